From an optimization exercise on the open Yosys and OpenROAD flow, aimed at small area; shortcuts taken in it are not production practice.
The RTL was checked by simulation tests, not by an equivalence proof against the original design.
The runs stand in the order in which they began. Some may have run side by side, so a run need not build on the results above it, and the first need not be the original design.
Not every run is shown, and edits may drop behaviour that the tests do not exercise.
Power figures rest on the tool's default switching activity, not on a simulated workload.

<file path="config.mk">
export PLATFORM = sky130hd
export DESIGN_NAME = qcv_rv32i_core
export DESIGN_NICKNAME = qcv_rv32i_core
export VERILOG_FILES = /design/flow/design.v
export SDC_FILE = /design/flow/constraint.sdc
export NUM_CORES = 8
export LEC_CHECK = 0
export CAP_MARGIN = 20
export CORE_MARGIN = 2
export CORE_UTILIZATION = 40
export SLEW_MARGIN = 20
</file>
<file path="constraint.sdc">
create_clock -name core_clock -period 15.0 [get_ports {clk_i}]
set_input_delay 3.0000 -clock core_clock [delete_from_list [all_inputs] [get_ports {clk_i}]]
set_output_delay 3.0000 -clock core_clock [all_outputs]
set_load 0.01 [all_outputs]
</file>
<file path="design.v">
module qcv_alu (
    input  wire [3:0]  operator_i,     
    input  wire [31:0] operand_a_i,    
    input  wire [31:0] operand_b_i,    
    output wire [31:0] adder_result_o,       
    output wire [31:0] result_o,             
    output wire        comparison_result_o,  
    output wire        is_equal_result_o     
);
    localparam ALU_ADD  = 4'b0000;  
    localparam ALU_SUB  = 4'b1000;  
    localparam ALU_SLL  = 4'b0001;  
    localparam ALU_SLT  = 4'b0010;  
    localparam ALU_SLTU = 4'b0011;  
    localparam ALU_XOR  = 4'b0100;  
    localparam ALU_SRL  = 4'b0101;  
    localparam ALU_SRA  = 4'b1101;  
    localparam ALU_OR   = 4'b0110;  
    localparam ALU_AND  = 4'b0111;  
    localparam ALU_LUI  = 4'b1111;  
    wire [31:0] operand_b_neg;     
    wire [32:0] adder_result_ext;  
    wire [31:0] shift_result;      
    wire [31:0] logic_result;      
    wire        op_a_lt_op_b_signed;  
    wire        op_a_lt_op_b_unsigned;  
    assign operand_b_neg = ~operand_b_i;
    assign adder_result_ext = (operator_i == ALU_SUB || operator_i == ALU_SLT || operator_i == ALU_SLTU) ?
                              ({1'b0, operand_a_i} + {1'b0, operand_b_neg} + 33'd1) :  
                              ({1'b0, operand_a_i} + {1'b0, operand_b_i} + 33'd0);    
    assign adder_result_o = adder_result_ext[31:0];
    wire [4:0] shamt = operand_b_i[4:0];
    wire [31:0] sll_result = operand_a_i << shamt;
    wire [31:0] srl_result = operand_a_i >> shamt;
    wire [31:0] sra_result = $signed(operand_a_i) >>> shamt;  
    assign shift_result = (operator_i == ALU_SLL) ? sll_result :
                          (operator_i == ALU_SRL) ? srl_result :
                          (operator_i == ALU_SRA) ? sra_result :
                          32'b0;  
    assign logic_result = (operator_i == ALU_AND) ? (operand_a_i & operand_b_i) :
                          (operator_i == ALU_OR)  ? (operand_a_i | operand_b_i) :
                          (operator_i == ALU_XOR) ? (operand_a_i ^ operand_b_i) :
                          32'b0;  
    assign op_a_lt_op_b_signed = $signed(operand_a_i) < $signed(operand_b_i);
    assign op_a_lt_op_b_unsigned = operand_a_i < operand_b_i;
    assign is_equal_result_o = (adder_result_o == 32'b0) & (operator_i == ALU_SUB);
    assign comparison_result_o = (operator_i == ALU_SLT)  ? op_a_lt_op_b_signed :
                                 (operator_i == ALU_SLTU) ? op_a_lt_op_b_unsigned :
                                 1'b0;  
    assign result_o = (operator_i == ALU_ADD || operator_i == ALU_SUB) ? adder_result_o :  
                      (operator_i == ALU_SLL || operator_i == ALU_SRL || operator_i == ALU_SRA) ? shift_result :  
                      (operator_i == ALU_AND || operator_i == ALU_OR || operator_i == ALU_XOR) ? logic_result :  
                      (operator_i == ALU_SLT || operator_i == ALU_SLTU) ? {31'b0, comparison_result_o} :  
                      (operator_i == ALU_LUI) ? operand_b_i :  
                      32'b0;
endmodule
module qcv_controller (
    input  wire        clk_i,
    input  wire        rst_ni,
    input  wire        illegal_insn_i,
    input  wire        ecall_insn_i,          
    input  wire        mret_insn_i,           
    input  wire        dret_insn_i,           
    input  wire        wfi_insn_i,            
    input  wire        ebrk_insn_i,           
    input  wire        csr_pipe_flush_i,      
    input  wire [1:0]  priv_mode_i,           
    input  wire        instr_valid_i,
    input  wire        instr_fetch_err_i,
    input  wire [31:0] pc_id_i,
    input  wire        load_err_i,
    input  wire        store_err_i,
    input  wire        branch_set_i,          
    input  wire        jump_set_i,            
    input  wire        stall_id_i,            
    output wire        instr_valid_clear_o,   
    output wire        id_in_ready_o,         
    output wire        instr_req_o,           
    output wire        pc_set_o,              
    output wire [1:0]  pc_mux_o,              
    output wire        exc_pc_mux_o,          
    output wire        controller_run_o,      
    output wire        flush_id_o,            
    output wire [6:0]  exc_cause_o,           
    output wire        csr_save_if_o,         
    output wire        csr_save_id_o,         
    output wire        csr_restore_mret_id_o, 
    output wire        csr_restore_dret_id_o, 
    output wire        csr_save_cause_o,      
    output wire [31:0] csr_mtval_o            
);
    localparam EXC_CAUSE_ILLEGAL_INSTRUCTION = 7'd2;
    localparam EXC_CAUSE_LOAD_ACCESS_FAULT   = 7'd5;  
    localparam EXC_CAUSE_STORE_ACCESS_FAULT  = 7'd7;  
    localparam EXC_CAUSE_INSTRUCTION_ACCESS_FAULT = 7'd1;  
    localparam PC_JUMP  = 2'b01;
    localparam PC_EXC   = 2'b10;
    localparam EXC_PC_EXC = 1'b0;
    wire exception_detected;  
    wire exception_in_id;     
    wire exception_in_lsu;    
    wire exception_in_if;     
    wire take_branch;         
    wire take_jump;           
    wire do_flush;            
    wire do_stall;            
    wire [6:0]  exc_cause_comb;
    wire [31:0] csr_mtval_comb;
    assign exception_in_id  = illegal_insn_i;  
    assign exception_in_lsu = load_err_i | store_err_i;  
    assign exception_in_if  = instr_fetch_err_i;  
    assign exception_detected = instr_valid_i & (exception_in_if | exception_in_id | exception_in_lsu);
    assign take_branch = branch_set_i;
    assign take_jump   = jump_set_i;
    assign do_stall = stall_id_i | exception_detected;
    assign do_flush = (take_branch | take_jump | exception_detected) & instr_valid_i;
    assign id_in_ready_o = ~do_stall;
    assign controller_run_o = ~do_stall;
    assign instr_valid_clear_o = do_flush;
    assign flush_id_o = do_flush;
    assign pc_set_o = do_flush;  
    assign pc_mux_o = exception_detected ? PC_EXC : PC_JUMP;  
    assign exc_pc_mux_o = EXC_PC_EXC;  
    assign exc_cause_comb = exception_in_if  ? EXC_CAUSE_INSTRUCTION_ACCESS_FAULT :
                            exception_in_id  ? EXC_CAUSE_ILLEGAL_INSTRUCTION :
                            load_err_i       ? EXC_CAUSE_LOAD_ACCESS_FAULT :
                            store_err_i      ? EXC_CAUSE_STORE_ACCESS_FAULT :
                            7'b0;  
    assign csr_mtval_comb = (exception_in_if | exception_in_id | exception_in_lsu) ? pc_id_i : 32'b0;
    assign exc_cause_o = exception_detected ? exc_cause_comb : 7'b0;
    assign csr_mtval_o = exception_detected ? csr_mtval_comb : 32'b0;
    assign csr_save_cause_o = exception_detected;
    assign csr_save_id_o = exception_detected;
    assign csr_save_if_o = 1'b0;  
    assign instr_req_o = 1'b1;
    assign csr_restore_mret_id_o = 1'b0;
    assign csr_restore_dret_id_o = 1'b0;
endmodule
module qcv_cs_registers (
    input  wire        clk_i,
    input  wire        rst_ni,
    input  wire [31:0] hart_id_i,           
    input  wire        csr_mtvec_init_i,    
    input  wire [31:0] boot_addr_i,         
    input  wire        csr_access_i,        
    input  wire [11:0] csr_addr_i,          
    input  wire [31:0] csr_wdata_i,         
    input  wire [1:0]  csr_op_i,            
    input  wire        csr_op_en_i,         
    input  wire [31:0] pc_if_i,             
    input  wire [31:0] pc_id_i,             
    input  wire        csr_save_if_i,       
    input  wire        csr_save_id_i,       
    input  wire        csr_save_cause_i,    
    input  wire [6:0]  csr_mcause_i,        
    input  wire [31:0] csr_mtval_i,         
    output wire [1:0]  priv_mode_id_o,      
    output wire [1:0]  priv_mode_lsu_o,     
    output wire [31:0] csr_mtvec_o,         
    output wire [31:0] csr_rdata_o,         
    output wire [31:0] csr_mepc_o,          
    output wire        illegal_csr_insn_o   
);
    localparam CSR_MSTATUS  = 12'h300;
    localparam CSR_MISA     = 12'h301;
    localparam CSR_MIE      = 12'h304;  
    localparam CSR_MTVEC    = 12'h305;
    localparam CSR_MSCRATCH = 12'h340;
    localparam CSR_MEPC     = 12'h341;
    localparam CSR_MCAUSE   = 12'h342;
    localparam CSR_MTVAL    = 12'h343;
    localparam CSR_MIP      = 12'h344;  
    localparam CSR_MHARTID  = 12'hF14;  
    localparam CSR_OP_READ  = 2'b00;  
    localparam CSR_OP_WRITE = 2'b01;
    localparam CSR_OP_SET   = 2'b10;
    localparam CSR_OP_CLEAR = 2'b11;
    localparam PRIV_LVL_M = 2'b11;
    localparam MISA_VALUE = 32'h40000100;  
    reg [31:0] mstatus_q;
    reg [31:0] mie_q;      
    reg [31:0] mip_q;      
    reg [31:0] mtvec_q;
    reg [31:0] mscratch_q;
    reg [31:0] mepc_q;
    reg [31:0] mcause_q;
    reg [31:0] mtval_q;
    reg [1:0]  priv_lvl_q;  
    wire [31:0] csr_read_data;     
    wire [31:0] csr_write_data;    
    wire        csr_write_enable;  
    wire        illegal_csr_addr;  
    wire        illegal_csr_write; 
    wire        illegal_csr_priv;  
    assign csr_read_data =
        (csr_addr_i == CSR_MSTATUS)  ? mstatus_q  :
        (csr_addr_i == CSR_MISA)     ? MISA_VALUE :
        (csr_addr_i == CSR_MIE)      ? mie_q      :  
        (csr_addr_i == CSR_MTVEC)    ? mtvec_q    :
        (csr_addr_i == CSR_MSCRATCH) ? mscratch_q :
        (csr_addr_i == CSR_MEPC)     ? mepc_q     :
        (csr_addr_i == CSR_MCAUSE)   ? mcause_q   :
        (csr_addr_i == CSR_MTVAL)    ? mtval_q    :
        (csr_addr_i == CSR_MIP)      ? mip_q      :  
        (csr_addr_i == CSR_MHARTID)  ? hart_id_i  :
        32'b0;  
    assign csr_write_data =
        (csr_op_i == CSR_OP_WRITE) ? csr_wdata_i :
        (csr_op_i == CSR_OP_SET)   ? (csr_read_data | csr_wdata_i) :
        (csr_op_i == CSR_OP_CLEAR) ? (csr_read_data & ~csr_wdata_i) :
        csr_read_data;  
    assign illegal_csr_addr = ~((csr_addr_i == CSR_MSTATUS)  ||
                                (csr_addr_i == CSR_MISA)     ||  
                                (csr_addr_i == CSR_MIE)      ||  
                                (csr_addr_i == CSR_MTVEC)    ||
                                (csr_addr_i == CSR_MSCRATCH) ||
                                (csr_addr_i == CSR_MEPC)     ||
                                (csr_addr_i == CSR_MCAUSE)   ||
                                (csr_addr_i == CSR_MTVAL)    ||
                                (csr_addr_i == CSR_MIP)      ||  
                                (csr_addr_i == CSR_MHARTID));     
    assign illegal_csr_write = (csr_op_i != CSR_OP_READ) &
                               ((csr_addr_i == CSR_MISA) || (csr_addr_i == CSR_MHARTID));
    assign illegal_csr_priv = 1'b0;  
    assign illegal_csr_insn_o = csr_access_i & (illegal_csr_addr | illegal_csr_write | illegal_csr_priv);
    assign csr_write_enable = csr_access_i & csr_op_en_i & (csr_op_i != CSR_OP_READ) & ~illegal_csr_insn_o;
    wire mstatus_en = csr_write_enable & (csr_addr_i == CSR_MSTATUS);
    wire mie_en     = csr_write_enable & (csr_addr_i == CSR_MIE);
    wire mip_en     = csr_write_enable & (csr_addr_i == CSR_MIP);
    wire mtvec_en   = csr_write_enable & (csr_addr_i == CSR_MTVEC);
    wire mscratch_en= csr_write_enable & (csr_addr_i == CSR_MSCRATCH);
    wire mepc_en    = csr_write_enable & (csr_addr_i == CSR_MEPC);
    wire mcause_en  = csr_write_enable & (csr_addr_i == CSR_MCAUSE);
    wire mtval_en   = csr_write_enable & (csr_addr_i == CSR_MTVAL);
    wire save_on_exception = csr_save_cause_i;  
    wire [31:0] pc_to_save = csr_save_id_i ? pc_id_i : pc_if_i;  
    localparam MSTATUS_MIE_BIT = 3;
    localparam MSTATUS_MPIE_BIT = 7;
    localparam MSTATUS_MPP_BIT_HI = 12;
    localparam MSTATUS_MPP_BIT_LO = 11;
    wire mstatus_mie = mstatus_q[MSTATUS_MIE_BIT];
    wire [1:0] mstatus_mpp = mstatus_q[MSTATUS_MPP_BIT_HI:MSTATUS_MPP_BIT_LO];
    wire [31:0] mstatus_next_write = csr_write_data;  
    wire [31:0] mstatus_next_exception;
    assign mstatus_next_exception = {mstatus_q[31:MSTATUS_MPP_BIT_HI+1],
                                     priv_lvl_q,  
                                     mstatus_q[MSTATUS_MPP_BIT_LO-1:MSTATUS_MPIE_BIT+1],
                                     mstatus_mie,  
                                     mstatus_q[MSTATUS_MPIE_BIT-1:MSTATUS_MIE_BIT+1],
                                     1'b0,  
                                     mstatus_q[MSTATUS_MIE_BIT-1:0]};
    always @(posedge clk_i or negedge rst_ni) begin
        if (!rst_ni) begin
            mstatus_q <= 32'b0;  
            priv_lvl_q <= PRIV_LVL_M;  
        end else begin
            if (save_on_exception) begin
                mstatus_q <= mstatus_next_exception;
                priv_lvl_q <= PRIV_LVL_M;  
            end else if (mstatus_en) begin
                mstatus_q <= mstatus_next_write;
            end
        end
    end
    always @(posedge clk_i or negedge rst_ni) begin
        if (!rst_ni) begin
            mie_q <= 32'b0;
        end else if (mie_en) begin
            mie_q <= csr_write_data;  
        end
    end
    always @(posedge clk_i or negedge rst_ni) begin
        if (!rst_ni) begin
            mip_q <= 32'b0;
        end else if (mip_en) begin
            mip_q <= csr_write_data;
        end
    end
    always @(posedge clk_i or negedge rst_ni) begin
        if (!rst_ni) begin
            mtvec_q <= 32'b0;  
        end else if (csr_mtvec_init_i) begin
             mtvec_q <= {boot_addr_i[31:2], 2'b00};  
        end else if (mtvec_en) begin
            mtvec_q <= {csr_write_data[31:2], csr_write_data[1:0] & 2'b01};
        end
    end
    always @(posedge clk_i or negedge rst_ni) begin
        if (!rst_ni) begin
            mscratch_q <= 32'b0;
        end else if (mscratch_en) begin
            mscratch_q <= csr_write_data;
        end
    end
    always @(posedge clk_i or negedge rst_ni) begin
        if (!rst_ni) begin
            mepc_q <= 32'b0;
        end else if (save_on_exception) begin
            mepc_q <= {pc_to_save[31:1], 1'b0};  
        end else if (mepc_en) begin
            mepc_q <= {csr_write_data[31:1], 1'b0};  
        end
    end
    always @(posedge clk_i or negedge rst_ni) begin
        if (!rst_ni) begin
            mcause_q <= 32'b0;
        end else if (save_on_exception) begin
            mcause_q <= {1'b0, 24'b0, csr_mcause_i};
        end else if (mcause_en) begin
            mcause_q <= csr_write_data;
        end
    end
    always @(posedge clk_i or negedge rst_ni) begin
        if (!rst_ni) begin
            mtval_q <= 32'b0;
        end else if (save_on_exception) begin
            mtval_q <= csr_mtval_i;  
        end else if (mtval_en) begin
            mtval_q <= csr_write_data;
        end
    end
    assign priv_mode_id_o  = priv_lvl_q;
    assign priv_mode_lsu_o = priv_lvl_q;
    assign csr_mtvec_o     = mtvec_q;
    assign csr_mepc_o      = mepc_q;
    assign csr_rdata_o     = csr_read_data;
endmodule
module qcv_decoder (
    input  wire [31:0] instr_rdata_i,
    output wire        illegal_insn_o,
    output wire        ebrk_insn_o,           
    output wire        mret_insn_o,           
    output wire        dret_insn_o,           
    output wire        ecall_insn_o,          
    output wire        wfi_insn_o,            
    output wire        jump_set_o,            
    output wire        imm_a_mux_sel_o,       
    output wire [2:0]  imm_b_mux_sel_o,       
    output wire [31:0] imm_i_type_o,
    output wire [31:0] imm_s_type_o,
    output wire [31:0] imm_b_type_o,
    output wire [31:0] imm_u_type_o,
    output wire [31:0] imm_j_type_o,
    output wire [31:0] zimm_rs1_type_o,       
    output wire        rf_wdata_sel_o,        
    output wire        rf_we_o,               
    output wire [4:0]  rf_raddr_a_o,          
    output wire [4:0]  rf_raddr_b_o,          
    output wire [4:0]  rf_waddr_o,            
    output wire        rf_ren_a_o,            
    output wire        rf_ren_b_o,            
    output wire [3:0]  alu_operator_o,        
    output wire [1:0]  alu_op_a_mux_sel_o,    
    output wire        alu_op_b_mux_sel_o,    
    output wire        csr_access_o,          
    output wire [1:0]  csr_op_o,              
    output wire        data_req_o,            
    output wire        data_we_o,             
    output wire [1:0]  data_type_o,           
    output wire        data_sign_extension_o, 
    output wire        jump_in_dec_o,         
    output wire        branch_in_dec_o        
);
    wire [6:0] opcode = instr_rdata_i[6:0];
    wire [4:0] rd     = instr_rdata_i[11:7];
    wire [2:0] funct3 = instr_rdata_i[14:12];
    wire [4:0] rs1    = instr_rdata_i[19:15];
    wire [4:0] rs2    = instr_rdata_i[24:20];
    wire [6:0] funct7 = instr_rdata_i[31:25];
    wire [11:0] imm_i_raw = instr_rdata_i[31:20];
    wire [11:0] imm_s_raw = {instr_rdata_i[31:25], instr_rdata_i[11:7]};
    wire [12:0] imm_b_raw = {instr_rdata_i[31], instr_rdata_i[7], instr_rdata_i[30:25], instr_rdata_i[11:8], 1'b0};
    wire [31:12] imm_u_raw = instr_rdata_i[31:12];
    wire [20:0] imm_j_raw = {instr_rdata_i[31], instr_rdata_i[19:12], instr_rdata_i[20], instr_rdata_i[30:21], 1'b0};
    assign imm_i_type_o = {{20{imm_i_raw[11]}}, imm_i_raw};
    assign imm_s_type_o = {{20{imm_s_raw[11]}}, imm_s_raw};
    assign imm_b_type_o = {{19{imm_b_raw[12]}}, imm_b_raw};
    assign imm_u_type_o = {imm_u_raw, 12'b0};
    assign imm_j_type_o = {{11{imm_j_raw[20]}}, imm_j_raw};
    assign zimm_rs1_type_o = {27'b0, rs1};
    localparam ALU_ADD  = 4'b0000;
    localparam ALU_SUB  = 4'b1000;
    localparam ALU_SLL  = 4'b0001;
    localparam ALU_SLT  = 4'b0010;
    localparam ALU_SLTU = 4'b0011;
    localparam ALU_XOR  = 4'b0100;
    localparam ALU_SRL  = 4'b0101;
    localparam ALU_SRA  = 4'b1101;
    localparam ALU_OR   = 4'b0110;
    localparam ALU_AND  = 4'b0111;
    localparam ALU_LUI  = 4'b1111;  
    localparam CSR_OP_READ  = 2'b00;  
    localparam CSR_OP_WRITE = 2'b01;
    localparam CSR_OP_SET   = 2'b10;
    localparam CSR_OP_CLEAR = 2'b11;
    reg        illegal_insn_int;
    reg        ebrk_insn_int;
    reg        mret_insn_int;
    reg        dret_insn_int;
    reg        ecall_insn_int;
    reg        wfi_insn_int;
    reg        jump_set_int;
    reg        imm_a_mux_sel_int;
    reg [2:0]  imm_b_mux_sel_int;
    reg        rf_wdata_sel_int;
    reg        rf_we_int;
    reg [4:0]  rf_raddr_a_int;
    reg [4:0]  rf_raddr_b_int;
    reg [4:0]  rf_waddr_int;
    reg        rf_ren_a_int;
    reg        rf_ren_b_int;
    reg [3:0]  alu_operator_int;
    reg [1:0]  alu_op_a_mux_sel_int;
    reg        alu_op_b_mux_sel_int;
    reg        csr_access_int;
    reg [1:0]  csr_op_int;
    reg        data_req_int;
    reg        data_we_int;
    reg [1:0]  data_type_int;
    reg        data_sign_extension_int;
    reg        jump_in_dec_int;
    reg        branch_in_dec_int;
    always @(*) begin
        illegal_insn_int        = 1'b0;
        ebrk_insn_int           = 1'b0;
        mret_insn_int           = 1'b0;
        dret_insn_int           = 1'b0;
        ecall_insn_int          = 1'b0;
        wfi_insn_int            = 1'b0;
        jump_set_int            = 1'b0;
        imm_a_mux_sel_int       = 1'b0;  
        imm_b_mux_sel_int       = 3'b000;  
        rf_wdata_sel_int        = 1'b0;  
        rf_we_int               = 1'b0;
        rf_raddr_a_int          = 5'b0;
        rf_raddr_b_int          = 5'b0;
        rf_waddr_int            = 5'b0;
        rf_ren_a_int            = 1'b0;
        rf_ren_b_int            = 1'b0;
        alu_operator_int        = ALU_ADD;  
        alu_op_a_mux_sel_int    = 2'b00;  
        alu_op_b_mux_sel_int    = 1'b0;  
        csr_access_int          = 1'b0;
        csr_op_int              = CSR_OP_READ;  
        data_req_int            = 1'b0;
        data_we_int             = 1'b0;
        data_type_int           = 2'b00;  
        data_sign_extension_int = 1'b0;
        jump_in_dec_int         = 1'b0;
        branch_in_dec_int       = 1'b0;
        case (opcode)
            7'b0110111: begin  
                rf_we_int            = 1'b1;
                rf_waddr_int         = rd;
                alu_operator_int     = ALU_LUI;  
                alu_op_b_mux_sel_int = 1'b1;  
                imm_b_mux_sel_int    = 3'b011;  
            end
            7'b0010111: begin  
                rf_we_int            = 1'b1;
                rf_waddr_int         = rd;
                alu_operator_int     = ALU_ADD;
                alu_op_a_mux_sel_int = 2'b01;  
                alu_op_b_mux_sel_int = 1'b1;  
                imm_b_mux_sel_int    = 3'b011;  
            end
            7'b1101111: begin  
                rf_we_int            = 1'b1;
                rf_waddr_int         = rd;
                alu_operator_int     = ALU_ADD;  
                alu_op_a_mux_sel_int = 2'b01;  
                alu_op_b_mux_sel_int = 1'b1;  
                imm_b_mux_sel_int    = 3'b100;  
                jump_in_dec_int      = 1'b1;
                jump_set_int         = 1'b1;  
            end
            7'b1100111: begin  
                rf_we_int            = 1'b1;
                rf_waddr_int         = rd;
                rf_ren_a_int         = 1'b1;  
                rf_raddr_a_int       = rs1;
                alu_operator_int     = ALU_ADD;  
                alu_op_a_mux_sel_int = 2'b01;  
                alu_op_b_mux_sel_int = 1'b1;  
                imm_b_mux_sel_int    = 3'b000;  
                jump_in_dec_int      = 1'b1;
                jump_set_int         = 1'b1;  
            end
            7'b1100011: begin  
                rf_ren_a_int         = 1'b1;  
                rf_raddr_a_int       = rs1;
                rf_ren_b_int         = 1'b1;  
                rf_raddr_b_int       = rs2;
                alu_operator_int     = ALU_SUB;  
                alu_op_a_mux_sel_int = 2'b00;  
                alu_op_b_mux_sel_int = 1'b0;  
                imm_b_mux_sel_int    = 3'b010;  
                branch_in_dec_int    = 1'b1;
            end
            7'b0000011: begin  
                rf_we_int            = 1'b1;
                rf_waddr_int         = rd;
                rf_ren_a_int         = 1'b1;  
                rf_raddr_a_int       = rs1;
                alu_operator_int     = ALU_ADD;  
                alu_op_a_mux_sel_int = 2'b00;  
                alu_op_b_mux_sel_int = 1'b1;  
                imm_b_mux_sel_int    = 3'b000;  
                data_req_int         = 1'b1;
                data_we_int          = 1'b0;  
                rf_wdata_sel_int     = 1'b1;  
                case (funct3)
                    3'b000: begin  
                        data_type_int           = 2'b01;  
                        data_sign_extension_int = 1'b1;
                    end
                    3'b001: begin  
                        data_type_int           = 2'b10;  
                        data_sign_extension_int = 1'b1;
                    end
                    3'b010: begin  
                        data_type_int           = 2'b11;  
                        data_sign_extension_int = 1'b0;  
                    end
                    3'b100: begin  
                        data_type_int           = 2'b01;  
                        data_sign_extension_int = 1'b0;
                    end
                    3'b101: begin  
                        data_type_int           = 2'b10;  
                        data_sign_extension_int = 1'b0;
                    end
                    default: illegal_insn_int = 1'b1;
                endcase
            end
            7'b0100011: begin  
                rf_ren_a_int         = 1'b1;  
                rf_raddr_a_int       = rs1;
                rf_ren_b_int         = 1'b1;  
                rf_raddr_b_int       = rs2;
                alu_operator_int     = ALU_ADD;  
                alu_op_a_mux_sel_int = 2'b00;  
                alu_op_b_mux_sel_int = 1'b1;  
                imm_b_mux_sel_int    = 3'b001;  
                data_req_int         = 1'b1;
                data_we_int          = 1'b1;  
                case (funct3)
                    3'b000: data_type_int = 2'b01;  
                    3'b001: data_type_int = 2'b10;  
                    3'b010: data_type_int = 2'b11;  
                    default: illegal_insn_int = 1'b1;
                endcase
            end
            7'b0010011: begin  
                rf_we_int            = 1'b1;
                rf_waddr_int         = rd;
                rf_ren_a_int         = 1'b1;  
                rf_raddr_a_int       = rs1;
                alu_op_a_mux_sel_int = 2'b00;  
                alu_op_b_mux_sel_int = 1'b1;  
                imm_b_mux_sel_int    = 3'b000;  
                case (funct3)
                    3'b000: alu_operator_int = ALU_ADD;   
                    3'b010: alu_operator_int = ALU_SLT;   
                    3'b011: alu_operator_int = ALU_SLTU;  
                    3'b100: alu_operator_int = ALU_XOR;   
                    3'b110: alu_operator_int = ALU_OR;    
                    3'b111: alu_operator_int = ALU_AND;   
                    3'b001: begin  
                        alu_operator_int = ALU_SLL;
                        if (funct7 != 7'b0000000) illegal_insn_int = 1'b1;
                    end
                    3'b101: begin  
                        if (funct7 == 7'b0000000) alu_operator_int = ALU_SRL;  
                        else if (funct7 == 7'b0100000) alu_operator_int = ALU_SRA;  
                        else illegal_insn_int = 1'b1;
                    end
                    default: illegal_insn_int = 1'b1;
                endcase
            end
            7'b0110011: begin  
                rf_we_int            = 1'b1;
                rf_waddr_int         = rd;
                rf_ren_a_int         = 1'b1;  
                rf_raddr_a_int       = rs1;
                rf_ren_b_int         = 1'b1;  
                rf_raddr_b_int       = rs2;
                alu_op_a_mux_sel_int = 2'b00;  
                alu_op_b_mux_sel_int = 1'b0;  
                case (funct3)
                    3'b000: begin  
                        if (funct7 == 7'b0000000) alu_operator_int = ALU_ADD;  
                        else if (funct7 == 7'b0100000) alu_operator_int = ALU_SUB;  
                        else illegal_insn_int = 1'b1;
                    end
                    3'b001: begin  
                        alu_operator_int = ALU_SLL;
                        if (funct7 != 7'b0000000) illegal_insn_int = 1'b1;
                    end
                    3'b010: begin  
                        alu_operator_int = ALU_SLT;
                        if (funct7 != 7'b0000000) illegal_insn_int = 1'b1;
                    end
                    3'b011: begin  
                        alu_operator_int = ALU_SLTU;
                        if (funct7 != 7'b0000000) illegal_insn_int = 1'b1;
                    end
                    3'b100: begin  
                        alu_operator_int = ALU_XOR;
                        if (funct7 != 7'b0000000) illegal_insn_int = 1'b1;
                    end
                    3'b101: begin  
                        if (funct7 == 7'b0000000) alu_operator_int = ALU_SRL;  
                        else if (funct7 == 7'b0100000) alu_operator_int = ALU_SRA;  
                        else illegal_insn_int = 1'b1;
                    end
                    3'b110: begin  
                        alu_operator_int = ALU_OR;
                        if (funct7 != 7'b0000000) illegal_insn_int = 1'b1;
                    end
                    3'b111: begin  
                        alu_operator_int = ALU_AND;
                        if (funct7 != 7'b0000000) illegal_insn_int = 1'b1;
                    end
                    default: illegal_insn_int = 1'b1;
                endcase
            end
            7'b0001111: begin  
                jump_in_dec_int = (funct3 == 3'b001);  
                jump_set_int    = (funct3 == 3'b001);  
            end
            7'b1110011: begin  
                csr_access_int = 1'b1;
                case (funct3)
                    3'b000: begin  
                        casex (instr_rdata_i[31:20])
                            12'b000000000000: ecall_insn_int = 1'b1;  
                            12'b000000000001: ebrk_insn_int  = 1'b1;  
                            12'b001100000010: mret_insn_int  = 1'b1;  
                            12'b011110110010: dret_insn_int  = 1'b1;  
                            12'b000100000101: wfi_insn_int   = 1'b1;  
                            default: illegal_insn_int = 1'b1;
                        endcase
                    end
                    3'b001: begin  
                        rf_we_int            = (rd != 5'b0);  
                        rf_waddr_int         = rd;
                        rf_ren_a_int         = 1'b1;  
                        rf_raddr_a_int       = rs1;
                        alu_op_a_mux_sel_int = 2'b00;  
                        csr_op_int           = CSR_OP_WRITE;
                        rf_wdata_sel_int     = 1'b1;  
                    end
                    3'b010: begin  
                        rf_we_int            = (rd != 5'b0);
                        rf_waddr_int         = rd;
                        rf_ren_a_int         = (rs1 != 5'b0);  
                        rf_raddr_a_int       = rs1;
                        alu_op_a_mux_sel_int = 2'b00;  
                        csr_op_int           = (rs1 == 5'b0) ? CSR_OP_READ : CSR_OP_SET;  
                        rf_wdata_sel_int     = 1'b1;  
                    end
                    3'b011: begin  
                        rf_we_int            = (rd != 5'b0);
                        rf_waddr_int         = rd;
                        rf_ren_a_int         = (rs1 != 5'b0);  
                        rf_raddr_a_int       = rs1;
                        alu_op_a_mux_sel_int = 2'b00;  
                        csr_op_int           = (rs1 == 5'b0) ? CSR_OP_READ : CSR_OP_CLEAR;  
                        rf_wdata_sel_int     = 1'b1;  
                    end
                    3'b101: begin  
                        rf_we_int            = (rd != 5'b0);
                        rf_waddr_int         = rd;
                        alu_op_a_mux_sel_int = 2'b10;  
                        imm_a_mux_sel_int    = 1'b1;  
                        csr_op_int           = CSR_OP_WRITE;
                        rf_wdata_sel_int     = 1'b1;  
                    end
                    3'b110: begin  
                        rf_we_int            = (rd != 5'b0);
                        rf_waddr_int         = rd;
                        alu_op_a_mux_sel_int = 2'b10;  
                        imm_a_mux_sel_int    = 1'b1;  
                        csr_op_int           = (rs1 == 5'b0) ? CSR_OP_READ : CSR_OP_SET;  
                        rf_wdata_sel_int     = 1'b1;  
                    end
                    3'b111: begin  
                        rf_we_int            = (rd != 5'b0);
                        rf_waddr_int         = rd;
                        alu_op_a_mux_sel_int = 2'b10;  
                        imm_a_mux_sel_int    = 1'b1;  
                        csr_op_int           = (rs1 == 5'b0) ? CSR_OP_READ : CSR_OP_CLEAR;  
                        rf_wdata_sel_int     = 1'b1;  
                    end
                    default: illegal_insn_int = 1'b1;
                endcase
            end
            default: illegal_insn_int = 1'b1;  
        endcase
        if (rf_waddr_int == 5'b0) begin
            rf_we_int = 1'b0;
        end
    end  
    assign illegal_insn_o        = illegal_insn_int;
    assign ebrk_insn_o           = ebrk_insn_int;
    assign mret_insn_o           = mret_insn_int;
    assign dret_insn_o           = dret_insn_int;
    assign ecall_insn_o          = ecall_insn_int;
    assign wfi_insn_o            = wfi_insn_int;
    assign jump_set_o            = jump_set_int;
    assign imm_a_mux_sel_o       = imm_a_mux_sel_int;
    assign imm_b_mux_sel_o       = imm_b_mux_sel_int;
    assign rf_wdata_sel_o        = rf_wdata_sel_int;
    assign rf_we_o               = rf_we_int;
    assign rf_raddr_a_o          = rf_raddr_a_int;
    assign rf_raddr_b_o          = rf_raddr_b_int;
    assign rf_waddr_o            = rf_waddr_int;
    assign rf_ren_a_o            = rf_ren_a_int;
    assign rf_ren_b_o            = rf_ren_b_int;
    assign alu_operator_o        = alu_operator_int;
    assign alu_op_a_mux_sel_o    = alu_op_a_mux_sel_int;
    assign alu_op_b_mux_sel_o    = alu_op_b_mux_sel_int;
    assign csr_access_o          = csr_access_int;
    assign csr_op_o              = csr_op_int;
    assign data_req_o            = data_req_int;
    assign data_we_o             = data_we_int;
    assign data_type_o           = data_type_int;
    assign data_sign_extension_o = data_sign_extension_int;
    assign jump_in_dec_o         = jump_in_dec_int;
    assign branch_in_dec_o       = branch_in_dec_int;
endmodule
module qcv_ex_block (
    input  wire        clk_i,
    input  wire        rst_ni,
    input  wire [3:0]  alu_operator_i,
    input  wire [31:0] alu_operand_a_i,
    input  wire [31:0] alu_operand_b_i,
    input  wire        alu_instr_first_cycle_i,  
    output wire [31:0] result_ex_o,            
    output wire [31:0] branch_target_o,        
    output wire        branch_decision_o,      
    output wire        ex_valid_o,             
    output wire [31:0] alu_adder_result_ex_o   
);
    wire [31:0] alu_result;
    wire [31:0] alu_adder_result;
    wire        alu_comparison_result;
    wire        alu_is_equal_result;  
    qcv_alu u_alu (
        .operator_i   (alu_operator_i),
        .operand_a_i  (alu_operand_a_i),
        .operand_b_i  (alu_operand_b_i),
        .adder_result_o      (alu_adder_result),
        .result_o            (alu_result),
        .comparison_result_o (alu_comparison_result),
        .is_equal_result_o   (alu_is_equal_result)
    );
    assign result_ex_o = alu_result;
    assign alu_adder_result_ex_o = alu_adder_result;
    assign branch_target_o = alu_adder_result;
    assign branch_decision_o = alu_comparison_result;
    assign ex_valid_o = 1'b1;
endmodule
module qcv_id_stage (
    input  wire        clk_i,
    input  wire        rst_ni,
    input  wire        instr_valid_i,
    input  wire [31:0] instr_rdata_i,
    input  wire        instr_fetch_err_i,
    input  wire [31:0] pc_id_i,
    output wire        instr_req_o,           
    output wire        instr_valid_clear_o,   
    output wire        id_in_ready_o,         
    output wire        pc_set_o,              
    output wire [1:0]  pc_mux_o,              
    output wire        exc_pc_mux_o,          
    input  wire        branch_decision_i,
    input  wire        ex_valid_i,
    input  wire [31:0] result_ex_i,
    output wire [3:0]  alu_operator_ex_o,
    output wire [31:0] alu_operand_a_ex_o,
    output wire [31:0] alu_operand_b_ex_o,
    output wire        instr_first_cycle_id_o,  
    input  wire        lsu_resp_valid_i,
    input  wire        lsu_load_err_i,
    input  wire        lsu_store_err_i,
    output wire        lsu_req_o,
    output wire        lsu_we_o,
    output wire [1:0]  lsu_type_o,
    output wire        lsu_sign_ext_o,
    output wire [31:0] lsu_wdata_o,
    input  wire [31:0] rf_rdata_a_i,
    input  wire [31:0] rf_rdata_b_i,
    output wire [4:0]  rf_raddr_a_o,
    output wire [4:0]  rf_raddr_b_o,
    output wire        rf_ren_a_o,
    output wire        rf_ren_b_o,
    input  wire [1:0]  priv_mode_i,
    input  wire        illegal_csr_insn_i,
    input  wire [31:0] csr_rdata_i,
    output wire        csr_access_o,
    output wire [1:0]  csr_op_o,
    output wire        csr_op_en_o,           
    output wire        csr_save_if_o,         
    output wire        csr_save_id_o,         
    output wire        csr_save_cause_o,      
    output wire [31:0] csr_mtval_o,           
    output wire [6:0]  exc_cause_o,           
    output wire [4:0]  rf_waddr_id_o,
    output wire [31:0] rf_wdata_id_o,
    output wire        rf_we_id_o,
    output wire        en_wb_o,               
    output wire        instr_id_done_o        
);
    wire        illegal_insn_dec;
    wire        ebrk_insn_dec;
    wire        mret_insn_dec;
    wire        dret_insn_dec;
    wire        ecall_insn_dec;
    wire        wfi_insn_dec;
    wire        jump_set_dec;
    wire        imm_a_mux_sel_dec;
    wire [2:0]  imm_b_mux_sel_dec;
    wire [31:0] imm_i_type_dec;
    wire [31:0] imm_s_type_dec;
    wire [31:0] imm_b_type_dec;
    wire [31:0] imm_u_type_dec;
    wire [31:0] imm_j_type_dec;
    wire [31:0] zimm_rs1_type_dec;
    wire        rf_wdata_sel_dec;
    wire        rf_we_dec;
    wire [4:0]  rf_raddr_a_dec;
    wire [4:0]  rf_raddr_b_dec;
    wire [4:0]  rf_waddr_dec;
    wire        rf_ren_a_dec;
    wire        rf_ren_b_dec;
    wire [3:0]  alu_operator_dec;
    wire [1:0]  alu_op_a_mux_sel_dec;
    wire        alu_op_b_mux_sel_dec;
    wire        csr_access_dec;
    wire [1:0]  csr_op_dec;
    wire        data_req_dec;
    wire        data_we_dec;
    wire [1:0]  data_type_dec;
    wire        data_sign_extension_dec;
    wire        jump_in_dec;
    wire        branch_in_dec;
    wire        controller_run;
    wire        flush_id;
    wire [31:0] alu_operand_a;
    wire [31:0] alu_operand_b;
    wire [31:0] immediate;  
    reg         id_fsm_q;  
    wire        id_fsm_next;
    wire        stall_id;  
    wire        branch_set;  
    wire        jump_set;    
    wire        instr_executing;  
    wire        instr_done;       
    wire [31:0] wb_rf_wdata;
    wire        wb_rf_we;
    qcv_decoder u_decoder (
        .instr_rdata_i          (instr_rdata_i),
        .illegal_insn_o         (illegal_insn_dec),
        .ebrk_insn_o            (ebrk_insn_dec),
        .mret_insn_o            (mret_insn_dec),
        .dret_insn_o            (dret_insn_dec),
        .ecall_insn_o           (ecall_insn_dec),
        .wfi_insn_o             (wfi_insn_dec),
        .jump_set_o             (jump_set_dec),
        .imm_a_mux_sel_o        (imm_a_mux_sel_dec),  
        .imm_b_mux_sel_o        (imm_b_mux_sel_dec),
        .imm_i_type_o           (imm_i_type_dec),
        .imm_s_type_o           (imm_s_type_dec),
        .imm_b_type_o           (imm_b_type_dec),
        .imm_u_type_o           (imm_u_type_dec),
        .imm_j_type_o           (imm_j_type_dec),
        .zimm_rs1_type_o        (zimm_rs1_type_dec),
        .rf_wdata_sel_o         (rf_wdata_sel_dec),
        .rf_we_o                (rf_we_dec),
        .rf_raddr_a_o           (rf_raddr_a_dec),
        .rf_raddr_b_o           (rf_raddr_b_dec),
        .rf_waddr_o             (rf_waddr_dec),
        .rf_ren_a_o             (rf_ren_a_dec),
        .rf_ren_b_o             (rf_ren_b_dec),
        .alu_operator_o         (alu_operator_dec),
        .alu_op_a_mux_sel_o     (alu_op_a_mux_sel_dec),
        .alu_op_b_mux_sel_o     (alu_op_b_mux_sel_dec),
        .csr_access_o           (csr_access_dec),
        .csr_op_o               (csr_op_dec),
        .data_req_o             (data_req_dec),
        .data_we_o              (data_we_dec),
        .data_type_o            (data_type_dec),
        .data_sign_extension_o  (data_sign_extension_dec),
        .jump_in_dec_o          (jump_in_dec),
        .branch_in_dec_o        (branch_in_dec)
    );
    qcv_controller u_controller (
        .clk_i                  (clk_i),
        .rst_ni                 (rst_ni),
        .illegal_insn_i         (illegal_insn_dec),
        .ecall_insn_i           (ecall_insn_dec),
        .mret_insn_i            (mret_insn_dec),
        .dret_insn_i            (dret_insn_dec),
        .wfi_insn_i             (wfi_insn_dec),
        .ebrk_insn_i            (ebrk_insn_dec),
        .csr_pipe_flush_i       (1'b0),  
        .priv_mode_i            (priv_mode_i),
        .instr_valid_i          (instr_valid_i),
        .instr_fetch_err_i      (instr_fetch_err_i),
        .pc_id_i                (pc_id_i),
        .load_err_i             (lsu_load_err_i),
        .store_err_i            (lsu_store_err_i),
        .branch_set_i           (branch_set),
        .jump_set_i             (jump_set),
        .stall_id_i             (stall_id),
        .instr_valid_clear_o    (instr_valid_clear_o),
        .id_in_ready_o          (id_in_ready_o),
        .controller_run_o       (controller_run),
        .instr_req_o            (instr_req_o),
        .pc_set_o               (pc_set_o),
        .pc_mux_o               (pc_mux_o),
        .exc_pc_mux_o           (exc_pc_mux_o),
        .exc_cause_o            (exc_cause_o),
        .csr_save_if_o          (csr_save_if_o),
        .csr_save_id_o          (csr_save_id_o),
        .csr_restore_mret_id_o  (),  
        .csr_restore_dret_id_o  (),  
        .csr_save_cause_o       (csr_save_cause_o),
        .csr_mtval_o            (csr_mtval_o),
        .flush_id_o             (flush_id)
    );
    assign immediate = (imm_b_mux_sel_dec == 3'b000) ? imm_i_type_dec :
                       (imm_b_mux_sel_dec == 3'b001) ? imm_s_type_dec :
                       (imm_b_mux_sel_dec == 3'b010) ? imm_b_type_dec :
                       (imm_b_mux_sel_dec == 3'b011) ? imm_u_type_dec :
                       (imm_b_mux_sel_dec == 3'b100) ? imm_j_type_dec :
                       32'b0;  
    assign alu_operand_a = (alu_op_a_mux_sel_dec == 2'b00) ? rf_rdata_a_i :
                           (alu_op_a_mux_sel_dec == 2'b01) ? pc_id_i :
                           (alu_op_a_mux_sel_dec == 2'b10) ? zimm_rs1_type_dec :
                           32'b0;  
    assign alu_operand_b = alu_op_b_mux_sel_dec ? immediate : rf_rdata_b_i;
    assign stall_id = id_fsm_q & ~lsu_resp_valid_i;
    assign id_fsm_next = ~id_fsm_q ? (instr_valid_i & controller_run & data_req_dec) :  
                         id_fsm_q  ? (lsu_resp_valid_i | flush_id) :  
                         1'b0;  
    always @(posedge clk_i or negedge rst_ni) begin
        if (!rst_ni) begin
            id_fsm_q <= 1'b0;
        end else begin
            if (flush_id) begin  
                id_fsm_q <= 1'b0;
            end else begin
                id_fsm_q <= id_fsm_next;
            end
        end
    end
    assign instr_executing = instr_valid_i & controller_run;
    assign instr_done = instr_executing & (~data_req_dec | lsu_resp_valid_i);
    wire [2:0] funct3 = instr_rdata_i[14:12];
    wire branch_cond_met;
    assign branch_cond_met = (branch_in_dec &
                             ((funct3 == 3'b000 & (result_ex_i == 32'b0)) |  
                              (funct3 == 3'b001 & (result_ex_i != 32'b0)) |  
                              (funct3 == 3'b100 & branch_decision_i) |  
                              (funct3 == 3'b101 & ~branch_decision_i)|  
                              (funct3 == 3'b110 & branch_decision_i) |  
                              (funct3 == 3'b111 & ~branch_decision_i)   
                             ));
    assign branch_set = instr_executing & branch_cond_met;
    assign jump_set   = instr_executing & jump_in_dec;  
    assign alu_operator_ex_o    = alu_operator_dec;
    assign alu_operand_a_ex_o   = alu_operand_a;
    assign alu_operand_b_ex_o   = alu_operand_b;
    assign instr_first_cycle_id_o = ~id_fsm_q;  
    assign lsu_req_o      = instr_executing & data_req_dec & ~id_fsm_q;  
    assign lsu_we_o       = data_we_dec;
    assign lsu_type_o     = data_type_dec;
    assign lsu_sign_ext_o = data_sign_extension_dec;
    assign lsu_wdata_o    = rf_rdata_b_i;  
    assign rf_raddr_a_o = rf_raddr_a_dec;
    assign rf_raddr_b_o = rf_raddr_b_dec;
    assign rf_ren_a_o   = instr_valid_i & controller_run & rf_ren_a_dec;  
    assign rf_ren_b_o   = instr_valid_i & controller_run & rf_ren_b_dec;
    assign csr_access_o = instr_executing & csr_access_dec;
    assign csr_op_o     = csr_op_dec;
    assign csr_op_en_o  = instr_executing;  
    assign wb_rf_wdata = rf_wdata_sel_dec ? csr_rdata_i : result_ex_i;
    assign rf_wdata_id_o = wb_rf_wdata;  
    assign rf_waddr_id_o = rf_waddr_dec;
    assign rf_we_id_o    = instr_done & rf_we_dec & ~data_req_dec;
    assign en_wb_o       = instr_done;  
    assign instr_id_done_o = instr_done;
endmodule
module qcv_if_stage (
    input  wire        clk_i,
    input  wire        rst_ni,
    input  wire [31:0] boot_addr_i,
    input  wire        req_i,            
    output wire        instr_req_o,
    output wire [31:0] instr_addr_o,
    input  wire        instr_gnt_i,
    input  wire        instr_rvalid_i,
    input  wire [31:0] instr_rdata_i,
    input  wire        instr_err_i,
    output wire        instr_valid_id_o,
    output wire        instr_new_id_o,      
    output wire [31:0] instr_rdata_id_o,
    output wire        instr_fetch_err_o,
    output wire [31:0] pc_id_o,
    input  wire        instr_valid_clear_i,  
    input  wire        pc_set_i,             
    input  wire [1:0]  pc_mux_i,             
    input  wire [0:0]  exc_pc_mux_i,         
    input  wire [6:0]  exc_cause,            
    input  wire [31:0] branch_target_ex_i,   
    input  wire        id_in_ready_i,        
    input  wire [31:0] csr_mepc_i,           
    input  wire [31:0] csr_depc_i,           
    input  wire [31:0] csr_mtvec_i,          
    output wire        csr_mtvec_init_o,     
    output wire        if_busy_o             
);
    localparam PC_BOOT  = 2'b00;  
    localparam PC_JUMP  = 2'b01;  
    localparam PC_EXC   = 2'b10;  
    localparam EXC_PC_EXC = 1'b0;  
    reg  [31:0] pc_q;              
    wire [31:0] pc_next;           
    wire [31:0] pc_plus4;          
    wire [31:0] exc_pc;            
    wire        pc_set;            
    wire        fetch_valid;
    wire [31:0] fetch_rdata;
    wire [31:0] fetch_addr;
    wire        fetch_err;
    wire        prefetch_busy;
    wire [31:0] fetch_addr_n;      
    reg         instr_valid_id_q;
    reg  [31:0] pc_id_q;
    reg  [31:0] instr_rdata_id_q;
    reg         instr_fetch_err_q;
    wire        if_id_pipe_valid;  
    wire        if_id_pipe_ready;  
    wire        if_id_pipe_flush;  
    assign pc_plus4 = pc_q + 32'd4;
    assign exc_pc = csr_mtvec_i;  
    assign pc_next = pc_set_i ?
                     (pc_mux_i == PC_JUMP ? branch_target_ex_i :
                      pc_mux_i == PC_EXC  ? exc_pc :
                      pc_plus4  
                     ) :
                     pc_plus4;  
    always @(posedge clk_i or negedge rst_ni) begin
        if (!rst_ni) begin
            pc_q <= 32'b0;
        end else begin
             pc_q <= pc_next;
        end
    end
    assign fetch_addr_n = pc_next;  
    qcv_prefetch_buffer u_prefetch_buffer (
        .clk_i            (clk_i),
        .rst_ni           (rst_ni),
        .req_i            (req_i),           
        .branch_i         (pc_set_i),        
        .addr_i           (pc_next),         
        .ready_i          (if_id_pipe_ready), 
        .valid_o          (fetch_valid),
        .rdata_o          (fetch_rdata),
        .addr_o           (fetch_addr),
        .err_o            (fetch_err),
        .instr_req_o      (instr_req_o),
        .instr_gnt_i      (instr_gnt_i),
        .instr_addr_o     (instr_addr_o),
        .instr_rdata_i    (instr_rdata_i),
        .instr_err_i      (instr_err_i),
        .instr_rvalid_i   (instr_rvalid_i),
        .busy_o           (prefetch_busy)
    );
    assign if_busy_o = prefetch_busy;
    assign if_id_pipe_ready = id_in_ready_i;  
    assign if_id_pipe_flush = instr_valid_clear_i | pc_set_i;  
    always @(posedge clk_i or negedge rst_ni) begin
        if (!rst_ni) begin
            instr_valid_id_q  <= 1'b0;
            pc_id_q           <= 32'b0;
            instr_rdata_id_q  <= 32'b0;
            instr_fetch_err_q <= 1'b0;
        end else begin
            if (if_id_pipe_flush) begin  
                instr_valid_id_q <= 1'b0;
                pc_id_q           <= 32'b0;
                instr_rdata_id_q  <= 32'b0;
                instr_fetch_err_q <= 1'b0;
            end else if (if_id_pipe_ready) begin  
                instr_valid_id_q  <= fetch_valid;
                if (fetch_valid) begin
                    pc_id_q           <= fetch_addr;
                    instr_rdata_id_q  <= fetch_rdata;
                    instr_fetch_err_q <= fetch_err;
                end else begin
                    instr_valid_id_q <= 1'b0;
                end
            end
        end
    end
    assign instr_valid_id_o  = instr_valid_id_q;
    assign pc_id_o           = pc_id_q;
    assign instr_rdata_id_o  = instr_rdata_id_q;
    assign instr_fetch_err_o = instr_fetch_err_q;
    assign instr_new_id_o    = instr_valid_id_q;  
    reg rst_req_q;
    always @(posedge clk_i or negedge rst_ni) begin
        if (!rst_ni) begin
            rst_req_q <= 1'b1;
        end else begin
            rst_req_q <= 1'b0;
        end
    end
    assign csr_mtvec_init_o = rst_req_q;
endmodule
module qcv_load_store_unit (
    input  wire        clk_i,
    input  wire        rst_ni,
    output wire        data_req_o,
    input  wire        data_gnt_i,
    input  wire        data_rvalid_i,
    input  wire        data_err_i,
    output wire [31:0] data_addr_o,
    output wire        data_we_o,
    output wire [3:0]  data_be_o,
    output wire [31:0] data_wdata_o,
    input  wire [31:0] data_rdata_i,
    input  wire        lsu_we_i,              
    input  wire [1:0]  lsu_type_i,            
    input  wire [31:0] lsu_wdata_i,           
    input  wire        lsu_sign_ext_i,        
    input  wire        lsu_req_i,             
    input  wire [31:0] adder_result_ex_i,     
    output wire [31:0] lsu_rdata_o,           
    output wire        lsu_rdata_valid_o,     
    output wire        addr_incr_req_o,       
    output wire [31:0] addr_last_o,           
    output wire        lsu_resp_valid_o,      
    output wire        load_err_o,            
    output wire        store_err_o,           
    output wire        busy_o                 
);
    localparam [1:0] FSM_IDLE      = 2'b00;
    localparam [1:0] FSM_WAIT_GNT  = 2'b01;
    localparam [1:0] FSM_WAIT_RVALID = 2'b10;
    reg [1:0]  ls_fsm_cs;  
    reg [1:0]  ls_fsm_ns;  
    reg [31:0] data_addr_q;       
    reg [3:0]  data_be_q;         
    reg [31:0] data_wdata_q;      
    reg        data_we_q;         
    reg        data_req_q;        
    reg [1:0]  data_type_q;       
    reg        data_sign_ext_q;   
    reg [1:0]  rdata_offset_q;    
    reg [31:0] lsu_rdata_q;       
    reg        lsu_rdata_valid_int;  
    reg        lsu_err_q;         
    reg [31:0] addr_last_q;       
    wire [1:0] addr_offset;       
    wire [31:0] data_addr_w_aligned;  
    wire [3:0]  data_be_calc;      
    wire [31:0] data_wdata_aligned;  
    wire        is_load;
    wire        is_store;
    wire        req_valid_and_ready;  
    assign addr_offset = adder_result_ex_i[1:0];
    assign data_addr_w_aligned = {adder_result_ex_i[31:2], 2'b00};
    assign data_be_calc = (lsu_type_i == 2'b01) ? (4'b1 << addr_offset) :  
                          (lsu_type_i == 2'b10) ? (4'b11 << addr_offset) :  
                          (lsu_type_i == 2'b11) ? 4'b1111 :  
                          4'b0000;  
    assign data_wdata_aligned = lsu_wdata_i << (addr_offset * 8);
    assign req_valid_and_ready = lsu_req_i & (ls_fsm_cs == FSM_IDLE);
    assign is_load = req_valid_and_ready & ~lsu_we_i;
    assign is_store = req_valid_and_ready & lsu_we_i;
    always @(*) begin
        ls_fsm_ns = ls_fsm_cs;  
        lsu_rdata_valid_int = 1'b0;  
        lsu_err_q = 1'b0;          
        case (ls_fsm_cs)
            FSM_IDLE: begin
                if (lsu_req_i) begin
                    ls_fsm_ns = FSM_WAIT_GNT;
                end
            end
            FSM_WAIT_GNT: begin
                if (data_gnt_i) begin
                    if (data_we_q) begin  
                        ls_fsm_ns = FSM_IDLE;  
                        lsu_err_q = data_err_i;  
                    end else begin  
                        ls_fsm_ns = FSM_WAIT_RVALID;
                    end
                end
            end
            FSM_WAIT_RVALID: begin  
                if (data_rvalid_i) begin
                    ls_fsm_ns = FSM_IDLE;
                    lsu_rdata_valid_int = 1'b1;  
                    lsu_err_q = data_err_i;    
                end
            end
            default: ls_fsm_ns = FSM_IDLE;
        endcase
    end
    always @(posedge clk_i or negedge rst_ni) begin
        if (!rst_ni) begin
            ls_fsm_cs <= FSM_IDLE;
        end else begin
            ls_fsm_cs <= ls_fsm_ns;
        end
    end
    always @(posedge clk_i or negedge rst_ni) begin
        if (!rst_ni) begin
            data_req_q <= 1'b0;
            data_addr_q <= 32'b0;
            data_be_q <= 4'b0;
            data_wdata_q <= 32'b0;
            data_we_q <= 1'b0;
            addr_last_q <= 32'b0;
        end else begin
            if (req_valid_and_ready) begin
                data_req_q <= 1'b1;  
                data_addr_q <= data_addr_w_aligned;
                data_be_q <= data_be_calc;
                data_wdata_q <= data_wdata_aligned;
                data_we_q <= lsu_we_i;
                addr_last_q <= adder_result_ex_i;  
            end else if (ls_fsm_cs == FSM_WAIT_GNT && data_gnt_i) begin
                data_req_q <= 1'b0;
            end else if (ls_fsm_cs == FSM_IDLE) begin
                 data_req_q <= 1'b0;  
            end
        end
    end
    assign data_req_o   = data_req_q;
    assign data_addr_o  = data_addr_q;
    assign data_be_o    = data_be_q;
    assign data_wdata_o = data_wdata_q;
    assign data_we_o    = data_we_q;
    always @(posedge clk_i or negedge rst_ni) begin
        if (!rst_ni) begin
            data_type_q <= 2'b0;
            data_sign_ext_q <= 1'b0;
            rdata_offset_q <= 2'b0;
        end else begin
            if (req_valid_and_ready) begin
                data_type_q <= lsu_type_i;
                data_sign_ext_q <= lsu_sign_ext_i;
                rdata_offset_q <= addr_offset;
            end
        end
    end
    wire [31:0] rdata_shifted = data_rdata_i >> (rdata_offset_q * 8);
    wire [15:0] rdata_half = rdata_shifted[15:0];
    wire [7:0]  rdata_byte = rdata_shifted[7:0];
    reg [31:0]  lsu_rdata_comb;  
    always @(*) begin
        case (data_type_q)
            2'b01: begin  
                lsu_rdata_comb = data_sign_ext_q ? {{24{rdata_byte[7]}}, rdata_byte} : {24'b0, rdata_byte};
            end
            2'b10: begin  
                lsu_rdata_comb = data_sign_ext_q ? {{16{rdata_half[15]}}, rdata_half} : {16'b0, rdata_half};
            end
            2'b11: begin  
                lsu_rdata_comb = data_rdata_i;
            end
            default: lsu_rdata_comb = 32'b0;  
        endcase
    end
    always @(posedge clk_i or negedge rst_ni) begin
        if (!rst_ni) begin
            lsu_rdata_q <= 32'b0;
        end else begin
            if (lsu_rdata_valid_int) begin
                lsu_rdata_q <= lsu_rdata_comb;
            end
        end
    end
    assign lsu_rdata_o = lsu_rdata_q;
    assign lsu_rdata_valid_o = lsu_rdata_valid_int;  
    assign lsu_resp_valid_o = lsu_rdata_valid_int | (ls_fsm_cs == FSM_WAIT_GNT && data_gnt_i && data_we_q);
    assign load_err_o  = lsu_err_q & lsu_rdata_valid_int;  
    assign store_err_o = lsu_err_q & (ls_fsm_cs == FSM_WAIT_GNT && data_gnt_i && data_we_q);   
    assign busy_o = (ls_fsm_cs != FSM_IDLE);
    assign addr_last_o = addr_last_q;
    assign addr_incr_req_o = 1'b0;  
endmodule
module qcv_prefetch_buffer (
    input  wire        clk_i,
    input  wire        rst_ni,
    input  wire        req_i,        
    input  wire        branch_i,     
    input  wire [31:0] addr_i,       
    input  wire        ready_i,      
    output wire        valid_o,      
    output wire [31:0] rdata_o,      
    output wire [31:0] addr_o,       
    output wire        err_o,        
    output wire        instr_req_o,    
    input  wire        instr_gnt_i,    
    output wire [31:0] instr_addr_o,   
    input  wire [31:0] instr_rdata_i,  
    input  wire        instr_err_i,    
    input  wire        instr_rvalid_i, 
    output wire        busy_o        
);
    localparam NUM_REQS = 2;  
    reg [31:0] fifo_rdata_q [NUM_REQS-1:0];
    reg [31:0] fifo_addr_q  [NUM_REQS-1:0];
    reg [NUM_REQS-1:0]       fifo_err_q   ;
    reg [NUM_REQS-1:0]       fifo_valid_q ;
    reg [0:0] fifo_wptr_q;  
    reg [0:0] fifo_rptr_q;  
    reg [1:0]  fifo_cnt_q;  
    reg [31:0] fetch_addr_q;         
    reg [31:0] stored_addr_q [NUM_REQS-1:0];  
    reg [NUM_REQS-1:0]       rdata_outstanding_q;  
    reg [NUM_REQS-1:0]       branch_discard_q;     
    wire fifo_full;
    wire fifo_empty;
    wire fifo_push;
    wire fifo_pop;
    wire [0:0] fifo_wptr_next;  
    wire [0:0] fifo_rptr_next;  
    reg  [1:0] fifo_cnt_next;
    wire [31:0] fetch_addr_next;
    wire        do_fetch;
    wire        mem_req_ok;
    wire        accept_branch;
    wire        clear_outstanding;
    wire [31:0] fifo_rdata_out;
    wire [31:0] fifo_addr_out;
    wire        fifo_err_out;
    assign fifo_empty = (fifo_cnt_q == 2'b00);
    assign fifo_full  = (fifo_cnt_q == NUM_REQS);  
    assign fifo_pop = ~fifo_empty & ready_i;
    assign fifo_push = instr_rvalid_i & ~branch_discard_q[0];  
    assign fifo_wptr_next = fifo_push ? ~fifo_wptr_q : fifo_wptr_q;
    assign fifo_rptr_next = fifo_pop  ? ~fifo_rptr_q : fifo_rptr_q;
    always @(*) begin
        case ({fifo_push, fifo_pop})
            2'b00: fifo_cnt_next = fifo_cnt_q;
            2'b01: fifo_cnt_next = fifo_cnt_q - 1;  
            2'b10: fifo_cnt_next = fifo_cnt_q + 1;  
            2'b11: fifo_cnt_next = fifo_cnt_q;      
            default: fifo_cnt_next = fifo_cnt_q;
        endcase
    end
    always @(posedge clk_i or negedge rst_ni) begin
        if (!rst_ni) begin
            fifo_valid_q[0] <= 1'b0;
            fifo_valid_q[1] <= 1'b0;
            fifo_wptr_q <= 1'b0;
            fifo_rptr_q <= 1'b0;
            fifo_cnt_q  <= 2'b00;
        end else begin
            fifo_wptr_q <= fifo_wptr_next;
            fifo_rptr_q <= fifo_rptr_next;
            fifo_cnt_q  <= fifo_cnt_next;
            if (fifo_push) begin
                fifo_rdata_q[fifo_wptr_q] <= instr_rdata_i;
                fifo_addr_q[fifo_wptr_q]  <= stored_addr_q[0];  
                fifo_err_q[fifo_wptr_q]   <= instr_err_i;
                fifo_valid_q[fifo_wptr_q] <= 1'b1;
            end
            if (fifo_pop) begin
                fifo_valid_q[fifo_rptr_q] <= 1'b0;
            end
            if (branch_i) begin
                fifo_valid_q[0] <= 1'b0;
                fifo_valid_q[1] <= 1'b0;
                fifo_wptr_q <= 1'b0;
                fifo_rptr_q <= 1'b0;
                fifo_cnt_q  <= 2'b00;
            end
        end
    end
    assign fifo_rdata_out = fifo_rdata_q[fifo_rptr_q];
    assign fifo_addr_out  = fifo_addr_q[fifo_rptr_q];
    assign fifo_err_out   = fifo_err_q[fifo_rptr_q];
    assign valid_o        = fifo_valid_q[fifo_rptr_q] & ~fifo_empty;  
    assign rdata_o        = fifo_rdata_out;
    assign addr_o         = fifo_addr_out;
    assign err_o          = fifo_err_out;
    assign fetch_addr_next = branch_i ? addr_i : fetch_addr_q + 32'd4;
    always @(posedge clk_i or negedge rst_ni) begin
        if (!rst_ni) begin
            fetch_addr_q <= 32'b0;  
        end else begin
            if (do_fetch || branch_i) begin
                 fetch_addr_q <= fetch_addr_next;
            end
        end
    end
    assign mem_req_ok = req_i & ~fifo_full & (rdata_outstanding_q[NUM_REQS-1] == 1'b0);  
    assign do_fetch = mem_req_ok & instr_gnt_i;  
    assign instr_req_o = mem_req_ok;
    assign instr_addr_o = fetch_addr_q;  
    assign accept_branch = branch_i;
    assign clear_outstanding = ~rst_ni | accept_branch;
    always @(posedge clk_i or negedge rst_ni) begin
        if (!rst_ni) begin
            rdata_outstanding_q[0] <= 1'b0;
            rdata_outstanding_q[1] <= 1'b0;
            branch_discard_q[0]    <= 1'b0;
            branch_discard_q[1]    <= 1'b0;
            stored_addr_q[0]       <= 32'b0;
            stored_addr_q[1]       <= 32'b0;
        end else begin
            if (instr_rvalid_i) begin  
                rdata_outstanding_q[0] <= rdata_outstanding_q[1];
                branch_discard_q[0]    <= branch_discard_q[1];
                stored_addr_q[0]       <= stored_addr_q[1];
            end else begin  
                if (do_fetch) begin  
                     rdata_outstanding_q[0] <= rdata_outstanding_q[1];
                     branch_discard_q[0]    <= branch_discard_q[1];
                     stored_addr_q[0]       <= stored_addr_q[1];
                end
            end
            if (do_fetch) begin
                rdata_outstanding_q[1] <= 1'b1;  
                branch_discard_q[1]    <= accept_branch;  
                stored_addr_q[1]       <= fetch_addr_q;  
            end else begin
                 if (~instr_rvalid_i) begin  
                     rdata_outstanding_q[1] <= rdata_outstanding_q[0] ? rdata_outstanding_q[1] : 1'b0;  
                 end else begin  
                     rdata_outstanding_q[1] <= 1'b0;
                 end
            end
            if (accept_branch) begin
                rdata_outstanding_q[0] <= 1'b0;  
                rdata_outstanding_q[1] <= 1'b0;
                branch_discard_q[0]    <= 1'b1;  
                branch_discard_q[1]    <= 1'b1;
            end
        end
    end
    assign busy_o = |rdata_outstanding_q | instr_req_o;  
endmodule
module qcv_register_file_ff (
    input  wire        clk_i,
    input  wire        rst_ni,
    input  wire [4:0]  raddr_a_i,
    output wire [31:0] rdata_a_o,
    input  wire [4:0]  raddr_b_i,
    output wire [31:0] rdata_b_o,
    input  wire [4:0]  waddr_a_i,
    input  wire [31:0] wdata_a_i,
    input  wire        we_a_i
);
    reg [31:0] rf_reg_q [31:1];
    integer i;
    always @(posedge clk_i or negedge rst_ni) begin
        if (!rst_ni) begin
            for (i = 1; i <= 31; i = i + 1) begin
                rf_reg_q[i] <= 32'b0;
            end
        end else begin
            if (we_a_i && (waddr_a_i != 5'b0)) begin
                rf_reg_q[waddr_a_i] <= wdata_a_i;
            end
        end
    end
    assign rdata_a_o = (raddr_a_i == 5'b0) ? 32'b0 : rf_reg_q[raddr_a_i];
    assign rdata_b_o = (raddr_b_i == 5'b0) ? 32'b0 : rf_reg_q[raddr_b_i];
endmodule
module qcv_wb (
    input  wire        clk_i,               
    input  wire        rst_ni,              
    input  wire        en_wb_i,             
    input  wire [4:0]  rf_waddr_id_i,       
    input  wire [31:0] rf_wdata_id_i,       
    input  wire        rf_we_id_i,          
    input  wire [31:0] rf_wdata_lsu_i,      
    input  wire        rf_we_lsu_i,         
    input  wire        lsu_resp_valid_i,    
    input  wire        lsu_resp_err_i,      
    output wire [4:0]  rf_waddr_wb_o,       
    output wire [31:0] rf_wdata_wb_o,       
    output wire        rf_we_wb_o           
);
    assign rf_waddr_wb_o = rf_waddr_id_i;
    assign rf_wdata_wb_o = rf_we_lsu_i ? rf_wdata_lsu_i : rf_wdata_id_i;
    assign rf_we_wb_o = rf_we_id_i | rf_we_lsu_i;
endmodule
module qcv_rv32i_core (
    input  wire        clk_i,
    input  wire        rst_ni,
    input  wire [31:0] hart_id_i,
    input  wire [31:0] boot_addr_i,
    output wire        instr_req_o,
    input  wire        instr_gnt_i,
    input  wire        instr_rvalid_i,
    output wire [31:0] instr_addr_o,
    input  wire [31:0] instr_rdata_i,
    input  wire        instr_err_i,
    output wire        data_req_o,
    input  wire        data_gnt_i,
    input  wire        data_rvalid_i,
    output wire        data_we_o,
    output wire [3:0]  data_be_o,
    output wire [31:0] data_addr_o,
    output wire [31:0] data_wdata_o,
    input  wire [31:0] data_rdata_i,
    input  wire        data_err_i,
    output wire        irq_pending_o,
    output wire        core_busy_o
);
    wire        if_instr_valid_id;
    wire        if_instr_new_id;
    wire [31:0] if_instr_rdata_id;
    wire        if_instr_fetch_err;
    wire [31:0] if_pc_id;
    wire        id_instr_req;           
    wire        id_instr_valid_clear;   
    wire        id_ready_if;            
    wire        id_pc_set;              
    wire [1:0]  id_pc_mux;              
    wire        id_exc_pc_mux;          
    wire [3:0]  id_alu_operator_ex;
    wire [31:0] id_alu_operand_a_ex;
    wire [31:0] id_alu_operand_b_ex;
    wire        id_instr_first_cycle;
    wire        ex_branch_decision;
    wire        ex_valid;
    wire [31:0] ex_result;
    wire [31:0] ex_branch_target;       
    wire        id_lsu_req;
    wire        id_lsu_we;
    wire [1:0]  id_lsu_type;
    wire        id_lsu_sign_ext;
    wire [31:0] id_lsu_wdata;
    wire        lsu_resp_valid;
    wire        lsu_load_err;
    wire        lsu_store_err;
    wire [31:0] lsu_rdata;              
    wire        lsu_rdata_valid;        
    wire        lsu_addr_incr_req;      
    wire [31:0] lsu_addr_last;          
    wire        lsu_busy;
    wire [31:0] ex_alu_adder_result;    
    wire [4:0]  id_rf_raddr_a;
    wire [4:0]  id_rf_raddr_b;
    wire        id_rf_ren_a;
    wire        id_rf_ren_b;
    wire [31:0] rf_rdata_a;
    wire [31:0] rf_rdata_b;
    wire [4:0]  id_rf_waddr;
    wire [31:0] id_rf_wdata;            
    wire        id_rf_we;               
    wire        id_en_wb;
    wire        id_instr_done;
    wire [4:0]  wb_rf_waddr;
    wire [31:0] wb_rf_wdata;
    wire        wb_rf_we;
    wire        id_csr_access;
    wire [1:0]  id_csr_op;
    wire        id_csr_op_en;
    wire        id_csr_save_if;
    wire        id_csr_save_id;
    wire        id_csr_save_cause;
    wire [31:0] id_csr_mtval;
    wire [6:0]  id_exc_cause;
    wire [1:0]  csr_priv_mode_id;
    wire        csr_illegal_insn;
    wire [31:0] csr_rdata;
    wire [31:0] csr_mepc;
    wire [31:0] csr_mtvec;
    wire        if_csr_mtvec_init;
    wire [1:0]  csr_priv_mode_lsu;  
    wire        if_busy;
    qcv_if_stage u_if_stage (
        .clk_i                (clk_i),
        .rst_ni               (rst_ni),
        .boot_addr_i          (boot_addr_i),
        .req_i                (1'b1),  
        .instr_req_o          (instr_req_o),
        .instr_addr_o         (instr_addr_o),
        .instr_gnt_i          (instr_gnt_i),
        .instr_rvalid_i       (instr_rvalid_i),
        .instr_rdata_i        (instr_rdata_i),
        .instr_err_i          (instr_err_i),
        .instr_valid_id_o     (if_instr_valid_id),
        .instr_new_id_o       (if_instr_new_id),  
        .instr_rdata_id_o     (if_instr_rdata_id),
        .instr_fetch_err_o    (if_instr_fetch_err),
        .pc_id_o              (if_pc_id),
        .instr_valid_clear_i  (id_instr_valid_clear),
        .pc_set_i             (id_pc_set),
        .pc_mux_i             (id_pc_mux),
        .exc_pc_mux_i         (id_exc_pc_mux),
        .exc_cause            (),  
        .branch_target_ex_i   (ex_branch_target),  
        .id_in_ready_i        (id_ready_if),
        .csr_mepc_i           (csr_mepc),
        .csr_depc_i           (32'b0),  
        .csr_mtvec_i          (csr_mtvec),
        .csr_mtvec_init_o     (if_csr_mtvec_init),
        .if_busy_o            (if_busy)
    );
    qcv_id_stage u_id_stage (
        .clk_i                (clk_i),
        .rst_ni               (rst_ni),
        .instr_valid_i        (if_instr_valid_id),
        .instr_rdata_i        (if_instr_rdata_id),
        .instr_fetch_err_i    (if_instr_fetch_err),
        .pc_id_i              (if_pc_id),
        .instr_req_o          (id_instr_req),
        .instr_valid_clear_o  (id_instr_valid_clear),
        .id_in_ready_o        (id_ready_if),
        .pc_set_o             (id_pc_set),
        .pc_mux_o             (id_pc_mux),
        .exc_pc_mux_o         (id_exc_pc_mux),
        .branch_decision_i    (ex_branch_decision),
        .ex_valid_i           (ex_valid),
        .result_ex_i          (ex_result),
        .alu_operator_ex_o    (id_alu_operator_ex),
        .alu_operand_a_ex_o   (id_alu_operand_a_ex),
        .alu_operand_b_ex_o   (id_alu_operand_b_ex),
        .instr_first_cycle_id_o(id_instr_first_cycle),
        .lsu_resp_valid_i     (lsu_resp_valid),
        .lsu_load_err_i       (lsu_load_err),
        .lsu_store_err_i      (lsu_store_err),
        .lsu_req_o            (id_lsu_req),
        .lsu_we_o             (id_lsu_we),
        .lsu_type_o           (id_lsu_type),
        .lsu_sign_ext_o       (id_lsu_sign_ext),
        .lsu_wdata_o          (id_lsu_wdata),
        .rf_rdata_a_i         (rf_rdata_a),
        .rf_rdata_b_i         (rf_rdata_b),
        .rf_raddr_a_o         (id_rf_raddr_a),
        .rf_raddr_b_o         (id_rf_raddr_b),
        .rf_ren_a_o           (id_rf_ren_a),
        .rf_ren_b_o           (id_rf_ren_b),
        .priv_mode_i          (csr_priv_mode_id),
        .illegal_csr_insn_i   (csr_illegal_insn),
        .csr_rdata_i          (csr_rdata),
        .csr_access_o         (id_csr_access),
        .csr_op_o             (id_csr_op),
        .csr_op_en_o          (id_csr_op_en),
        .csr_save_if_o        (id_csr_save_if),
        .csr_save_id_o        (id_csr_save_id),
        .csr_save_cause_o     (id_csr_save_cause),
        .csr_mtval_o          (id_csr_mtval),  
        .exc_cause_o          (id_exc_cause),  
        .rf_waddr_id_o        (id_rf_waddr),
        .rf_wdata_id_o        (id_rf_wdata),
        .rf_we_id_o           (id_rf_we),
        .en_wb_o              (id_en_wb),
        .instr_id_done_o      (id_instr_done)
    );
    qcv_ex_block u_ex_block (
        .clk_i                  (clk_i),
        .rst_ni                 (rst_ni),
        .alu_operator_i         (id_alu_operator_ex),
        .alu_operand_a_i        (id_alu_operand_a_ex),
        .alu_operand_b_i        (id_alu_operand_b_ex),
        .alu_instr_first_cycle_i(id_instr_first_cycle),
        .result_ex_o            (ex_result),
        .branch_target_o        (ex_branch_target),
        .branch_decision_o      (ex_branch_decision),
        .ex_valid_o             (ex_valid),
        .alu_adder_result_ex_o  (ex_alu_adder_result)
    );
    qcv_load_store_unit u_lsu (
        .clk_i                (clk_i),
        .rst_ni               (rst_ni),
        .data_req_o           (data_req_o),
        .data_gnt_i           (data_gnt_i),
        .data_rvalid_i        (data_rvalid_i),
        .data_err_i           (data_err_i),
        .data_addr_o          (data_addr_o),
        .data_we_o            (data_we_o),
        .data_be_o            (data_be_o),
        .data_wdata_o         (data_wdata_o),
        .data_rdata_i         (data_rdata_i),
        .lsu_we_i             (id_lsu_we),
        .lsu_type_i           (id_lsu_type),
        .lsu_wdata_i          (rf_rdata_b),  
        .lsu_sign_ext_i       (id_lsu_sign_ext),
        .lsu_req_i            (id_lsu_req),
        .adder_result_ex_i    (ex_alu_adder_result),  
        .lsu_rdata_o          (lsu_rdata),
        .lsu_rdata_valid_o    (lsu_rdata_valid),
        .addr_incr_req_o      (lsu_addr_incr_req),  
        .addr_last_o          (lsu_addr_last),      
        .lsu_resp_valid_o     (lsu_resp_valid),
        .load_err_o           (lsu_load_err),
        .store_err_o          (lsu_store_err),
        .busy_o               (lsu_busy)
    );
    qcv_wb u_wb_stage (
        .clk_i              (clk_i),  
        .rst_ni             (rst_ni),  
        .en_wb_i            (id_en_wb),
        .rf_waddr_id_i      (id_rf_waddr),
        .rf_wdata_id_i      (id_rf_wdata),  
        .rf_we_id_i         (id_rf_we),     
        .rf_wdata_lsu_i     (lsu_rdata),
        .rf_we_lsu_i        (lsu_rdata_valid & ~lsu_load_err),  
        .lsu_resp_valid_i   (lsu_resp_valid),  
        .lsu_resp_err_i     (lsu_load_err | lsu_store_err),  
        .rf_waddr_wb_o      (wb_rf_waddr),
        .rf_wdata_wb_o      (wb_rf_wdata),
        .rf_we_wb_o         (wb_rf_we)
    );
    qcv_register_file_ff u_register_file (
        .clk_i        (clk_i),
        .rst_ni       (rst_ni),
        .raddr_a_i    (id_rf_raddr_a),
        .rdata_a_o    (rf_rdata_a),
        .raddr_b_i    (id_rf_raddr_b),
        .rdata_b_o    (rf_rdata_b),
        .waddr_a_i    (wb_rf_waddr),
        .wdata_a_i    (wb_rf_wdata),
        .we_a_i       (wb_rf_we)
    );
    qcv_cs_registers u_cs_registers (
        .clk_i                (clk_i),
        .rst_ni               (rst_ni),
        .hart_id_i            (hart_id_i),
        .csr_mtvec_init_i     (if_csr_mtvec_init),
        .boot_addr_i          (boot_addr_i),
        .csr_access_i         (id_csr_access),
        .csr_addr_i           (if_instr_rdata_id[31:20]),  
        .csr_wdata_i          (id_alu_operand_a_ex),  
        .csr_op_i             (id_csr_op),
        .csr_op_en_i          (id_csr_op_en),
        .pc_if_i              (if_pc_id),  
        .pc_id_i              (if_pc_id),
        .csr_save_if_i        (id_csr_save_if),
        .csr_save_id_i        (id_csr_save_id),
        .csr_save_cause_i     (id_csr_save_cause),
        .csr_mcause_i         (id_exc_cause),  
        .csr_mtval_i          (id_csr_mtval),  
        .priv_mode_id_o       (csr_priv_mode_id),
        .priv_mode_lsu_o      (csr_priv_mode_lsu),  
        .csr_rdata_o          (csr_rdata),
        .illegal_csr_insn_o   (csr_illegal_insn),
        .csr_mtvec_o          (csr_mtvec),
        .csr_mepc_o           (csr_mepc)
    );
    assign core_busy_o = if_busy | lsu_busy;
    assign irq_pending_o = 1'b0;  
endmodule
</file>
<file path="run.sh">
#!/bin/bash
# synth_recipe.tcl (not shown) runs the flow's synth.tcl, then flattens the netlist and writes it again
# the make line also repeats each setting of config.mk as NAME=value (left out here)
make -C /OpenROAD-flow-scripts/flow DESIGN_CONFIG=/design/flow/config.mk WORK_HOME=/design/flow/orfs CLKGATE_MAP_FILE= SYNTH_SCRIPT=/design/flow/synth_recipe.tcl finish
</file>
==> impl_metrics.env, run 1 <==
export IMPL_pwr_density_cell_nw_per_um2=160
export IMPL_htree_levels=4
export IMPL_num_vias=103243
export IMPL_cts_resized=0
export IMPL_clk_pin_slew_ns=0.07
export IMPL_wl_per_cell_um=44.0
export IMPL_min_path_type="flip-flop to flip-flop"
export IMPL_dr_pass1_iters=13
export IMPL_cts_tree="built"
export IMPL_grt_remaining_overflow=0
export IMPL_path_buf_inv=5
export IMPL_die_x_um=488
export IMPL_fin_crit_ns=12.44
export IMPL_synthFlopType="dfrtp_1"
export IMPL_netlist_area_um2=93800
export IMPL_avgSynthCellArea_um2=8.74
export IMPL_synth_seq_area_share_pct=44.9
export IMPL_cts_made_buffers=186
export IMPL_crit_type="flip-flop to flip-flop"
export IMPL_fmax_mhz=80.4
export IMPL_synth_simple_area_share_pct=16.4
export IMPL_drv_slew=0
export IMPL_async_flop_share_pct=92.2
export IMPL_final_nets=10949
export IMPL_worstSetupEndpointType="flip-flop"
export IMPL_status="no timing/DRC/antenna violations"
export IMPL_p_leak_nw=44.4
export IMPL_die_area_um2=239000
export IMPL_grt_pass1_vias=92704
export IMPL_synthXorXnorAreaFrac_pct=0.355
export IMPL_rsz0062_at_grt="no"
export IMPL_io_pins=241
export IMPL_place_gp_congestion=1.10
export IMPL_ir_drop_v=0.000185
export IMPL_synth_cell_type_count=114
export IMPL_preCtsSetupSlack_ns=3.51
export IMPL_start_util_pct=40.3
export IMPL_drive_gt1_share_pct=12.1
export IMPL_root_buffer="clkbuf_16"
export IMPL_hold_violations=0
export IMPL_grt_pass1_wl_mm=821
export IMPL_wirelength_mm=620
export IMPL_synth_seq_cells=1657
export IMPL_synth_compound_area_share_pct=26.2
export IMPL_slowest_delay_ns=1.13
export IMPL_critPathMostFrequentCell="buf_4"
export IMPL_synthMuxAreaShare_pct=5.82
export IMPL_max_slew_margin_pct=6.72
export IMPL_hpwl_mm=430
export IMPL_synth_top_family_by_area="compound AO/OA/AOI/OAI gates"
export IMPL_arrival_ns=13.23
export IMPL_worst_setup_path_start_kind="flip-flop"
export IMPL_clkLatencyLatePin_ns=0.95
export IMPL_critical_path_top_delay_family="compound AO/OA/AOI/OAI gates"
export IMPL_syn_inst=10732
export IMPL_fin_skew_ns=0.113
export IMPL_drv_cap=0
export IMPL_grt_use_total_pct=50.4
export IMPL_rows=177
export IMPL_cp_required_ns=15.79
export IMPL_post_route_period_util_pct=82.9
export IMPL_grt_max_degree=165
export IMPL_drcViolationCount=0
export IMPL_setup_viol=0
export IMPL_ctsHoldBuffers=0
export IMPL_antenna_left=0
export IMPL_antenna_found_initial=87
export IMPL_fp_dieH_um=488
export IMPL_final_util_pct=46.7
export IMPL_worst_pin_slew_ns=1.40
export IMPL_port_buffers=235
export IMPL_drtIter0Drc=20111
export IMPL_clkSinkCount=1657
export IMPL_syn2layout_area_growth_pct=15.8
export IMPL_synth_edff_count=130
export IMPL_cp_max_fo=24
export IMPL_yosysWarnings=11
export IMPL_cp_slowest_cell="a211oi_1"
export IMPL_viasPerCell=7.33
export IMPL_cts_setup_buffers=0
export IMPL_synthAdderAreaFrac_pct=1.46
export IMPL_clockBufferDepth=3
export IMPL_fin_ws_ns=2.56
export IMPL_setup_tns_ns=0
export IMPL_core_area_um2=233000
==> power breakdown <==
group	switching, mW	internal [mW]	leakage [nW]	total, mW
combinational	4.96	1.60	19.2	6.56
clock	2.15	2.94	3.23	5.08
sequential	0.800	4.93	22.0	5.73
==> metrics by stage <==
stage	instances	total power [mW]	instance area [um2]	hold WS, ns
2_1_floorplan	10735	8.34	93900	0.437
3_3_place_gp	13638	11.7	101000	0.442
3_5_place_dp	13644	11.8	102000	0.448
4_1_cts	13982	16.8	108000	0.462
5_1_grt	13995	17.4	108000	0.473
6_report	14079	17.4	109000	0.462
==> per-layer routing <==
metal,GRT usage [%],vias up,share of wire (%),wire (um)
met4,36.8,79,9.4,58200
met5,4.00,-,0.30,1850
li1,-,39569,-,-
met3,26.0,2875,16,99100
met1,62.5,50600,37,227000
met2,65.6,10120,38,233000
==> final timing paths <==
path | from | endpoint | slack [ns] | cells past startpoint
setup reg to reg | u_if_stage.instr_rdata_id_q[6] | u_if_stage.u_prefetch_buffer.fetch_addr_q[24] | 2.56 | 32
hold reg to reg | flip-flop | u_if_stage.u_prefetch_buffer.fifo_addr_q[0][17] | 0.46 | 0
setup / recovery | u_if_stage.instr_rdata_id_q[6] | u_if_stage.u_prefetch_buffer.fetch_addr_q[24] | 2.56 | 32
min in group asynchronous | rst_ni | u_register_file.rf_reg_q[22][4] | 2.03 | 1
hold / removal | flip-flop | u_if_stage.u_prefetch_buffer.fifo_addr_q[0][17] | 0.46 | 0
max in group asynchronous | rst_ni | u_if_stage.instr_rdata_id_q[17] | 9.59 | 5
==> synthesized netlist by cell type (all sizes together) (48+ instances only) <==
library cell  number  area share [%]
dfrtp           1526              41
a31oi             78            0.52
nand4             96            0.64
nand3            182            0.97
ha               106             1.4
nand2           1477             5.9
and3              72            0.48
nor2            1009             4.0
buf              220             1.2
o21ai           1114             5.9
o2111ai           49            0.46
edfxtp           130             4.2
nor4              82            0.57
a22o             186             1.7
a211oi           236             1.9
o211ai            54            0.43
nor3             203             1.1
mux2             146             1.8
a22oi            308             2.5
a222oi            64            0.68
mux2i            333             3.6
nand3b            48            0.39
a221oi           190             1.8
a21oi            980             5.2
clkbuf           773             3.1
inv              143            0.57
o22ai            112            0.75
==> sequential cells by signal, indices dropped and copies added, names as in the netlist, 64 cells and up, named ones only <==
register	flops
u_if_stage.u_prefetch_buffer.stored_addr_q	64
u_if_stage.u_prefetch_buffer.fifo_addr_q	64
u_register_file.rf_reg_q	992
u_if_stage.u_prefetch_buffer.fifo_rdata_q	64
==> final cells by class <==
cell class,instances,area (um2)
multi-input combinational,7939,48400
clock inverter,75,1350
inverter,146,549
clock buffer,263,5340
tap,3132,3920
sequential,1657,42100
antenna,92,230
timing repair buffer,775,6740
fill,22764,124000
==> worst reg2reg max path: cells and delay by family (launching register included) <==
family | cells | cell delay (ns)
and+or+nand+nor | 8 | 2.45
adders and majority gates | 2 | 1.04
DFF | 1 | 0.85
buffers and inverters | 5 | 1.50
AOI/OAI and AO/OA | 16 | 6.21
xor gates and xnor gates | 1 | 0.28
==> cell families after synthesis <==
kind of cell             count (synthesis)
AO/OA/AOI/OAI                         3825
AND/OR/NAND/NOR                       3464
flip-flops                            1657
buffers and inverters                 1139
multiplexers                           500
adder cells (fa/ha/maj)                108
XOR/XNOR                                38
other                                    1
==> cell usage in the layout (no fill, tap or decap), types with 92 or more instances in the layout <==
master,n
nand3_1,178
nor2_1,975
mux2i_1,332
a221oi_1,189
a22oi_1,308
dfrtp_1,1515
clkbuf_16,189
nand4_1,96
a22o_1,186
buf_4,514
a21oi_1,935
edfxtp_1,130
o21ai_0,1089
diode_2,92
nor3_1,185
clkdlybuf4s50_1,234
inv_1,131
a211oi_1,227
nand2_1,1452
mux2_2,146
o22ai_1,112
ha_1,106
==> run 2: changes to the inputs <==
==> design.v (replaced) <==
module qcv_rv32i_core (
    input  wire        clk_i,
    input  wire        rst_ni,
    input  wire [31:0] hart_id_i,
    input  wire [31:0] boot_addr_i,
    output wire        instr_req_o,
    input  wire        instr_gnt_i,
    input  wire        instr_rvalid_i,
    output wire [31:0] instr_addr_o,
    input  wire [31:0] instr_rdata_i,
    input  wire        instr_err_i,
    output wire        data_req_o,
    input  wire        data_gnt_i,
    input  wire        data_rvalid_i,
    output wire        data_we_o,
    output wire [3:0]  data_be_o,
    output wire [31:0] data_addr_o,
    output wire [31:0] data_wdata_o,
    input  wire [31:0] data_rdata_i,
    input  wire        data_err_i,
    output wire        irq_pending_o,
    output wire        core_busy_o
);
    reg  [31:0] fifo_rdata0, fifo_rdata1;
    reg  [31:0] fifo_addr0, fifo_addr1;
    reg         fifo_err0, fifo_err1;
    reg         fifo_valid0, fifo_valid1;
    reg         fifo_wptr_q, fifo_rptr_q;
    reg  [1:0]  fifo_cnt_q;
    reg  [31:0] fetch_addr_q;
    reg  [31:0] stored_addr0, stored_addr1;
    reg         outst0, outst1;
    reg         disc0, disc1;
    reg         id_valid_q;
    reg         id_clr_q;       
    reg  [31:0] id_instr_q;
    reg  [31:0] id_pc_q;
    reg         id_ferr_q;
    reg         rst_req_q;
    reg         id_fsm_q;
    reg         ls_gnt_q;       
    reg         ls_rv_q;        
    reg  [29:0] ls_addr_q;
    reg  [3:0]  ls_be_q;
    reg  [31:0] ls_wdata_q;
    reg         ls_we_q;
    reg  [1:0]  ls_type_q;
    reg         ls_sign_q;
    reg  [1:0]  ls_off_q;
    reg  [31:0] ls_rdata_q;
    reg  [31:0] mstatus_q;
    reg  [31:0] mie_q, mip_q, mscratch_q, mcause_q, mtval_q;
    reg  [30:0] mepc_q;
    reg         mie_v, mip_v, mscratch_v, mcause_v, mtval_v, mepc_v;
    reg  [31:0] mtvec_q;
    wire [31:0] ins = id_instr_q;
    wire [6:0]  opcode = ins[6:0];
    wire [4:0]  rd     = ins[11:7];
    wire [2:0]  f3     = ins[14:12];
    wire [4:0]  rs1    = ins[19:15];
    wire [4:0]  rs2    = ins[24:20];
    wire [6:0]  f7     = ins[31:25];
    wire op_lui    = (opcode == 7'b0110111);
    wire op_auipc  = (opcode == 7'b0010111);
    wire op_jal    = (opcode == 7'b1101111);
    wire op_jalr   = (opcode == 7'b1100111);
    wire op_branch = (opcode == 7'b1100011);
    wire op_load   = (opcode == 7'b0000011);
    wire op_store  = (opcode == 7'b0100011);
    wire op_imm    = (opcode == 7'b0010011);
    wire op_reg    = (opcode == 7'b0110011);
    wire op_misc   = (opcode == 7'b0001111);
    wire op_system = (opcode == 7'b1110011);
    wire f7_zero = (f7 == 7'b0000000);
    wire f7_alt  = (f7 == 7'b0100000);
    wire sys_f3_csr = op_system & (f3[1:0] != 2'b00);    
    reg illegal_dec;
    always @(*) begin
        illegal_dec = 1'b0;
        if (op_load)  illegal_dec = (f3 == 3'b011) | (f3[2] & f3[1]);
        else if (op_store) illegal_dec = f3[2] | (f3[1] & f3[0]);
        else if (op_imm) begin
            if (f3 == 3'b001) illegal_dec = ~f7_zero;
            else if (f3 == 3'b101) illegal_dec = ~(f7_zero | f7_alt);
        end
        else if (op_reg) begin
            if (f3 == 3'b000 || f3 == 3'b101) illegal_dec = ~(f7_zero | f7_alt);
            else illegal_dec = ~f7_zero;
        end
        else if (op_system) begin
            if (f3 == 3'b100) illegal_dec = 1'b1;
            else if (f3 == 3'b000)
                illegal_dec = ~((ins[31:20] == 12'h000) | (ins[31:20] == 12'h001) |
                                (ins[31:20] == 12'h302) | (ins[31:20] == 12'h7b2) |
                                (ins[31:20] == 12'h105));
        end
        else if (!(op_lui | op_auipc | op_jal | op_jalr | op_branch | op_misc))
            illegal_dec = 1'b1;
    end
    wire data_req_dec = op_load | op_store;
    wire jump_dec     = op_jal | op_jalr | (op_misc & (f3 == 3'b001));
    wire use_rs1 = op_jalr | op_branch | op_load | op_store | op_imm | op_reg |
                   (op_system & ~f3[2] & (f3[1:0] != 2'b00));
    wire use_rs2 = op_branch | op_store | op_reg;
    wire [4:0] raddr_a = use_rs1 ? rs1 : 5'd0;
    wire [4:0] raddr_b = use_rs2 ? rs2 : 5'd0;
    wire wr_class = op_lui | op_auipc | op_jal | op_jalr | op_load | op_imm | op_reg | sys_f3_csr;
    wire [4:0] waddr = (wr_class & ~id_clr_q) ? rd : 5'd0;
    reg  [991:0] rf_q;
    reg  [31:1]  rf_v;
    wire [31:0]  rf_wdata;
    wire         rf_we;
    wire [31:0] rf_rdata_a, rf_rdata_b;
    wire [31:0] dec_a, dec_b, dec_w;
    genvar gi;
    generate
        for (gi = 0; gi < 32; gi = gi + 1) begin : g_dec
            assign dec_a[gi] = (raddr_a == gi);
            assign dec_b[gi] = (raddr_b == gi);
            assign dec_w[gi] = (waddr == gi);
        end
    endgenerate
    wire [31:1] sel_a = dec_a[31:1] & rf_v;
    wire [31:1] sel_b = dec_b[31:1] & rf_v;
    generate
        for (gi = 1; gi < 32; gi = gi + 1) begin : g_rf
            always @(posedge clk_i) begin
                if (rf_we & dec_w[gi]) rf_q[gi*32-32 +: 32] <= rf_wdata;
            end
            always @(posedge clk_i or negedge rst_ni) begin
                if (!rst_ni) rf_v[gi] <= 1'b0;
                else if (rf_we & dec_w[gi]) rf_v[gi] <= 1'b1;
            end
        end
    endgenerate
    integer ri;
    reg [31:0] ra_acc, rb_acc;
    always @(*) begin
        ra_acc = 32'b0;
        rb_acc = 32'b0;
        for (ri = 1; ri < 32; ri = ri + 1) begin
            ra_acc = ra_acc | ({32{sel_a[ri]}} & rf_q[ri*32-32 +: 32]);
            rb_acc = rb_acc | ({32{sel_b[ri]}} & rf_q[ri*32-32 +: 32]);
        end
    end
    assign rf_rdata_a = ra_acc;
    assign rf_rdata_b = rb_acc;
    wire ls_store_done = ls_gnt_q & data_gnt_i & ls_we_q;
    wire lsu_rvalid    = ls_rv_q & data_rvalid_i;
    wire lsu_resp_valid = lsu_rvalid | ls_store_done;
    wire load_err  = lsu_rvalid & data_err_i;
    wire store_err = ls_store_done & data_err_i;
    wire exc_any  = id_ferr_q | illegal_dec | load_err | store_err;
    wire exc_det  = id_valid_q & exc_any;
    wire stall_id = id_fsm_q & ~lsu_resp_valid;
    wire do_stall = stall_id | exc_det;
    wire executing = id_valid_q & ~do_stall;
    wire [31:0] imm_i = {{20{ins[31]}}, ins[31:20]};
    wire [31:0] imm_s = {{20{ins[31]}}, ins[31:25], ins[11:7]};
    wire [31:0] imm_u = {ins[31:12], 12'b0};
    wire [31:0] imm_j = {{12{ins[31]}}, ins[19:12], ins[20], ins[30:21], 1'b0};
    wire use_imm_i = op_jalr | op_load | op_imm;
    reg  [31:0] imm;
    always @(*) begin
        imm = 32'b0;
        if (use_imm_i) imm = imm_i;
        else if (op_store) imm = imm_s;
        else if (op_lui | op_auipc) imm = imm_u;
        else if (op_jal) imm = imm_j;
    end
    wire sel_pc  = op_auipc | op_jal | op_jalr;
    wire op_b_imm = op_lui | op_auipc | op_jal | op_jalr | op_load | op_store | op_imm;
    wire [31:0] opa = sel_pc ? id_pc_q : rf_rdata_a;    
    wire [31:0] opb = op_b_imm ? imm : rf_rdata_b;
    wire alu_regimm = op_imm | op_reg;
    wire is_sub  = op_branch | (op_reg & (f3 == 3'b000) & ins[30]) |
                   (alu_regimm & (f3[2:1] == 2'b01));
    wire [32:0] add_res = {1'b0, opa} + {1'b0, is_sub ? ~opb : opb} + {32'b0, is_sub};
    wire [31:0] adder = add_res[31:0];
    wire sltu = ~add_res[32];
    wire slt  = (opa[31] ^ opb[31]) ? opa[31] : adder[31];
    wire [4:0]  shamt = opb[4:0];
    wire        sh_left = (f3 == 3'b001);
    wire        sh_fill = ins[30] & opa[31];
    wire [31:0] opa_rev;
    generate
        for (gi = 0; gi < 32; gi = gi + 1) begin : g_rev
            assign opa_rev[gi] = opa[31-gi];
        end
    endgenerate
    wire [31:0] sh_in = sh_left ? opa_rev : opa;
    wire [63:0] sh_ext = {{32{sh_fill & ~sh_left}}, sh_in};
    wire [63:0] sh_full = sh_ext >> shamt;
    wire [31:0] sh_r = sh_full[31:0];
    wire [31:0] sh_l;
    generate
        for (gi = 0; gi < 32; gi = gi + 1) begin : g_rev2
            assign sh_l[gi] = sh_r[31-gi];
        end
    endgenerate
    reg [31:0] alu_res;
    always @(*) begin
        alu_res = adder;
        if (alu_regimm) begin
            case (f3)
                3'b001: alu_res = sh_l;
                3'b010: alu_res = {31'b0, slt};
                3'b011: alu_res = {31'b0, sltu};
                3'b100: alu_res = opa ^ opb;
                3'b101: alu_res = sh_r;
                3'b110: alu_res = opa | opb;
                3'b111: alu_res = opa & opb;
                default: alu_res = adder;
            endcase
        end
    end
    wire diff_zero = (adder == 32'b0);
    wire br_cond = (f3 == 3'b000) ? diff_zero :
                   (f3 == 3'b001) ? ~diff_zero :
                   (f3 == 3'b101) | (f3 == 3'b111);
    wire take = (op_branch & br_cond) | jump_dec;
    wire do_flush = id_valid_q & (exc_any | (~do_stall & take));
    wire [11:0] caddr = ins[31:20];
    wire a_mstatus  = (caddr == 12'h300);
    wire a_misa     = (caddr == 12'h301);
    wire a_mie      = (caddr == 12'h304);
    wire a_mtvec    = (caddr == 12'h305);
    wire a_mscratch = (caddr == 12'h340);
    wire a_mepc     = (caddr == 12'h341);
    wire a_mcause   = (caddr == 12'h342);
    wire a_mtval    = (caddr == 12'h343);
    wire a_mip      = (caddr == 12'h344);
    wire a_mhartid  = (caddr == 12'hF14);
    wire [31:0] csr_rdata =
        ({32{a_mstatus}}           & mstatus_q) |
        ({32{a_misa}}              & 32'h40000100) |
        ({32{a_mie & mie_v}}       & mie_q) |
        ({32{a_mtvec}}             & mtvec_q) |
        ({32{a_mscratch & mscratch_v}} & mscratch_q) |
        ({32{a_mepc & mepc_v}}     & {mepc_q, 1'b0}) |
        ({32{a_mcause & mcause_v}} & mcause_q) |
        ({32{a_mtval & mtval_v}}   & mtval_q) |
        ({32{a_mip & mip_v}}       & mip_q) |
        ({32{a_mhartid}}           & hart_id_i);
    wire [31:0] csr_wsrc = f3[2] ? {27'b0, rs1} : rf_rdata_a;
    wire csr_wr_op  = (f3[1:0] == 2'b01) | ((f3[1:0] != 2'b00) & (rs1 != 5'd0));
    wire csr_rw_ok  = a_mstatus | a_mie | a_mtvec | a_mscratch | a_mepc | a_mcause | a_mtval | a_mip;
    wire csr_we     = executing & op_system & csr_wr_op & csr_rw_ok;
    wire [31:0] csr_wdata = (f3[1:0] == 2'b01) ? csr_wsrc :
                            (f3[1:0] == 2'b10) ? (csr_rdata | csr_wsrc) :
                                                 (csr_rdata & ~csr_wsrc);
    wire [2:0] exc_cause = id_ferr_q ? 3'd1 : illegal_dec ? 3'd2 : load_err ? 3'd5 : 3'd7;
    always @(posedge clk_i or negedge rst_ni) begin
        if (!rst_ni) begin
            mstatus_q <= 32'b0;
        end else if (exc_det) begin
            mstatus_q[12:11] <= 2'b11;
            mstatus_q[7]     <= mstatus_q[3];
            mstatus_q[3]     <= 1'b0;
        end else if (csr_we & a_mstatus) begin
            mstatus_q <= csr_wdata;
        end
    end
    always @(posedge clk_i) begin
        if (rst_req_q) mtvec_q <= {boot_addr_i[31:2], 2'b00};
        else if (csr_we & a_mtvec) mtvec_q <= {csr_wdata[31:2], 1'b0, csr_wdata[0]};
        if (csr_we & a_mie) mie_q <= csr_wdata;
        if (csr_we & a_mip) mip_q <= csr_wdata;
        if (csr_we & a_mscratch) mscratch_q <= csr_wdata;
        if (exc_det) begin
            mepc_q   <= id_pc_q[31:1];
            mcause_q <= {29'b0, exc_cause};
            mtval_q  <= id_pc_q;
        end else begin
            if (csr_we & a_mepc)   mepc_q   <= csr_wdata[31:1];
            if (csr_we & a_mcause) mcause_q <= csr_wdata;
            if (csr_we & a_mtval)  mtval_q  <= csr_wdata;
        end
    end
    always @(posedge clk_i or negedge rst_ni) begin
        if (!rst_ni) begin
            mie_v <= 1'b0; mip_v <= 1'b0; mscratch_v <= 1'b0;
            mepc_v <= 1'b0; mcause_v <= 1'b0; mtval_v <= 1'b0;
        end else begin
            if (csr_we & a_mie) mie_v <= 1'b1;
            if (csr_we & a_mip) mip_v <= 1'b1;
            if (csr_we & a_mscratch) mscratch_v <= 1'b1;
            if (exc_det | (csr_we & a_mepc))   mepc_v   <= 1'b1;
            if (exc_det | (csr_we & a_mcause)) mcause_v <= 1'b1;
            if (exc_det | (csr_we & a_mtval))  mtval_v  <= 1'b1;
        end
    end
    wire rf_we_lsu = lsu_rvalid & ~data_err_i;
    wire rf_we_id  = executing & wr_class & ~op_load;
    assign rf_we    = rf_we_id | rf_we_lsu;
    assign rf_wdata = rf_we_lsu ? ls_rdata_q : (op_system ? csr_rdata : alu_res);
    always @(posedge clk_i or negedge rst_ni) begin
        if (!rst_ni) id_fsm_q <= 1'b0;
        else if (do_flush) id_fsm_q <= 1'b0;
        else id_fsm_q <= id_fsm_q ? lsu_resp_valid : (executing & data_req_dec);
    end
    wire lsu_req = executing & data_req_dec & ~id_fsm_q;
    wire ls_idle = ~ls_gnt_q & ~ls_rv_q;
    wire ls_start = lsu_req & ls_idle;
    wire [1:0] ls_type = (f3[1:0] == 2'b00) ? 2'b01 : (f3[1:0] == 2'b01) ? 2'b10 : 2'b11;
    wire [1:0] aoff = adder[1:0];
    wire [3:0] be_calc = (ls_type == 2'b01) ? (4'b0001 << aoff) :
                         (ls_type == 2'b10) ? (4'b0011 << aoff) : 4'b1111;
    always @(posedge clk_i or negedge rst_ni) begin
        if (!rst_ni) begin
            ls_gnt_q <= 1'b0;
            ls_rv_q  <= 1'b0;
        end else begin
            if (ls_idle) ls_gnt_q <= lsu_req;
            else if (ls_gnt_q & data_gnt_i) begin
                ls_gnt_q <= 1'b0;
                ls_rv_q  <= ~ls_we_q;
            end else if (ls_rv_q & data_rvalid_i) ls_rv_q <= 1'b0;
        end
    end
    always @(posedge clk_i) begin
        if (ls_start) begin
            ls_addr_q  <= adder[31:2];
            ls_be_q    <= be_calc;
            ls_wdata_q <= rf_rdata_b << {aoff, 3'b000};
            ls_we_q    <= op_store;
            ls_type_q  <= ls_type;
            ls_sign_q  <= ~f3[2];
            ls_off_q   <= aoff;
        end
    end
    wire [31:0] rsh = data_rdata_i >> {ls_off_q, 3'b000};
    wire [31:0] ld_val = (ls_type_q == 2'b01) ? {{24{ls_sign_q & rsh[7]}}, rsh[7:0]} :
                         (ls_type_q == 2'b10) ? {{16{ls_sign_q & rsh[15]}}, rsh[15:0]} :
                         data_rdata_i;
    always @(posedge clk_i or negedge rst_ni) begin
        if (!rst_ni) ls_rdata_q <= 32'b0;
        else if (lsu_rvalid) ls_rdata_q <= ld_val;
    end
    assign data_req_o   = ls_gnt_q;
    assign data_addr_o  = {ls_addr_q, 2'b00};
    assign data_be_o    = ls_be_q;
    assign data_wdata_o = ls_wdata_q;
    assign data_we_o    = ls_we_q;
    wire branch = do_flush;
    wire [31:0] br_target = exc_det ? mtvec_q : adder;
    wire id_ready = ~do_stall;
    wire fifo_empty = (fifo_cnt_q == 2'b00);
    wire fifo_full  = (fifo_cnt_q == 2'b10);
    wire fifo_pop   = ~fifo_empty & id_ready;
    wire fifo_push  = instr_rvalid_i & ~disc0;
    wire mem_req_ok = ~fifo_full & ~outst1;
    wire do_fetch   = mem_req_ok & instr_gnt_i;
    assign instr_req_o  = mem_req_ok;
    assign instr_addr_o = fetch_addr_q;
    always @(posedge clk_i or negedge rst_ni) begin
        if (!rst_ni) begin
            fifo_valid0 <= 1'b0;
            fifo_valid1 <= 1'b0;
            fifo_wptr_q <= 1'b0;
            fifo_rptr_q <= 1'b0;
            fifo_cnt_q  <= 2'b00;
        end else if (branch) begin
            fifo_valid0 <= 1'b0;
            fifo_valid1 <= 1'b0;
            fifo_wptr_q <= 1'b0;
            fifo_rptr_q <= 1'b0;
            fifo_cnt_q  <= 2'b00;
        end else begin
            fifo_wptr_q <= fifo_wptr_q ^ fifo_push;
            fifo_rptr_q <= fifo_rptr_q ^ fifo_pop;
            if (fifo_push & ~fifo_pop) fifo_cnt_q <= fifo_cnt_q + 2'd1;
            else if (~fifo_push & fifo_pop) fifo_cnt_q <= fifo_cnt_q - 2'd1;
            if (fifo_pop & ~fifo_rptr_q) fifo_valid0 <= 1'b0;
            else if (fifo_push & ~fifo_wptr_q) fifo_valid0 <= 1'b1;
            if (fifo_pop & fifo_rptr_q) fifo_valid1 <= 1'b0;
            else if (fifo_push & fifo_wptr_q) fifo_valid1 <= 1'b1;
        end
    end
    always @(posedge clk_i) begin
        if (fifo_push & ~fifo_wptr_q) begin
            fifo_rdata0 <= instr_rdata_i;
            fifo_addr0  <= stored_addr0;
            fifo_err0   <= instr_err_i;
        end
        if (fifo_push & fifo_wptr_q) begin
            fifo_rdata1 <= instr_rdata_i;
            fifo_addr1  <= stored_addr0;
            fifo_err1   <= instr_err_i;
        end
    end
    wire        f_valid = (fifo_rptr_q ? fifo_valid1 : fifo_valid0) & ~fifo_empty;
    wire [31:0] f_rdata = fifo_rptr_q ? fifo_rdata1 : fifo_rdata0;
    wire [31:0] f_addr  = fifo_rptr_q ? fifo_addr1  : fifo_addr0;
    wire        f_err   = fifo_rptr_q ? fifo_err1   : fifo_err0;
    always @(posedge clk_i or negedge rst_ni) begin
        if (!rst_ni) fetch_addr_q <= 32'b0;
        else if (branch) fetch_addr_q <= br_target;
        else if (do_fetch) fetch_addr_q <= fetch_addr_q + 32'd4;
    end
    always @(posedge clk_i or negedge rst_ni) begin
        if (!rst_ni) begin
            outst0 <= 1'b0; outst1 <= 1'b0;
            disc0  <= 1'b0; disc1  <= 1'b0;
            stored_addr0 <= 32'b0;
            stored_addr1 <= 32'b0;
        end else begin
            if (instr_rvalid_i | do_fetch) begin
                stored_addr0 <= stored_addr1;
            end
            if (do_fetch) stored_addr1 <= fetch_addr_q;
            if (branch) begin
                outst0 <= 1'b0; outst1 <= 1'b0;
                disc0  <= 1'b1; disc1  <= 1'b1;
            end else begin
                if (instr_rvalid_i | do_fetch) begin
                    outst0 <= outst1;
                    disc0  <= disc1;
                end
                if (do_fetch) begin
                    outst1 <= 1'b1;
                    disc1  <= 1'b0;
                end else if (~instr_rvalid_i) begin
                    outst1 <= outst0 & outst1;
                end else begin
                    outst1 <= 1'b0;
                end
            end
        end
    end
    wire id_load = ~branch & id_ready & f_valid;
    always @(posedge clk_i or negedge rst_ni) begin
        if (!rst_ni) begin
            id_valid_q <= 1'b0;
            id_clr_q   <= 1'b1;
            rst_req_q  <= 1'b1;
        end else begin
            rst_req_q <= 1'b0;
            if (branch) begin
                id_valid_q <= 1'b0;
                id_clr_q   <= 1'b1;
            end else if (id_ready) begin
                id_valid_q <= f_valid;
                if (f_valid) id_clr_q <= 1'b0;
            end
        end
    end
    always @(posedge clk_i) begin
        if (id_load) begin
            id_instr_q <= f_rdata;
            id_pc_q    <= f_addr;
            id_ferr_q  <= f_err;
        end
    end
    assign core_busy_o   = outst0 | outst1 | mem_req_ok | ls_gnt_q | ls_rv_q;
    assign irq_pending_o = 1'b0;
endmodule
==> impl_metrics.env, run 2 <==
export IMPL_status="no timing/DRC/antenna violations"
export IMPL_min_from="stored_addr0[30]"
export IMPL_largest_register="rf_q"
export IMPL_die_x_um=460
export IMPL_root_buffer="clkbuf_16"
export IMPL_synthFlopType="edfxtp_1"
export IMPL_io_pins=241
export IMPL_pwr_share_seq_pct=43.5
export IMPL_wl_per_cell_um=50.7
export IMPL_wirelength_mm=521
export IMPL_cp_slowest_cell="nand3_1"
export IMPL_fin_crit_ns=12.65
export IMPL_arrival_ns=13.42
export IMPL_cts_setup_buffers=0
export IMPL_synth_top_cell_area_share_pct=52.4
export IMPL_pwr_density_cell_nw_per_um2=144
export IMPL_slowest_delay_ns=1.00
export IMPL_port_buffers=235
export IMPL_grt_pass1_wl_mm=674
export IMPL_clk_pin_slew_ns=0.06
export IMPL_antenna_found_initial=93
export IMPL_path_buf_inv=6
export IMPL_synth_cell_type_count=98
export IMPL_viasPerCell=7.72
export IMPL_num_vias=79387
export IMPL_synth_most_common_cell="edfxtp_1"
export IMPL_drcViolationCount=0
export IMPL_fin_skew_ns=0.0783
export IMPL_reg2reg_from="id_instr_q[13]"
export IMPL_htree_levels=4
export IMPL_pwr_share_clk_pct=34.2
export IMPL_n_fill_cell=18601
export IMPL_max_slew_margin_pct=8.11
export IMPL_grt_pass1_vias=71033
export IMPL_setup_tns_ns=0
export IMPL_synthAdderAreaFrac_pct=1.57
export IMPL_grt_max_degree=135
export IMPL_critical_path_top_delay_family="compound AO/OA/AOI/OAI gates"
export IMPL_drv_slew=0
export IMPL_worst_setup_path_start_kind="flip-flop"
export IMPL_syn_inst=7036
export IMPL_synth_edff_count=1451
export IMPL_post_route_period_util_pct=84.3
export IMPL_core_area_um2=207000
export IMPL_dr_pass1_iters=12
export IMPL_cts_resized=0
export IMPL_netlist_area_um2=83200
export IMPL_ir_drop_v=0.000138
export IMPL_cp_max_fo=54
export IMPL_synth_seq_cells=1694
export IMPL_worst_pin_slew_ns=1.38
export IMPL_ctsHoldBuffers=0
export IMPL_cell_internal_pwr_mw=9.26
export IMPL_dpl_instance_area_um2=91200
export IMPL_yosysTopAreaCell="edfxtp_1"
export IMPL_synthMuxAreaShare_pct=3.09
export IMPL_cp_required_ns=15.78
export IMPL_synth_area_leaders="edfxtp_1 52%, dfrtp_1 6.3%, a22oi_1 3.6%, nand2_1 2.8%, nand4_1 2.5%"
export IMPL_rrSetupSlack_ns=2.35
export IMPL_async_flop_share_pct=12.6
export IMPL_fp_dieH_um=460
export IMPL_cts_made_buffers=182
export IMPL_seqCellArea_um2=49500
export IMPL_synth_seq_area_share_pct=59.5
export IMPL_drv_cap=0
export IMPL_synth_simple_area_share_pct=14.0
export IMPL_r2r_end="fetch_addr_q[10]"
export IMPL_clkLatencyLatePin_ns=0.92
export IMPL_min_path_type="flip-flop to flip-flop"
export IMPL_setup_viol=0
export IMPL_r2r_cells=28
export IMPL_critPathMostFrequentCell="buf_4"
export IMPL_synth_top_family_by_area="compound AO/OA/AOI/OAI gates"
export IMPL_worstSetupEndpointType="flip-flop"
export IMPL_switchingPower_mw=4.79
export IMPL_drtIter0Drc=18085
export IMPL_crit_type="flip-flop to flip-flop"
export IMPL_synth_compound_area_share_pct=17.5
export IMPL_rows=167
export IMPL_synthXorXnorAreaFrac_pct=1.18
export IMPL_clockBufferDepth=3
export IMPL_place_gp_congestion=1.07
export IMPL_hold_violations=0
export IMPL_avgSynthCellArea_um2=11.8
export IMPL_start_util_pct=40.2
export IMPL_syn2layout_area_growth_pct=17.5
export IMPL_yosysWarnings=1
export IMPL_grt_use_total_pct=48.0
export IMPL_swShare_pct=34.1
export IMPL_antenna_left=0
export IMPL_min_path_cells=0
export IMPL_grt_remaining_overflow=0
export IMPL_multiInputGateArea_um2=32000
export IMPL_fmax_mhz=79.1
export IMPL_netlist_top_cells_count="1451 x edfxtp_1, 615 x nand2_1, 468 x clkbuf_1"
export IMPL_drive_gt1_share_pct=14.7
export IMPL_hpwl_mm=341
export IMPL_final_common_cell="edfxtp_1"
export IMPL_rsz0062_at_grt="no"
export IMPL_largest_reg_flops=992
export IMPL_final_nets=7582
export IMPL_clkSinkCount=1694
export IMPL_layout_common_cells="1451 x edfxtp_1, 613 x nand2_1, 420 x buf_4, 400 x a22oi_1, 338 x nand4_1"
export IMPL_hold_path_endpoint="fifo_addr0[30]"
export IMPL_die_area_um2=212000
export IMPL_combPwrFrac_pct=22.2
export IMPL_cts_tree="built"
export IMPL_final_cell_area_um2=97700
export IMPL_p_leak_nw=34.4
-- run 2: changes by cell type after synthesis, moves of 637 or more --
cell	delta
a21oi_1	-759
dfrtp_1	-1315
edfxtp_1	+1321
nand2_1	-862
nor2_1	-637
o21ai_0	-867
-- run 2: stage by stage --
step	total power [mW]	worst slack [ns]	hold WS, ns	instances	utilization, %
2_1_floorplan	7.46	3.55	0.431	7039	-
3_5_place_dp	9.13	3.19	0.445	9857	44.1
4_1_cts	13.8	3.16	0.452	10197	47.1
5_1_grt	14.2	2.24	0.472	10211	47.2
6_report	14.0	2.35	0.449	10288	47.3
3_3_place_gp	9.10	3.36	0.440	9855	44.0
-- run 2: layout make-up --
class                   instances  share of cell area, %
repair buffers                666                   5.87
flip-flops and latches       1694                   50.6
clock inverters               119                   1.43
clock buffers                 221                   4.99
well taps                    2704                   3.46
multi-input cells            4642                   32.8
inverters                     156                  0.599
diodes                         86                  0.220
-- run 2: metal layers --
| layer | wire (um) | GRT usage (%) | up-vias |
|---|---|---|---|
| met2 | 204000 | 64.5 | 8700 |
| met4 | 56400 | 40.9 | 44 |
| met1 | 177000 | 56.8 | 39081 |
| met3 | 84200 | 23.4 | 2674 |
| met5 | 669 | 1.26 | - |
| li1 | - | - | 28888 |
-- run 2: how the worst max path moves through the flow --
stage	startpoint	depth (start not counted)	end	slack [ns]
floorplan	data_rvalid_i	6	ls_addr_q[0]	3.55
global placement	id_instr_q[13]	28	id_instr_q[15]	3.36
detailed placement	id_instr_q[13]	28	fetch_addr_q[10]	3.19
CTS	id_instr_q[13]	28	fetch_addr_q[10]	3.16
global route	id_instr_q[13]	28	fetch_addr_q[6]	2.24
finish	id_instr_q[13]	28	fetch_addr_q[10]	2.35
-- run 2: power groups by stage --
stage	registers, mW	clock network (mW)	logic (mW)
6_report	6.12	4.81	3.12
5_1_grt	6.13	4.97	3.14
4_1_cts	6.10	4.79	2.95
3_5_place_dp	6.19	0	2.94
3_3_place_gp	6.18	0	2.92
2_1_floorplan	6.02	0	1.44
-- run 2: cells by family (layout without fill, tap and decap cells) --
family,Yosys count,count (layout)
buffers and inverters,703,1162
xor gates and xnor gates,112,112
AOI/OAI and AO/OA,1927,1927
muxes,237,237
and+or+nand+nor,2258,2258
DFF,1694,1694
adders and majority gates,104,104
other,1,90
==> run 3: changes to the inputs <==
--- a/design.v
+++ b/design.v
@@ -1 +1,158 @@
+module qcv_fa (input a, input b, input c, output s, output co);
+    assign {co, s} = a + b + c;
+endmodule
+module qcv_addsub (
+    input  wire [31:0] a,
+    input  wire [31:0] b,
+    input  wire        sub,
+    output wire [31:0] y,
+    output wire        co
+);
+    localparam LO = 16;
+    wire [31:0] bx = b ^ {32{sub}};
+    wire [LO:0] cl;
+    wire [32:LO] c0, c1;
+    wire [31:LO] s0, s1;
+    wire cn = ~cl[LO];
+    assign cl[0] = sub;
+    genvar i;
+    generate
+        for (i = 0; i < LO; i = i + 1) begin : g_lo
+            qcv_fa u (.a(a[i]), .b(bx[i]), .c(cl[i]), .s(y[i]), .co(cl[i+1]));
+        end
+        assign c0[LO] = 1'b0;
+        assign c1[LO] = 1'b1;
+        for (i = LO; i < 32; i = i + 1) begin : g_hi
+            qcv_fa u0 (.a(a[i]), .b(bx[i]), .c(c0[i]), .s(s0[i]), .co(c0[i+1]));
+            qcv_fa u1 (.a(a[i]), .b(bx[i]), .c(c1[i]), .s(s1[i]), .co(c1[i+1]));
+            qcv_ao22 um (.a1(cn), .b1(s0[i]), .a2(cl[LO]), .b2(s1[i]), .y(y[i]));
+        end
+    endgenerate
+    qcv_ao22 umc (.a1(cn), .b1(c0[32]), .a2(cl[LO]), .b2(c1[32]), .y(co));
+endmodule
+module qcv_alu (
+    input  wire [31:0] opa,
+    input  wire [31:0] opb,
+    input  wire        is_sub,
+    input  wire [2:0]  f3,
+    input  wire        ins30,
+    input  wire        regimm,      
+    output wire [31:0] adder,
+    output reg  [31:0] res,
+    output wire        eq           
+);
+    wire co;
+    qcv_addsub u_add (.a(opa), .b(opb), .sub(is_sub), .y(adder), .co(co));
+    wire sltu = ~co;
+    wire slt  = (opa[31] ^ opb[31]) ? opa[31] : adder[31];
+    wire [31:0] x = opa ^ opb;
+    assign eq = ~|x;
+    wire [4:0]  shamt = opb[4:0];
+    wire        sh_left = (f3 == 3'b001);
+    wire        sh_fill = ins30 & opa[31] & ~sh_left;
+    wire [31:0] opa_rev, sh_l;
+    genvar gi;
+    generate
+        for (gi = 0; gi < 32; gi = gi + 1) begin : g_rev
+            assign opa_rev[gi] = opa[31-gi];
+        end
+    endgenerate
+    wire [31:0] sh_in = sh_left ? opa_rev : opa;
+    wire [63:0] sh_full = {{32{sh_fill}}, sh_in} >> shamt;
+    wire [31:0] sh_r = sh_full[31:0];
+    generate
+        for (gi = 0; gi < 32; gi = gi + 1) begin : g_rev2
+            assign sh_l[gi] = sh_r[31-gi];
+        end
+    endgenerate
+    always @(*) begin
+        res = adder;
+        if (regimm) begin
+            case (f3)
+                3'b001: res = sh_l;
+                3'b010: res = {31'b0, slt};
+                3'b011: res = {31'b0, sltu};
+                3'b100: res = x;
+                3'b101: res = sh_r;
+                3'b110: res = opa | opb;
+                3'b111: res = opa & opb;
+                default: res = adder;
+            endcase
+        end
+    end
+endmodule
+module qcv_aoi222 (input a1, input b1, input a2, input b2, input a3, input b3, output y);
+    assign y = ~((a1 & b1) | (a2 & b2) | (a3 & b3));
+endmodule
+module qcv_ao222 (input a1, input b1, input a2, input b2, input a3, input b3, output y);
+    assign y = (a1 & b1) | (a2 & b2) | (a3 & b3);
+endmodule
+module qcv_ao22 (input a1, input b1, input a2, input b2, output y);
+    assign y = (a1 & b1) | (a2 & b2);
+endmodule
+module qcv_nand2 (input a, input b, output y);
+    assign y = ~(a & b);
+endmodule
+module qcv_or_nand4x2_nand3 (input [3:0] a, input [3:0] b, input [2:0] c, output y);
+    assign y = ~(&a) | ~(&b) | ~(&c);
+endmodule
+module qcv_ld32 (input [31:0] d, input [31:0] q, input ld, input hold, output [31:0] y);
+    genvar i;
+    generate
+        for (i = 0; i < 32; i = i + 1) begin : g
+            qcv_ao22 u (.a1(ld), .b1(d[i]), .a2(hold), .b2(q[i]), .y(y[i]));
+        end
+    endgenerate
+endmodule
+module qcv_sel3x32 (input [31:0] a, input [31:0] b, input [31:0] c,
+                    input sa, input sb, input sc, output [31:0] y);
+    genvar i;
+    generate
+        for (i = 0; i < 32; i = i + 1) begin : g
+            qcv_ao222 u (.a1(sa), .b1(a[i]), .a2(sb), .b2(b[i]), .a3(sc), .b3(c[i]), .y(y[i]));
+        end
+    endgenerate
+endmodule
+module qcv_rf_rdport (
+    input  wire [991:0] rf,
+    input  wire [31:1]  sel,
+    output wire [31:0]  rdata
+);
+    genvar b, k;
+    generate
+        for (b = 0; b < 32; b = b + 1) begin : g_bit
+            wire [10:0] n;
+            for (k = 0; k < 10; k = k + 1) begin : g_grp
+                qcv_aoi222 u_aoi (
+                    .a1(sel[3*k+1]), .b1(rf[(3*k+0)*32+b]),
+                    .a2(sel[3*k+2]), .b2(rf[(3*k+1)*32+b]),
+                    .a3(sel[3*k+3]), .b3(rf[(3*k+2)*32+b]),
+                    .y(n[k]));
+            end
+            qcv_nand2 u_last (.a(sel[31]), .b(rf[30*32+b]), .y(n[10]));
+            qcv_or_nand4x2_nand3 u_or (.a(n[3:0]), .b(n[7:4]), .c(n[10:8]), .y(rdata[b]));
+        end
+    endgenerate
+endmodule
+module qcv_csr_rdmux (
+    input  wire [9*32-1:0] d,
+    input  wire [8:0]      s,
+    input  wire            s_misa,
+    output wire [31:0]     y
+);
+    genvar b;
+    generate
+        for (b = 0; b < 32; b = b + 1) begin : g_bit
+            wire [2:0] n;
+            qcv_aoi222 u0 (.a1(s[0]), .b1(d[0*32+b]), .a2(s[1]), .b2(d[1*32+b]), .a3(s[2]), .b3(d[2*32+b]), .y(n[0]));
+            qcv_aoi222 u1 (.a1(s[3]), .b1(d[3*32+b]), .a2(s[4]), .b2(d[4*32+b]), .a3(s[5]), .b3(d[5*32+b]), .y(n[1]));
+            qcv_aoi222 u2 (.a1(s[6]), .b1(d[6*32+b]), .a2(s[7]), .b2(d[7*32+b]), .a3(s[8]), .b3(d[8*32+b]), .y(n[2]));
+            if (b == 30 || b == 8) begin : g_misa
+                assign y[b] = ~(n[0] & n[1] & n[2]) | s_misa;
+            end else begin : g_plain
+                assign y[b] = ~(n[0] & n[1] & n[2]);
+            end
+        end
+    endgenerate
+endmodule
 module qcv_rv32i_core (
@@ -30,3 +187,4 @@
     reg  [31:0] fetch_addr_q;
-    reg  [31:0] stored_addr0, stored_addr1;
+    reg  [1:0]  sd0;
+    reg         sd1;
     reg         outst0, outst1;
@@ -52,5 +210,8 @@
     reg  [31:0] mie_q, mip_q, mscratch_q, mcause_q, mtval_q;
-    reg  [30:0] mepc_q;
+    reg  [31:1] mepc_q;
+    reg  [31:2] mtvec_hi_q;
+    reg         mtvec_lo_q;
     reg         mie_v, mip_v, mscratch_v, mcause_v, mtval_v, mepc_v;
-    reg  [31:0] mtvec_q;
+    reg  [991:0] rf_q;
+    reg  [31:1]  rf_v;
     wire [31:0] ins = id_instr_q;
@@ -108,26 +269,18 @@
     wire [4:0] waddr = (wr_class & ~id_clr_q) ? rd : 5'd0;
-    reg  [991:0] rf_q;
-    reg  [31:1]  rf_v;
-    wire [31:0]  rf_wdata;
-    wire         rf_we;
+    wire [31:0] rf_wdata;
+    wire        rf_we;
     wire [31:0] rf_rdata_a, rf_rdata_b;
-    wire [31:0] dec_a, dec_b, dec_w;
+    wire [31:1] sel_a, sel_b, rf_wen;
     genvar gi;
     generate
-        for (gi = 0; gi < 32; gi = gi + 1) begin : g_dec
-            assign dec_a[gi] = (raddr_a == gi);
-            assign dec_b[gi] = (raddr_b == gi);
-            assign dec_w[gi] = (waddr == gi);
-        end
-    endgenerate
-    wire [31:1] sel_a = dec_a[31:1] & rf_v;
-    wire [31:1] sel_b = dec_b[31:1] & rf_v;
-    generate
         for (gi = 1; gi < 32; gi = gi + 1) begin : g_rf
-            always @(posedge clk_i) begin
-                if (rf_we & dec_w[gi]) rf_q[gi*32-32 +: 32] <= rf_wdata;
-            end
+            assign sel_a[gi]  = (raddr_a == gi) & rf_v[gi];
+            assign sel_b[gi]  = (raddr_b == gi) & rf_v[gi];
+            assign rf_wen[gi] = rf_we & (waddr == gi);
+            wire [31:0] d;
+            qcv_ld32 u_ld (.d(rf_wdata), .q(rf_q[gi*32-32 +: 32]), .ld(rf_wen[gi]), .hold(~rf_wen[gi]), .y(d));
+            always @(posedge clk_i) rf_q[gi*32-32 +: 32] <= d;
             always @(posedge clk_i or negedge rst_ni) begin
                 if (!rst_ni) rf_v[gi] <= 1'b0;
-                else if (rf_we & dec_w[gi]) rf_v[gi] <= 1'b1;
+                else if (rf_wen[gi]) rf_v[gi] <= 1'b1;
             end
@@ -135,16 +288,6 @@
     endgenerate
-    integer ri;
-    reg [31:0] ra_acc, rb_acc;
-    always @(*) begin
-        ra_acc = 32'b0;
-        rb_acc = 32'b0;
-        for (ri = 1; ri < 32; ri = ri + 1) begin
-            ra_acc = ra_acc | ({32{sel_a[ri]}} & rf_q[ri*32-32 +: 32]);
-            rb_acc = rb_acc | ({32{sel_b[ri]}} & rf_q[ri*32-32 +: 32]);
-        end
-    end
-    assign rf_rdata_a = ra_acc;
-    assign rf_rdata_b = rb_acc;
-    wire ls_store_done = ls_gnt_q & data_gnt_i & ls_we_q;
-    wire lsu_rvalid    = ls_rv_q & data_rvalid_i;
+    qcv_rf_rdport u_rd_a (.rf(rf_q), .sel(sel_a), .rdata(rf_rdata_a));
+    qcv_rf_rdport u_rd_b (.rf(rf_q), .sel(sel_b), .rdata(rf_rdata_b));
+    wire ls_store_done  = ls_gnt_q & data_gnt_i & ls_we_q;
+    wire lsu_rvalid     = ls_rv_q & data_rvalid_i;
     wire lsu_resp_valid = lsu_rvalid | ls_store_done;
@@ -152,6 +295,6 @@
     wire store_err = ls_store_done & data_err_i;
-    wire exc_any  = id_ferr_q | illegal_dec | load_err | store_err;
-    wire exc_det  = id_valid_q & exc_any;
-    wire stall_id = id_fsm_q & ~lsu_resp_valid;
-    wire do_stall = stall_id | exc_det;
+    wire exc_any   = id_ferr_q | illegal_dec | load_err | store_err;
+    wire exc_det   = id_valid_q & exc_any;
+    wire stall_id  = id_fsm_q & ~lsu_resp_valid;
+    wire do_stall  = stall_id | exc_det;
     wire executing = id_valid_q & ~do_stall;
@@ -170,53 +313,18 @@
     end
-    wire sel_pc  = op_auipc | op_jal | op_jalr;
+    wire sel_pc   = op_auipc | op_jal | op_jalr;
     wire op_b_imm = op_lui | op_auipc | op_jal | op_jalr | op_load | op_store | op_imm;
-    wire [31:0] opa = sel_pc ? id_pc_q : rf_rdata_a;    
+    wire [31:0] opa;
+    qcv_ld32 u_opa (.d(id_pc_q), .q(rf_rdata_a), .ld(sel_pc), .hold(~sel_pc), .y(opa));
     wire [31:0] opb = op_b_imm ? imm : rf_rdata_b;
     wire alu_regimm = op_imm | op_reg;
-    wire is_sub  = op_branch | (op_reg & (f3 == 3'b000) & ins[30]) |
-                   (alu_regimm & (f3[2:1] == 2'b01));
-    wire [32:0] add_res = {1'b0, opa} + {1'b0, is_sub ? ~opb : opb} + {32'b0, is_sub};
-    wire [31:0] adder = add_res[31:0];
-    wire sltu = ~add_res[32];
-    wire slt  = (opa[31] ^ opb[31]) ? opa[31] : adder[31];
-    wire [4:0]  shamt = opb[4:0];
-    wire        sh_left = (f3 == 3'b001);
-    wire        sh_fill = ins[30] & opa[31];
-    wire [31:0] opa_rev;
-    generate
-        for (gi = 0; gi < 32; gi = gi + 1) begin : g_rev
-            assign opa_rev[gi] = opa[31-gi];
-        end
-    endgenerate
-    wire [31:0] sh_in = sh_left ? opa_rev : opa;
-    wire [63:0] sh_ext = {{32{sh_fill & ~sh_left}}, sh_in};
-    wire [63:0] sh_full = sh_ext >> shamt;
-    wire [31:0] sh_r = sh_full[31:0];
-    wire [31:0] sh_l;
-    generate
-        for (gi = 0; gi < 32; gi = gi + 1) begin : g_rev2
-            assign sh_l[gi] = sh_r[31-gi];
-        end
-    endgenerate
-    reg [31:0] alu_res;
-    always @(*) begin
-        alu_res = adder;
-        if (alu_regimm) begin
-            case (f3)
-                3'b001: alu_res = sh_l;
-                3'b010: alu_res = {31'b0, slt};
-                3'b011: alu_res = {31'b0, sltu};
-                3'b100: alu_res = opa ^ opb;
-                3'b101: alu_res = sh_r;
-                3'b110: alu_res = opa | opb;
-                3'b111: alu_res = opa & opb;
-                default: alu_res = adder;
-            endcase
-        end
-    end
-    wire diff_zero = (adder == 32'b0);
-    wire br_cond = (f3 == 3'b000) ? diff_zero :
-                   (f3 == 3'b001) ? ~diff_zero :
+    wire is_sub = op_branch | (op_reg & (f3 == 3'b000) & ins[30]) |
+                  (alu_regimm & (f3[2:1] == 2'b01));
+    wire [31:0] adder, alu_res;
+    wire        ops_eq;
+    qcv_alu u_alu (.opa(opa), .opb(opb), .is_sub(is_sub), .f3(f3), .ins30(ins[30]),
+                   .regimm(alu_regimm), .adder(adder), .res(alu_res), .eq(ops_eq));
+    wire br_cond = (f3 == 3'b000) ? ops_eq :
+                   (f3 == 3'b001) ? ~ops_eq :
                    (f3 == 3'b101) | (f3 == 3'b111);
-    wire take = (op_branch & br_cond) | jump_dec;
+    wire take     = (op_branch & br_cond) | jump_dec;
     wire do_flush = id_valid_q & (exc_any | (~do_stall & take));
@@ -233,13 +341,10 @@
     wire a_mhartid  = (caddr == 12'hF14);
-    wire [31:0] csr_rdata =
-        ({32{a_mstatus}}           & mstatus_q) |
-        ({32{a_misa}}              & 32'h40000100) |
-        ({32{a_mie & mie_v}}       & mie_q) |
-        ({32{a_mtvec}}             & mtvec_q) |
-        ({32{a_mscratch & mscratch_v}} & mscratch_q) |
-        ({32{a_mepc & mepc_v}}     & {mepc_q, 1'b0}) |
-        ({32{a_mcause & mcause_v}} & mcause_q) |
-        ({32{a_mtval & mtval_v}}   & mtval_q) |
-        ({32{a_mip & mip_v}}       & mip_q) |
-        ({32{a_mhartid}}           & hart_id_i);
+    wire [31:0] mtvec_q = {mtvec_hi_q, 1'b0, mtvec_lo_q};
+    wire [31:0] csr_rdata;
+    qcv_csr_rdmux u_csr_rd (
+        .d({hart_id_i, mip_q, mtval_q, mcause_q, {mepc_q, 1'b0}, mscratch_q, mtvec_q, mie_q, mstatus_q}),
+        .s({a_mhartid, a_mip & mip_v, a_mtval & mtval_v, a_mcause & mcause_v, a_mepc & mepc_v,
+            a_mscratch & mscratch_v, a_mtvec, a_mie & mie_v, a_mstatus}),
+        .s_misa(a_misa),
+        .y(csr_rdata));
     wire [31:0] csr_wsrc = f3[2] ? {27'b0, rs1} : rf_rdata_a;
@@ -252,28 +357,41 @@
     wire [2:0] exc_cause = id_ferr_q ? 3'd1 : illegal_dec ? 3'd2 : load_err ? 3'd5 : 3'd7;
+    wire we_mstatus  = csr_we & a_mstatus;
+    wire we_mie      = csr_we & a_mie;
+    wire we_mip      = csr_we & a_mip;
+    wire we_mscratch = csr_we & a_mscratch;
+    wire we_mtvec    = csr_we & a_mtvec;
+    wire we_mepc     = csr_we & a_mepc;
+    wire we_mcause   = csr_we & a_mcause;
+    wire we_mtval    = csr_we & a_mtval;
+    wire [31:0] mstatus_d, mstatus_t;
+    qcv_ld32 u_ms (.d(csr_wdata), .q(mstatus_q), .ld(we_mstatus), .hold(~we_mstatus), .y(mstatus_t));
+    assign mstatus_d = {mstatus_t[31:13], mstatus_t[12:11] | {2{exc_det}}, mstatus_t[10:8],
+                        exc_det ? mstatus_q[3] : mstatus_t[7], mstatus_t[6:4],
+                        mstatus_t[3] & ~exc_det, mstatus_t[2:0]};
     always @(posedge clk_i or negedge rst_ni) begin
-        if (!rst_ni) begin
-            mstatus_q <= 32'b0;
-        end else if (exc_det) begin
-            mstatus_q[12:11] <= 2'b11;
-            mstatus_q[7]     <= mstatus_q[3];
-            mstatus_q[3]     <= 1'b0;
-        end else if (csr_we & a_mstatus) begin
-            mstatus_q <= csr_wdata;
-        end
+        if (!rst_ni) mstatus_q <= 32'b0;
+        else mstatus_q <= mstatus_d;
     end
+    wire [31:0] mie_d, mip_d, mscratch_d, mtval_d, mcause_d, mepc_d, mtvec_d;
+    qcv_ld32 u_mie (.d(csr_wdata), .q(mie_q), .ld(we_mie), .hold(~we_mie), .y(mie_d));
+    qcv_ld32 u_mip (.d(csr_wdata), .q(mip_q), .ld(we_mip), .hold(~we_mip), .y(mip_d));
+    qcv_ld32 u_mscr (.d(csr_wdata), .q(mscratch_q), .ld(we_mscratch), .hold(~we_mscratch), .y(mscratch_d));
+    qcv_sel3x32 u_mtval (.a(id_pc_q), .b(csr_wdata), .c(mtval_q),
+                         .sa(exc_det), .sb(we_mtval), .sc(~(exc_det | we_mtval)), .y(mtval_d));
+    qcv_sel3x32 u_mepc (.a(id_pc_q), .b(csr_wdata), .c({mepc_q, 1'b0}),
+                        .sa(exc_det), .sb(we_mepc), .sc(~(exc_det | we_mepc)), .y(mepc_d));
+    wire [31:0] mcause_t;
+    qcv_ld32 u_mcause (.d(csr_wdata), .q(mcause_q), .ld(we_mcause), .hold(~(exc_det | we_mcause)), .y(mcause_t));
+    assign mcause_d = {mcause_t[31:3], mcause_t[2:0] | (exc_det ? exc_cause : 3'b000)};
+    qcv_sel3x32 u_mtvec (.a({boot_addr_i[31:2], 2'b00}), .b(csr_wdata), .c(mtvec_q),
+                         .sa(rst_req_q), .sb(we_mtvec), .sc(~(rst_req_q | we_mtvec)), .y(mtvec_d));
     always @(posedge clk_i) begin
-        if (rst_req_q) mtvec_q <= {boot_addr_i[31:2], 2'b00};
-        else if (csr_we & a_mtvec) mtvec_q <= {csr_wdata[31:2], 1'b0, csr_wdata[0]};
-        if (csr_we & a_mie) mie_q <= csr_wdata;
-        if (csr_we & a_mip) mip_q <= csr_wdata;
-        if (csr_we & a_mscratch) mscratch_q <= csr_wdata;
-        if (exc_det) begin
-            mepc_q   <= id_pc_q[31:1];
-            mcause_q <= {29'b0, exc_cause};
-            mtval_q  <= id_pc_q;
-        end else begin
-            if (csr_we & a_mepc)   mepc_q   <= csr_wdata[31:1];
-            if (csr_we & a_mcause) mcause_q <= csr_wdata;
-            if (csr_we & a_mtval)  mtval_q  <= csr_wdata;
-        end
+        mie_q      <= mie_d;
+        mip_q      <= mip_d;
+        mscratch_q <= mscratch_d;
+        mtval_q    <= mtval_d;
+        mepc_q     <= mepc_d[31:1];
+        mcause_q   <= mcause_d;
+        mtvec_hi_q <= mtvec_d[31:2];
+        mtvec_lo_q <= mtvec_d[0];
     end
@@ -284,8 +402,8 @@
         end else begin
-            if (csr_we & a_mie) mie_v <= 1'b1;
-            if (csr_we & a_mip) mip_v <= 1'b1;
-            if (csr_we & a_mscratch) mscratch_v <= 1'b1;
-            if (exc_det | (csr_we & a_mepc))   mepc_v   <= 1'b1;
-            if (exc_det | (csr_we & a_mcause)) mcause_v <= 1'b1;
-            if (exc_det | (csr_we & a_mtval))  mtval_v  <= 1'b1;
+            if (we_mie) mie_v <= 1'b1;
+            if (we_mip) mip_v <= 1'b1;
+            if (we_mscratch) mscratch_v <= 1'b1;
+            if (exc_det | we_mepc)   mepc_v   <= 1'b1;
+            if (exc_det | we_mcause) mcause_v <= 1'b1;
+            if (exc_det | we_mtval)  mtval_v  <= 1'b1;
         end
@@ -294,4 +412,6 @@
     wire rf_we_id  = executing & wr_class & ~op_load;
-    assign rf_we    = rf_we_id | rf_we_lsu;
-    assign rf_wdata = rf_we_lsu ? ls_rdata_q : (op_system ? csr_rdata : alu_res);
+    assign rf_we   = rf_we_id | rf_we_lsu;
+    qcv_sel3x32 u_wb (.a(ls_rdata_q), .b(csr_rdata), .c(alu_res),
+                      .sa(rf_we_lsu), .sb(~rf_we_lsu & op_system), .sc(~rf_we_lsu & ~op_system),
+                      .y(rf_wdata));
     always @(posedge clk_i or negedge rst_ni) begin
@@ -303,3 +423,2 @@
     wire ls_idle = ~ls_gnt_q & ~ls_rv_q;
-    wire ls_start = lsu_req & ls_idle;
     wire [1:0] ls_type = (f3[1:0] == 2'b00) ? 2'b01 : (f3[1:0] == 2'b01) ? 2'b10 : 2'b11;
@@ -320,12 +439,13 @@
     end
+    wire [31:0] ls_wd_new = rf_rdata_b << {aoff, 3'b000};
+    wire [31:0] ls_wdata_d, ls_addr_d, ls_misc_d;
+    qcv_ld32 u_ls_wd (.d(ls_wd_new), .q(ls_wdata_q), .ld(ls_idle), .hold(~ls_idle), .y(ls_wdata_d));
+    qcv_ld32 u_ls_ad (.d({2'b00, adder[31:2]}), .q({2'b00, ls_addr_q}), .ld(ls_idle), .hold(~ls_idle), .y(ls_addr_d));
+    qcv_ld32 u_ls_mi (.d({21'b0, be_calc, op_store, ls_type, ~f3[2], aoff}),
+                      .q({21'b0, ls_be_q, ls_we_q, ls_type_q, ls_sign_q, ls_off_q}),
+                      .ld(ls_idle), .hold(~ls_idle), .y(ls_misc_d));
     always @(posedge clk_i) begin
-        if (ls_start) begin
-            ls_addr_q  <= adder[31:2];
-            ls_be_q    <= be_calc;
-            ls_wdata_q <= rf_rdata_b << {aoff, 3'b000};
-            ls_we_q    <= op_store;
-            ls_type_q  <= ls_type;
-            ls_sign_q  <= ~f3[2];
-            ls_off_q   <= aoff;
-        end
+        ls_wdata_q <= ls_wdata_d;
+        ls_addr_q  <= ls_addr_d[29:0];
+        {ls_be_q, ls_we_q, ls_type_q, ls_sign_q, ls_off_q} <= ls_misc_d[10:0];
     end
@@ -335,5 +455,7 @@
                          data_rdata_i;
+    wire [31:0] ls_rdata_d;
+    qcv_ld32 u_ls_rd (.d(ld_val), .q(ls_rdata_q), .ld(lsu_rvalid), .hold(~lsu_rvalid), .y(ls_rdata_d));
     always @(posedge clk_i or negedge rst_ni) begin
         if (!rst_ni) ls_rdata_q <= 32'b0;
-        else if (lsu_rvalid) ls_rdata_q <= ld_val;
+        else ls_rdata_q <= ls_rdata_d;
     end
@@ -344,4 +466,3 @@
     assign data_we_o    = ls_we_q;
-    wire branch = do_flush;
-    wire [31:0] br_target = exc_det ? mtvec_q : adder;
+    wire branch   = do_flush;
     wire id_ready = ~do_stall;
@@ -351,2 +472,3 @@
     wire fifo_push  = instr_rvalid_i & ~disc0;
+    wire [31:0] push_addr = {fetch_addr_q[31:2] - {28'b0, sd0}, fetch_addr_q[1:0]};
     wire mem_req_ok = ~fifo_full & ~outst1;
@@ -379,22 +501,28 @@
     end
+    wire push0 = fifo_push & ~fifo_wptr_q;
+    wire push1 = fifo_push & fifo_wptr_q;
+    wire [31:0] f_rdata0_d, f_rdata1_d, f_addr0_d, f_addr1_d, f_err_d;
+    qcv_ld32 u_fd0 (.d(instr_rdata_i), .q(fifo_rdata0), .ld(push0), .hold(~push0), .y(f_rdata0_d));
+    qcv_ld32 u_fd1 (.d(instr_rdata_i), .q(fifo_rdata1), .ld(push1), .hold(~push1), .y(f_rdata1_d));
+    qcv_ld32 u_fa0 (.d(push_addr), .q(fifo_addr0), .ld(push0), .hold(~push0), .y(f_addr0_d));
+    qcv_ld32 u_fa1 (.d(push_addr), .q(fifo_addr1), .ld(push1), .hold(~push1), .y(f_addr1_d));
     always @(posedge clk_i) begin
-        if (fifo_push & ~fifo_wptr_q) begin
-            fifo_rdata0 <= instr_rdata_i;
-            fifo_addr0  <= stored_addr0;
-            fifo_err0   <= instr_err_i;
-        end
-        if (fifo_push & fifo_wptr_q) begin
-            fifo_rdata1 <= instr_rdata_i;
-            fifo_addr1  <= stored_addr0;
-            fifo_err1   <= instr_err_i;
-        end
-    end
-    wire        f_valid = (fifo_rptr_q ? fifo_valid1 : fifo_valid0) & ~fifo_empty;
-    wire [31:0] f_rdata = fifo_rptr_q ? fifo_rdata1 : fifo_rdata0;
-    wire [31:0] f_addr  = fifo_rptr_q ? fifo_addr1  : fifo_addr0;
-    wire        f_err   = fifo_rptr_q ? fifo_err1   : fifo_err0;
+        fifo_rdata0 <= f_rdata0_d;
+        fifo_rdata1 <= f_rdata1_d;
+        fifo_addr0  <= f_addr0_d;
+        fifo_addr1  <= f_addr1_d;
+        if (push0) fifo_err0 <= instr_err_i;
+        if (push1) fifo_err1 <= instr_err_i;
+    end
+    wire f_valid = (fifo_rptr_q ? fifo_valid1 : fifo_valid0) & ~fifo_empty;
+    wire f_err   = fifo_rptr_q ? fifo_err1 : fifo_err0;
+    wire [31:0] br_target, fetch_addr_d;
+    wire        s_br  = branch;
+    wire        s_inc = do_fetch & ~branch;
+    qcv_ld32 u_tgt (.d(mtvec_q), .q(adder), .ld(exc_det), .hold(~exc_det), .y(br_target));
+    qcv_sel3x32 u_fetch (.a(br_target), .b(fetch_addr_q + 32'd4), .c(fetch_addr_q),
+                         .sa(s_br), .sb(s_inc), .sc(~(s_br | s_inc)), .y(fetch_addr_d));
     always @(posedge clk_i or negedge rst_ni) begin
         if (!rst_ni) fetch_addr_q <= 32'b0;
-        else if (branch) fetch_addr_q <= br_target;
-        else if (do_fetch) fetch_addr_q <= fetch_addr_q + 32'd4;
+        else fetch_addr_q <= fetch_addr_d;
     end
@@ -404,9 +532,11 @@
             disc0  <= 1'b0; disc1  <= 1'b0;
-            stored_addr0 <= 32'b0;
-            stored_addr1 <= 32'b0;
+            sd0 <= 2'd0;
+            sd1 <= 1'b0;
         end else begin
-            if (instr_rvalid_i | do_fetch) begin
-                stored_addr0 <= stored_addr1;
+            if (do_fetch) begin
+                sd0 <= {sd1, ~sd1};
+                sd1 <= 1'b1;
+            end else if (instr_rvalid_i) begin
+                sd0 <= {1'b0, sd1};
             end
-            if (do_fetch) stored_addr1 <= fetch_addr_q;
             if (branch) begin
@@ -431,2 +561,4 @@
     wire id_load = ~branch & id_ready & f_valid;
+    wire id_ld0  = id_load & ~fifo_rptr_q;
+    wire id_ld1  = id_load & fifo_rptr_q;
     always @(posedge clk_i or negedge rst_ni) begin
@@ -447,8 +579,11 @@
     end
+    wire [31:0] id_instr_d, id_pc_d;
+    qcv_sel3x32 u_id_i (.a(fifo_rdata0), .b(fifo_rdata1), .c(id_instr_q),
+                        .sa(id_ld0), .sb(id_ld1), .sc(~id_load), .y(id_instr_d));
+    qcv_sel3x32 u_id_p (.a(fifo_addr0), .b(fifo_addr1), .c(id_pc_q),
+                        .sa(id_ld0), .sb(id_ld1), .sc(~id_load), .y(id_pc_d));
     always @(posedge clk_i) begin
-        if (id_load) begin
-            id_instr_q <= f_rdata;
-            id_pc_q    <= f_addr;
-            id_ferr_q  <= f_err;
-        end
+        id_instr_q <= id_instr_d;
+        id_pc_q    <= id_pc_d;
+        if (id_load) id_ferr_q <= f_err;
     end
--- a/config.mk
+++ b/config.mk
@@ -11 +11,3 @@
 export SLEW_MARGIN = 20
+export SYNTH_HIERARCHICAL = 1
+export SYNTH_MINIMUM_KEEP_SIZE = 0
==> impl_metrics.env, run 3 <==
export IMPL_p_total_mw=11.9
export IMPL_drive_gt1_share_pct=10.8
export IMPL_drv_slew=0
export IMPL_largest_reg_flops=992
export IMPL_seqCellArea_um2=33500
export IMPL_root_buffer="clkbuf_16"
export IMPL_cell_internal_pwr_mw=8.07
export IMPL_min_path_type="flip-flop to flip-flop"
export IMPL_wl_per_cell_um=37.6
export IMPL_yosysWarnings=10
export IMPL_switchingPower_mw=3.79
export IMPL_antenna_left=0
export IMPL_post_route_period_util_pct=93.1
export IMPL_die_area_um2=183000
export IMPL_largest_register="rf_q"
export IMPL_port_buffers=235
export IMPL_hold_slack_ns=0.462
export IMPL_clockBufferDepth=3
export IMPL_grt_use_total_pct=37.8
export IMPL_crit_type="flip-flop to flip-flop"
export IMPL_layout_common_cells="1479 x a22o_1, 1475 x dfxtp_1, 960 x a222oi_1, 320 x inv_1, 320 x buf_4"
export IMPL_ctsHoldBuffers=0
export IMPL_max_slew_margin_pct=10.1
export IMPL_worst_setup_path_start_kind="flip-flop"
export IMPL_pwr_share_clk_pct=37.6
export IMPL_pwr_share_seq_pct=43.5
export IMPL_start_util_pct=40.2
export IMPL_die_x_um=428
export IMPL_dr_pass1_iters=12
export IMPL_cp_max_fo=31
export IMPL_cts_tree="built"
export IMPL_grt_pass1_wl_mm=505
export IMPL_cts_resized=0
export IMPL_hold_violations=0
export IMPL_drcViolationCount=0
export IMPL_rsz0062_at_grt="no"
export IMPL_num_vias=71929
export IMPL_clk_pin_slew_ns=0.06
export IMPL_fin_crit_ns=13.96
export IMPL_fin_skew_ns=0.0350
export IMPL_cts_made_buffers=173
export IMPL_ir_drop_v=0.000105
export IMPL_p_leak_nw=34.2
export IMPL_arrival_ns=14.72
export IMPL_drtIter0Drc=15668
export IMPL_grt_pass1_vias=66269
export IMPL_worst_pin_slew_ns=1.35
export IMPL_clkLatencyLatePin_ns=0.84
export IMPL_multiInputGateArea_um2=36500
export IMPL_cp_required_ns=15.76
export IMPL_viasPerCell=7.50
export IMPL_fmax_mhz=71.6
export IMPL_htree_levels=4
export IMPL_io_pins=241
export IMPL_place_gp_congestion=0.986
export IMPL_final_nets=7347
export IMPL_combPwrFrac_pct=18.9
export IMPL_netlist_area_um2=71800
export IMPL_drv_cap=0
export IMPL_hpwl_mm=236
export IMPL_syn_inst=6500
export IMPL_cp_slowest_cell="fa_1"
export IMPL_grt_remaining_overflow=0
export IMPL_setup_tns_ns=0
export IMPL_pwr_density_cell_nw_per_um2=140
export IMPL_placedCellCount=9256
export IMPL_syn2layout_area_growth_pct=18.4
export IMPL_fp_dieH_um=428
export IMPL_setup_viol=0
export IMPL_status="no timing/DRC/antenna violations"
export IMPL_fin_cells=9594
export IMPL_n_fill_cell=16329
export IMPL_worstSetupEndpointType="flip-flop"
export IMPL_clkSinkCount=1633
export IMPL_core_area_um2=178000
export IMPL_wirelength_mm=361
export IMPL_cts_setup_buffers=0
export IMPL_swShare_pct=32.0
export IMPL_grt_max_degree=73
export IMPL_rows=155
export IMPL_avgSynthCellArea_um2=11.0
export IMPL_final_common_cell="a22o_1"
export IMPL_critPathMostFrequentCell="fa_1"
export IMPL_antenna_found_initial=21
export IMPL_slowest_delay_ns=0.68
-- run 3: path summary, 6_finish.rpt --
kind / start / endpoint / slack [ns] / cells after the start
min in group asynchronous: rst_ni / ls_rdata_q[0] / 2.11 / 1
worst max-delay path: id_instr_q[4] / rf_q[252] / 1.04 / 36
worst max register to register: id_instr_q[4] / rf_q[252] / 1.04 / 36
worst min register to register: mscratch_v / mscratch_v / 0.46 / 1
worst min-delay path: mscratch_v / mscratch_v / 0.46 / 1
max in group asynchronous: rst_ni / fetch_addr_q[13] / 10.81 / 3
-- run 3: metrics by stage --
| step | utilization [%] | cell area (um2) | setup WS (ns) |
|---|---|---|---|
| finish | 47.7 | 85000 | 1.04 |
| global route | 47.6 | 85000 | 0.951 |
| CTS | 47.6 | 84900 | 1.34 |
| detailed placement | 44.3 | 79100 | 1.36 |
| global placement | 44.3 | 79000 | 1.41 |
| floorplan | - | 71800 | 3.25 |
-- run 3: cell type report --
class                      count  area share, %
antenna                        9         0.0265
multi-input combinational   4375           43.0
clock buffer                 252           5.98
clock inverter                67          0.895
sequential                  1633           39.4
tap                         2355           3.47
timing repair buffer         568           5.81
inverter                     335           1.48
-- run 3: critical path: cells and delay by family, from the launching register on --
family | cells | cell delay [ns]
AND/OR/NAND/NOR | 7 | 2.26
AO/OA/AOI/OAI | 9 | 3.19
flip-flops | 1 | 0.67
adder cells (fa/ha/maj) | 15 | 6.45
buffers and inverters | 5 | 1.22
-- run 3: routing by layer --
metal  routed length, um  GRT usage (%)  share of wire, %
met2              152000           55.6                42
met4               32900           27.9               9.1
met1              128000           46.4                35
met5                  73              0             0.020
met3               48700           11.8                13
-- run 3: power groups by stage --
stage               registers, mW  clock network [mW]  logic, mW
detailed placement           5.23                   0       2.17
finish                       5.16                4.46       2.24
CTS                          5.14                4.48       2.19
global route                 5.19                4.66       2.37
global placement             5.22                   0       2.14
floorplan                    5.02                   0       1.36
==> run 4: changes to the inputs <==
==> flow/run.sh (new file) <==
#!/bin/bash
# Own layout flow: the standard ORFS flow (standard.sh) with three changes:
#  - synthesis maps logic with an area-oriented ABC script (flow/abc_area.script);
#    everything else in synthesis, including the registers, is the standard flow's own
#  - port buffers use the smallest buffer cell
#  - clock tree synthesis inserts no dummy loads and uses larger sink clusters
# Each tool's full output is in orfs/logs/; make's output is in own_flow.log.
set -uo pipefail
W=$(pwd)
F=$W/flow
sed "s|source \$::env(SCRIPTS_DIR)/synth.tcl|source $W/own_synth.tcl|" synth_recipe.tcl > own_synth_recipe.tcl
sed "s|^source \$::env(SCRIPTS_DIR)/synth_preamble.tcl\$|source \$::env(SCRIPTS_DIR)/synth_preamble.tcl\nset abc_args [lreplace \$abc_args 1 1 $F/abc_area.script]|" \
    "$FLOW_HOME/scripts/synth.tcl" > own_synth.tcl
if ! grep -q "own_synth.tcl" own_synth_recipe.tcl || ! grep -q "abc_area.script" own_synth.tcl; then
    echo "could not patch the synthesis script" > own_flow.log
    exit 1
fi
bash standard.sh \
    "SYNTH_SCRIPT=$W/own_synth_recipe.tcl" \
    "BUFFER_PORTS_ARGS=-buffer_cell sky130_fd_sc_hd__buf_1" \
    "CTS_ARGS=-sink_clustering_enable -repair_clock_nets -dont_use_dummy_load -sink_clustering_size 30 -sink_clustering_max_diameter 100" \
    finish > own_flow.log 2>&1
==> flow/abc_area.script (new file) <==
strash
ifraig
scorr
dc2
strash
dch -f
amap
topo
==> standard.sh (new file) <==
#!/bin/bash
# synth_recipe.tcl (not shown) runs the flow's synth.tcl, then flattens the netlist and writes it again
# the make line also repeats each setting of config.mk as NAME=value (left out here)
make -C /OpenROAD-flow-scripts/flow DESIGN_CONFIG=/design/flow/config.mk WORK_HOME=/design/flow/orfs CLKGATE_MAP_FILE= SYNTH_SCRIPT=/design/flow/synth_recipe.tcl "${@:-finish}"
removed: run.sh
==> impl_metrics.env, run 4 <==
export IMPL_dr_pass1_iters=14
export IMPL_min_path_type="flip-flop to flip-flop"
export IMPL_yosysWarnings=10
export IMPL_largest_register="rf_q"
export IMPL_ir_drop_v=0.000120
export IMPL_crit_type="flip-flop to flip-flop"
export IMPL_placedCellCount=9260
export IMPL_final_util_pct=45.4
export IMPL_io_pins=241
export IMPL_grt_use_total_pct=37.7
export IMPL_r2r_cells=48
export IMPL_cp_max_fo=31
export IMPL_preCtsSetupSlack_ns=0.478
export IMPL_avgSynthCellArea_um2=10.8
export IMPL_num_vias=69910
export IMPL_drive_gt1_share_pct=7.70
export IMPL_place_gp_congestion=1.01
export IMPL_grt_max_degree=67
export IMPL_fmax_mhz=69.6
export IMPL_setup_viol=0
export IMPL_rows=152
export IMPL_hold_violations=0
export IMPL_worstSetupEndpointType="flip-flop"
export IMPL_critPathMostFrequentCell="fa_1"
export IMPL_fp_dieH_um=419
export IMPL_drv_cap=0
export IMPL_core_area_um2=172000
export IMPL_die_area_um2=176000
export IMPL_cp_slowest_cell="o21ai_1"
export IMPL_root_buffer="clkbuf_16"
export IMPL_grt_pass1_vias=63595
export IMPL_htree_levels=3
export IMPL_n_fill_cell=16250
export IMPL_multiInputGateArea_um2=34300
export IMPL_antenna_left=0
export IMPL_start_util_pct=40.2
export IMPL_setup_tns_ns=0
export IMPL_arrival_ns=15.02
export IMPL_clockBufferDepth=3
export IMPL_layout_common_cells="1478 x dfxtp_1, 1470 x a22o_1, 959 x a222oi_1, 543 x clkinv_1, 322 x buf_4"
export IMPL_hpwl_mm=232
export IMPL_viasPerCell=7.49
export IMPL_cts_made_buffers=70
export IMPL_syn_inst=6393
export IMPL_ctsHoldBuffers=0
export IMPL_clk_pin_slew_ns=0.12
export IMPL_seqCellArea_um2=33500
export IMPL_final_nets=7286
export IMPL_port_buffers=235
export IMPL_pwr_density_cell_nw_per_um2=125
export IMPL_antenna_found_initial=19
export IMPL_netlist_area_um2=69000
export IMPL_fin_ws_ns=0.623
export IMPL_syn2layout_area_growth_pct=12.8
export IMPL_largest_reg_flops=992
export IMPL_worst_setup_path_start_kind="flip-flop"
export IMPL_wirelength_mm=347
export IMPL_slowest_delay_ns=0.47
export IMPL_cp_required_ns=15.65
export IMPL_wl_per_cell_um=37.2
export IMPL_grt_pass1_wl_mm=484
export IMPL_drtIter0Drc=15110
export IMPL_rsz0062_at_grt="no"
export IMPL_drv_slew=0
export IMPL_post_route_period_util_pct=95.8
export IMPL_clkLatencyLatePin_ns=0.77
export IMPL_fin_skew_ns=0.126
export IMPL_fin_cells=9333
export IMPL_min_path_cells=2
export IMPL_p_leak_nw=27.9
export IMPL_max_slew_margin_pct=16.1
export IMPL_cts_tree="built"
export IMPL_die_x_um=419
export IMPL_status="no timing/DRC/antenna violations"
export IMPL_drcViolationCount=0
export IMPL_fin_crit_ns=14.38
export IMPL_n_antenna_cell=0
export IMPL_clkSinkCount=1633
export IMPL_final_common_cell="dfxtp_1"
export IMPL_worst_pin_slew_ns=1.25
export IMPL_grt_remaining_overflow=0
-- run 4: cell type report --
cell class                      instances  share of cell area [%]
Clock buffer                           70                    2.25
Inverter                              549                    2.66
Multi-Input combinational cell       4213                    44.1
Sequential cell                      1633                    43.0
Tap cell                             2310                    3.71
Timing Repair Buffer                  558                    4.28
-- run 4: power breakdown --
part           leakage [nW]  internal, mW  switching, mW
sequential             13.9          4.76          0.411
combinational          13.2         0.668           1.60
clock                 0.863         0.846           1.45
-- run 4: per-stage QoR --
step | hold slack, ns | total power [mW] | area (um2)
after global placement | 0.441 | 7.38 | 76000
after global routing | 0.480 | 10.0 | 77800
after detailed placement | 0.442 | 7.42 | 76000
after CTS | 0.444 | 9.63 | 77800
after floorplan | 0.424 | 6.38 | 69300
final | 0.452 | 9.73 | 77800
-- run 4: timing repair --
item / CTS / global route
gates resized for setup: 0 / 3
setup buffers: 0 / 2
endpoints found under the setup margin: 0 / 97
-- run 4: routing by layer --
| layer | track usage [%] | vias to the layer above | wire length (um) |
|---|---|---|---|
| met5 | 0.194 | - | 166 |
| met3 | 13.4 | 1052 | 53500 |
| met2 | 52.2 | 5816 | 138000 |
| met4 | 20.1 | 20 | 22800 |
| li1 | - | 28690 | - |
| met1 | 50.7 | 34332 | 133000 |
-- run 4: worst paths after layout --
path | end | slack, ns | start
worst max register to register | rf_q[736] | 0.62 | id_instr_q[3]
worst min-delay path | id_pc_q[4] | 0.45 | fifo_addr0[4]
min in group asynchronous | fetch_addr_q[30] | 2.38 | rst_ni
worst min register to register | id_pc_q[4] | 0.45 | fifo_addr0[4]
worst max-delay path | rf_q[736] | 0.62 | id_instr_q[3]
max in group asynchronous | rf_v[3] | 10.40 | rst_ni
-- run 4: critical path, delay by kind of cell (launching register included) --
| family | cells | cell delay (ns) |
|---|---|---|
| AOI/OAI and AO/OA | 10 | 2.71 |
| buffers and inverters | 8 | 1.80 |
| DFF | 1 | 0.39 |
| adders and majority gates | 16 | 6.75 |
| and+or+nand+nor | 14 | 2.61 |
==> run 5: changes to the inputs <==
--- a/design.v
+++ b/design.v
@@ -201,3 +201,2 @@
     reg  [29:0] ls_addr_q;
-    reg  [3:0]  ls_be_q;
     reg  [31:0] ls_wdata_q;
@@ -213,3 +212,3 @@
     reg         mtvec_lo_q;
-    reg         mie_v, mip_v, mscratch_v, mcause_v, mtval_v, mepc_v;
+    reg         mstatus_v, mie_v, mip_v, mscratch_v, mcause_v, mtval_v, mepc_v;
     reg  [991:0] rf_q;
@@ -346,3 +345,3 @@
         .s({a_mhartid, a_mip & mip_v, a_mtval & mtval_v, a_mcause & mcause_v, a_mepc & mepc_v,
-            a_mscratch & mscratch_v, a_mtvec, a_mie & mie_v, a_mstatus}),
+            a_mscratch & mscratch_v, a_mtvec, a_mie & mie_v, a_mstatus & mstatus_v}),
         .s_misa(a_misa),
@@ -366,10 +365,8 @@
     wire [31:0] mstatus_d, mstatus_t;
-    qcv_ld32 u_ms (.d(csr_wdata), .q(mstatus_q), .ld(we_mstatus), .hold(~we_mstatus), .y(mstatus_t));
+    qcv_ld32 u_ms (.d(csr_wdata), .q(mstatus_q), .ld(we_mstatus),
+                   .hold(~we_mstatus & ~(exc_det & ~mstatus_v)), .y(mstatus_t));
     assign mstatus_d = {mstatus_t[31:13], mstatus_t[12:11] | {2{exc_det}}, mstatus_t[10:8],
-                        exc_det ? mstatus_q[3] : mstatus_t[7], mstatus_t[6:4],
+                        exc_det ? (mstatus_v & mstatus_q[3]) : mstatus_t[7], mstatus_t[6:4],
                         mstatus_t[3] & ~exc_det, mstatus_t[2:0]};
-    always @(posedge clk_i or negedge rst_ni) begin
-        if (!rst_ni) mstatus_q <= 32'b0;
-        else mstatus_q <= mstatus_d;
-    end
+    always @(posedge clk_i) mstatus_q <= mstatus_d;
     wire [31:0] mie_d, mip_d, mscratch_d, mtval_d, mcause_d, mepc_d, mtvec_d;
@@ -399,2 +396,3 @@
         if (!rst_ni) begin
+            mstatus_v <= 1'b0;
             mie_v <= 1'b0; mip_v <= 1'b0; mscratch_v <= 1'b0;
@@ -402,2 +400,3 @@
         end else begin
+            if (exc_det | we_mstatus) mstatus_v <= 1'b1;
             if (we_mie) mie_v <= 1'b1;
@@ -425,4 +424,2 @@
     wire [1:0] aoff = adder[1:0];
-    wire [3:0] be_calc = (ls_type == 2'b01) ? (4'b0001 << aoff) :
-                         (ls_type == 2'b10) ? (4'b0011 << aoff) : 4'b1111;
     always @(posedge clk_i or negedge rst_ni) begin
@@ -443,4 +440,4 @@
     qcv_ld32 u_ls_ad (.d({2'b00, adder[31:2]}), .q({2'b00, ls_addr_q}), .ld(ls_idle), .hold(~ls_idle), .y(ls_addr_d));
-    qcv_ld32 u_ls_mi (.d({21'b0, be_calc, op_store, ls_type, ~f3[2], aoff}),
-                      .q({21'b0, ls_be_q, ls_we_q, ls_type_q, ls_sign_q, ls_off_q}),
+    qcv_ld32 u_ls_mi (.d({25'b0, op_store, ls_type, ~f3[2], aoff}),
+                      .q({25'b0, ls_we_q, ls_type_q, ls_sign_q, ls_off_q}),
                       .ld(ls_idle), .hold(~ls_idle), .y(ls_misc_d));
@@ -449,3 +446,3 @@
         ls_addr_q  <= ls_addr_d[29:0];
-        {ls_be_q, ls_we_q, ls_type_q, ls_sign_q, ls_off_q} <= ls_misc_d[10:0];
+        {ls_we_q, ls_type_q, ls_sign_q, ls_off_q} <= ls_misc_d[6:0];
     end
@@ -463,3 +460,4 @@
     assign data_addr_o  = {ls_addr_q, 2'b00};
-    assign data_be_o    = ls_be_q;
+    assign data_be_o    = (ls_type_q == 2'b01) ? (4'b0001 << ls_off_q) :
+                          (ls_type_q == 2'b10) ? (4'b0011 << ls_off_q) : 4'b1111;
     assign data_wdata_o = ls_wdata_q;
--- a/flow/run.sh
+++ b/flow/run.sh
@@ -20,3 +20,3 @@
     "BUFFER_PORTS_ARGS=-buffer_cell sky130_fd_sc_hd__buf_1" \
-    "CTS_ARGS=-sink_clustering_enable -repair_clock_nets -dont_use_dummy_load -sink_clustering_size 30 -sink_clustering_max_diameter 100" \
+    "CTS_ARGS=-sink_clustering_enable -repair_clock_nets -dont_use_dummy_load -sink_clustering_size 25 -sink_clustering_max_diameter 90" \
     finish > own_flow.log 2>&1
==> impl_metrics.env, run 5 <==
export IMPL_drv_slew=0
export IMPL_avgSynthCellArea_um2=10.7
export IMPL_min_path_type="flip-flop to flip-flop"
export IMPL_worstSetupEndpointType="flip-flop"
export IMPL_port_buffers=235
export IMPL_viasPerCell=7.45
export IMPL_root_buffer="clkbuf_16"
export IMPL_grt_use_total_pct=37.6
export IMPL_largest_reg_flops=992
export IMPL_clkLatencyLatePin_ns=0.79
export IMPL_grt_pass1_vias=63576
export IMPL_drv_cap=0
export IMPL_setup_viol=0
export IMPL_cts_made_buffers=85
export IMPL_worst_setup_path_start_kind="flip-flop"
export IMPL_num_vias=69731
export IMPL_crit_type="flip-flop to flip-flop"
export IMPL_path_buf_inv=4
export IMPL_cp_slowest_cell="a222oi_1"
export IMPL_met2_usage_pct=54.1
export IMPL_final_common_cell="dfxtp_1"
export IMPL_die_x_um=419
export IMPL_syn2layout_area_growth_pct=13.2
export IMPL_place_gp_congestion=1.01
export IMPL_die_area_um2=176000
export IMPL_hold_violations=0
export IMPL_wl_per_cell_um=37.0
export IMPL_fin_crit_ns=14.72
export IMPL_critical_path_top_delay_family="adder cells"
export IMPL_start_util_pct=40.2
export IMPL_grt_busiest_layer="met2"
export IMPL_cp_required_ns=15.67
export IMPL_ir_drop_v=0.000145
export IMPL_critPathMostFrequentCell="fa_1"
export IMPL_drtIter0Drc=15519
export IMPL_worst_pin_slew_ns=1.24
export IMPL_use_met1_pct=49.5
export IMPL_yosysWarnings=10
export IMPL_syn_inst=6419
export IMPL_largest_register="rf_q"
export IMPL_max_slew_margin_pct=16.4
export IMPL_status="no timing/DRC/antenna violations"
export IMPL_use_met3_pct=11.1
export IMPL_fp_dieH_um=419
export IMPL_final_nets=7301
export IMPL_core_area_um2=171000
export IMPL_wirelength_mm=346
export IMPL_hold_slack_ns=0.450
export IMPL_fin_ws_ns=0.275
export IMPL_preCtsSetupSlack_ns=-0.0108
export IMPL_arrival_ns=15.39
export IMPL_fin_skew_ns=0.106
export IMPL_cp_max_fo=20
export IMPL_antenna_left=0
export IMPL_grt_max_degree=70
export IMPL_pwr_density_cell_nw_per_um2=128
export IMPL_clk_pin_slew_ns=0.10
export IMPL_ctsHoldBuffers=0
export IMPL_antenna_found_initial=21
export IMPL_slowest_delay_ns=0.81
export IMPL_clkSinkCount=1630
export IMPL_grt_pass1_wl_mm=484
export IMPL_io_pins=241
export IMPL_netlist_area_um2=68900
export IMPL_drive_gt1_share_pct=7.59
export IMPL_p_leak_nw=27.8
export IMPL_cts_tree="built"
export IMPL_htree_levels=3
export IMPL_hpwl_mm=230
export IMPL_clockBufferDepth=3
export IMPL_dr_pass1_iters=14
export IMPL_rsz0062_at_grt="no"
export IMPL_post_route_period_util_pct=98.2
export IMPL_fmax_mhz=67.9
export IMPL_layout_common_cells="1506 x dfxtp_1, 1464 x a22o_1, 958 x a222oi_1, 559 x clkinv_1, 292 x buf_4"
export IMPL_drcViolationCount=0
export IMPL_final_util_pct=45.5
export IMPL_rows=152
export IMPL_grt_remaining_overflow=0
## run 5: power breakdown
group	internal (mW)	switching (mW)	leakage [nW]
Combinational	0.702	1.70	13.1
Clock	1.01	1.47	1.05
Sequential	4.74	0.393	13.7
Total	6.45	3.57	27.8
## run 5: worst reg2reg max path, delay by kind of cell (launching register included)
kind / cells / cell delay, ns
compound gates: 7 / 2.94
fa+ha+maj: 14 / 6.09
buf+inv: 4 / 1.56
flops: 1 / 0.37
simple gates: 12 / 3.69
## run 5: per-layer routing
metal | up-vias | wire, um
met3 | 1036 | 47900
li1 | 28718 | -
met1 | 34265 | 130000
met4 | 26 | 26100
met5 | - | 172
met2 | 5686 | 142000
## run 5: path summary, 6_finish.rpt
kind,startpoint,slack [ns],cells after the start,to
min reg2reg,fifo_addr1[13],0.45,2,id_pc_q[13]
min,fifo_addr1[13],0.45,2,id_pc_q[13]
max,id_instr_q[2],0.28,37,rf_q[914]
min in group asynchronous,rst_ni,2.23,2,fetch_addr_q[21]
max in group asynchronous,rst_ni,11.16,4,ls_rdata_q[14]
max reg2reg,id_instr_q[2],0.28,37,rf_q[914]
## run 5: layout make-up
cell class	count	area (um2)
clock buffers	85	2130
well taps	2310	2890
multi-input cells	4225	34400
flip-flops and latches	1630	33300
fillers	16227	93400
repair buffers	532	3190
diodes	6	15.0
inverters	566	2130
## run 5: what timing repair did
action | 4_1_cts | 5_1_grt
gates resized for setup | 1 | 4
endpoints found under the setup margin | 12 | 131
setup buffers | 0 | 3
endpoints found under the hold margin | 0 | 0
## run 5: through the flow
step	instances	power, mW	cell area [um2]	setup TNS (ns)
floorplan	6426	6.43	69200	0
global placement	9258	7.48	75700	0
detailed placement	9258	7.53	75700	-0.0266
CTS	9343	9.93	77900	0
global route	9348	10.3	78000	0
finish	9354	10.0	78000	0
==> run 6: changes to the inputs <==
--- a/config.mk
+++ b/config.mk
@@ -7,6 +7,7 @@
 export LEC_CHECK = 0
-export CAP_MARGIN = 20
+export CAP_MARGIN = 10
 export CORE_MARGIN = 2
 export CORE_UTILIZATION = 40
-export SLEW_MARGIN = 20
+export PLACE_DENSITY = 0.72
+export SLEW_MARGIN = 10
 export SYNTH_HIERARCHICAL = 1
==> impl_metrics.env, run 6 <==
export IMPL_status="no timing/DRC/antenna violations"
export IMPL_critPathMostFrequentCell="fa_1"
export IMPL_cp_slowest_cell="clkinvlp_4"
export IMPL_port_buffers=235
export IMPL_cts_tree="built"
export IMPL_slowest_delay_ns=0.78
export IMPL_pwr_density_cell_nw_per_um2=128
export IMPL_hpwl_mm=217
export IMPL_dr_pass1_iters=14
export IMPL_grt_pass1_vias=65326
export IMPL_cp_required_ns=15.67
export IMPL_fin_skew_ns=0.118
export IMPL_clkSinkCount=1630
export IMPL_pwr_share_seq_pct=51.4
export IMPL_cp_max_fo=20
export IMPL_crit_type="flip-flop to flip-flop"
export IMPL_n_fill_cell=16025
export IMPL_start_util_pct=40.2
export IMPL_antenna_left=0
export IMPL_final_nets=7279
export IMPL_worstSetupEndpointType="flip-flop"
export IMPL_clk_pin_slew_ns=0.10
export IMPL_netlist_area_um2=68900
export IMPL_swShare_pct=35.7
export IMPL_grt_pass1_wl_mm=475
export IMPL_grt_remaining_overflow=0
export IMPL_drv_slew=0
export IMPL_multiInputGateArea_um2=34400
export IMPL_placedCellCount=9239
export IMPL_final_common_cell="dfxtp_1"
export IMPL_rsz0062_at_grt="no"
export IMPL_fin_cells=9329
export IMPL_post_route_period_util_pct=98.0
export IMPL_fp_dieH_um=419
export IMPL_min_path_cells=2
export IMPL_max_slew_margin_pct=8.27
export IMPL_cts_made_buffers=83
export IMPL_antenna_found_initial=11
export IMPL_ctsHoldBuffers=0
export IMPL_place_gp_congestion=1.03
export IMPL_avgSynthCellArea_um2=10.7
export IMPL_ir_drop_v=0.000174
export IMPL_p_leak_nw=27.7
export IMPL_syn_inst=6419
export IMPL_yosysWarnings=10
export IMPL_clockBufferDepth=3
export IMPL_pwr_share_clk_pct=24.3
export IMPL_setup_tns_ns=0
export IMPL_root_buffer="clkbuf_16"
export IMPL_drcViolationCount=0
export IMPL_rows=152
export IMPL_setup_viol=0
export IMPL_seqCellArea_um2=33300
export IMPL_fin_crit_ns=14.70
export IMPL_combPwrFrac_pct=24.3
export IMPL_cell_internal_pwr_mw=6.43
export IMPL_grt_use_total_pct=36.6
export IMPL_fmax_mhz=68.0
export IMPL_drive_gt1_share_pct=7.43
export IMPL_worst_pin_slew_ns=1.37
export IMPL_num_vias=71090
export IMPL_syn2layout_area_growth_pct=12.9
export IMPL_htree_levels=3
export IMPL_die_x_um=419
export IMPL_wirelength_mm=339
export IMPL_die_area_um2=176000
export IMPL_worst_setup_path_start_kind="flip-flop"
export IMPL_arrival_ns=15.37
export IMPL_drv_cap=0
export IMPL_core_area_um2=171000
export IMPL_layout_common_cells="1506 x dfxtp_1, 1464 x a22o_1, 958 x a222oi_1, 549 x clkinv_1, 285 x nor2_1"
export IMPL_viasPerCell=7.62
export IMPL_largest_register="rf_q"
export IMPL_largest_reg_flops=992
export IMPL_min_path_type="flip-flop to flip-flop"
export IMPL_drtIter0Drc=16656
export IMPL_wl_per_cell_um=36.3
export IMPL_rrSetupSlack_ns=0.30
export IMPL_clkLatencyLatePin_ns=0.80
export IMPL_switchingPower_mw=3.56
export IMPL_r2r_cells=40
export IMPL_grt_max_degree=109
export IMPL_hold_violations=0
export IMPL_io_pins=241
run 6: worst paths after layout:
kind                                     to     startpoint
max                                rf_q[93]  id_instr_q[2]
min                              id_pc_q[7]  fifo_addr0[7]
max reg2reg                        rf_q[93]  id_instr_q[2]
min reg2reg                      id_pc_q[7]  fifo_addr0[7]
max in group asynchronous          rf_v[31]         rst_ni
min in group asynchronous  fetch_addr_q[24]         rst_ni
run 6: timing repair:
| item | in CTS | in global routing |
|---|---|---|
| setup buffers | 0 | 3 |
| hold endpoints to repair | 0 | 0 |
| setup endpoints to repair | 0 | 527 |
| resized for setup | 0 | 3 |
run 6: worst max-delay path, delay by kind of cell, from the launching register on:
kind            cells  cell delay, ns
compound gates      7            2.79
flops               1            0.36
fa+ha+maj          15            6.19
simple gates       11            2.87
buf+inv             7            2.43
run 6: stage by stage:
step	hold slack [ns]	total power, mW	area (um2)	worst slack [ns]	util, %
detailed placement	0.446	7.51	75700	0.166	44.2
global placement	0.443	7.46	75700	0.217	44.2
finish	0.459	9.99	77800	0.300	45.4
CTS	0.452	9.84	77800	0.116	45.4
global route	0.476	10.3	77800	0.0568	45.4
floorplan	0.424	6.43	69200	0.158	-
run 6: metal layers:
| metal | part of all wire [%] | global-route usage [%] | up-vias |
|---|---|---|---|
| li1 | - | - | 28674 |
| met1 | 34 | 44.8 | 34435 |
| met2 | 40 | 52.0 | 6488 |
| met3 | 15 | 12.5 | 1479 |
| met4 | 10 | 29.6 | 14 |
| met5 | 0.072 | 1.19 | - |
run 6: cell type report:
class                           instances  share of cell area [%]
Antenna cell                            3                 0.00965
Clock buffer                           83                    2.67
Inverter                              566                    2.74
Multi-Input combinational cell       4225                    44.2
Sequential cell                      1630                    42.8
Tap cell                             2310                    3.72
Timing Repair Buffer                  512                    3.93
run 6: power groups by stage:
stage	Clock, mW	Combinational, mW	Sequential (mW)
2_1_floorplan	0	1.37	5.06
3_3_place_gp	0	2.27	5.19
3_5_place_dp	0	2.31	5.20
4_1_cts	2.41	2.32	5.11
5_1_grt	2.57	2.54	5.16
6_report	2.43	2.42	5.13
==> run 7: changes to the inputs <==
--- a/design.v
+++ b/design.v
@@ -95,2 +95,8 @@
 endmodule
+module qcv_nand3 (input a, input b, input c, output y);
+    assign y = ~(a & b & c);
+endmodule
+module qcv_inv (input a, output y);
+    assign y = ~a;
+endmodule
 module qcv_or_nand4x2_nand3 (input [3:0] a, input [3:0] b, input [2:0] c, output y);
@@ -261,9 +267,12 @@
     wire jump_dec     = op_jal | op_jalr | (op_misc & (f3 == 3'b001));
-    wire use_rs1 = op_jalr | op_branch | op_load | op_store | op_imm | op_reg |
-                   (op_system & ~f3[2] & (f3[1:0] != 2'b00));
-    wire use_rs2 = op_branch | op_store | op_reg;
-    wire [4:0] raddr_a = use_rs1 ? rs1 : 5'd0;
-    wire [4:0] raddr_b = use_rs2 ? rs2 : 5'd0;
+    function f_use_rs1(input [31:0] i);
+        f_use_rs1 = (i[6:0] == 7'b1100111) | (i[6:0] == 7'b1100011) | (i[6:0] == 7'b0000011) |
+                    (i[6:0] == 7'b0100011) | (i[6:0] == 7'b0010011) | (i[6:0] == 7'b0110011) |
+                    ((i[6:0] == 7'b1110011) & ~i[14] & (i[13:12] != 2'b00));
+    endfunction
+    function f_use_rs2(input [31:0] i);
+        f_use_rs2 = (i[6:0] == 7'b1100011) | (i[6:0] == 7'b0100011) | (i[6:0] == 7'b0110011);
+    endfunction
+    reg use_rs1, use_rs2;
     wire wr_class = op_lui | op_auipc | op_jal | op_jalr | op_load | op_imm | op_reg | sys_f3_csr;
-    wire [4:0] waddr = (wr_class & ~id_clr_q) ? rd : 5'd0;
     wire [31:0] rf_wdata;
@@ -271,11 +280,27 @@
     wire [31:0] rf_rdata_a, rf_rdata_b;
-    wire [31:1] sel_a, sel_b, rf_wen;
+    wire [31:1] sel_a, sel_b, sel_an, sel_bn, rf_wen, rf_wn, rf_hold;
+    wire [3:0] ra_h, rb_h, w_h;
+    wire [7:0] ra_l, rb_l, w_l;
     genvar gi;
     generate
+        for (gi = 0; gi < 4; gi = gi + 1) begin : g_pdh
+            assign ra_h[gi] = use_rs1 & (rs1[4:3] == gi);
+            assign rb_h[gi] = use_rs2 & (rs2[4:3] == gi);
+            assign w_h[gi]  = rf_we & wr_class & ~id_clr_q & (rd[4:3] == gi);
+        end
+        for (gi = 0; gi < 8; gi = gi + 1) begin : g_pdl
+            assign ra_l[gi] = (rs1[2:0] == gi);
+            assign rb_l[gi] = (rs2[2:0] == gi);
+            assign w_l[gi]  = (rd[2:0] == gi);
+        end
         for (gi = 1; gi < 32; gi = gi + 1) begin : g_rf
-            assign sel_a[gi]  = (raddr_a == gi) & rf_v[gi];
-            assign sel_b[gi]  = (raddr_b == gi) & rf_v[gi];
-            assign rf_wen[gi] = rf_we & (waddr == gi);
+            qcv_nand3 u_san (.a(ra_h[gi/8]), .b(ra_l[gi%8]), .c(rf_v[gi]), .y(sel_an[gi]));
+            qcv_inv   u_sa  (.a(sel_an[gi]), .y(sel_a[gi]));
+            qcv_nand3 u_sbn (.a(rb_h[gi/8]), .b(rb_l[gi%8]), .c(rf_v[gi]), .y(sel_bn[gi]));
+            qcv_inv   u_sb  (.a(sel_bn[gi]), .y(sel_b[gi]));
+            qcv_nand2 u_wn  (.a(w_h[gi/8]), .b(w_l[gi%8]), .y(rf_wn[gi]));
+            qcv_inv   u_we  (.a(rf_wn[gi]), .y(rf_wen[gi]));
+            qcv_inv   u_wh  (.a(rf_wen[gi]), .y(rf_hold[gi]));
             wire [31:0] d;
-            qcv_ld32 u_ld (.d(rf_wdata), .q(rf_q[gi*32-32 +: 32]), .ld(rf_wen[gi]), .hold(~rf_wen[gi]), .y(d));
+            qcv_ld32 u_ld (.d(rf_wdata), .q(rf_q[gi*32-32 +: 32]), .ld(rf_wen[gi]), .hold(rf_hold[gi]), .y(d));
             always @(posedge clk_i) rf_q[gi*32-32 +: 32] <= d;
@@ -584,2 +609,4 @@
         id_instr_q <= id_instr_d;
+        use_rs1    <= f_use_rs1(id_instr_d);
+        use_rs2    <= f_use_rs2(id_instr_d);
         id_pc_q    <= id_pc_d;
--- a/flow/run.sh
+++ b/flow/run.sh
@@ -1,5 +1,3 @@
 #!/bin/bash
-# Own layout flow: the standard ORFS flow (standard.sh) with three changes:
-#  - synthesis maps logic with an area-oriented ABC script (flow/abc_area.script);
-#    everything else in synthesis, including the registers, is the standard flow's own
+# Own layout flow: the standard ORFS flow (standard.sh) with these changes:
 #  - port buffers use the smallest buffer cell
@@ -11,3 +9,3 @@
 sed "s|source \$::env(SCRIPTS_DIR)/synth.tcl|source $W/own_synth.tcl|" synth_recipe.tcl > own_synth_recipe.tcl
-sed "s|^source \$::env(SCRIPTS_DIR)/synth_preamble.tcl\$|source \$::env(SCRIPTS_DIR)/synth_preamble.tcl\nset abc_args [lreplace \$abc_args 1 1 $F/abc_area.script]|" \
+sed "s|^source \$::env(SCRIPTS_DIR)/synth_preamble.tcl\$|source \$::env(SCRIPTS_DIR)/synth_preamble.tcl\nset abc_args [lreplace \$abc_args 1 1 $F/abc_area.script]\nlappend abc_args -dont_use sky130_fd_sc_hd__clkinv_1 -dont_use sky130_fd_sc_hd__clkinv_2 -dont_use sky130_fd_sc_hd__clkinvlp_2|" \
     "$FLOW_HOME/scripts/synth.tcl" > own_synth.tcl
--- a/config.mk
+++ b/config.mk
@@ -7,7 +7,6 @@
 export LEC_CHECK = 0
-export CAP_MARGIN = 10
+export CAP_MARGIN = 20
 export CORE_MARGIN = 2
 export CORE_UTILIZATION = 40
-export PLACE_DENSITY = 0.72
-export SLEW_MARGIN = 10
+export SLEW_MARGIN = 20
 export SYNTH_HIERARCHICAL = 1
==> impl_metrics.env, run 7 <==
export IMPL_cts_made_buffers=82
export IMPL_cp_slowest_cell="fa_1"
export IMPL_crit_type="flip-flop to flip-flop"
export IMPL_antenna_found_initial=14
export IMPL_min_path_type="flip-flop to flip-flop"
export IMPL_clkSinkCount=1632
export IMPL_slowest_delay_ns=0.69
export IMPL_drive_gt1_share_pct=6.05
export IMPL_r2r_cells=39
export IMPL_met1Wirelength_mm=132
export IMPL_root_buffer="clkbuf_16"
export IMPL_largest_reg_flops=992
export IMPL_yosysWarnings=10
export IMPL_cts_tree="built"
export IMPL_netlist_area_um2=69100
export IMPL_viasPerCell=7.47
export IMPL_grt_max_degree=69
export IMPL_arrival_ns=14.28
export IMPL_wl_per_cell_um=36.4
export IMPL_status="no timing/DRC/antenna violations"
export IMPL_grt_pass1_wl_mm=479
export IMPL_largest_register="rf_q"
export IMPL_fin_skew_ns=0.104
export IMPL_wirelength_mm=342
export IMPL_port_buffers=235
export IMPL_clk_pin_slew_ns=0.10
export IMPL_start_util_pct=40.3
export IMPL_cts_setup_buffers=0
export IMPL_crit_end="rf_q[319]"
export IMPL_setup_viol=0
export IMPL_drv_cap=0
export IMPL_cp_max_fo=32
export IMPL_antenna_left=0
export IMPL_worst_pin_slew_ns=1.20
export IMPL_hpwl_mm=227
export IMPL_place_gp_congestion=1.06
export IMPL_critPathMostFrequentCell="fa_1"
export IMPL_rrSetupSlack_ns=1.37
export IMPL_ctsHoldBuffers=0
export IMPL_dr_wl_met3_mm=51.5
export IMPL_htree_levels=3
export IMPL_grt_pass1_vias=63332
export IMPL_worstSetupEndpointType="flip-flop"
export IMPL_avgSynthCellArea_um2=10.7
export IMPL_setup_tns_ns=0
export IMPL_worst_setup_path_start_kind="flip-flop"
export IMPL_syn_inst=6467
export IMPL_fin_ws_ns=1.37
export IMPL_io_pins=241
export IMPL_syn2layout_area_growth_pct=11.9
export IMPL_n_antenna_cell=0
export IMPL_ir_drop_v=0.000163
export IMPL_min_from="fifo_addr1[2]"
export IMPL_rows=152
export IMPL_drv_slew=0
export IMPL_grt_use_total_pct=37.0
export IMPL_die_area_um2=176000
export IMPL_grt_remaining_overflow=0
export IMPL_dr_pass1_iters=15
export IMPL_post_route_period_util_pct=90.9
export IMPL_core_area_um2=172000
export IMPL_preCtsSetupSlack_ns=1.99
export IMPL_route_met2_wl_mm=137
export IMPL_cp_required_ns=15.65
export IMPL_pwr_density_cell_nw_per_um2=127
export IMPL_fin_crit_ns=13.63
export IMPL_rsz0062_at_grt="no"
export IMPL_r2r_end="rf_q[319]"
export IMPL_final_common_cell="dfxtp_1"
export IMPL_num_vias=70077
export IMPL_drtIter0Drc=16201
export IMPL_fp_dieH_um=420
export IMPL_final_nets=7339
export IMPL_clockBufferDepth=3
export IMPL_startpoint="id_instr_q[20]"
export IMPL_reg2reg_from="id_instr_q[20]"
export IMPL_clkLatencyLatePin_ns=0.76
export IMPL_p_leak_nw=30.4
export IMPL_max_slew_margin_pct=20.0
export IMPL_die_x_um=420
export IMPL_cts_resized=0
export IMPL_hold_violations=0
export IMPL_drcViolationCount=0
export IMPL_layout_common_cells="1508 x dfxtp_1, 1464 x a22o_1, 962 x a222oi_1, 611 x inv_1, 291 x nor2_1"
export IMPL_highest_layer="met5"
export IMPL_fmax_mhz=73.4
-- run 7: layer usage --
layer  vias up  track usage [%]
li1      28686                -
met1     34761             51.5
met2      5750             51.7
met3       878             10.7
met4         2             18.5
met5         -                0
-- run 7: worst min-delay path by stage --
stage	to	slack [ns]	cells past startpoint
floorplan	mepc_v	0.42	1
global placement	mcause_v	0.44	1
detailed placement	mepc_v	0.44	1
CTS	id_pc_q[2]	0.45	2
global route	id_pc_q[2]	0.47	2
finish	id_pc_q[2]	0.45	2
-- run 7: metrics by stage --
stage                     utilization (%)  cells  power (mW)  instance area (um2)  hold slack [ns]
final                                45.1   9386        9.86                77300            0.447
after global routing                 45.1   9386        10.2                77300            0.468
after CTS                            45.1   9385        9.76                77300            0.454
after detailed placement             43.9   9303        7.41                75200            0.442
after global placement               43.9   9303        7.36                75200            0.443
after floorplan                         -   6474        6.37                69100            0.424
-- run 7: power by group --
part / internal [mW] / switching (mW) / total [mW]
registers: 4.74 / 0.412 / 5.16
logic: 0.673 / 1.59 / 2.27
clock network: 0.979 / 1.45 / 2.43
total: 6.40 / 3.46 / 9.86
-- run 7: cell type report --
type | count | area [um2]
clock buffer | 82 | 2050
fill | 16272 | 94200
tap | 2310 | 2890
timing repair buffer | 525 | 3080
sequential | 1632 | 33300
inverter | 625 | 2350
multi-input combinational | 4212 | 33600
-- run 7: worst max-delay path: cells and delay by family, from the launching register on --
family | cells | cell delay (ns)
AOI/OAI and AO/OA | 7 | 1.79
adders and majority gates | 15 | 6.56
buffers and inverters | 10 | 2.60
DFF | 1 | 0.58
and+or+nand+nor | 7 | 1.99
==> run 8: changes to the inputs <==
--- a/design.v
+++ b/design.v
@@ -121,5 +121,22 @@
 endmodule
-module qcv_rf_rdport (
+module qcv_aoi22 (input a1, input b1, input a2, input b2, output y);
+    assign y = ~((a1 & b1) | (a2 & b2));
+endmodule
+module qcv_sel4x32 (input [31:0] a, input [31:0] b, input [31:0] c, input [31:0] d,
+                    input sa, input sb, input sc, input sd, output [31:0] y);
+    genvar i;
+    generate
+        for (i = 0; i < 32; i = i + 1) begin : g
+            wire n0, n1;
+            qcv_aoi22 u0 (.a1(sa), .b1(a[i]), .a2(sb), .b2(b[i]), .y(n0));
+            qcv_aoi22 u1 (.a1(sc), .b1(c[i]), .a2(sd), .b2(d[i]), .y(n1));
+            qcv_nand2 u2 (.a(n0), .b(n1), .y(y[i]));
+        end
+    endgenerate
+endmodule
+module qcv_rf_rdport #(parameter HAS_X = 1) (
     input  wire [991:0] rf,
     input  wire [31:1]  sel,
+    input  wire [31:0]  x,
+    input  wire         sel_x,
     output wire [31:0]  rdata
@@ -137,3 +154,7 @@
             end
-            qcv_nand2 u_last (.a(sel[31]), .b(rf[30*32+b]), .y(n[10]));
+            if (HAS_X) begin : g_x
+                qcv_aoi22 u_last (.a1(sel[31]), .b1(rf[30*32+b]), .a2(sel_x), .b2(x[b]), .y(n[10]));
+            end else begin : g_nx
+                qcv_nand2 u_last (.a(sel[31]), .b(rf[30*32+b]), .y(n[10]));
+            end
             qcv_or_nand4x2_nand3 u_or (.a(n[3:0]), .b(n[7:4]), .c(n[10:8]), .y(rdata[b]));
@@ -268,3 +289,3 @@
     function f_use_rs1(input [31:0] i);
-        f_use_rs1 = (i[6:0] == 7'b1100111) | (i[6:0] == 7'b1100011) | (i[6:0] == 7'b0000011) |
+        f_use_rs1 = (i[6:0] == 7'b1100011) | (i[6:0] == 7'b0000011) |
                     (i[6:0] == 7'b0100011) | (i[6:0] == 7'b0010011) | (i[6:0] == 7'b0110011) |
@@ -275,3 +296,6 @@
     endfunction
-    reg use_rs1, use_rs2;
+    function f_sel_pc(input [31:0] i);
+        f_sel_pc = (i[6:0] == 7'b0010111) | (i[6:0] == 7'b1101111) | (i[6:0] == 7'b1100111);
+    endfunction
+    reg use_rs1, use_rs2, sel_pc;
     wire wr_class = op_lui | op_auipc | op_jal | op_jalr | op_load | op_imm | op_reg | sys_f3_csr;
@@ -312,4 +336,4 @@
     endgenerate
-    qcv_rf_rdport u_rd_a (.rf(rf_q), .sel(sel_a), .rdata(rf_rdata_a));
-    qcv_rf_rdport u_rd_b (.rf(rf_q), .sel(sel_b), .rdata(rf_rdata_b));
+    qcv_rf_rdport #(.HAS_X(1)) u_rd_a (.rf(rf_q), .sel(sel_a), .x(id_pc_q), .sel_x(sel_pc), .rdata(rf_rdata_a));
+    qcv_rf_rdport #(.HAS_X(0)) u_rd_b (.rf(rf_q), .sel(sel_b), .x(32'b0), .sel_x(1'b0), .rdata(rf_rdata_b));
     wire ls_store_done  = ls_gnt_q & data_gnt_i & ls_we_q;
@@ -337,6 +361,4 @@
     end
-    wire sel_pc   = op_auipc | op_jal | op_jalr;
     wire op_b_imm = op_lui | op_auipc | op_jal | op_jalr | op_load | op_store | op_imm;
-    wire [31:0] opa;
-    qcv_ld32 u_opa (.d(id_pc_q), .q(rf_rdata_a), .ld(sel_pc), .hold(~sel_pc), .y(opa));
+    wire [31:0] opa = rf_rdata_a;
     wire [31:0] opb = op_b_imm ? imm : rf_rdata_b;
@@ -541,8 +563,8 @@
     wire f_err   = fifo_rptr_q ? fifo_err1 : fifo_err0;
-    wire [31:0] br_target, fetch_addr_d;
-    wire        s_br  = branch;
+    wire [31:0] fetch_addr_d;
+    wire        s_exc = exc_det;
+    wire        s_br  = branch & ~exc_det;
     wire        s_inc = do_fetch & ~branch;
-    qcv_ld32 u_tgt (.d(mtvec_q), .q(adder), .ld(exc_det), .hold(~exc_det), .y(br_target));
-    qcv_sel3x32 u_fetch (.a(br_target), .b(fetch_addr_q + 32'd4), .c(fetch_addr_q),
-                         .sa(s_br), .sb(s_inc), .sc(~(s_br | s_inc)), .y(fetch_addr_d));
+    qcv_sel4x32 u_fetch (.a(mtvec_q), .b(adder), .c(fetch_addr_q + 32'd4), .d(fetch_addr_q),
+                         .sa(s_exc), .sb(s_br), .sc(s_inc), .sd(~(branch | s_inc)), .y(fetch_addr_d));
     always @(posedge clk_i or negedge rst_ni) begin
@@ -610,2 +632,3 @@
         use_rs1    <= f_use_rs1(id_instr_d);
+        sel_pc     <= f_sel_pc(id_instr_d);
         use_rs2    <= f_use_rs2(id_instr_d);
--- a/flow/run.sh
+++ b/flow/run.sh
@@ -3,3 +3,4 @@
 #  - port buffers use the smallest buffer cell
-#  - clock tree synthesis inserts no dummy loads and uses larger sink clusters
+#  - clock tree synthesis builds the tree from clkbuf_8 cells with sink clusters
+#    sized to keep flip-flop clock-pin slew well under the limit, and inserts no dummy loads
 # Each tool's full output is in orfs/logs/; make's output is in own_flow.log.
@@ -18,3 +19,3 @@
     "BUFFER_PORTS_ARGS=-buffer_cell sky130_fd_sc_hd__buf_1" \
-    "CTS_ARGS=-sink_clustering_enable -repair_clock_nets -dont_use_dummy_load -sink_clustering_size 25 -sink_clustering_max_diameter 90" \
+    "CTS_ARGS=-sink_clustering_enable -repair_clock_nets -dont_use_dummy_load -buf_list sky130_fd_sc_hd__clkbuf_8 -sink_clustering_size 16 -sink_clustering_max_diameter 65" \
     finish > own_flow.log 2>&1
==> impl_metrics.env, run 8 <==
export IMPL_status="no timing/DRC/antenna violations"
export IMPL_ir_drop_v=0.0000892
export IMPL_rsz0062_at_grt="no"
export IMPL_cts_resized=0
export IMPL_clkSinkCount=1633
export IMPL_viasPerCell=7.36
export IMPL_switchingPower_mw=3.44
export IMPL_crit_end="rf_q[352]"
export IMPL_wirelength_mm=343
export IMPL_grt_remaining_overflow=0
export IMPL_use_met3_pct=10.1
export IMPL_reg2reg_from="id_instr_q[20]"
export IMPL_start_util_pct=40.2
export IMPL_final_nets=7352
export IMPL_port_buffers=235
export IMPL_cell_internal_pwr_mw=6.13
export IMPL_antenna_found_initial=11
export IMPL_grt_busiest_layer="met2"
export IMPL_cts_made_buffers=121
export IMPL_fp_dieH_um=419
export IMPL_core_area_um2=171000
export IMPL_cts_tree="built"
export IMPL_syn_inst=6429
export IMPL_final_common_cell="dfxtp_1"
export IMPL_startpoint="id_instr_q[20]"
export IMPL_largest_register="rf_q"
export IMPL_grt_max_degree=69
export IMPL_avgSynthCellArea_um2=10.7
export IMPL_rrSetupSlack_ns=1.20
export IMPL_use_met1_pct=46.3
export IMPL_clkLatencyLatePin_ns=0.98
export IMPL_hpwl_mm=226
export IMPL_r2r_end="rf_q[352]"
export IMPL_dr_pass1_iters=15
export IMPL_cts_setup_buffers=0
export IMPL_htree_levels=3
export IMPL_worstSetupEndpointType="flip-flop"
export IMPL_drive_gt1_share_pct=7.11
export IMPL_post_route_period_util_pct=92.0
export IMPL_drv_slew=0
export IMPL_cp_max_fo=31
export IMPL_netlist_area_um2=68800
export IMPL_drcViolationCount=0
export IMPL_clk_pin_slew_ns=0.10
export IMPL_critPathMostFrequentCell="fa_1"
export IMPL_swShare_pct=36.0
export IMPL_max_slew_margin_pct=20.3
export IMPL_worst_pin_slew_ns=1.18
export IMPL_crit_type="flip-flop to flip-flop"
export IMPL_die_x_um=419
export IMPL_largest_reg_flops=992
export IMPL_drtIter0Drc=15114
export IMPL_pwr_share_seq_pct=55.1
export IMPL_met2_usage_pct=54.5
export IMPL_grt_use_total_pct=37.3
export IMPL_grt_pass1_wl_mm=479
export IMPL_dpl_instance_area_um2=75100
export IMPL_io_pins=241
export IMPL_min_path_type="flip-flop to flip-flop"
export IMPL_clockBufferDepth=3
export IMPL_fin_crit_ns=13.80
export IMPL_cp_required_ns=15.79
export IMPL_yosysWarnings=10
export IMPL_place_gp_congestion=1.05
export IMPL_cp_slowest_cell="a222oi_1"
export IMPL_setup_tns_ns=0
export IMPL_arrival_ns=14.59
export IMPL_fmax_mhz=72.5
export IMPL_layout_common_cells="1509 x dfxtp_1, 1400 x a22o_1, 927 x a222oi_1, 558 x inv_1, 307 x nor2_1"
export IMPL_combPwrFrac_pct=22.2
export IMPL_rows=152
export IMPL_num_vias=69275
export IMPL_fin_skew_ns=0.149
export IMPL_ctsHoldBuffers=0
export IMPL_wl_per_cell_um=36.4
export IMPL_p_leak_nw=30.0
export IMPL_slowest_delay_ns=0.80
export IMPL_setup_viol=0
export IMPL_final_cell_area_um2=76800
export IMPL_pwr_share_clk_pct=22.7
export IMPL_die_area_um2=175000
export IMPL_drv_cap=0
export IMPL_root_buffer="clkbuf_8"
export IMPL_antenna_left=0
export IMPL_r2r_cells=39
export IMPL_pwr_density_cell_nw_per_um2=125
export IMPL_syn2layout_area_growth_pct=11.5
export IMPL_worst_setup_path_start_kind="flip-flop"
export IMPL_hold_violations=0
export IMPL_grt_pass1_vias=64225
[run 8: worst min path at each step]
stage                  start          to  cells after the start
6_report       fifo_addr0[6]  id_pc_q[6]                      2
5_1_grt        fifo_addr0[6]  id_pc_q[6]                      2
4_1_cts        fifo_addr0[6]  id_pc_q[6]                      2
3_5_place_dp         mtval_v     mtval_v                      1
3_3_place_gp         mtval_v     mtval_v                      1
2_1_floorplan       mcause_v    mcause_v                      1
[run 8: final cells by class]
type	count	area, um2
well taps	2310	2890
clock buffers	121	1670
fillers	16318	94600
repair buffers	537	3150
flip-flops and latches	1633	33300
multi-input cells	4204	33500
diodes	8	20.0
inverters	594	2230
[run 8: critical path, delay by kind of cell (launching register included)]
| family | cells | cell delay, ns |
|---|---|---|
| fa+ha+maj | 16 | 6.62 |
| flops | 1 | 0.64 |
| buf+inv | 4 | 1.06 |
| simple gates | 10 | 2.29 |
| compound gates | 9 | 3.01 |
[run 8: layer usage]
layer / vias up / routed length (um)
met5: - / 7
met4: 2 / 33100
met3: 1115 / 44300
met2: 5456 / 142000
met1: 34079 / 124000
li1: 28623 / -
[run 8: power by group through the flow]
stage          sequential, mW  combinational (mW)  clock [mW]
2_1_floorplan            5.09                1.25           0
3_5_place_dp             5.34                2.07           0
6_report                 5.28                2.13        2.17
4_1_cts                  5.24                2.07        2.18
5_1_grt                  5.30                2.27        2.33
3_3_place_gp             5.33                2.03           0
[run 8: per-stage QoR]
step | hold slack (ns) | std cells | power [mW] | util [%] | setup WS [ns]
finish | 0.395 | 9407 | 9.57 | 44.8 | 1.20
global route | 0.432 | 9402 | 9.90 | 44.8 | 1.30
CTS | 0.389 | 9397 | 9.50 | 44.8 | 1.80
detailed placement | 0.445 | 9276 | 7.41 | 43.8 | 1.88
global placement | 0.440 | 9275 | 7.37 | 43.8 | 1.97
floorplan | 0.424 | 6436 | 6.35 | - | 0.669
==> run 9: changes to the inputs <==
--- a/design.v
+++ b/design.v
@@ -487,4 +487,4 @@
     qcv_ld32 u_ls_ad (.d({2'b00, adder[31:2]}), .q({2'b00, ls_addr_q}), .ld(ls_idle), .hold(~ls_idle), .y(ls_addr_d));
-    qcv_ld32 u_ls_mi (.d({25'b0, op_store, ls_type, ~f3[2], aoff}),
-                      .q({25'b0, ls_we_q, ls_type_q, ls_sign_q, ls_off_q}),
+    qcv_ld32 u_ls_mi (.d({26'b0, op_store, ls_type, ~f3[2], aoff}),
+                      .q({26'b0, ls_we_q, ls_type_q, ls_sign_q, ls_off_q}),
                       .ld(ls_idle), .hold(~ls_idle), .y(ls_misc_d));
--- a/flow/run.sh
+++ b/flow/run.sh
@@ -3,2 +3,3 @@
 #  - port buffers use the smallest buffer cell
+#  - timing-driven global placement keeps its repairs only from overflow 0.3 on
 #  - clock tree synthesis builds the tree from clkbuf_8 cells with sink clusters
@@ -19,2 +20,3 @@
     "BUFFER_PORTS_ARGS=-buffer_cell sky130_fd_sc_hd__buf_1" \
+    "GPL_KEEP_OVERFLOW=0.3" \
     "CTS_ARGS=-sink_clustering_enable -repair_clock_nets -dont_use_dummy_load -buf_list sky130_fd_sc_hd__clkbuf_8 -sink_clustering_size 16 -sink_clustering_max_diameter 65" \
==> impl_metrics.env, run 9 <==
export IMPL_combPwrFrac_pct=22.1
export IMPL_grt_pass1_wl_mm=482
export IMPL_yosysWarnings=8
export IMPL_grt_remaining_overflow=0
export IMPL_cts_resized=0
export IMPL_max_slew_margin_pct=19.2
export IMPL_status="no timing/DRC/antenna violations"
export IMPL_cts_made_buffers=120
export IMPL_worstSetupEndpointType="flip-flop"
export IMPL_io_pins=241
export IMPL_avgSynthCellArea_um2=10.7
export IMPL_switchingPower_mw=3.46
export IMPL_pwr_density_cell_nw_per_um2=125
export IMPL_ctsHoldBuffers=0
export IMPL_largest_reg_flops=992
export IMPL_worst_setup_path_start_kind="flip-flop"
export IMPL_root_buffer="clkbuf_8"
export IMPL_swShare_pct=36.1
export IMPL_grt_pass1_vias=64144
export IMPL_crit_type="flip-flop to flip-flop"
export IMPL_antenna_found_initial=10
export IMPL_port_buffers=235
export IMPL_fin_ws_ns=1.28
export IMPL_cp_max_fo=31
export IMPL_syn_inst=6429
export IMPL_viasPerCell=7.47
export IMPL_place_gp_congestion=1.05
export IMPL_grt_max_degree=70
export IMPL_core_area_um2=171000
export IMPL_p_total_mw=9.59
export IMPL_p_leak_nw=29.5
export IMPL_htree_levels=3
export IMPL_layout_common_cells="1508 x dfxtp_1, 1400 x a22o_1, 927 x a222oi_1, 464 x inv_1, 307 x nor2_1"
export IMPL_pwr_share_clk_pct=22.8
export IMPL_netlist_area_um2=68800
export IMPL_cp_required_ns=15.85
export IMPL_cell_internal_pwr_mw=6.12
export IMPL_clkSinkCount=1633
export IMPL_placedCellCount=9221
export IMPL_drv_slew=0
export IMPL_preCtsSetupSlack_ns=2.20
export IMPL_die_area_um2=175000
export IMPL_hold_violations=0
export IMPL_final_nets=7294
export IMPL_cp_slowest_cell="a222oi_1"
export IMPL_arrival_ns=14.57
export IMPL_num_vias=69778
export IMPL_clkLatencyLatePin_ns=1.00
export IMPL_drcViolationCount=0
export IMPL_fin_crit_ns=13.72
export IMPL_drtIter0Drc=15198
export IMPL_syn2layout_area_growth_pct=11.2
export IMPL_rsz0062_at_grt="no"
export IMPL_setup_tns_ns=0
export IMPL_dpl_instance_area_um2=74800
export IMPL_final_cell_area_um2=76500
export IMPL_fin_skew_ns=0.165
export IMPL_die_x_um=419
export IMPL_clockBufferDepth=3
export IMPL_fp_dieH_um=419
export IMPL_hold_slack_ns=0.418
export IMPL_drive_gt1_share_pct=7.62
export IMPL_dr_pass1_iters=13
export IMPL_fin_cells=9347
export IMPL_slowest_delay_ns=0.82
export IMPL_drv_cap=0
export IMPL_grt_use_total_pct=37.7
export IMPL_ir_drop_v=0.000125
export IMPL_final_util_pct=44.7
export IMPL_min_path_type="flip-flop to flip-flop"
export IMPL_largest_register="rf_q"
export IMPL_final_common_cell="dfxtp_1"
export IMPL_clk_pin_slew_ns=0.10
export IMPL_antenna_left=0
export IMPL_rows=152
export IMPL_wirelength_mm=348
export IMPL_fmax_mhz=72.9
export IMPL_hpwl_mm=222
export IMPL_pwr_share_seq_pct=55.1
export IMPL_worst_pin_slew_ns=1.21
export IMPL_cts_setup_buffers=0
export IMPL_setup_viol=0
export IMPL_wl_per_cell_um=37.2
export IMPL_post_route_period_util_pct=91.5
export IMPL_critPathMostFrequentCell="fa_1"
export IMPL_start_util_pct=40.2
export IMPL_cts_tree="built"
## run 9: final cells by class
type	count	area, um2
Fill cell	16341	94800
Multi-Input combinational cell	4204	33600
Sequential cell	1633	33300
Tap cell	2310	2890
Timing Repair Buffer	480	2770
Inverter	594	2230
Clock buffer	120	1650
Antenna cell	6	15.0
## run 9: critical path: cells and delay by family, from the launching register on
kind                       cells  cell delay (ns)
buffers and inverters          7             2.21
and+or+nand+nor                7             2.17
AOI/OAI and AO/OA              7             2.35
DFF                            1             0.50
adders and majority gates     15             6.32
## run 9: worst paths after layout
kind                                     start                to  slack (ns)  cells past startpoint
worst max-delay path            id_instr_q[20]         rf_q[607]        1.28                     36
worst min-delay path             fifo_addr0[6]        id_pc_q[6]        0.42                      2
worst max register to register  id_instr_q[20]         rf_q[607]        1.28                     36
worst min register to register   fifo_addr0[6]        id_pc_q[6]        0.42                      2
max in group asynchronous               rst_ni  fetch_addr_q[20]       11.15                      3
min in group asynchronous               rst_ni    ls_rdata_q[24]        1.84                      1
## run 9: power groups by stage
stage               registers [mW]  logic (mW)  clock network, mW
floorplan                     5.09        1.25                  0
global placement              5.34        2.02                  0
detailed placement            5.35        2.05                  0
CTS                           5.26        2.06               2.18
global route                  5.30        2.25               2.33
finish                        5.28        2.12               2.18
## run 9: layer usage
metal,share of wire [%],up-vias,track usage (%)
met3,14,1248,12.4
met1,35,34236,46.0
met4,9.7,10,30.2
li1,-,28531,-
met2,41,5753,54.4
met5,0.058,-,0.0278
==> run 10: changes to the inputs <==
--- a/design.v
+++ b/design.v
@@ -39,5 +39,8 @@
     input  wire        regimm,      
+    input  wire        st,          
+    input  wire [31:0] st_data,
     output wire [31:0] adder,
     output reg  [31:0] res,
-    output wire        eq           
+    output wire        eq,          
+    output wire [31:0] st_aligned   
 );
@@ -49,6 +52,7 @@
     assign eq = ~|x;
-    wire [4:0]  shamt = opb[4:0];
-    wire        sh_left = (f3 == 3'b001);
+    wire [4:0]  shamt = st ? {adder[1:0], 3'b000} : opb[4:0];
+    wire        sh_left = st | (f3 == 3'b001);
     wire        sh_fill = ins30 & opa[31] & ~sh_left;
-    wire [31:0] opa_rev, sh_l;
+    wire [31:0] lsrc = st ? st_data : opa;
+    wire [31:0] lsrc_rev, sh_l;
     genvar gi;
@@ -56,6 +60,6 @@
         for (gi = 0; gi < 32; gi = gi + 1) begin : g_rev
-            assign opa_rev[gi] = opa[31-gi];
+            assign lsrc_rev[gi] = lsrc[31-gi];
         end
     endgenerate
-    wire [31:0] sh_in = sh_left ? opa_rev : opa;
+    wire [31:0] sh_in = sh_left ? lsrc_rev : opa;
     wire [63:0] sh_full = {{32{sh_fill}}, sh_in} >> shamt;
@@ -67,2 +71,3 @@
     endgenerate
+    assign st_aligned = sh_l;
     always @(*) begin
@@ -367,6 +372,7 @@
                   (alu_regimm & (f3[2:1] == 2'b01));
-    wire [31:0] adder, alu_res;
+    wire [31:0] adder, alu_res, st_aligned;
     wire        ops_eq;
     qcv_alu u_alu (.opa(opa), .opb(opb), .is_sub(is_sub), .f3(f3), .ins30(ins[30]),
-                   .regimm(alu_regimm), .adder(adder), .res(alu_res), .eq(ops_eq));
+                   .regimm(alu_regimm), .st(op_store), .st_data(rf_rdata_b),
+                   .adder(adder), .res(alu_res), .eq(ops_eq), .st_aligned(st_aligned));
     wire br_cond = (f3 == 3'b000) ? ops_eq :
@@ -483,3 +489,3 @@
     end
-    wire [31:0] ls_wd_new = rf_rdata_b << {aoff, 3'b000};
+    wire [31:0] ls_wd_new = st_aligned;    
     wire [31:0] ls_wdata_d, ls_addr_d, ls_misc_d;
==> impl_metrics.env, run 10 <==
export IMPL_io_pins=241
export IMPL_grt_max_degree=68
export IMPL_rrSetupSlack_ns=1.31
export IMPL_cts_resized=0
export IMPL_min_path_type="flip-flop to flip-flop"
export IMPL_cp_max_fo=18
export IMPL_fin_crit_ns=13.69
export IMPL_grt_pass1_wl_mm=481
export IMPL_crit_end="rf_q[477]"
export IMPL_viasPerCell=7.47
export IMPL_root_buffer="clkbuf_8"
export IMPL_final_nets=7344
export IMPL_drv_slew=0
export IMPL_grt_remaining_overflow=0
export IMPL_startpoint="id_instr_q[20]"
export IMPL_worst_pin_slew_ns=1.30
export IMPL_core_area_um2=171000
export IMPL_slowest_delay_ns=0.68
export IMPL_max_slew_margin_pct=13.6
export IMPL_port_buffers=235
export IMPL_num_vias=69800
export IMPL_final_common_cell="dfxtp_1"
export IMPL_place_gp_congestion=1.05
export IMPL_antenna_left=0
export IMPL_r2r_end="rf_q[477]"
export IMPL_drv_cap=0
export IMPL_critPathMostFrequentCell="fa_1"
export IMPL_dr_pass1_iters=13
export IMPL_fin_skew_ns=0.117
export IMPL_grt_pass1_vias=63629
export IMPL_grt_use_total_pct=37.6
export IMPL_cp_slowest_cell="fa_1"
export IMPL_antenna_found_initial=23
export IMPL_rsz0062_at_grt="no"
export IMPL_cp_required_ns=15.85
export IMPL_start_util_pct=40.2
export IMPL_wirelength_mm=346
export IMPL_largest_reg_flops=992
export IMPL_min_from="fifo_addr0[14]"
export IMPL_hold_violations=0
export IMPL_wl_per_cell_um=37.1
export IMPL_ctsHoldBuffers=0
export IMPL_setup_tns_ns=0
export IMPL_r2r_cells=36
export IMPL_crit_type="flip-flop to flip-flop"
export IMPL_clkLatencyLatePin_ns=1.01
export IMPL_hold_slack_ns=0.441
export IMPL_netlist_area_um2=68700
export IMPL_syn_inst=6450
export IMPL_worstSetupEndpointType="flip-flop"
export IMPL_clk_pin_slew_ns=0.10
export IMPL_syn2layout_area_growth_pct=11.4
export IMPL_drcViolationCount=0
export IMPL_reg2reg_from="id_instr_q[20]"
export IMPL_status="no timing/DRC/antenna violations"
export IMPL_dpl_instance_area_um2=74700
export IMPL_clkSinkCount=1633
export IMPL_largest_register="rf_q"
export IMPL_drive_gt1_share_pct=7.63
export IMPL_avgSynthCellArea_um2=10.7
export IMPL_drtIter0Drc=15468
export IMPL_post_route_period_util_pct=91.3
export IMPL_pwr_density_cell_nw_per_um2=129
export IMPL_setup_viol=0
export IMPL_cts_tree="built"
export IMPL_layout_common_cells="1508 x dfxtp_1, 1400 x a22o_1, 930 x a222oi_1, 495 x inv_1"
export IMPL_final_cell_area_um2=76600
export IMPL_fp_dieH_um=419
export IMPL_rows=152
export IMPL_arrival_ns=14.54
export IMPL_cts_made_buffers=131
export IMPL_die_x_um=419
export IMPL_hpwl_mm=227
export IMPL_clockBufferDepth=3
export IMPL_worst_setup_path_start_kind="flip-flop"
export IMPL_cts_setup_buffers=0
export IMPL_yosysWarnings=8
export IMPL_ir_drop_v=0.000106
export IMPL_fmax_mhz=73.0
export IMPL_die_area_um2=175000
export IMPL_n_fill_cell=16349
export IMPL_htree_levels=4
export IMPL_p_leak_nw=29.7
## run 10: report_power, final
part	switching [mW]	internal, mW	total, mW
combinational	1.61	0.707	2.31
clock	1.48	0.784	2.26
sequential	0.525	4.77	5.29
## run 10: worst max-delay path, delay by kind of cell (launching register included)
kind            cells  cell delay (ns)
flops               1             0.57
simple gates        7             1.84
buf+inv             6             1.86
fa+ha+maj          16             6.88
compound gates      7             2.39
## run 10: metal layers
| layer | vias up | routed length [um] | track usage [%] |
|---|---|---|---|
| met2 | 5679 | 148000 | 56.2 |
| met4 | 10 | 27700 | 25.5 |
| met3 | 1160 | 46300 | 10.7 |
| met1 | 34374 | 124000 | 46.9 |
| li1 | 28577 | - | - |
| met5 | - | 55 | 0 |
## run 10: layout make-up
cell class | instances | area [um2] | share of cell area (%)
repair buffers | 498 | 2860 | 3.73
diodes | 24 | 60.1 | 0.0784
flip-flops and latches | 1633 | 33300 | 43.5
multi-input cells | 4208 | 33400 | 43.7
inverters | 611 | 2300 | 3.00
well taps | 2233 | 2790 | 3.65
clock buffers | 131 | 1800 | 2.35
## run 10: how the worst min path moves through the flow
stage / depth (start not counted) / to / slack (ns)
after detailed placement: 2 / mtval_q[4] / 0.45
after floorplan: 1 / mcause_v / 0.42
after global routing: 2 / id_pc_q[14] / 0.45
after CTS: 2 / id_pc_q[14] / 0.43
after global placement: 2 / mepc_q[4] / 0.44
final: 2 / id_pc_q[14] / 0.44
## run 10: per-stage QoR
| step | power [mW] | cells | utilization [%] | worst slack [ns] |
|---|---|---|---|---|
| floorplan | 6.43 | 6457 | - | 0.845 |
| global placement | 7.55 | 9182 | 43.6 | 1.98 |
| detailed placement | 7.60 | 9182 | 43.7 | 2.01 |
| CTS | 9.78 | 9313 | 44.7 | 1.94 |
| global route | 10.2 | 9318 | 44.7 | 1.30 |
| finish | 9.87 | 9338 | 44.7 | 1.31 |
==> run 11: changes to the inputs <==
--- a/flow/run.sh
+++ b/flow/run.sh
@@ -3,2 +3,4 @@
 #  - port buffers use the smallest buffer cell
+#  - before global placement, cells driving three or more pins are swapped for the
+#    stronger cell of the same function and area (flow/free_upsize.tcl)
 #  - timing-driven global placement keeps its repairs only from overflow 0.3 on
@@ -21,2 +23,3 @@
     "GPL_KEEP_OVERFLOW=0.3" \
+    "PRE_GLOBAL_PLACE_TCL=$F/free_upsize.tcl" \
     "CTS_ARGS=-sink_clustering_enable -repair_clock_nets -dont_use_dummy_load -buf_list sky130_fd_sc_hd__clkbuf_8 -sink_clustering_size 16 -sink_clustering_max_diameter 65" \
==> flow/free_upsize.tcl (new file) <==
# Before global placement: a cell whose output drives several pins is swapped
# for the stronger variant of the same function that has the same area
# (inv_1 -> inv_2, o21ai_0 -> o21ai_1, ...). Area is unchanged.
set swaps {
  inv_1 inv_2  o21ai_0 o21ai_1  and2_0 and2_1  or2_0 or2_2  or2_1 or2_2
  a31o_1 a31o_2  a21boi_0 a21boi_1  o311ai_0 o311ai_1  mux2_1 mux2_2
  a21bo_1 a21bo_2  o211a_1 o211a_2  o21ba_1 o21ba_2  o221a_1 o221a_2
  or3b_1 or3b_2  or4b_1 or4b_2  and4bb_1 and4bb_2
}
set min_fanout 3
set db [ord::get_db]
set block [ord::get_db_block]
set to {}
foreach {a b} $swaps { dict set to sky130_fd_sc_hd__$a [$db findMaster sky130_fd_sc_hd__$b] }
set n 0
foreach inst [$block getInsts] {
  set m [[$inst getMaster] getName]
  if {![dict exists $to $m]} { continue }
  foreach it [$inst getITerms] {
    if {[$it isOutputSignal]} {
      set net [$it getNet]
      if {$net ne "NULL" && [llength [$net getITerms]] > $min_fanout} {
        $inst swapMaster [dict get $to $m]
        incr n
      }
    }
  }
}
puts "free_upsize: $n cells changed to a stronger cell of the same area"
==> impl_metrics.env, run 11 <==
export IMPL_critPathMostFrequentCell="fa_1"
export IMPL_htree_levels=4
export IMPL_num_vias=69046
export IMPL_grt_pass1_wl_mm=479
export IMPL_arrival_ns=14.54
export IMPL_root_buffer="clkbuf_8"
export IMPL_largest_reg_flops=992
export IMPL_clk_pin_slew_ns=0.10
export IMPL_setup_tns_ns=0
export IMPL_clockBufferDepth=3
export IMPL_rows=152
export IMPL_port_buffers=235
export IMPL_drive_gt1_share_pct=9.42
export IMPL_wirelength_mm=344
export IMPL_fin_crit_ns=13.73
export IMPL_die_x_um=419
export IMPL_cp_slowest_cell="a222oi_1"
export IMPL_setup_viol=0
export IMPL_rsz0062_at_grt="no"
export IMPL_fin_skew_ns=0.110
export IMPL_min_path_type="flip-flop to flip-flop"
export IMPL_grt_pass1_vias=62961
export IMPL_cts_tree="built"
export IMPL_worstSetupEndpointType="flip-flop"
export IMPL_netlist_area_um2=68700
export IMPL_hold_slack_ns=0.451
export IMPL_hpwl_mm=224
export IMPL_syn_inst=6450
export IMPL_final_common_cell="dfxtp_1"
export IMPL_drv_cap=0
export IMPL_antenna_left=0
export IMPL_ctsHoldBuffers=0
export IMPL_cts_setup_buffers=0
export IMPL_grt_use_total_pct=37.4
export IMPL_clkSinkCount=1633
export IMPL_largest_register="rf_q"
export IMPL_crit_type="flip-flop to flip-flop"
export IMPL_slowest_delay_ns=1.04
export IMPL_wl_per_cell_um=37.2
export IMPL_cts_resized=0
export IMPL_worst_setup_path_start_kind="flip-flop"
export IMPL_drtIter0Drc=14706
export IMPL_cts_made_buffers=133
export IMPL_final_nets=7268
export IMPL_layout_common_cells="1508 x dfxtp_1, 1400 x a22o_1, 930 x a222oi_1, 334 x inv_1"
export IMPL_post_route_period_util_pct=91.5
export IMPL_hold_violations=0
export IMPL_status="no timing/DRC/antenna violations"
export IMPL_die_area_um2=175000
export IMPL_grt_max_degree=109
export IMPL_viasPerCell=7.47
export IMPL_max_slew_margin_pct=9.99
export IMPL_antenna_found_initial=18
export IMPL_grt_remaining_overflow=0
export IMPL_drv_slew=0
export IMPL_avgSynthCellArea_um2=10.7
export IMPL_cp_max_fo=31
export IMPL_fmax_mhz=72.8
export IMPL_yosysWarnings=8
export IMPL_start_util_pct=40.2
export IMPL_clkLatencyLatePin_ns=0.97
export IMPL_pwr_density_cell_nw_per_um2=130
export IMPL_drcViolationCount=0
export IMPL_ir_drop_v=0.000113
export IMPL_path_buf_inv=5
export IMPL_syn2layout_area_growth_pct=10.6
export IMPL_core_area_um2=171000
export IMPL_critical_path_top_delay_family="adder cells"
export IMPL_worst_pin_slew_ns=1.35
export IMPL_p_leak_nw=29.3
export IMPL_io_pins=241
export IMPL_dr_pass1_iters=14
export IMPL_place_gp_congestion=1.07
export IMPL_fp_dieH_um=419
export IMPL_cp_required_ns=15.81
-- run 11: worst min-delay path: stages (launching register included) --
cell and delay [ns]:
dfxtp_1 0.33, a222oi_1 0.08, inv_1 0.06
-- run 11: power by group --
part	switching (mW)	internal [mW]	leakage, nW
Clock	1.48	0.795	0.956
Sequential	0.548	4.77	13.8
Combinational	1.58	0.701	14.5
Total	3.61	6.26	29.3
-- run 11: cell type report --
class                      count  area [um2]
fill                       16484       95100
multi-input combinational   4208       33500
inverter                     611        2290
tap                         2233        2790
antenna                       10        25.0
timing repair buffer         420        2290
clock buffer                 133        1830
sequential                  1633       33300
-- run 11: layer usage --
metal | part of all wire [%] | vias up | global-route usage (%) | wire (um)
met2 | 42 | 5464 | 55.4 | 146000
met5 | 0.033 | - | 0 | 115
li1 | - | 28450 | - | -
met3 | 13 | 1022 | 9.73 | 44500
met1 | 36 | 34094 | 47.1 | 125000
met4 | 8.4 | 16 | 27.1 | 29100
-- run 11: final timing paths --
path	slack, ns	startpoint	cells after the start	end
worst max register to register	1.27	id_instr_q[20]	35	rf_q[23]
worst min-delay path	0.45	fifo_addr0[5]	2	id_pc_q[5]
worst min register to register	0.45	fifo_addr0[5]	2	id_pc_q[5]
worst max-delay path	1.27	id_instr_q[20]	35	rf_q[23]
min in group asynchronous	2.04	rst_ni	1	ls_rdata_q[22]
max in group asynchronous	11.01	rst_ni	3	rf_v[12]
-- run 11: through the flow --
step | std cells | setup slack (ns) | area (um2) | total power [mW] | utilization (%)
4_1_cts | 9237 | 1.86 | 76000 | 9.80 | 44.4
6_report | 9248 | 1.27 | 76000 | 9.87 | 44.4
2_1_floorplan | 6457 | 0.845 | 68800 | 6.43 | -
3_3_place_gp | 9104 | 1.97 | 74100 | 7.55 | 43.3
5_1_grt | 9243 | 1.05 | 76000 | 10.2 | 44.4
3_5_place_dp | 9104 | 1.88 | 74100 | 7.59 | 43.3
==> run 12: changes to the inputs <==
--- a/design.v
+++ b/design.v
@@ -117,2 +117,8 @@
 endmodule
+module qcv_ld32b (input [31:0] d, input [31:0] q, input ldn, input holdn, output [31:0] y);
+    wire ld, hold;
+    qcv_inv u_l (.a(ldn), .y(ld));
+    qcv_inv u_h (.a(holdn), .y(hold));
+    qcv_ld32 u (.d(d), .q(q), .ld(ld), .hold(hold), .y(y));
+endmodule
 module qcv_sel3x32 (input [31:0] a, input [31:0] b, input [31:0] c,
@@ -141,2 +147,19 @@
 endmodule
+module qcv_sel3x32b (input [31:0] a, input [31:0] b, input [31:0] c,
+                     input san, input sbn, input scn, output [31:0] y);
+    wire sa, sb, sc;
+    qcv_inv u_a (.a(san), .y(sa));
+    qcv_inv u_b (.a(sbn), .y(sb));
+    qcv_inv u_c (.a(scn), .y(sc));
+    qcv_sel3x32 u (.a(a), .b(b), .c(c), .sa(sa), .sb(sb), .sc(sc), .y(y));
+endmodule
+module qcv_sel4x32b (input [31:0] a, input [31:0] b, input [31:0] c, input [31:0] d,
+                     input san, input sbn, input scn, input sdn, output [31:0] y);
+    wire sa, sb, sc, sd;
+    qcv_inv u_a (.a(san), .y(sa));
+    qcv_inv u_b (.a(sbn), .y(sb));
+    qcv_inv u_c (.a(scn), .y(sc));
+    qcv_inv u_d (.a(sdn), .y(sd));
+    qcv_sel4x32 u (.a(a), .b(b), .c(c), .d(d), .sa(sa), .sb(sb), .sc(sc), .sd(sd), .y(y));
+endmodule
 module qcv_rf_rdport #(parameter HAS_X = 1) (
@@ -418,4 +441,4 @@
     wire [31:0] mstatus_d, mstatus_t;
-    qcv_ld32 u_ms (.d(csr_wdata), .q(mstatus_q), .ld(we_mstatus),
-                   .hold(~we_mstatus & ~(exc_det & ~mstatus_v)), .y(mstatus_t));
+    qcv_ld32b u_ms (.d(csr_wdata), .q(mstatus_q), .ldn(~we_mstatus),
+                    .holdn(we_mstatus | (exc_det & ~mstatus_v)), .y(mstatus_t));
     assign mstatus_d = {mstatus_t[31:13], mstatus_t[12:11] | {2{exc_det}}, mstatus_t[10:8],
@@ -425,14 +448,14 @@
     wire [31:0] mie_d, mip_d, mscratch_d, mtval_d, mcause_d, mepc_d, mtvec_d;
-    qcv_ld32 u_mie (.d(csr_wdata), .q(mie_q), .ld(we_mie), .hold(~we_mie), .y(mie_d));
-    qcv_ld32 u_mip (.d(csr_wdata), .q(mip_q), .ld(we_mip), .hold(~we_mip), .y(mip_d));
-    qcv_ld32 u_mscr (.d(csr_wdata), .q(mscratch_q), .ld(we_mscratch), .hold(~we_mscratch), .y(mscratch_d));
-    qcv_sel3x32 u_mtval (.a(id_pc_q), .b(csr_wdata), .c(mtval_q),
-                         .sa(exc_det), .sb(we_mtval), .sc(~(exc_det | we_mtval)), .y(mtval_d));
-    qcv_sel3x32 u_mepc (.a(id_pc_q), .b(csr_wdata), .c({mepc_q, 1'b0}),
-                        .sa(exc_det), .sb(we_mepc), .sc(~(exc_det | we_mepc)), .y(mepc_d));
+    qcv_ld32b u_mie (.d(csr_wdata), .q(mie_q), .ldn(~we_mie), .holdn(we_mie), .y(mie_d));
+    qcv_ld32b u_mip (.d(csr_wdata), .q(mip_q), .ldn(~we_mip), .holdn(we_mip), .y(mip_d));
+    qcv_ld32b u_mscr (.d(csr_wdata), .q(mscratch_q), .ldn(~we_mscratch), .holdn(we_mscratch), .y(mscratch_d));
+    qcv_sel3x32b u_mtval (.a(id_pc_q), .b(csr_wdata), .c(mtval_q),
+                          .san(~exc_det), .sbn(~we_mtval), .scn(exc_det | we_mtval), .y(mtval_d));
+    qcv_sel3x32b u_mepc (.a(id_pc_q), .b(csr_wdata), .c({mepc_q, 1'b0}),
+                         .san(~exc_det), .sbn(~we_mepc), .scn(exc_det | we_mepc), .y(mepc_d));
     wire [31:0] mcause_t;
-    qcv_ld32 u_mcause (.d(csr_wdata), .q(mcause_q), .ld(we_mcause), .hold(~(exc_det | we_mcause)), .y(mcause_t));
+    qcv_ld32b u_mcause (.d(csr_wdata), .q(mcause_q), .ldn(~we_mcause), .holdn(exc_det | we_mcause), .y(mcause_t));
     assign mcause_d = {mcause_t[31:3], mcause_t[2:0] | (exc_det ? exc_cause : 3'b000)};
-    qcv_sel3x32 u_mtvec (.a({boot_addr_i[31:2], 2'b00}), .b(csr_wdata), .c(mtvec_q),
-                         .sa(rst_req_q), .sb(we_mtvec), .sc(~(rst_req_q | we_mtvec)), .y(mtvec_d));
+    qcv_sel3x32b u_mtvec (.a({boot_addr_i[31:2], 2'b00}), .b(csr_wdata), .c(mtvec_q),
+                          .san(~rst_req_q), .sbn(~we_mtvec), .scn(rst_req_q | we_mtvec), .y(mtvec_d));
     always @(posedge clk_i) begin
@@ -465,5 +488,5 @@
     assign rf_we   = rf_we_id | rf_we_lsu;
-    qcv_sel3x32 u_wb (.a(ls_rdata_q), .b(csr_rdata), .c(alu_res),
-                      .sa(rf_we_lsu), .sb(~rf_we_lsu & op_system), .sc(~rf_we_lsu & ~op_system),
-                      .y(rf_wdata));
+    qcv_sel3x32b u_wb (.a(ls_rdata_q), .b(csr_rdata), .c(alu_res),
+                       .san(~rf_we_lsu), .sbn(rf_we_lsu | ~op_system), .scn(rf_we_lsu | op_system),
+                       .y(rf_wdata));
     always @(posedge clk_i or negedge rst_ni) begin
@@ -491,7 +514,7 @@
     wire [31:0] ls_wdata_d, ls_addr_d, ls_misc_d;
-    qcv_ld32 u_ls_wd (.d(ls_wd_new), .q(ls_wdata_q), .ld(ls_idle), .hold(~ls_idle), .y(ls_wdata_d));
-    qcv_ld32 u_ls_ad (.d({2'b00, adder[31:2]}), .q({2'b00, ls_addr_q}), .ld(ls_idle), .hold(~ls_idle), .y(ls_addr_d));
-    qcv_ld32 u_ls_mi (.d({26'b0, op_store, ls_type, ~f3[2], aoff}),
-                      .q({26'b0, ls_we_q, ls_type_q, ls_sign_q, ls_off_q}),
-                      .ld(ls_idle), .hold(~ls_idle), .y(ls_misc_d));
+    qcv_ld32b u_ls_wd (.d(ls_wd_new), .q(ls_wdata_q), .ldn(~ls_idle), .holdn(ls_idle), .y(ls_wdata_d));
+    qcv_ld32b u_ls_ad (.d({2'b00, adder[31:2]}), .q({2'b00, ls_addr_q}), .ldn(~ls_idle), .holdn(ls_idle), .y(ls_addr_d));
+    qcv_ld32b u_ls_mi (.d({26'b0, op_store, ls_type, ~f3[2], aoff}),
+                       .q({26'b0, ls_we_q, ls_type_q, ls_sign_q, ls_off_q}),
+                       .ldn(~ls_idle), .holdn(ls_idle), .y(ls_misc_d));
     always @(posedge clk_i) begin
@@ -506,3 +529,3 @@
     wire [31:0] ls_rdata_d;
-    qcv_ld32 u_ls_rd (.d(ld_val), .q(ls_rdata_q), .ld(lsu_rvalid), .hold(~lsu_rvalid), .y(ls_rdata_d));
+    qcv_ld32b u_ls_rd (.d(ld_val), .q(ls_rdata_q), .ldn(~lsu_rvalid), .holdn(lsu_rvalid), .y(ls_rdata_d));
     always @(posedge clk_i or negedge rst_ni) begin
@@ -555,6 +578,6 @@
     wire [31:0] f_rdata0_d, f_rdata1_d, f_addr0_d, f_addr1_d, f_err_d;
-    qcv_ld32 u_fd0 (.d(instr_rdata_i), .q(fifo_rdata0), .ld(push0), .hold(~push0), .y(f_rdata0_d));
-    qcv_ld32 u_fd1 (.d(instr_rdata_i), .q(fifo_rdata1), .ld(push1), .hold(~push1), .y(f_rdata1_d));
-    qcv_ld32 u_fa0 (.d(push_addr), .q(fifo_addr0), .ld(push0), .hold(~push0), .y(f_addr0_d));
-    qcv_ld32 u_fa1 (.d(push_addr), .q(fifo_addr1), .ld(push1), .hold(~push1), .y(f_addr1_d));
+    qcv_ld32b u_fd0 (.d(instr_rdata_i), .q(fifo_rdata0), .ldn(~push0), .holdn(push0), .y(f_rdata0_d));
+    qcv_ld32b u_fd1 (.d(instr_rdata_i), .q(fifo_rdata1), .ldn(~push1), .holdn(push1), .y(f_rdata1_d));
+    qcv_ld32b u_fa0 (.d(push_addr), .q(fifo_addr0), .ldn(~push0), .holdn(push0), .y(f_addr0_d));
+    qcv_ld32b u_fa1 (.d(push_addr), .q(fifo_addr1), .ldn(~push1), .holdn(push1), .y(f_addr1_d));
     always @(posedge clk_i) begin
@@ -573,4 +596,4 @@
     wire        s_inc = do_fetch & ~branch;
-    qcv_sel4x32 u_fetch (.a(mtvec_q), .b(adder), .c(fetch_addr_q + 32'd4), .d(fetch_addr_q),
-                         .sa(s_exc), .sb(s_br), .sc(s_inc), .sd(~(branch | s_inc)), .y(fetch_addr_d));
+    qcv_sel4x32b u_fetch (.a(mtvec_q), .b(adder), .c(fetch_addr_q + 32'd4), .d(fetch_addr_q),
+                          .san(~s_exc), .sbn(~s_br), .scn(~s_inc), .sdn(branch | s_inc), .y(fetch_addr_d));
     always @(posedge clk_i or negedge rst_ni) begin
@@ -631,6 +654,6 @@
     wire [31:0] id_instr_d, id_pc_d;
-    qcv_sel3x32 u_id_i (.a(fifo_rdata0), .b(fifo_rdata1), .c(id_instr_q),
-                        .sa(id_ld0), .sb(id_ld1), .sc(~id_load), .y(id_instr_d));
-    qcv_sel3x32 u_id_p (.a(fifo_addr0), .b(fifo_addr1), .c(id_pc_q),
-                        .sa(id_ld0), .sb(id_ld1), .sc(~id_load), .y(id_pc_d));
+    qcv_sel3x32b u_id_i (.a(fifo_rdata0), .b(fifo_rdata1), .c(id_instr_q),
+                         .san(~id_ld0), .sbn(~id_ld1), .scn(id_load), .y(id_instr_d));
+    qcv_sel3x32b u_id_p (.a(fifo_addr0), .b(fifo_addr1), .c(id_pc_q),
+                         .san(~id_ld0), .sbn(~id_ld1), .scn(id_load), .y(id_pc_d));
     always @(posedge clk_i) begin
==> impl_metrics.env, run 12 <==
export IMPL_htree_levels=4
export IMPL_num_vias=69096
export IMPL_drcViolationCount=0
export IMPL_die_area_um2=175000
export IMPL_setup_viol=0
export IMPL_clk_pin_slew_ns=0.10
export IMPL_dpl_instance_area_um2=73900
export IMPL_rsz0062_at_grt="no"
export IMPL_max_slew_margin_pct=19.1
export IMPL_grt_busiest_layer="met2"
export IMPL_final_common_cell="dfxtp_1"
export IMPL_critPathMostFrequentCell="fa_1"
export IMPL_clkSinkCount=1633
export IMPL_use_met3_pct=10.2
export IMPL_use_met1_pct=46.2
export IMPL_grt_max_degree=67
export IMPL_io_pins=241
export IMPL_swShare_pct=35.7
export IMPL_ir_drop_v=0.000109
export IMPL_hold_violations=0
export IMPL_drv_slew=0
export IMPL_place_gp_congestion=1.05
export IMPL_clkLatencyLatePin_ns=0.97
export IMPL_p_leak_nw=29.3
export IMPL_fin_crit_ns=13.55
export IMPL_drive_gt1_share_pct=9.19
export IMPL_cts_tree="built"
export IMPL_cts_setup_buffers=0
export IMPL_cts_made_buffers=131
export IMPL_final_util_pct=44.2
export IMPL_drtIter0Drc=15711
export IMPL_r2r_cells=40
export IMPL_largest_register="rf_q"
export IMPL_grt_use_total_pct=36.1
export IMPL_worstSetupEndpointType="flip-flop"
export IMPL_setup_tns_ns=0
export IMPL_crit_type="flip-flop to flip-flop"
export IMPL_dr_pass1_iters=12
export IMPL_largest_reg_flops=992
export IMPL_post_route_period_util_pct=90.3
export IMPL_pwr_share_clk_pct=23.4
export IMPL_min_path_cells=2
export IMPL_syn2layout_area_growth_pct=10.0
export IMPL_wirelength_mm=333
export IMPL_avgSynthCellArea_um2=10.6
export IMPL_cp_slowest_cell="fa_1"
export IMPL_wl_per_cell_um=35.6
export IMPL_netlist_area_um2=68900
export IMPL_fin_skew_ns=0.108
export IMPL_status="no timing/DRC/antenna violations"
export IMPL_viasPerCell=7.40
export IMPL_syn_inst=6494
export IMPL_multiInputGateArea_um2=33200
export IMPL_worst_setup_path_start_kind="flip-flop"
export IMPL_pwr_share_seq_pct=54.3
export IMPL_root_buffer="clkbuf_8"
export IMPL_slowest_delay_ns=0.67
export IMPL_cp_max_fo=31
export IMPL_met2_usage_pct=53.8
export IMPL_fp_dieH_um=419
export IMPL_grt_pass1_wl_mm=467
export IMPL_grt_pass1_vias=63270
export IMPL_p_total_mw=9.66
export IMPL_core_area_um2=171000
export IMPL_arrival_ns=14.38
export IMPL_combPwrFrac_pct=22.3
export IMPL_antenna_found_initial=11
export IMPL_final_nets=7282
export IMPL_ctsHoldBuffers=0
export IMPL_cp_required_ns=15.83
export IMPL_start_util_pct=40.2
export IMPL_cell_internal_pwr_mw=6.21
export IMPL_port_buffers=235
export IMPL_drv_cap=0
export IMPL_grt_remaining_overflow=0
export IMPL_die_x_um=419
export IMPL_layout_common_cells="1508 x dfxtp_1, 1400 x a22o_1, 932 x a222oi_1, 339 x inv_1, 320 x inv_2"
export IMPL_min_path_type="flip-flop to flip-flop"
export IMPL_rows=152
export IMPL_final_cell_area_um2=75800
export IMPL_n_fill_cell=16458
export IMPL_seqCellArea_um2=33300
export IMPL_hpwl_mm=218
export IMPL_fmax_mhz=73.8
export IMPL_yosysWarnings=8
export IMPL_clockBufferDepth=3
export IMPL_worst_pin_slew_ns=1.21
export IMPL_switchingPower_mw=3.44
export IMPL_antenna_left=0
export IMPL_cts_resized=0
export IMPL_pwr_density_cell_nw_per_um2=127
run 12: final timing paths:
| check | from | to | slack (ns) |
|---|---|---|---|
| setup / recovery | id_instr_q[20] | rf_q[800] | 1.45 |
| hold / removal | fifo_addr0[27] | id_pc_q[27] | 0.45 |
| setup reg to reg | id_instr_q[20] | rf_q[800] | 1.45 |
| hold reg to reg | fifo_addr0[27] | id_pc_q[27] | 0.45 |
| max in group asynchronous | rst_ni | ls_rdata_q[25] | 11.12 |
| min in group asynchronous | rst_ni | fetch_addr_q[22] | 1.97 |
run 12: through the flow:
| stage | cells | setup WS [ns] | hold slack [ns] |
|---|---|---|---|
| after floorplan | 6501 | 0.878 | 0.424 |
| after global placement | 9198 | 2.04 | 0.445 |
| after detailed placement | 9198 | 2.02 | 0.449 |
| after CTS | 9329 | 2.00 | 0.450 |
| after global routing | 9331 | 1.48 | 0.465 |
| final | 9335 | 1.45 | 0.448 |
run 12: final cells by class:
class | instances | area share [%]
Sequential cell | 1633 | 44.0
Clock buffer | 131 | 2.38
Antenna cell | 6 | 0.0198
Timing Repair Buffer | 392 | 2.72
Inverter | 659 | 3.26
Tap cell | 2310 | 3.81
Multi-Input combinational cell | 4204 | 43.8
run 12: per-layer routing:
metal | wire, um | part of all wire, %
met3 | 44400 | 13
met2 | 141000 | 42
met1 | 123000 | 37
met5 | 113 | 0.034
met4 | 24700 | 7.4
run 12: power groups by stage:
stage	clock network (mW)	logic, mW	registers (mW)
CTS	2.28	2.09	5.21
finish	2.26	2.15	5.24
global placement	0	2.06	5.30
detailed placement	0	2.08	5.31
global route	2.44	2.29	5.27
floorplan	0	1.26	5.12
run 12: critical path, delay by kind of cell, from the launching register on:
family,cells,cell delay (ns)
DFF,1,0.65
and+or+nand+nor,10,2.18
buffers and inverters,4,1.23
adders and majority gates,16,6.81
AOI/OAI and AO/OA,10,2.56
==> run 13: changes to the inputs <==
--- a/design.v
+++ b/design.v
@@ -10,23 +10,43 @@
 );
-    localparam LO = 16;
+    localparam S1 = 11;
+    localparam S2 = 22;
     wire [31:0] bx = b ^ {32{sub}};
-    wire [LO:0] cl;
-    wire [32:LO] c0, c1;
-    wire [31:LO] s0, s1;
-    wire cn = ~cl[LO];
+    wire [S1:0] cl;
+    wire [S2:S1] m0, m1;           
+    wire [32:S2] h0, h1;           
+    wire [S2-1:S1] ms0, ms1;
+    wire [31:S2] hs0, hs1;
     assign cl[0] = sub;
+    assign m0[S1] = 1'b0;
+    assign m1[S1] = 1'b1;
+    assign h0[S2] = 1'b0;
+    assign h1[S2] = 1'b1;
     genvar i;
     generate
-        for (i = 0; i < LO; i = i + 1) begin : g_lo
+        for (i = 0; i < S1; i = i + 1) begin : g_lo
             qcv_fa u (.a(a[i]), .b(bx[i]), .c(cl[i]), .s(y[i]), .co(cl[i+1]));
         end
-        assign c0[LO] = 1'b0;
-        assign c1[LO] = 1'b1;
-        for (i = LO; i < 32; i = i + 1) begin : g_hi
-            qcv_fa u0 (.a(a[i]), .b(bx[i]), .c(c0[i]), .s(s0[i]), .co(c0[i+1]));
-            qcv_fa u1 (.a(a[i]), .b(bx[i]), .c(c1[i]), .s(s1[i]), .co(c1[i+1]));
-            qcv_ao22 um (.a1(cn), .b1(s0[i]), .a2(cl[LO]), .b2(s1[i]), .y(y[i]));
+        for (i = S1; i < S2; i = i + 1) begin : g_mid
+            qcv_fa u0 (.a(a[i]), .b(bx[i]), .c(m0[i]), .s(ms0[i]), .co(m0[i+1]));
+            qcv_fa u1 (.a(a[i]), .b(bx[i]), .c(m1[i]), .s(ms1[i]), .co(m1[i+1]));
+        end
+        for (i = S2; i < 32; i = i + 1) begin : g_hi
+            qcv_fa u0 (.a(a[i]), .b(bx[i]), .c(h0[i]), .s(hs0[i]), .co(h0[i+1]));
+            qcv_fa u1 (.a(a[i]), .b(bx[i]), .c(h1[i]), .s(hs1[i]), .co(h1[i+1]));
+        end
+    endgenerate
+    wire c1  = cl[S1];
+    wire c1n = ~c1;
+    wire c2, c2n;
+    qcv_ao22 uc2 (.a1(c1n), .b1(m0[S2]), .a2(c1), .b2(m1[S2]), .y(c2));
+    assign c2n = ~c2;
+    generate
+        for (i = S1; i < S2; i = i + 1) begin : g_mid_sel
+            qcv_ao22 um (.a1(c1n), .b1(ms0[i]), .a2(c1), .b2(ms1[i]), .y(y[i]));
+        end
+        for (i = S2; i < 32; i = i + 1) begin : g_hi_sel
+            qcv_ao22 um (.a1(c2n), .b1(hs0[i]), .a2(c2), .b2(hs1[i]), .y(y[i]));
         end
     endgenerate
-    qcv_ao22 umc (.a1(cn), .b1(c0[32]), .a2(cl[LO]), .b2(c1[32]), .y(co));
+    qcv_ao22 umc (.a1(c2n), .b1(h0[32]), .a2(c2), .b2(h1[32]), .y(co));
 endmodule
--- a/flow/run.sh
+++ b/flow/run.sh
@@ -5,3 +5,4 @@
 #    stronger cell of the same function and area (flow/free_upsize.tcl)
-#  - timing-driven global placement keeps its repairs only from overflow 0.3 on
+#  - global placement runs its repair of slew and capacitance but weights no nets
+#    for timing: the design has ample slack
 #  - clock tree synthesis builds the tree from clkbuf_8 cells with sink clusters
@@ -22,5 +23,5 @@
     "BUFFER_PORTS_ARGS=-buffer_cell sky130_fd_sc_hd__buf_1" \
-    "GPL_KEEP_OVERFLOW=0.3" \
+    "GLOBAL_PLACEMENT_ARGS=-timing_driven_nets_percentage 0" \
     "PRE_GLOBAL_PLACE_TCL=$F/free_upsize.tcl" \
-    "CTS_ARGS=-sink_clustering_enable -repair_clock_nets -dont_use_dummy_load -buf_list sky130_fd_sc_hd__clkbuf_8 -sink_clustering_size 16 -sink_clustering_max_diameter 65" \
+    "CTS_ARGS=-sink_clustering_enable -repair_clock_nets -dont_use_dummy_load -buf_list sky130_fd_sc_hd__clkbuf_8 -sink_clustering_size 16 -sink_clustering_max_diameter 60" \
     finish > own_flow.log 2>&1
--- a/config.mk
+++ b/config.mk
@@ -10,2 +10,3 @@
 export CORE_UTILIZATION = 40
+export PLACE_DENSITY = 0.7
 export SLEW_MARGIN = 20
==> impl_metrics.env, run 13 <==
export IMPL_ir_drop_v=0.000104
export IMPL_grt_use_total_pct=35.1
export IMPL_grt_max_degree=67
export IMPL_setup_viol=0
export IMPL_core_area_um2=172000
export IMPL_drcViolationCount=0
export IMPL_fin_skew_ns=0.148
export IMPL_placedCellCount=9103
export IMPL_largest_register="rf_q"
export IMPL_hpwl_mm=205
export IMPL_antenna_found_initial=17
export IMPL_final_nets=7183
export IMPL_io_pins=241
export IMPL_cp_required_ns=15.84
export IMPL_rows=152
export IMPL_fin_cells=9236
export IMPL_wirelength_mm=327
export IMPL_clockBufferDepth=3
export IMPL_syn_inst=6506
export IMPL_hold_violations=0
export IMPL_cp_slowest_cell="a222oi_1"
export IMPL_critPathMostFrequentCell="fa_1"
export IMPL_setup_tns_ns=0
export IMPL_die_area_um2=176000
export IMPL_rsz0062_at_grt="no"
export IMPL_worst_pin_slew_ns=1.18
export IMPL_wl_per_cell_um=35.4
export IMPL_pwr_density_cell_nw_per_um2=128
export IMPL_syn2layout_area_growth_pct=8.61
export IMPL_p_total_mw=9.61
export IMPL_grt_pass1_vias=63704
export IMPL_ctsHoldBuffers=0
export IMPL_clkLatencyLatePin_ns=1.04
export IMPL_drtIter0Drc=16853
export IMPL_p_leak_nw=28.7
export IMPL_start_util_pct=40.2
export IMPL_worstSetupEndpointType="flip-flop"
export IMPL_port_buffers=235
export IMPL_worst_setup_path_start_kind="flip-flop"
export IMPL_avgSynthCellArea_um2=10.6
export IMPL_dr_pass1_iters=14
export IMPL_cts_made_buffers=121
export IMPL_drv_cap=0
export IMPL_drv_slew=0
export IMPL_cts_setup_buffers=0
export IMPL_num_vias=69542
export IMPL_critical_path_top_delay_family="adder cells"
export IMPL_htree_levels=3
export IMPL_cts_resized=0
export IMPL_clk_pin_slew_ns=0.10
export IMPL_grt_remaining_overflow=0
export IMPL_die_x_um=419
export IMPL_path_buf_inv=6
export IMPL_fmax_mhz=72.3
export IMPL_largest_reg_flops=992
export IMPL_layout_common_cells="1509 x dfxtp_1, 1406 x a22o_1, 932 x a222oi_1, 339 x inv_1, 321 x inv_2"
export IMPL_slowest_delay_ns=0.74
export IMPL_final_common_cell="dfxtp_1"
export IMPL_grt_pass1_wl_mm=459
export IMPL_crit_type="flip-flop to flip-flop"
export IMPL_drive_gt1_share_pct=7.58
export IMPL_clkSinkCount=1633
export IMPL_cts_tree="built"
export IMPL_min_path_type="flip-flop to flip-flop"
export IMPL_yosysWarnings=8
export IMPL_place_gp_congestion=1.05
export IMPL_netlist_area_um2=69000
export IMPL_arrival_ns=14.67
export IMPL_status="no timing/DRC/antenna violations"
export IMPL_root_buffer="clkbuf_8"
export IMPL_fp_dieH_um=419
export IMPL_fin_crit_ns=13.83
export IMPL_viasPerCell=7.53
export IMPL_antenna_left=0
export IMPL_cp_max_fo=32
export IMPL_max_slew_margin_pct=21.0
export IMPL_post_route_period_util_pct=92.2
[run 13: cell type report]
class / count / area [um2]
fill: 16564 / 96600
sequential: 1633 / 33300
multi-input combinational: 4217 / 33300
tap: 2310 / 2890
inverter: 660 / 2480
clock buffer: 121 / 1670
timing repair buffer: 284 / 1250
antenna: 11 / 27.5
[run 13: final timing paths]
check / from / to / slack (ns) / cells past startpoint
worst max-delay path: id_instr_q[20] / rf_q[800] / 1.17 / 39
worst min-delay path: fifo_rdata0[26] / id_instr_q[26] / 0.43 / 2
worst max register to register: id_instr_q[20] / rf_q[800] / 1.17 / 39
worst min register to register: fifo_rdata0[26] / id_instr_q[26] / 0.43 / 2
max in group asynchronous: rst_ni / ls_rdata_q[5] / 11.30 / 3
min in group asynchronous: rst_ni / fetch_addr_q[28] / 1.88 / 1
[run 13: tightest hold or removal path: cells and delay by family (launching register included)]
family	cells	cell delay [ns]
DFF	1	0.34
AOI/OAI and AO/OA	1	0.09
buffers and inverters	1	0.05
[run 13: layer usage]
layer / global-route usage [%] / vias up / wire length, um
met5: 0.778 / - / 322
met4: 21.2 / 14 / 25200
met3: 13.7 / 1361 / 51600
met2: 51.5 / 6236 / 135000
met1: 43.3 / 33679 / 115000
li1: - / 28252 / -
[run 13: per-stage QoR]
step                      area [um2]  setup WS (ns)  utilization (%)  hold slack [ns]
after CTS                      74900           2.32             43.7            0.430
after floorplan                69000           2.29                -            0.424
after global placement         73200           2.11             42.7            0.441
after global routing           74900           1.23             43.7            0.485
after detailed placement       73200           2.40             42.7            0.441
final                          75000           1.17             43.7            0.431
[run 13: power breakdown]
part / total, mW / switching, mW / internal, mW
Clock: 2.16 / 1.44 / 0.715
Sequential: 5.27 / 0.498 / 4.77
Combinational: 2.18 / 1.53 / 0.649

==> separate check: timing with driven ports <==
The flow's constraints put no driver on any port. The routed layouts listed below were extracted and timed again, unchanged, in two steps. Step 1: set_driving_cell puts a clkbuf_16 on clk_i and a buf_2 on each other input, an assumption about the parent block. Step 2, shift: input delay + t, output delay - t, t = (earliest + latest rising clock arrival at the registers) / 2. This alone moves slack from input paths to output paths. Slacks: ideal / step 1 / step 2; pairs: ideal / step 1.
| run | t, ns | slack for setup (ns) | clock arrival spread, ns | worst data-port slew with drivers (ns) | pins driven straight from the clock port |
|---|---|---|---|---|---|
| run 1 | 0.988 | 2.560 / 2.560 / 2.560 | 0.113 / 0.113 | 0.11 | 1 |
| run 2 | 0.978 | 2.353 / 2.353 / 2.353 | 0.079 / 0.079 | 0.08 | 1 |
| run 3 | 0.917 | 1.041 / 1.041 / 1.041 | 0.035 / 0.035 | 0.06 | 1 |
| run 4 | 0.790 | 0.623 / 0.623 / 0.623 | 0.127 / 0.127 | 0.07 | 1 |
| run 5 | 0.819 | 0.275 / 0.275 / 0.275 | 0.105 / 0.105 | 0.12 | 1 |
| run 6 | 0.827 | 0.300 / 0.300 / 0.300 | 0.118 / 0.118 | 0.05 | 1 |
| run 7 | 0.789 | 1.367 / 1.367 / 1.367 | 0.104 / 0.104 | 0.08 | 1 |
| run 8 | 0.986 | 1.198 / 1.198 / 1.198 | 0.151 / 0.150 | 0.12 | 1 |
| run 9 | 1.003 | 1.280 / 1.280 / 1.280 | 0.165 / 0.166 | 0.12 | 1 |
| run 10 | 1.035 | 1.305 / 1.305 / 1.305 | 0.117 / 0.116 | 0.14 | 1 |
| run 11 | 1.003 | 1.269 / 1.269 / 1.269 | 0.110 / 0.110 | 0.14 | 1 |
| run 12 | 0.992 | 1.451 / 1.451 / 1.451 | 0.109 / 0.108 | 0.08 | 1 |
| run 13 | 1.049 | 1.174 / 1.174 / 1.174 | 0.147 / 0.148 | 0.11 | 1 |
After both steps every run listed still meets setup and hold.
